Context: an optimization exercise on an open-source flow, tuned for small area. The choices shown serve that exercise and are no tape-out recipe. At most, simulation tests tie the RTL to the original design; equivalence was not proved. The runs stand in the order in which they began. Some may have run side by side, so a run need not build on the results above it, and the first need not be the original design. Some runs may be left out. An edit can pass the tests and still lose a function that they never use. Only the layout flow was run in runs 14 and 16 to 18; the RTL was not checked for function there.

`design/flow/config.mk`:
```
export PLATFORM = sky130hd
export DESIGN_NAME = tx_upconverter
export DESIGN_NICKNAME = tx_upconverter
export VERILOG_FILES = /design/flow/design.v
export SDC_FILE = /design/flow/constraint.sdc
export NUM_CORES = 4
export LEC_CHECK = 0
export CAP_MARGIN = 20
export CORE_MARGIN = 2
export CORE_UTILIZATION = 40
export SLEW_MARGIN = 20
```
`design/flow/constraint.sdc`:
```
create_clock -name core_clock -period 6.0 [get_ports {clk}]
set_input_delay 1.2000 -clock core_clock [delete_from_list [all_inputs] [get_ports {clk}]]
set_output_delay 1.2000 -clock core_clock [all_outputs]
set_load 0.01 [all_outputs]
```
`design/flow/design.v`:
```
module CicInterpM5(
    input clock,
    input rst,                   
    output reg req,              
    input signed [IBITS-1:0] x_real,     
    input signed [IBITS-1:0] x_imag,
    output signed [OBITS-1:0] y_real,    
    output signed [OBITS-1:0] y_imag
    );
    parameter RRRR = 320;        
    parameter IBITS = 20;        
    parameter OBITS = 16;        
    parameter GBITS = 34;        
    localparam CBITS = IBITS + GBITS;    
    reg [8:0] counter;       
    reg signed [CBITS-1:0] x0, x1, x2, x3, x4, x5, dx0, dx1, dx2, dx3, dx4;      
    reg signed [CBITS-1:0] y1, y2, y3, y4, y5;   
    reg signed [CBITS-1:0] q0, q1, q2, q3, q4, q5, dq0, dq1, dq2, dq3, dq4;      
    reg signed [CBITS-1:0] s1, s2, s3, s4, s5;   
    wire signed [CBITS-1:0] sxtxr, sxtxi;
    assign sxtxr = {{(CBITS - IBITS){x_real[IBITS-1]}}, x_real};     
    assign sxtxi = {{(CBITS - IBITS){x_imag[IBITS-1]}}, x_imag};
    assign y_real = y5[CBITS-1 -:OBITS] + y5[(CBITS-1)-OBITS];       
    assign y_imag = s5[CBITS-1 -:OBITS] + s5[(CBITS-1)-OBITS];
    always @(posedge clock)
    begin
        if (rst)
        begin
            counter <= 0;
            req <= 0;
            x0 <= 0;
            x1 <= 0;
            x2 <= 0;
            x3 <= 0;
            x4 <= 0;
            x5 <= 0;
            q0 <= 0;
            q1 <= 0;
            q2 <= 0;
            q3 <= 0;
            q4 <= 0;
            q5 <= 0;
            y1 <= 0;
            y2 <= 0;
            y3 <= 0;
            y4 <= 0;
            y5 <= 0;
            s1 <= 0;
            s2 <= 0;
            s3 <= 0;
            s4 <= 0;
            s5 <= 0;
            dx0 <= 0;
            dx1 <= 0;
            dx2 <= 0;
            dx3 <= 0;
            dx4 <= 0;
            dq0 <= 0;
            dq1 <= 0;
            dq2 <= 0;
            dq3 <= 0;
            dq4 <= 0;
        end
        else
        begin
            if (counter == RRRR - 1)
            begin    
                counter <= 1'd0;
                x0 <= sxtxr;
                q0 <= sxtxi;
                req <= 1'd1;
                x1 <= x0 - dx0;
                x2 <= x1 - dx1;         
                x3 <= x2 - dx2;             
                x4 <= x3 - dx3;             
                x5 <= x4 - dx4;         
                dx0 <= x0;
                dx1 <= x1;
                dx2 <= x2;
                dx3 <= x3;
                dx4 <= x4;
                q1 <= q0 - dq0;
                q2 <= q1 - dq1;
                q3 <= q2 - dq2;
                q4 <= q3 - dq3;
                q5 <= q4 - dq4;
                dq0 <= q0;
                dq1 <= q1;
                dq2 <= q2;
                dq3 <= q3;
                dq4 <= q4;
            end
            else
            begin
                counter <= counter + 1'd1;
                x5 <= 0;     
                q5 <= 0;
                req <= 1'd0;
            end
            y1 <= y1 + x5;
            y2 <= y2 + y1;
            y3 <= y3 + y2;
            y4 <= y4 + y3;
            y5 <= y5 + y4;
            s1 <= s1 + q5;
            s2 <= s2 + s1;
            s3 <= s3 + s2;
            s4 <= s4 + s3;
            s5 <= s5 + s4;
        end
    end
endmodule
module cpl_cordic(
  input clock,
  input signed [WF-1:0] frequency,
  input signed [IN_WIDTH-1:0] in_data_I,
  input signed [IN_WIDTH-1:0] in_data_Q,
  output signed [WO-1:0] out_data_I,
  output signed [WO-1:0] out_data_Q
  );
parameter IN_WIDTH   = 16;  
parameter EXTRA_BITS = 5;   
parameter OUT_WIDTH = WR;   
localparam WR =  IN_WIDTH + EXTRA_BITS + 2;  
localparam WZ =  IN_WIDTH + EXTRA_BITS - 1;  
localparam STG = IN_WIDTH + EXTRA_BITS - 2;  
localparam WO = OUT_WIDTH;
localparam WF = 32;  
localparam WP = 32;  
localparam WT = 32;
wire signed [WT-1:0] atan_table [1:WT-1];
assign atan_table[01] = 32'b00100101110010000000101000111011;  
assign atan_table[02] = 32'b00010011111101100111000010110111;  
assign atan_table[03] = 32'b00001010001000100010001110101000;  
assign atan_table[04] = 32'b00000101000101100001101010000110;  
assign atan_table[05] = 32'b00000010100010111010111111000011;  
assign atan_table[06] = 32'b00000001010001011110110000111101;  
assign atan_table[07] = 32'b00000000101000101111100010101010;  
assign atan_table[08] = 32'b00000000010100010111110010100111;  
assign atan_table[09] = 32'b00000000001010001011111001011101;  
assign atan_table[10] = 32'b00000000000101000101111100110000;  
assign atan_table[11] = 32'b00000000000010100010111110011000;  
assign atan_table[12] = 32'b00000000000001010001011111001100;  
assign atan_table[13] = 32'b00000000000000101000101111100110;  
assign atan_table[14] = 32'b00000000000000010100010111110011;  
assign atan_table[15] = 32'b00000000000000001010001011111010;  
assign atan_table[16] = 32'b00000000000000000101000101111101;  
assign atan_table[17] = 32'b00000000000000000010100010111110;  
assign atan_table[18] = 32'b00000000000000000001010001011111;  
assign atan_table[19] = 32'b00000000000000000000101000110000;  
assign atan_table[20] = 32'b00000000000000000000010100011000;  
assign atan_table[21] = 32'b00000000000000000000001010001100;  
assign atan_table[22] = 32'b00000000000000000000000101000110;  
assign atan_table[23] = 32'b00000000000000000000000010100011;  
assign atan_table[24] = 32'b00000000000000000000000001010001;  
assign atan_table[25] = 32'b00000000000000000000000000101001;  
assign atan_table[26] = 32'b00000000000000000000000000010100;  
assign atan_table[27] = 32'b00000000000000000000000000001010;  
assign atan_table[28] = 32'b00000000000000000000000000000101;  
assign atan_table[29] = 32'b00000000000000000000000000000011;  
assign atan_table[30] = 32'b00000000000000000000000000000001;  
assign atan_table[31] = 32'b00000000000000000000000000000001;  
reg [WP-1:0] phase;
wire [1:0] quadrant = phase[WP-1:WP-2];
reg signed [WR-1:0] X [0:STG-1];
reg signed [WR-1:0] Y [0:STG-1];
reg signed [WZ-1:0] Z [0:STG-1];
wire signed [WR-1:0] in_data_I_ext = {{2{in_data_I[IN_WIDTH-1]}}, in_data_I, {EXTRA_BITS{1'b0}}};
wire signed [WR-1:0] in_data_Q_ext = {{2{in_data_Q[IN_WIDTH-1]}}, in_data_Q, {EXTRA_BITS{1'b0}}};
always @(posedge clock)
  begin
  case (quadrant)
    0: begin X[0] <=  in_data_I_ext - in_data_Q_ext;   Y[0] <=  in_data_I_ext + in_data_Q_ext; end
    1: begin X[0] <= -in_data_I_ext - in_data_Q_ext;   Y[0] <=  in_data_I_ext - in_data_Q_ext; end
    2: begin X[0] <= -in_data_I_ext + in_data_Q_ext;   Y[0] <= -in_data_I_ext - in_data_Q_ext; end
    3: begin X[0] <=  in_data_I_ext + in_data_Q_ext;   Y[0] <= -in_data_I_ext + in_data_Q_ext; end
  endcase
  Z[0] <= {~phase[WP-3], ~phase[WP-3], phase[WP-4:WP-WZ-1]};
  if (frequency == 1'b0)
    phase <= 1'b0;
  else
    phase <= phase + frequency;
  end
genvar n;
generate
  for (n=0; n<=(STG-2); n=n+1)
    begin : stages
    wire signed [WR-1:0] X_shr = {{(n+1){X[n][WR-1]}}, X[n][WR-1:n+1]};
    wire signed [WR-1:0] Y_shr = {{(n+1){Y[n][WR-1]}}, Y[n][WR-1:n+1]};
    wire [WZ-2-n:0] atan = atan_table[n+1][WT-2-n:WT-WZ] + atan_table[n+1][WT-WZ-1];
    wire Z_sign = Z[n][WZ-1-n];
    always @(posedge clock)
      begin
      X[n+1] <= Z_sign ? X[n] + Y_shr + Y[n][n] : X[n] - Y_shr - Y[n][n];
      Y[n+1] <= Z_sign ? Y[n] - X_shr - X[n][n] : Y[n] + X_shr + X[n][n];
      if (n < STG-2)
        begin : angles
        Z[n+1][WZ-2-n:0] <= Z_sign ? Z[n][WZ-2-n:0] + atan : Z[n][WZ-2-n:0] - atan;
        end
      end
    end
endgenerate
generate
  if (OUT_WIDTH == WR)
    begin
    assign out_data_I = X[STG-1];
    assign out_data_Q = Y[STG-1];
    end
  else
    begin
    reg signed [WO-1:0] rounded_I;
    reg signed [WO-1:0] rounded_Q;
    always @(posedge clock)
      begin
      rounded_I <= X[STG-1][WR-1 : WR-WO] + X[STG-1][WR-1-WO];
      rounded_Q <= Y[STG-1][WR-1 : WR-WO] + Y[STG-1][WR-1-WO];
      end
    assign out_data_I = rounded_I;
    assign out_data_Q = rounded_Q;
    end
endgenerate
endmodule
module tx_upconverter(
  input clk,
  input rst,
  input [31:0] frequency,
  input signed [19:0] x_real,
  input signed [19:0] x_imag,
  output req,
  output signed [15:0] out_I,
  output signed [15:0] out_Q
  );
  localparam GBITS = 31;
  localparam RRRR = 200;
  wire signed [15:0] y2_r, y2_i;
  CicInterpM5 #(.RRRR(RRRR), .IBITS(20), .OBITS(16), .GBITS(GBITS)) in2 (
    .clock(clk),
    .rst(rst),
    .req(req),
    .x_real(x_real),
    .x_imag(x_imag),
    .y_real(y2_r),
    .y_imag(y2_i)
    );
  cpl_cordic #(.OUT_WIDTH(16)) cordic_inst (
    .clock(clk),
    .frequency(frequency),
    .in_data_I(y2_i),
    .in_data_Q(y2_r),
    .out_data_I(out_I),
    .out_data_Q(out_Q)
    );
endmodule
```
`design/flow/run.sh`:
```
#!/bin/bash
# synth_recipe.tcl (not shown) runs the flow's synth.tcl, then flattens the netlist and writes it again
# the make line also repeats each setting of config.mk as NAME=value (left out here)
make -C /OpenROAD-flow-scripts/flow DESIGN_CONFIG=/design/flow/config.mk WORK_HOME=/design/flow/orfs CLKGATE_MAP_FILE= SYNTH_SCRIPT=/design/flow/synth_recipe.tcl finish
```
==> results of run 1 <==
## metrics by stage
stage	hold WS, ns	util [%]	setup WS (ns)	cell area (um2)
floorplan	0.310	-	1.74	209000
global placement	0.316	41.8	0.921	217000
detailed placement	0.312	41.8	0.999	217000
CTS	0.325	43.9	0.993	228000
global route	0.332	43.9	0.458	228000
finish	0.325	43.9	0.929	228000
## cells in the mapped netlist, drive strengths merged (49+ instances only)
cell,count,area share [%]
a22o,75,0.31
a221oi,54,0.23
and4,53,0.22
ha,3364,20
mux2i,101,0.48
o21a,242,0.87
and3,173,0.52
and2,94,0.28
a21o,993,3.6
nor4,79,0.24
a311oi,49,0.21
o31ai,186,0.67
or3,234,0.70
a21boi,129,0.46
nor2b,301,0.90
nand2b,345,1.0
inv,3258,5.9
a41oi,55,0.23
fa,161,1.5
nor3,460,1.1
a2111oi,55,0.25
a211oi,190,0.68
nand3,396,0.95
o211ai,131,0.47
a31oi,234,0.70
o21bai,342,1.2
xor2,726,3.0
nand2,1931,3.5
nor2,2058,3.7
xnor2,1514,6.3
dfxtp,2503,24
buf,54,0.099
o22ai,73,0.22
a21oi,2147,5.1
o41ai,68,0.32
a211o,74,0.31
o21ai,2016,4.8
clkbuf,521,0.94
nand4,185,0.55
or2,82,0.25
## area by class of cell
cell class | instances | area [um2] | share of cell area [%]
diodes | 4 | 10.0 | 0.00438
clock buffers | 407 | 8720 | 3.82
clock inverters | 157 | 2200 | 0.962
inverters | 3265 | 12300 | 5.37
multi-input cells | 20000 | 145000 | 63.3
flip-flops and latches | 2503 | 50100 | 22.0
well taps | 6942 | 8690 | 3.80
repair buffers | 190 | 1820 | 0.798
## worst max-delay path, cell delays in order, from the launching register on
cell and delay (ns):
dfxtp_1 0.33, ha_1 0.27, ha_1 0.36, inv_1 0.17, ha_1 0.22, o21ai_0 0.14, nor3_1 0.71, nand3_1 0.18
xor2_1 0.21, ha_1 0.43, nor3_1 0.30, a31oi_1 0.16, a21oi_1 0.29, a221o_1 0.25, nand2_1 0.11, or3_1 0.32
a31oi_1 0.14, a211oi_1 0.07, a211o_1 0.30
## cells by family (layout without fill, tap and decap cells)
kind of cell / count (synthesis) / in the layout / share of synthesized area [%]
mux: 162 / 162 / 0.931
other cells: 0 / 4 / 0
simple gates: 6544 / 6544 / 14.5
compound gates: 7552 / 7552 / 22.6
buf+inv: 3840 / 4019 / 6.90
flops: 2503 / 2503 / 24.0
xor+xnor: 2240 / 2240 / 9.39
fa+ha+maj: 3525 / 3525 / 21.7
## metal layers
| layer | global-route usage, % | vias to the layer above | wire length, um |
|---|---|---|---|
| met4 | 4.48 | 0 | 12800 |
| li1 | - | 91100 | - |
| met5 | 0 | - | 0 |
| met1 | 25.9 | 80600 | 254000 |
| met3 | 1.80 | 636 | 17400 |
| met2 | 32.2 | 2461 | 238000 |
## worst min-delay path by stage
stage                    startpoint  cells past startpoint              endpoint
4_1_cts         cordic_inst.Z[7][2]                      0   cordic_inst.Z[8][2]
3_3_place_gp   cordic_inst.Z[13][1]                      0  cordic_inst.Z[14][1]
5_1_grt         cordic_inst.Z[7][2]                      0   cordic_inst.Z[8][2]
6_report        cordic_inst.Z[7][2]                      0   cordic_inst.Z[8][2]
3_5_place_dp    cordic_inst.Z[7][2]                      0   cordic_inst.Z[8][2]
2_1_floorplan   cordic_inst.Z[9][0]                      0  cordic_inst.Z[10][0]
==> results.cfg, run 1 <==
[outcome]
status = no timing/DRC/antenna violations

[sta]
drv_slew = 0
hold_viol = 0
finalCriticalPeriod_ns = 5.07
slew_headroom_pct = 27.3
fin_crit_sh_pct = 84.5
setup_viol = 0
finClkSkew_ns = 0.110
worst_pin_slew_ns = 1.09
tns_ns = 0
rsz0062_at_grt = no
max_freq_mhz = 197

[worst_setup_path]
crit_type = flip-flop to flip-flop
crit_fanout = 8
r2r-start = in2.s5[34]
r2r_end = cordic_inst.X[0][21]
cp-end-kind = flip-flop
r2r_setup_slack_ns = 0.93
startpoint = in2.s5[34]
endpoint = cordic_inst.X[0][21]
crit_required_ns = 6.79
arrival_ns = 5.87
rr_worst_depth = 18
start_kind = flip-flop

[layout]
syn_to_final_growth_pct = 9.25
layout_common_cells = 3364 x ha_1, 3254 x inv_1, 2484 x dfxtp_1, 2147 x a21oi_1, 2056 x nor2_1
largestRegisters = cordic_inst.X x419, cordic_inst.Y x418, cordic_inst.Z x204
largest_reg_flops = 419
drive_gt1_share_pct = 3.23
top_register = cordic_inst.X
final_common_cell = ha_1
fill_cells = 52300
finalNetCount = 29900
fin_cells = 33500

[drt]
finalWirelength_um = 523000
via_per_inst = 5.22
drt-pass1-iter-count = 6
dr.first_iter.drc_count = 9826
drtAntennaViolNets = 0
drc = 0
vias = 175000
wire_per_inst_um = 15.6

[die]
design.die.area_um2 = 528000
coreArea_um2 = 521000
fp-row-count = 265
dieWidth_um = 727
start_util_pct = 40.2
die_h_um = 727
pin_count = 107

[grt]
grt_usage_pct = 19.0
antenna_found_initial = 4
grt_max_degree = 213
first_global_vias = 165000
grt_overflow_total = 0
grt_pass1_wl_um = 851000

[place]
place_congestion = 0.892
io_buffers = 106
place_inst = 32900
post-dp-hpwl_um = 414000

[cts]
cts_setup_buffers = 0
worstSkewPairLatency_ns = 0.99
cts.sinks = 2503
cts.path.max_buffers = 4
h-tree-depth = 5
holdBufCountCts = 0
cts_tree = yes
cts_resized = 0
clock-root-buffer = clkbuf_16
cts-buffers-inserted = 313
path_clk_slew_ns = 0.06

[logic_synthesis]
syn-num-nets = 30000
synth_ff_type = dfxtp_1
synth-seq-cells = 2503
synthCells = 26400
ys_seq_area_share_pct = 24.0
ys_types = 95
yosysWarnings = 5
synth_area_per_cell_um2 = 7.93
ys_async_sr_fraction_pct = 0
synth_area_um2 = 209000
synth_edf_count = 0

[min_path]
hold_class = flip-flop to flip-flop

[job]
drv_cap = 0
Power of run 1 is not shown: the default activity estimate is doubtful for this run.
==> run 2: changes to the inputs <==
==> design/flow/design.v (replaced) <==
module CicInterpM5(
    input clock,
    input rst,                   
    output reg req,              
    input signed [19:0] x_real,  
    input signed [19:0] x_imag,
    output reg signed [16:0] p_out,    
    output reg signed [16:0] m_out     
    );
    reg [7:0] counter;
    reg [3:0] ev;            
    always @(posedge clock)
    begin
        if (rst)
        begin
            counter <= 0;
            req <= 0;
            ev <= 0;
        end
        else
        begin
            if (counter == 8'd199)
            begin
                counter <= 0;
                req <= 1'b1;
                if (ev != 4'd9) ev <= ev + 1'd1;
            end
            else
            begin
                counter <= counter + 1'd1;
                req <= 1'b0;
            end
        end
    end
    wire wr_new  = (counter >= 8'd171) && (counter <= 8'd190);    
    wire ser_b0  = (counter == 8'd171);                           
    wire ser_b1  = (counter == 8'd172);
    wire ser_b19 = (counter == 8'd190);                           
    wire ser_ext = (counter >= 8'd191) && (counter <= 8'd194);    
    wire [4:0] bidx = counter[4:0] - 5'd11;                       
    wire [3:0] ld;
    assign ld[0] = (counter == 8'd195);
    assign ld[1] = (counter == 8'd196);
    assign ld[2] = (counter == 8'd197);
    assign ld[3] = (counter == 8'd198);
    wire [4:0] mv = {ev >= 4'd9, ev >= 4'd8, ev >= 4'd7, ev >= 4'd6, ev >= 4'd5};
    wire [15:0] yr, yi;        
    cic_chan ch_r (.clk(clock), .rst(rst), .x(x_real), .wr_new(wr_new), .bidx(bidx),
                   .ser_b0(ser_b0), .ser_b1(ser_b1), .ser_b19(ser_b19), .ser_ext(ser_ext),
                   .ld(ld), .mv(mv), .y(yr));
    cic_chan ch_i (.clk(clock), .rst(rst), .x(x_imag), .wr_new(wr_new), .bidx(bidx),
                   .ser_b0(ser_b0), .ser_b1(ser_b1), .ser_b19(ser_b19), .ser_ext(ser_ext),
                   .ld(ld), .mv(mv), .y(yi));
    wire [16:0] yi17 = {yi[15], yi};
    wire [16:0] yr17 = {yr[15], yr};
    wire [16:0] psum, msum;
    cadd #(.W(17), .B0(8), .B(9)) padd (.a(yi17), .b(yr17), .ci(1'b0), .s(psum));
    cadd #(.W(17), .B0(8), .B(9)) madd (.a(yi17), .b(~yr17), .ci(1'b1), .s(msum));
    always @(posedge clock)
    begin
        p_out <= psum;
        m_out <= msum;
    end
endmodule
module cic_chan(
    input clk,
    input rst,
    input [19:0] x,
    input wr_new,
    input [4:0] bidx,
    input ser_b0, ser_b1, ser_b19, ser_ext,
    input [3:0] ld,
    input [4:0] mv,
    output [15:0] y
    );
    reg [179:0] sr;
    wire lin = wr_new ? x[bidx] : sr[179];
    always @(posedge clk) sr <= {sr[178:0], lin};
    wire [4:0] tap = {sr[179], sr[159], sr[139], sr[119], sr[99]} & mv;
    reg [4:0] sgn;
    always @(posedge clk) if (ser_b19) sgn <= tap;
    wire [4:0] op = ser_ext ? sgn : tap;
    wire a0 = op[0], a1 = op[1], a2 = op[2], a3 = op[3], a4 = op[4];
    reg cp, cu, cv, cw, cr, a2d, ud1, ud2;
    wire cp_i = ser_b0 ? 1'b1 : cp;
    wire cu_i = ser_b0 ? 1'b1 : cu;
    wire cv_i = ser_b0 ? 1'b0 : cv;
    wire cw_i = ser_b0 ? 1'b0 : cw;
    wire cr_i = ser_b0 ? 1'b0 : cr;
    wire p = a2 ^ ~a1 ^ cp_i;
    wire u = p ^ ~a3 ^ cu_i;
    wire v = a0 ^ a4 ^ cv_i;
    wire a2s = ser_b0 ? 1'b0 : a2d;
    wire w = v ^ a2s ^ cw_i;
    wire u4 = (ser_b0 | ser_b1) ? 1'b0 : ud2;
    wire r = w ^ u4 ^ cr_i;
    always @(posedge clk)
    begin
        cp <= (a2 & ~a1) | (cp_i & (a2 ^ ~a1));
        cu <= (p & ~a3) | (cu_i & (p ^ ~a3));
        cv <= (a0 & a4) | (cv_i & (a0 ^ a4));
        cw <= (v & a2s) | (cw_i & (v ^ a2s));
        cr <= (w & u4) | (cr_i & (w ^ u4));
        a2d <= a2;
        ud1 <= u;
        ud2 <= ud1;
    end
    reg [23:0] d;
    always @(posedge clk) d <= {d[22:0], r};
    reg [9:0] y1s0;
    reg [9:0] y1s1;
    reg [3:0] y1s2;
    reg y1g3;    
    always @(posedge clk)
    begin
        if (rst)
        begin
            y1s0 <= 0;
            y1s1 <= 0;
            y1s2 <= 0;
            y1g3 <= 0;
        end
        else
        begin
            if (ld[0]) y1s0 <= {d[14], d[15], d[16], d[17], d[18], d[19], d[20], d[21], d[22], d[23]};
            if (ld[1]) y1s1 <= {d[5], d[6], d[7], d[8], d[9], d[10], d[11], d[12], d[13], d[14]};
            if (ld[2]) y1s2 <= {d[2], d[3], d[4], d[5]};
            if (ld[3]) y1g3 <= d[3];
        end
    end
    reg [9:0] y2s0;
    wire [9:0] n2s0;
    wire o2s0;
    reg [9:0] y2s1;
    wire [9:0] n2s1;
    wire o2s1;
    reg c2s1;
    reg [9:0] y2s2;
    wire [9:0] n2s2;
    wire o2s2;
    reg c2s2;
    reg [0:0] y2s3;
    wire [0:0] n2s3;
    wire o2s3;
    reg c2s3;
    reg [9:0] y3s0;
    wire [9:0] n3s0;
    wire o3s0;
    reg [9:0] y3s1;
    wire [9:0] n3s1;
    wire o3s1;
    reg c3s1;
    reg [9:0] y3s2;
    wire [9:0] n3s2;
    wire o3s2;
    reg c3s2;
    reg [6:0] y3s3;
    wire [6:0] n3s3;
    wire o3s3;
    reg c3s3;
    reg y3sd1;
    reg [9:0] y4s0;
    wire [9:0] n4s0;
    wire o4s0;
    reg [9:0] y4s1;
    wire [9:0] n4s1;
    wire o4s1;
    reg c4s1;
    reg [9:0] y4s2;
    wire [9:0] n4s2;
    wire o4s2;
    reg c4s2;
    reg [9:0] y4s3;
    wire [9:0] n4s3;
    wire o4s3;
    reg c4s3;
    reg [3:0] y4s4;
    wire [3:0] n4s4;
    wire o4s4;
    reg c4s4;
    reg [9:0] y5s0;
    wire [9:0] n5s0;
    wire o5s0;
    reg [9:0] y5s1;
    wire [9:0] n5s1;
    wire o5s1;
    reg c5s1;
    reg [9:0] y5s2;
    wire [9:0] n5s2;
    wire o5s2;
    reg c5s2;
    reg [9:0] y5s3;
    wire [9:0] n5s3;
    wire o5s3;
    reg c5s3;
    reg [10:0] y5s4;
    wire [10:0] n5s4;
    wire o5s4;
    reg c5s4;
    radd #(10) a2s0 (.a(y2s0), .b({y1s0[9], y1s0[8], y1s0[7], y1s0[6], y1s0[5], y1s0[4], y1s0[3], y1s0[2], y1s0[1], y1s0[0]}), .ci(1'b0), .s(n2s0), .co(o2s0));
    radd #(10) a2s1 (.a(y2s1), .b({y1s1[9], y1s1[8], y1s1[7], y1s1[6], y1s1[5], y1s1[4], y1s1[3], y1s1[2], y1s1[1], y1s1[0]}), .ci(c2s1), .s(n2s1), .co(o2s1));
    radd #(10) a2s2 (.a(y2s2), .b({y1s2[3], y1s2[3], y1s2[3], y1s2[3], y1s2[3], y1s2[3], y1s2[3], y1s2[2], y1s2[1], y1s2[0]}), .ci(c2s2), .s(n2s2), .co(o2s2));
    radd #(1) a2s3 (.a(y2s3), .b({y1g3}), .ci(c2s3), .s(n2s3), .co(o2s3));
    radd #(10) a3s0 (.a(y3s0), .b({y2s0[9], y2s0[8], y2s0[7], y2s0[6], y2s0[5], y2s0[4], y2s0[3], y2s0[2], y2s0[1], y2s0[0]}), .ci(1'b0), .s(n3s0), .co(o3s0));
    radd #(10) a3s1 (.a(y3s1), .b({y2s1[9], y2s1[8], y2s1[7], y2s1[6], y2s1[5], y2s1[4], y2s1[3], y2s1[2], y2s1[1], y2s1[0]}), .ci(c3s1), .s(n3s1), .co(o3s1));
    radd #(10) a3s2 (.a(y3s2), .b({y2s2[9], y2s2[8], y2s2[7], y2s2[6], y2s2[5], y2s2[4], y2s2[3], y2s2[2], y2s2[1], y2s2[0]}), .ci(c3s2), .s(n3s2), .co(o3s2));
    radd #(7) a3s3 (.a(y3s3), .b({y2s3[0], y2s3[0], y2s3[0], y2s3[0], y2s3[0], y2s3[0], y2s3[0]}), .ci(c3s3), .s(n3s3), .co(o3s3));
    radd #(10) a4s0 (.a(y4s0), .b({y3s0[9], y3s0[8], y3s0[7], y3s0[6], y3s0[5], y3s0[4], y3s0[3], y3s0[2], y3s0[1], y3s0[0]}), .ci(1'b0), .s(n4s0), .co(o4s0));
    radd #(10) a4s1 (.a(y4s1), .b({y3s1[9], y3s1[8], y3s1[7], y3s1[6], y3s1[5], y3s1[4], y3s1[3], y3s1[2], y3s1[1], y3s1[0]}), .ci(c4s1), .s(n4s1), .co(o4s1));
    radd #(10) a4s2 (.a(y4s2), .b({y3s2[9], y3s2[8], y3s2[7], y3s2[6], y3s2[5], y3s2[4], y3s2[3], y3s2[2], y3s2[1], y3s2[0]}), .ci(c4s2), .s(n4s2), .co(o4s2));
    radd #(10) a4s3 (.a(y4s3), .b({y3s3[6], y3s3[6], y3s3[6], y3s3[6], y3s3[5], y3s3[4], y3s3[3], y3s3[2], y3s3[1], y3s3[0]}), .ci(c4s3), .s(n4s3), .co(o4s3));
    radd #(4) a4s4 (.a(y4s4), .b({y3sd1, y3sd1, y3sd1, y3sd1}), .ci(c4s4), .s(n4s4), .co(o4s4));
    radd #(10) a5s0 (.a(y5s0), .b({y4s0[9], y4s0[8], y4s0[7], y4s0[6], y4s0[5], y4s0[4], y4s0[3], y4s0[2], y4s0[1], y4s0[0]}), .ci(1'b0), .s(n5s0), .co(o5s0));
    radd #(10) a5s1 (.a(y5s1), .b({y4s1[9], y4s1[8], y4s1[7], y4s1[6], y4s1[5], y4s1[4], y4s1[3], y4s1[2], y4s1[1], y4s1[0]}), .ci(c5s1), .s(n5s1), .co(o5s1));
    radd #(10) a5s2 (.a(y5s2), .b({y4s2[9], y4s2[8], y4s2[7], y4s2[6], y4s2[5], y4s2[4], y4s2[3], y4s2[2], y4s2[1], y4s2[0]}), .ci(c5s2), .s(n5s2), .co(o5s2));
    radd #(10) a5s3 (.a(y5s3), .b({y4s3[9], y4s3[8], y4s3[7], y4s3[6], y4s3[5], y4s3[4], y4s3[3], y4s3[2], y4s3[1], y4s3[0]}), .ci(c5s3), .s(n5s3), .co(o5s3));
    radd #(11) a5s4 (.a(y5s4), .b({y4s4[3], y4s4[3], y4s4[3], y4s4[3], y4s4[3], y4s4[3], y4s4[3], y4s4[3], y4s4[2], y4s4[1], y4s4[0]}), .ci(c5s4), .s(n5s4), .co(o5s4));
    always @(posedge clk)
    begin
        if (rst)
        begin
            y2s0 <= 10'd0;
            c2s1 <= 0;
            y2s1 <= 10'd0;
            c2s2 <= 0;
            y2s2 <= 10'd0;
            c2s3 <= 0;
            y2s3 <= 1'd0;
            y3s0 <= 10'd0;
            c3s1 <= 0;
            y3s1 <= 10'd0;
            c3s2 <= 0;
            y3s2 <= 10'd0;
            c3s3 <= 0;
            y3s3 <= 7'd0;
            y3sd1 <= 0;
            y4s0 <= 10'd0;
            c4s1 <= 0;
            y4s1 <= 10'd0;
            c4s2 <= 0;
            y4s2 <= 10'd0;
            c4s3 <= 0;
            y4s3 <= 10'd0;
            c4s4 <= 0;
            y4s4 <= 4'd0;
            y5s0 <= 10'd0;
            c5s1 <= 0;
            y5s1 <= 10'd0;
            c5s2 <= 0;
            y5s2 <= 10'd0;
            c5s3 <= 0;
            y5s3 <= 10'd16;
            c5s4 <= 0;
            y5s4 <= 11'd0;
        end
        else
        begin
            y2s0 <= n2s0;
            c2s1 <= o2s0;
            y2s1 <= n2s1;
            c2s2 <= o2s1;
            y2s2 <= n2s2;
            c2s3 <= o2s2;
            y2s3 <= n2s3;
            y3s0 <= n3s0;
            c3s1 <= o3s0;
            y3s1 <= n3s1;
            c3s2 <= o3s1;
            y3s2 <= n3s2;
            c3s3 <= o3s2;
            y3s3 <= n3s3;
            y3sd1 <= y3s3[6];
            y4s0 <= n4s0;
            c4s1 <= o4s0;
            y4s1 <= n4s1;
            c4s2 <= o4s1;
            y4s2 <= n4s2;
            c4s3 <= o4s2;
            y4s3 <= n4s3;
            c4s4 <= o4s3;
            y4s4 <= n4s4;
            y5s0 <= n5s0;
            c5s1 <= o5s0;
            y5s1 <= n5s1;
            c5s2 <= o5s1;
            y5s2 <= n5s2;
            c5s3 <= o5s2;
            y5s3 <= n5s3;
            c5s4 <= o5s3;
            y5s4 <= n5s4;
        end
    end
    reg ob39d1;
    reg ob38d1;
    reg ob37d1;
    reg ob36d1;
    reg ob35d1;
    always @(posedge clk)
    begin
        ob39d1 <= y5s3[9];
        ob38d1 <= y5s3[8];
        ob37d1 <= y5s3[7];
        ob36d1 <= y5s3[6];
        ob35d1 <= y5s3[5];
    end
    assign y = {y5s4[10], y5s4[9], y5s4[8], y5s4[7], y5s4[6], y5s4[5], y5s4[4], y5s4[3], y5s4[2], y5s4[1], y5s4[0], ob39d1, ob38d1, ob37d1, ob36d1, ob35d1};
endmodule
module cpl_cordic(
  input clock,
  input [31:0] frequency,
  input signed [16:0] in_p,
  input signed [16:0] in_m,
  output reg signed [15:0] out_data_I,
  output reg signed [15:0] out_data_Q
  );
localparam WR = 23;    
localparam WZ = 20;    
localparam STG = 19;   
localparam WT = 32;
wire [WT-1:0] atan_table [1:WT-1];
assign atan_table[01] = 32'b00100101110010000000101000111011;  
assign atan_table[02] = 32'b00010011111101100111000010110111;  
assign atan_table[03] = 32'b00001010001000100010001110101000;  
assign atan_table[04] = 32'b00000101000101100001101010000110;  
assign atan_table[05] = 32'b00000010100010111010111111000011;  
assign atan_table[06] = 32'b00000001010001011110110000111101;  
assign atan_table[07] = 32'b00000000101000101111100010101010;  
assign atan_table[08] = 32'b00000000010100010111110010100111;  
assign atan_table[09] = 32'b00000000001010001011111001011101;  
assign atan_table[10] = 32'b00000000000101000101111100110000;  
assign atan_table[11] = 32'b00000000000010100010111110011000;  
assign atan_table[12] = 32'b00000000000001010001011111001100;  
assign atan_table[13] = 32'b00000000000000101000101111100110;  
assign atan_table[14] = 32'b00000000000000010100010111110011;  
assign atan_table[15] = 32'b00000000000000001010001011111010;  
assign atan_table[16] = 32'b00000000000000000101000101111101;  
assign atan_table[17] = 32'b00000000000000000010100010111110;  
assign atan_table[18] = 32'b00000000000000000001010001011111;  
assign atan_table[19] = 32'b00000000000000000000101000110000;  
assign atan_table[20] = 32'b00000000000000000000010100011000;  
assign atan_table[21] = 32'b00000000000000000000001010001100;  
assign atan_table[22] = 32'b00000000000000000000000101000110;  
assign atan_table[23] = 32'b00000000000000000000000010100011;  
assign atan_table[24] = 32'b00000000000000000000000001010001;  
assign atan_table[25] = 32'b00000000000000000000000000101001;  
assign atan_table[26] = 32'b00000000000000000000000000010100;  
assign atan_table[27] = 32'b00000000000000000000000000001010;  
assign atan_table[28] = 32'b00000000000000000000000000000101;  
assign atan_table[29] = 32'b00000000000000000000000000000011;  
assign atan_table[30] = 32'b00000000000000000000000000000001;  
assign atan_table[31] = 32'b00000000000000000000000000000001;  
reg [31:0] phase;
wire [31:0] phase_sum;
cadd #(.W(32), .B0(7), .B(7)) nco_add (.a(phase), .b(frequency), .ci(1'b0), .s(phase_sum));
always @(posedge clock)
  if (frequency == 32'd0)
    phase <= 32'd0;      
  else
    phase <= phase_sum;
wire [1:0] quadrant = phase[31:30];
wire [17:0] p18 = {in_p[16], in_p};
wire [17:0] m18 = {in_m[16], in_m};
wire [17:0] xv = quadrant[0] ? p18 : m18;
wire [17:0] yv = quadrant[0] ? m18 : p18;
wire xneg = quadrant[1] ^ quadrant[0];
wire yneg = quadrant[1];
wire [17:0] xlow, ylow;      
assign xlow[0] = 1'b0;
assign ylow[0] = 1'b0;
genvar j;
generate
  for (j = 1; j < 18; j = j + 1) begin : neg
    assign xlow[j] = xlow[j-1] | xv[j-1];
    assign ylow[j] = ylow[j-1] | yv[j-1];
  end
endgenerate
reg [WR-1:0] X [0:STG-1];
reg [WR-1:0] Y [0:STG-1];
reg [WZ-1:0] Z [0:STG-1];
always @(posedge clock)
  begin
  X[0] <= {xv ^ ({18{xneg}} & xlow), 5'b0};
  Y[0] <= {yv ^ ({18{yneg}} & ylow), 5'b0};
  Z[0] <= {~phase[29], ~phase[29], phase[28:11]};
  end
genvar n;
generate
  for (n = 0; n <= STG-2; n = n + 1)
    begin : stages
    wire [WR-1:0] X_shr = {{(n+1){X[n][WR-1]}}, X[n][WR-1:n+1]};
    wire [WR-1:0] Y_shr = {{(n+1){Y[n][WR-1]}}, Y[n][WR-1:n+1]};
    wire [WZ-2-n:0] atan = atan_table[n+1][WT-2-n:WT-WZ] + atan_table[n+1][WT-WZ-1];
    wire zs = Z[n][WZ-1-n];
    wire [WR-1:0] xn, yn;
    cadd #(.W(WR), .B0(8), .B(8)) ax (.a(X[n]), .b(Y_shr ^ {WR{~zs}}), .ci(Y[n][n] ^ ~zs), .s(xn));
    cadd #(.W(WR), .B0(8), .B(8)) ay (.a(Y[n]), .b(X_shr ^ {WR{zs}}),  .ci(X[n][n] ^ zs),  .s(yn));
    always @(posedge clock)
      begin
      X[n+1] <= xn;
      Y[n+1] <= yn;
      end
    if (n < STG-2)
      begin : angles
      wire [WZ-2-n:0] zn;
      cadd #(.W(WZ-1-n), .B0(8), .B(8)) az (.a(Z[n][WZ-2-n:0]), .b(atan ^ {(WZ-1-n){~zs}}), .ci(~zs), .s(zn));
      always @(posedge clock)
        Z[n+1][WZ-2-n:0] <= zn;
      end
    end
endgenerate
wire [15:0] xr, yr;
cinc #(16) ix (.a(X[STG-1][WR-1 : WR-16]), .ci(X[STG-1][WR-1-16]), .s(xr));
cinc #(16) iy (.a(Y[STG-1][WR-1 : WR-16]), .ci(Y[STG-1][WR-1-16]), .s(yr));
always @(posedge clock)
  begin
  out_data_I <= xr;
  out_data_Q <= yr;
  end
endmodule
module tx_upconverter(
  input clk,
  input rst,
  input [31:0] frequency,
  input signed [19:0] x_real,
  input signed [19:0] x_imag,
  output req,
  output signed [15:0] out_I,
  output signed [15:0] out_Q
  );
  wire signed [16:0] sum_p, sum_m;    
  CicInterpM5 in2 (
    .clock(clk),
    .rst(rst),
    .req(req),
    .x_real(x_real),
    .x_imag(x_imag),
    .p_out(sum_p),
    .m_out(sum_m)
    );
  cpl_cordic cordic_inst (
    .clock(clk),
    .frequency(frequency),
    .in_p(sum_p),
    .in_m(sum_m),
    .out_data_I(out_I),
    .out_data_Q(out_Q)
    );
endmodule
module cadd #(parameter W = 23, parameter B0 = 12, parameter B = 11) (
  input  [W-1:0] a,
  input  [W-1:0] b,
  input          ci,
  output [W-1:0] s
  );
  wire [W:0] c;       
  wire [W-1:0] s0;    
  wire [W-1:0] ones;  
  wire [W-1:0] bc;    
  assign c[0] = ci;
  genvar i;
  generate
    for (i = 0; i < W; i = i + 1) begin : g
      if (i < B0) begin : lo
        assign s0[i] = a[i] ^ b[i] ^ c[i];
        assign c[i+1] = (a[i] & b[i]) | (c[i] & (a[i] ^ b[i]));
        assign ones[i] = 1'b0;
        assign bc[i] = 1'b0;
        assign s[i] = s0[i];
      end else if (((i - B0) % B) == 0) begin : st
        assign s0[i] = a[i] ^ b[i];
        assign c[i+1] = a[i] & b[i];
        assign ones[i] = 1'b1;
        if (i == B0) begin : f
          assign bc[i] = c[i];
        end else begin : n
          assign bc[i] = c[i] | (bc[i-1] & ones[i-1] & s0[i-1]);
        end
        assign s[i] = s0[i] ^ bc[i];
      end else begin : md
        assign s0[i] = a[i] ^ b[i] ^ c[i];
        assign c[i+1] = (a[i] & b[i]) | (c[i] & (a[i] ^ b[i]));
        assign ones[i] = ones[i-1] & s0[i-1];
        assign bc[i] = bc[i-1];
        assign s[i] = s0[i] ^ (bc[i] & ones[i]);
      end
    end
  endgenerate
endmodule
module radd #(parameter W = 13) (
  input  [W-1:0] a,
  input  [W-1:0] b,
  input          ci,
  output [W-1:0] s,
  output         co
  );
  wire [W:0] c;
  assign c[0] = ci;
  genvar i;
  generate
    for (i = 0; i < W; i = i + 1) begin : g
      assign s[i] = a[i] ^ b[i] ^ c[i];
      assign c[i+1] = (a[i] & b[i]) | (c[i] & (a[i] ^ b[i]));
    end
  endgenerate
  assign co = c[W];
endmodule
module cinc #(parameter W = 16) (
  input  [W-1:0] a,
  input          ci,
  output [W-1:0] s
  );
  wire [W:0] c;
  assign c[0] = ci;
  genvar i;
  generate
    for (i = 0; i < W; i = i + 1) begin : g
      assign s[i] = a[i] ^ c[i];
      assign c[i+1] = a[i] & c[i];
    end
  endgenerate
endmodule
==> results.cfg, run 2 <==
[outcome]
status = no timing/DRC/antenna violations

[cts]
holdBufCountCts = 0
cts.path.max_buffers = 3
cts_tree = yes
path_clk_slew_ns = 0.06
cts-buffers-inserted = 199
worstSkewPairLatency_ns = 0.82
cts.sinks = 2001
h-tree-depth = 4
clock-root-buffer = clkbuf_16

[drt]
drc = 0
vias = 45400
finalWirelength_um = 137000
drt-pass1-iter-count = 5
wire_per_inst_um = 12.7
via_per_inst = 4.20
drtAntennaViolNets = 0
dr.first_iter.drc_count = 1384

[logic_synthesis]
synth_ff_type = dfxtp_1
synth.top_cells.by_count = 1991 x dfxtp_1, 1202 x fa_1, 1174 x inv_1, 660 x xnor2_1, 502 x xor2_1
yosys.area_share.simple_pct = 6.76
synth-xor-area-share_pct = 11.2
synthMostInstantiatedCell = dfxtp_1
muxShareOfSynthArea_pct = 0.771
synthCells = 7372
ys_async_sr_fraction_pct = 0
yosys.area.top_type_share_pct = 43.7
synth_top_family_by_area = adder cells
synthTopCellsByArea = dfxtp_1 44%, fa_1 26%, xnor2_1 6.3%, inv_1 4.8%, xor2_1 4.8%
yosysWarnings = 9
synth_compound_area_share_pct = 0.975
synth_area_um2 = 91100
synth_fa_ha_area_share_pct = 30.8
syn-num-nets = 8966
synth_edf_count = 10
ys_types = 66
synth_area_per_cell_um2 = 12.4
ys_seq_area_share_pct = 44.1
synth-seq-cells = 2001
yosysTopAreaCell = dfxtp_1

[die]
pin_count = 107
start_util_pct = 40.1
fp-row-count = 175
coreArea_um2 = 227000
die_h_um = 481
design.die.area_um2 = 232000
dieWidth_um = 481

[layout]
syn_to_final_growth_pct = 13.6
fill_cells = 20500
finalNetCount = 9234
multi_input_area_um2 = 46300
drive_gt1_share_pct = 7.74
top_register = cordic_inst.X
layout_common_cells = 1974 x dfxtp_1, 1183 x fa_1, 1173 x inv_1, 654 x xnor2_1, 494 x xor2_1
largestRegisters = cordic_inst.X x419, cordic_inst.Y x418, cordic_inst.Z x204
register_area_um2 = 40200
final_common_cell = dfxtp_1
largest_reg_flops = 419

[worst_setup_path]
slowest_delay_ns = 0.49
arrival_ns = 6.52
path_buf_inv = 3
crit_family = simple AND/OR/NAND/NOR gates
start_kind = input port
cp-end-kind = flip-flop
crit_required_ns = 6.73
crit_type = input port to flip-flop
crit_fanout = 3
slowest_stage = clkdlybuf4s50_1

[sta]
slew_headroom_pct = 41.7
max_freq_mhz = 173
setup_viol = 0
hold_ws_ns = 0.317
worst_pin_slew_ns = 0.874
drv_slew = 0
tns_ns = 0
hold_viol = 0
finClkSkew_ns = 0.0319
fin_crit_sh_pct = 96.6
finalCriticalPeriod_ns = 5.79

[grt]
antenna_found_initial = 1
grt_max_degree = 167
grt_usage_pct = 12.4
grt_pass1_wl_um = 240000
first_global_vias = 49800
grt_overflow_total = 0

[place]
post-dp-hpwl_um = 108000
io_buffers = 106
place_congestion = 0.813

[min_path]
hold_class = flip-flop to flip-flop

[job]
drv_cap = 0
==> run 2: cell types whose count changed in the layout (fill, tap and decap cells not counted), sizes merged, moves of 266 or more <==
| cell | change |
|---|---|
| nand3 | -266 |
| nand2 | -1716 |
| xnor2 | -854 |
| o21ai | -2002 |
| a21o | -988 |
| nor3 | -433 |
| fa | +1041 |
| ha | -3046 |
| dfxtp | -512 |
| inv | -2103 |
| nand2b | -332 |
| a21oi | -2075 |
| nor2 | -1810 |
| o21bai | -342 |
==> run 2: what timing repair did <==
action,in CTS,in global routing
buffers inserted,0,7
endpoints found under the setup margin,0,55
endpoints found under the hold margin,0,0
resized for setup,0,53
==> run 2: cell families after synthesis <==
group           after synthesis
xor+xnor                   1162
fa+ha+maj                  1520
mux                          56
buf+inv                    1322
simple gates               1172
flops                      2001
compound gates              139
==> run 2: metrics by stage <==
step | utilization, % | instances | instance area [um2] | setup slack (ns)
3_5_place_dp | 42.5 | 10400 | 96400 | -0.815
2_1_floorplan | - | 7372 | 91300 | 0.00114
4_1_cts | 45.5 | 10800 | 103000 | 0.0498
6_report | 45.6 | 10800 | 104000 | 0.205
3_3_place_gp | 42.5 | 10400 | 96400 | -0.797
5_1_grt | 45.6 | 10800 | 104000 | -0.00163
==> run 2: final timing paths <==
path	start	endpoint	slack, ns	cells past startpoint
max	frequency[0]	cordic_inst.phase[30]	0.21	26
min	in2.ch_i.sr[131]	in2.ch_i.sr[132]	0.32	0
max reg2reg	cordic_inst.Z[11][8]	cordic_inst.X[12][22]	0.29	20
min reg2reg	in2.ch_i.sr[131]	in2.ch_i.sr[132]	0.32	0
==> run 2: routing by layer <==
| metal | global-route usage [%] | wire length [um] |
|---|---|---|
| met1 | 15.7 | 60900 |
| met2 | 21.4 | 68200 |
| met3 | 2.14 | 3950 |
| met4 | 4.43 | 4380 |
| met5 | 0 | 0 |
==> run 2: area by class of cell <==
| class | instances | area share [%] |
|---|---|---|
| antenna | 3 | 0.00725 |
| sequential | 2001 | 38.8 |
| inverter | 1174 | 4.25 |
| clock buffer | 273 | 5.44 |
| tap | 3009 | 3.63 |
| clock inverter | 92 | 1.28 |
| multi-input combinational | 4049 | 44.7 |
| timing repair buffer | 215 | 1.86 |
Power of run 2 is not shown: default switching activity piles up to over one toggle a cycle in this logic, so the estimate is an artifact.
==> run 3: changes to the inputs <==
--- a/design/flow/config.mk
+++ b/design/flow/config.mk
@@ -9,3 +9,4 @@
 export CORE_MARGIN = 2
 export CORE_UTILIZATION = 40
+export CTS_BUF_LIST = sky130_fd_sc_hd__clkbuf_4
 export SLEW_MARGIN = 20
==> results.cfg, run 3 <==
[layout]
top_register = cordic_inst.X
final_util_pct = 45.3
syn_to_final_growth_pct = 12.9
layout_common_cells = 1975 x dfxtp_1, 1185 x fa_1, 1173 x inv_1, 746 x clkbuf_4, 654 x xnor2_1
largestRegisters = cordic_inst.X x419, cordic_inst.Y x418, cordic_inst.Z x204
finalNetCount = 9566
drive_gt1_share_pct = 12.8
final_common_cell = dfxtp_1
largest_reg_flops = 419

[logic_synthesis]
yosysTopAreaCell = dfxtp_1
synthCells = 7372
ys_seq_area_share_pct = 44.1
synth.top_cells.by_count = 1991 x dfxtp_1, 1202 x fa_1, 1174 x inv_1, 660 x xnor2_1, 502 x xor2_1
ys_types = 66
syn-num-nets = 8966
synth-seq-cells = 2001
synth_area_per_cell_um2 = 12.4
synth_ff_type = dfxtp_1
yosys.area.top_type_share_pct = 43.7
ys_async_sr_fraction_pct = 0
synth_area_um2 = 91100
yosysWarnings = 9
synth_edf_count = 10
synthTopCellsByArea = dfxtp_1 44%, fa_1 26%, xnor2_1 6.3%, inv_1 4.8%, xor2_1 4.8%
synthMostInstantiatedCell = dfxtp_1

[grt]
grt_max_degree = 167
grt_overflow_total = 0
grt_pass1_wl_um = 246000
grt_usage_pct = 12.7
antenna_found_initial = 3
first_global_vias = 52900

[worst_setup_path]
cp_common_cell = fa_1
path_buf_inv = 1
crit_required_ns = 7.17
crit_type = flip-flop to flip-flop
arrival_ns = 6.90
startpoint = cordic_inst.Z[11][8]
slowest_stage = fa_1
crit_fanout = 10
r2r-start = cordic_inst.Z[11][8]
crit_family = adder cells
path_cells = xor2_1, fa_1, fa_1, fa_1, fa_1, fa_1, fa_1, fa_1, inv_1, fa_2, and3_4, and3_1, nand3_1, nor2_1, ha_1, or2_2, and3b_1, and3_1, nand3_1, xnor2_1
slowest_delay_ns = 0.45
cp-end-kind = flip-flop
start_kind = flip-flop

[die]
coreArea_um2 = 227000
design.die.area_um2 = 232000
die_h_um = 481
start_util_pct = 40.1
fp-row-count = 175
dieWidth_um = 481
pin_count = 107

[drt]
drc = 0
dr.first_iter.drc_count = 1226
drtAntennaViolNets = 0
vias = 47400
via_per_inst = 4.19
finalWirelength_um = 141000
drt-pass1-iter-count = 5
wire_per_inst_um = 12.4

[place]
pre_cts_ws_ns = -0.815
post-dp-hpwl_um = 108000
place_congestion = 0.813
io_buffers = 106

[cts]
h-tree-depth = 6
path_clk_slew_ns = 0.06
cts-buffers-inserted = 536
worstSkewPairLatency_ns = 1.28
cts.path.max_buffers = 4
clock-root-buffer = clkbuf_4
cts_tree = yes
cts.sinks = 2001

[sta]
finClkSkew_ns = 0.0806
worst_pin_slew_ns = 0.867
drv_slew = 0
fin_crit_sh_pct = 95.4
max_freq_mhz = 175
setup_viol = 0
finalCriticalPeriod_ns = 5.73
fin_ws_ns = 0.274
hold_ws_ns = 0.298
hold_viol = 0
slew_headroom_pct = 42.2

[min_path]
min_from = in2.ch_r.sr[74]
hold_class = flip-flop to flip-flop

[job]
drv_cap = 0

[outcome]
status = no timing/DRC/antenna violations
## run 3: logic make-up after synthesis
kind of cell    after synthesis  share of synthesized area (%)
simple gates               1172                           6.76
compound gates              139                          0.975
fa+ha+maj                  1520                           30.8
buf+inv                    1322                           5.50
mux                          56                          0.771
xor+xnor                   1162                           11.2
flops                      2001                           44.1
## run 3: worst paths after layout
kind	slack, ns	cells after the start	to
hold reg to reg	0.30	0	in2.ch_r.sr[75]
setup reg to reg	0.27	20	cordic_inst.X[12][22]
hold / removal	0.30	0	in2.ch_r.sr[75]
setup / recovery	0.27	20	cordic_inst.X[12][22]
## run 3: layer usage
layer  up-vias  GRT usage [%]  routed length, um  share of wire (%)
met3       351           2.93               5070                3.6
met5         -              0                 11             0.0078
met2       653           21.4              69800                 50
met1     22900           15.4              60700                 43
met4         2           6.26               5150                3.7
li1      23600              -                  -                  -
## run 3: area by class of cell
| class | count | area, um2 |
|---|---|---|
| clock buffer | 746 | 5600 |
| sequential | 2001 | 40200 |
| timing repair buffer | 210 | 1890 |
| tap | 3009 | 3760 |
| fill | 20900 | 124000 |
| antenna | 12 | 30.0 |
| inverter | 1174 | 4410 |
| multi-input combinational | 4049 | 46300 |
| clock inverter | 119 | 741 |
## run 3: timing repair
item	in CTS	in global routing
endpoints found under the hold margin	0	0
gates resized for setup	0	47
buffers inserted	0	2
hold buffers	0	0
endpoints found under the setup margin	0	55
## run 3: stage by stage
stage	area, um2	cells	setup TNS, ns
after floorplan	91300	7372	0
after global placement	96400	10400	-3.73
after detailed placement	96400	10400	-4.17
after CTS	103000	11300	0
after global routing	103000	11300	-0.0191
final	103000	11300	0
## run 3: worst reg2reg max path, cell delays in order, from the launching register on
cell and delay [ns]:
dfxtp_4 0.41, xor2_1 0.20, fa_1 0.45, fa_1 0.43, fa_1 0.43, fa_1 0.43
fa_1 0.44, fa_1 0.43, fa_1 0.41, inv_1 0.10, fa_2 0.26, and3_4 0.21
and3_1 0.21, nand3_1 0.13, nor2_1 0.13, ha_1 0.16, or2_2 0.11, and3b_1 0.22
and3_1 0.24, nand3_1 0.11, xnor2_1 0.13
Power of run 3 is left out for the same reason.
==> run 4: changes to the inputs <==
--- a/design/flow/config.mk
+++ b/design/flow/config.mk
@@ -8,5 +8,6 @@
 export CAP_MARGIN = 20
 export CORE_MARGIN = 2
-export CORE_UTILIZATION = 40
-export CTS_BUF_LIST = sky130_fd_sc_hd__clkbuf_4
+export CORE_UTILIZATION = 55
+export CTS_BUF_LIST = sky130_fd_sc_hd__clkbuf_4 sky130_fd_sc_hd__clkbuf_8
+export CTS_CLUSTER_SIZE = 20
 export SLEW_MARGIN = 20
==> results.cfg, run 4 <==
[outcome]
status = no timing/DRC/antenna violations

[cts]
path_clk_slew_ns = 0.06
cts.sinks = 2001
holdBufCountCts = 0
cts-buffers-inserted = 344
worstSkewPairLatency_ns = 1.03
h-tree-depth = 5
cts_tree = yes
cts.path.max_buffers = 4
clock-root-buffer = clkbuf_8

[logic_synthesis]
synth_ff_type = dfxtp_1
ys_types = 66
synthMostInstantiatedCell = dfxtp_1
ys_async_sr_fraction_pct = 0
yosysTopAreaCell = dfxtp_1
synth-seq-cells = 2001
ys_seq_area_share_pct = 44.1
synthCells = 7372
yosys.area.top_type_share_pct = 43.7
synth_area_per_cell_um2 = 12.4
synth.top_cells.by_count = 1991 x dfxtp_1, 1202 x fa_1, 1174 x inv_1, 660 x xnor2_1, 502 x xor2_1
syn-num-nets = 8966
yosysWarnings = 9
synth_area_um2 = 91100
synth_edf_count = 10
synthTopCellsByArea = dfxtp_1 44%, fa_1 26%, xnor2_1 6.3%, inv_1 4.8%, xor2_1 4.8%

[job]
drv_cap = 0

[worst_setup_path]
arrival_ns = 6.65
crit_required_ns = 6.92
crit_type = flip-flop to flip-flop
cp_common_cell = fa_1
crit_fanout = 9
cp-end-kind = flip-flop
start_kind = flip-flop
rr_worst_depth = 20
crit_family = adder cells
path_depth = 20
path_buf_inv = 1
slowest_delay_ns = 0.46
path_cells = xor2_1, fa_1, fa_1, fa_1, fa_1, fa_1, fa_1, fa_1, inv_1, fa_2, and3_4, and3_4, nand3_1, nor2_1, ha_1, or2_2, and3b_1, and3_2, nand3_1, xnor2_1
slowest_stage = fa_1

[sta]
finalCriticalPeriod_ns = 5.73
hold_viol = 0
setup_viol = 0
max_freq_mhz = 174
worst_pin_slew_ns = 0.930
fin_crit_sh_pct = 95.6
fin_ws_ns = 0.267
drv_slew = 0
slew_headroom_pct = 37.8
finClkSkew_ns = 0.0784

[min_path]
hold_depth = 0
hold_class = flip-flop to flip-flop

[place]
place_congestion = 0.828
pre_cts_ws_ns = -0.678
io_buffers = 106
post-dp-hpwl_um = 108000

[drt]
vias = 46000
finalWirelength_um = 141000
drt-pass1-iter-count = 4
via_per_inst = 4.51
drtAntennaViolNets = 0
dr.first_iter.drc_count = 1473
wire_per_inst_um = 13.8
drc = 0

[layout]
multi_input_area_um2 = 46300
syn_to_final_growth_pct = 12.8
largest_reg_flops = 419
final_common_cell = dfxtp_1
layout_common_cells = 1974 x dfxtp_1, 1188 x fa_1, 1173 x inv_1, 654 x xnor2_1, 494 x xor2_1
top_register = cordic_inst.X
fill_cells = 13300
register_area_um2 = 40200
drive_gt1_share_pct = 10.7
largestRegisters = cordic_inst.X x419, cordic_inst.Y x418, cordic_inst.Z x204
finalNetCount = 9369

[grt]
grt_overflow_total = 0
grt_usage_pct = 17.7
antenna_found_initial = 1
grt_max_degree = 119
grt_pass1_wl_um = 245000
first_global_vias = 50800

[die]
fp-row-count = 149
pin_count = 107
design.die.area_um2 = 169000
dieWidth_um = 411
coreArea_um2 = 165000
start_util_pct = 55.3
die_h_um = 411
-- run 4: metrics by stage --
step	hold slack [ns]	setup TNS, ns	cells	instance area [um2]	util [%]
6_report	0.282	0	10200	103000	62.4
4_1_cts	0.281	0	10200	103000	62.3
3_3_place_gp	0.310	-3.13	9618	95300	57.9
2_1_floorplan	0.310	0	7372	91300	-
3_5_place_dp	0.312	-3.28	9618	95300	57.9
5_1_grt	0.271	-0.00429	10200	103000	62.4
-- run 4: worst reg2reg max path: cells and delay by family (launching register included) --
kind                     cells  cell delay [ns]
adder cells (fa/ha/maj)      9             3.48
AND/OR/NAND/NOR              8             1.33
flip-flops                   1             0.41
XOR/XNOR                     2             0.36
buffers and inverters        1             0.10
-- run 4: kinds of logic after synthesis --
| logic type | Yosys count | synth area share [%] |
|---|---|---|
| mux | 56 | 0.771 |
| flops | 2001 | 44.1 |
| simple gates | 1172 | 6.76 |
| compound gates | 139 | 0.975 |
| fa+ha+maj | 1520 | 30.8 |
| xor+xnor | 1162 | 11.2 |
| buf+inv | 1322 | 5.50 |
-- run 4: what timing repair did --
action,CTS,global route
gates resized for setup,0,45
buffers inserted,0,0
endpoints found under the setup margin,0,52
-- run 4: worst paths after layout --
path / from / end / slack (ns)
worst max-delay path: cordic_inst.Z[11][8] / cordic_inst.X[12][22] / 0.27
worst min-delay path: in2.ch_r.sr[29] / in2.ch_r.sr[30] / 0.28
worst max register to register: cordic_inst.Z[11][8] / cordic_inst.X[12][22] / 0.27
worst min register to register: in2.ch_r.sr[29] / in2.ch_r.sr[30] / 0.28
-- run 4: cell type report --
class,count,area share (%)
clock inverter,63,0.579
multi-input combinational,4049,45.0
clock buffer,526,6.53
tap,2189,2.66
antenna,2,0.00487
timing repair buffer,205,1.78
sequential,2001,39.1
inverter,1174,4.29
-- run 4: per-layer routing --
metal | global-route usage, % | up-vias | wire (um)
met1 | 23.0 | 22300 | 62900
met4 | 6.02 | 0 | 3660
met3 | 3.53 | 284 | 4820
met5 | 0 | - | 0
met2 | 29.6 | 488 | 69300
li1 | - | 23000 | -
Power of run 4 is left out for the same reason.
==> run 5: changes to the inputs <==
--- a/design/flow/design.v
+++ b/design/flow/design.v
@@ -33,15 +33,15 @@
         end
     end
-    wire wr_new  = (counter >= 8'd171) && (counter <= 8'd190);    
-    wire ser_b0  = (counter == 8'd171);                           
-    wire ser_b1  = (counter == 8'd172);
-    wire ser_b19 = (counter == 8'd190);                           
-    wire ser_ext = (counter >= 8'd191) && (counter <= 8'd194);    
-    wire [4:0] bidx = counter[4:0] - 5'd11;                       
+    wire wr_new  = (counter >= 8'd172) && (counter <= 8'd191);    
+    wire ser_b0  = (counter == 8'd172);                           
+    wire ser_b1  = (counter == 8'd173);
+    wire ser_b19 = (counter == 8'd191);                           
+    wire ser_ext = (counter >= 8'd192) && (counter <= 8'd195);    
+    wire [4:0] bidx = counter[4:0] - 5'd12;                       
     wire [3:0] ld;
-    assign ld[0] = (counter == 8'd195);
-    assign ld[1] = (counter == 8'd196);
-    assign ld[2] = (counter == 8'd197);
-    assign ld[3] = (counter == 8'd198);
+    assign ld[0] = (counter == 8'd196);
+    assign ld[1] = (counter == 8'd197);
+    assign ld[2] = (counter == 8'd198);
+    assign ld[3] = (counter == 8'd199);
     wire [4:0] mv = {ev >= 4'd9, ev >= 4'd8, ev >= 4'd7, ev >= 4'd6, ev >= 4'd5};
     wire [15:0] yr, yi;        
@@ -358,5 +358,8 @@
   else
     phase <= phase_sum;
-wire [1:0] quadrant = phase[31:30];
+reg [20:0] pd;
+always @(posedge clock)
+  pd <= phase[31:11];
+wire [1:0] quadrant = pd[20:19];
 wire [17:0] p18 = {in_p[16], in_p};
 wire [17:0] m18 = {in_m[16], in_m};
@@ -382,9 +385,9 @@
   X[0] <= {xv ^ ({18{xneg}} & xlow), 5'b0};
   Y[0] <= {yv ^ ({18{yneg}} & ylow), 5'b0};
-  Z[0] <= {~phase[29], ~phase[29], phase[28:11]};
+  Z[0] <= {~pd[18], ~pd[18], pd[17:0]};
   end
 genvar n;
 generate
-  for (n = 0; n <= STG-2; n = n + 1)
+  for (n = 0; n <= STG-3; n = n + 1)
     begin : stages
     wire [WR-1:0] X_shr = {{(n+1){X[n][WR-1]}}, X[n][WR-1:n+1]};
@@ -392,7 +395,13 @@
     wire [WZ-2-n:0] atan = atan_table[n+1][WT-2-n:WT-WZ] + atan_table[n+1][WT-WZ-1];
     wire zs = Z[n][WZ-1-n];
+    localparam LZ = (n == 0) ? 4 : (n == 1) ? 2 : 0;
     wire [WR-1:0] xn, yn;
-    cadd #(.W(WR), .B0(8), .B(8)) ax (.a(X[n]), .b(Y_shr ^ {WR{~zs}}), .ci(Y[n][n] ^ ~zs), .s(xn));
-    cadd #(.W(WR), .B0(8), .B(8)) ay (.a(Y[n]), .b(X_shr ^ {WR{zs}}),  .ci(X[n][n] ^ zs),  .s(yn));
+    cadd #(.W(WR-LZ), .B0(7), .B(8)) ax (.a(X[n][WR-1:LZ]), .b(Y_shr[WR-1:LZ] ^ {(WR-LZ){~zs}}), .ci(Y[n][n] ^ ~zs), .s(xn[WR-1:LZ]));
+    cadd #(.W(WR-LZ), .B0(7), .B(8)) ay (.a(Y[n][WR-1:LZ]), .b(X_shr[WR-1:LZ] ^ {(WR-LZ){zs}}),  .ci(X[n][n] ^ zs),  .s(yn[WR-1:LZ]));
+    if (LZ > 0)
+      begin : lz
+      assign xn[LZ-1:0] = {LZ{1'b0}};
+      assign yn[LZ-1:0] = {LZ{1'b0}};
+      end
     always @(posedge clock)
       begin
@@ -403,5 +412,5 @@
       begin : angles
       wire [WZ-2-n:0] zn;
-      cadd #(.W(WZ-1-n), .B0(8), .B(8)) az (.a(Z[n][WZ-2-n:0]), .b(atan ^ {(WZ-1-n){~zs}}), .ci(~zs), .s(zn));
+      cadd #(.W(WZ-1-n), .B0(7), .B(8)) az (.a(Z[n][WZ-2-n:0]), .b(atan ^ {(WZ-1-n){~zs}}), .ci(~zs), .s(zn));
       always @(posedge clock)
         Z[n+1][WZ-2-n:0] <= zn;
@@ -409,7 +418,16 @@
     end
 endgenerate
+wire zs17 = Z[STG-2][WZ-1-(STG-2)];
+wire [4:0] ux = Y[STG-2][WR-1:WR-5] ^ {5{~zs17}};
+wire sux = Y[STG-2][WR-1] ^ ~zs17;
+wire [4:0] uy = X[STG-2][WR-1:WR-5] ^ {5{zs17}};
+wire suy = X[STG-2][WR-1] ^ zs17;
+wire [6:0] lox, loy;
+wire cox, coy;
+radd #(7) lx (.a(X[STG-2][6:0]), .b({~sux, sux, ux}), .ci(Y[STG-2][STG-2] ^ ~zs17), .s(lox), .co(cox));
+radd #(7) ly (.a(Y[STG-2][6:0]), .b({~suy, suy, uy}), .ci(X[STG-2][STG-2] ^ zs17),  .s(loy), .co(coy));
 wire [15:0] xr, yr;
-cinc #(16) ix (.a(X[STG-1][WR-1 : WR-16]), .ci(X[STG-1][WR-1-16]), .s(xr));
-cinc #(16) iy (.a(Y[STG-1][WR-1 : WR-16]), .ci(Y[STG-1][WR-1-16]), .s(yr));
+cinc #(16) ix (.a(X[STG-2][WR-1:7]), .ci(cox), .s(xr));
+cinc #(16) iy (.a(Y[STG-2][WR-1:7]), .ci(coy), .s(yr));
 always @(posedge clock)
   begin
@@ -510,11 +528,11 @@
   output [W-1:0] s
   );
-  wire [W:0] c;
-  assign c[0] = ci;
+  wire [W:0] p;
+  assign p[0] = 1'b1;
   genvar i;
   generate
     for (i = 0; i < W; i = i + 1) begin : g
-      assign s[i] = a[i] ^ c[i];
-      assign c[i+1] = a[i] & c[i];
+      assign s[i] = a[i] ^ (ci & p[i]);
+      assign p[i+1] = p[i] & a[i];
     end
   endgenerate
--- a/design/flow/config.mk
+++ b/design/flow/config.mk
@@ -8,6 +8,4 @@
 export CAP_MARGIN = 20
 export CORE_MARGIN = 2
-export CORE_UTILIZATION = 55
-export CTS_BUF_LIST = sky130_fd_sc_hd__clkbuf_4 sky130_fd_sc_hd__clkbuf_8
-export CTS_CLUSTER_SIZE = 20
+export CORE_UTILIZATION = 40
 export SLEW_MARGIN = 20
==> results.cfg, run 5 <==
[outcome]
status = no timing/DRC/antenna violations

[cts]
path_clk_slew_ns = 0.06
cts_tree = yes
cts-buffers-inserted = 201
worstSkewPairLatency_ns = 0.84
cts.sinks = 1988
h-tree-depth = 4
clock-root-buffer = clkbuf_16
cts.path.max_buffers = 3

[grt]
grt_overflow_total = 0
first_global_vias = 50000
grt_max_degree = 147
grt_pass1_wl_um = 238000
grt_usage_pct = 12.4
antenna_found_initial = 1

[drt]
dr_wl_met3_um = 3990
drc = 0
dr.first_iter.drc_count = 1465
drt-pass1-iter-count = 4
met2_length_um = 68000
highest_layer = met4
drtAntennaViolNets = 0
vias = 45200
wl_met1_um = 59900
via_per_inst = 4.21
finalWirelength_um = 135000
wire_per_inst_um = 12.6

[sta]
slew_headroom_pct = 28.5
fin_crit_sh_pct = 96.6
setup_viol = 0
finClkSkew_ns = 0.0655
drv_slew = 0
finalCriticalPeriod_ns = 5.80
worst_pin_slew_ns = 1.07
rsz0062_at_grt = no
max_freq_mhz = 173
hold_viol = 0

[worst_setup_path]
crit_required_ns = 6.71
cp-end-kind = flip-flop
crit_fanout = 2
r2r_end = cordic_inst.X[15][22]
arrival_ns = 6.51
rr_worst_depth = 20
slowest_delay_ns = 0.43
crit_family = adder cells
path_buf_inv = 3
r2r-start = cordic_inst.Z[14][5]
cp_common_cell = fa_2
crit_type = input port to flip-flop
start_kind = input port
slowest_stage = clkdlybuf4s50_1
r2r_setup_slack_ns = 0.37
path_depth = 28

[logic_synthesis]
yosys.area_share.simple_pct = 7.18
synth_compound_area_share_pct = 1.08
synthCells = 7343
synth_area_um2 = 90200
synth_top_family_by_area = adder cells
muxShareOfSynthArea_pct = 0.659
ys_seq_area_share_pct = 44.3
ys_types = 62
synth-seq-cells = 1988
synth_area_per_cell_um2 = 12.3
synth_ff_type = dfxtp_1
synth-xor-area-share_pct = 11.6
synth.top_cells.by_count = 1978 x dfxtp_1, 1172 x fa_1, 1093 x inv_1, 648 x xnor2_1, 542 x xor2_1
yosys.area.top_type_share_pct = 43.9
synth_edf_count = 10
synth_fa_ha_area_share_pct = 30.1
synthTopCellsByArea = dfxtp_1 44%, fa_1 26%, xnor2_1 6.3%, xor2_1 5.3%, inv_1 4.6%
ys_async_sr_fraction_pct = 0
syn-num-nets = 8880
yosysWarnings = 9
synthMostInstantiatedCell = dfxtp_1
yosysTopAreaCell = dfxtp_1

[die]
design.die.area_um2 = 229000
pin_count = 107
coreArea_um2 = 224000
fp-row-count = 174
die_h_um = 479
start_util_pct = 40.2
dieWidth_um = 479

[job]
drv_cap = 0

[layout]
fin_cells = 10700
syn_to_final_growth_pct = 13.6
finalNetCount = 9128
final_common_cell = dfxtp_1
drive_gt1_share_pct = 6.94
top_register = cordic_inst.Y
largestRegisters = cordic_inst.Y x402, cordic_inst.X x401, cordic_inst.Z x204
largest_reg_flops = 402
layout_common_cells = 1964 x dfxtp_1, 1161 x fa_1, 1092 x inv_1, 641 x xnor2_1, 536 x xor2_1

[place]
place_inst = 10400
post-dp-hpwl_um = 106000
io_buffers = 106
place_congestion = 0.783

[min_path]
hold_depth = 0
hold_class = flip-flop to flip-flop
min_from = in2.ch_i.sr[102]
min_to = in2.ch_i.sr[103]
## run 5: stage by stage
step / util, % / TNS [ns] / hold slack (ns) / worst slack [ns] / area (um2)
after global routing: 45.6 / 0 / 0.319 / 0.00488 / 102000
after floorplan: - / -0.0233 / 0.310 / -0.0223 / 90300
after detailed placement: 42.5 / -4.27 / 0.312 / -0.824 / 95300
final: 45.6 / 0 / 0.320 / 0.203 / 102000
after global placement: 42.5 / -5.04 / 0.310 / -0.917 / 95300
after CTS: 45.6 / 0 / 0.321 / 0.0878 / 102000
## run 5: metal layers
layer | up-vias | track usage (%)
li1 | 22600 | -
met1 | 22000 | 15.5
met4 | 0 | 3.74
met5 | - | 0
met3 | 237 | 2.29
met2 | 385 | 21.8
## run 5: worst max path at each step
stage | start | endpoint | slack [ns]
6_report | frequency[0] | cordic_inst.phase[28] | 0.20
5_1_grt | cordic_inst.Z[16][3] | cordic_inst.X[17][22] | 0.005
4_1_cts | frequency[0] | cordic_inst.phase[29] | 0.09
3_5_place_dp | frequency[0] | cordic_inst.phase[29] | -0.82
3_3_place_gp | frequency[7] | cordic_inst.phase[31] | -0.92
2_1_floorplan | frequency[0] | cordic_inst.phase[28] | -0.02
## run 5: timing repair
action                                  in CTS  in global routing
hold buffers                                 0                  0
buffers inserted                             0                  2
endpoints found under the setup margin       0                  9
gates resized for setup                      0                  7
hold endpoints to repair                     0                  0
## run 5: logic make-up (layout without fill, tap and decap cells)
family	after synthesis	after routing
AND/OR/NAND/NOR	1254	1254
multiplexers	43	43
AO/OA/AOI/OAI	163	163
other	0	1
flip-flops	1988	1988
buffers and inverters	1240	1650
adder cells (fa/ha/maj)	1465	1465
XOR/XNOR	1190	1190
## run 5: layout make-up
cell class	count	area, um2
antenna	1	2.50
clock buffer	280	5780
clock inverter	85	1250
fill	20300	122000
inverter	1093	4100
multi-input combinational	4115	45800
sequential	1988	39900
tap	2992	3740
timing repair buffer	192	1800
Power of run 5 is left out for the same reason.
==> run 6: changes to the inputs <==
--- a/design/flow/config.mk
+++ b/design/flow/config.mk
@@ -9,3 +9,5 @@
 export CORE_MARGIN = 2
 export CORE_UTILIZATION = 40
+export CTS_CLUSTER_DIAMETER = 80
+export CTS_CLUSTER_SIZE = 25
 export SLEW_MARGIN = 20
==> results.cfg, run 6 <==
[place]
place_congestion = 0.783
place_inst = 10400
io_buffers = 106
pre_cts_ws_ns = -0.824
post-dp-hpwl_um = 106000

[cts]
path_clk_slew_ns = 0.09
cts.path.max_buffers = 3
h-tree-depth = 3
clock-root-buffer = clkbuf_16
worstSkewPairLatency_ns = 0.76
cts.sinks = 1988
cts_tree = yes
cts-buffers-inserted = 107

[drt]
vias = 44400
dr.first_iter.drc_count = 1448
wire_per_inst_um = 12.5
drt-pass1-iter-count = 5
drtAntennaViolNets = 0
finalWirelength_um = 132000
via_per_inst = 4.21
drc = 0

[layout]
largest_reg_flops = 402
fin_cells = 10600
syn_to_final_growth_pct = 9.61
finalNetCount = 9034
final_common_cell = dfxtp_1
largestRegisters = cordic_inst.Y x402, cordic_inst.X x401, cordic_inst.Z x204
top_register = cordic_inst.Y
final_util_pct = 44.0
layout_common_cells = 1964 x dfxtp_1, 1161 x fa_1, 1092 x inv_1, 641 x xnor2_1, 536 x xor2_1
drive_gt1_share_pct = 4.91

[logic_synthesis]
yosysWarnings = 9
synth_area_um2 = 90200
yosys.area.top_type_share_pct = 43.9
synth.top_cells.by_count = 1978 x dfxtp_1, 1172 x fa_1, 1093 x inv_1, 648 x xnor2_1, 542 x xor2_1
synth-seq-cells = 1988
synth_ff_type = dfxtp_1
ys_seq_area_share_pct = 44.3
synthCells = 7343
synthTopCellsByArea = dfxtp_1 44%, fa_1 26%, xnor2_1 6.3%, xor2_1 5.3%, inv_1 4.6%
ys_types = 62
synth_area_per_cell_um2 = 12.3
ys_async_sr_fraction_pct = 0
synth_edf_count = 10
yosysTopAreaCell = dfxtp_1
syn-num-nets = 8880
synthMostInstantiatedCell = dfxtp_1

[worst_setup_path]
cp-end-kind = flip-flop
startpoint = frequency[0]
crit_required_ns = 6.66
r2r-start = cordic_inst.Z[14][5]
endpoint = cordic_inst.phase[28]
crit_fanout = 2
rr_worst_depth = 20
r2r_setup_slack_ns = 0.36
arrival_ns = 6.44
start_kind = input port
r2r_end = cordic_inst.X[15][22]
crit_type = input port to flip-flop

[sta]
worst_pin_slew_ns = 1.07
setup_viol = 0
max_freq_mhz = 173
hold_viol = 0
slew_headroom_pct = 28.4
fin_ws_ns = 0.217
fin_crit_sh_pct = 96.4
finClkSkew_ns = 0.0557
finalCriticalPeriod_ns = 5.78
rsz0062_at_grt = yes
hold_ws_ns = 0.320
drv_slew = 0

[die]
dieWidth_um = 479
pin_count = 107
fp-row-count = 174
coreArea_um2 = 224000
design.die.area_um2 = 229000
start_util_pct = 40.2
die_h_um = 479

[min_path]
hold_class = flip-flop to flip-flop

[grt]
grt_overflow_total = 0
grt_max_degree = 147
grt_pass1_wl_um = 233000
antenna_found_initial = 1
first_global_vias = 48700
grt_usage_pct = 12.1

[job]
drv_cap = 0

[outcome]
status = no timing/DRC/antenna violations
-- run 6: cell count changes in the layout (fill, tap and decap cells not counted), sizes merged --
cell      delta
clkinv      -26
clkbuf     -166
inv         +20
bufinv      -16
clkinvlp     -7
-- run 6: area by class of cell --
type                       count  area (um2)
antenna                        1        2.50
clock buffer                 114        2710
clock inverter                56         744
fill                       20600      126000
inverter                    1093        4100
multi-input combinational   4115       45800
sequential                  1988       39900
tap                         2992        3740
timing repair buffer         192        1800
-- run 6: metal layers --
| metal | vias to the layer above | part of all wire, % | track usage (%) |
|---|---|---|---|
| met3 | 173 | 2.2 | 1.72 |
| li1 | 22300 | - | - |
| met5 | - | 0 | 0 |
| met2 | 294 | 51 | 21.5 |
| met1 | 21700 | 45 | 15.4 |
| met4 | 0 | 2.4 | 3.07 |
-- run 6: kinds of logic after synthesis --
| kind of cell | count (synthesis) | share of synthesized area (%) |
|---|---|---|
| buf+inv | 1240 | 5.19 |
| mux | 43 | 0.659 |
| xor+xnor | 1190 | 11.6 |
| flops | 1988 | 44.3 |
| compound gates | 163 | 1.08 |
| fa+ha+maj | 1465 | 30.1 |
| simple gates | 1254 | 7.18 |
-- run 6: metrics by stage --
step                      area (um2)  setup TNS (ns)
final                          98800               0
after global routing           98800         -0.0215
after CTS                      98800               0
after detailed placement       95300           -4.27
after global placement         95300           -5.04
after floorplan                90300         -0.0233
-- run 6: worst min path at each step --
| stage | start | end | cells after the start |
|---|---|---|---|
| floorplan | cordic_inst.pd[0] | cordic_inst.Z[0][0] | 0 |
| global placement | in2.ch_r.sr[168] | in2.ch_r.sr[169] | 0 |
| detailed placement | in2.ch_i.sr[140] | in2.ch_i.sr[141] | 0 |
| CTS | in2.ch_r.sr[35] | in2.ch_r.sr[36] | 0 |
| global route | in2.ch_r.sr[35] | in2.ch_r.sr[36] | 0 |
| finish | in2.ch_r.sr[35] | in2.ch_r.sr[36] | 0 |
-- run 6: timing repair --
| action | CTS | global route |
|---|---|---|
| buffers inserted | 0 | 2 |
| resized for setup | 0 | 7 |
| setup endpoints to repair | 0 | 11 |
| hold buffers | 0 | 0 |
-- run 6: worst max-delay path: stages --
cell	delay, ns
clkdlybuf4s50_1	0.43
ha_2	0.20
fa_2	0.39
fa_2	0.36
fa_2	0.39
fa_2	0.35
fa_2	0.35
inv_2	0.06
fa_2	0.19
nor2_1	0.05
nand2_1	0.09
or2_4	0.14
nor4_4	0.04
ha_2	0.16
nand2b_4	0.13
and3b_1	0.17
nand2b_1	0.12
nor4_2	0.05
ha_1	0.17
nand2b_4	0.13
and3b_1	0.18
nand2b_1	0.11
nor4_2	0.06
ha_1	0.18
or2_4	0.25
buf_4	0.14
ha_4	0.22
nor2b_1	0.12
Power of run 6 is left out for the same reason.
==> run 7: changes to the inputs <==
--- a/design/flow/config.mk
+++ b/design/flow/config.mk
@@ -9,5 +9,5 @@
 export CORE_MARGIN = 2
 export CORE_UTILIZATION = 40
-export CTS_CLUSTER_DIAMETER = 80
-export CTS_CLUSTER_SIZE = 25
+export CTS_CLUSTER_DIAMETER = 100
+export CTS_CLUSTER_SIZE = 30
 export SLEW_MARGIN = 20
==> results.cfg, run 7 <==
[outcome]
status = no timing/DRC/antenna violations

[cts]
worstSkewPairLatency_ns = 0.74
cts.sinks = 1988
cts_tree = yes
cts.path.max_buffers = 3
path_clk_slew_ns = 0.11
cts-buffers-inserted = 79
holdBufCountCts = 0
h-tree-depth = 3
clock-root-buffer = clkbuf_16

[worst_setup_path]
slowest_stage = clkdlybuf4s50_1
start_kind = input port
slowest_delay_ns = 0.43
crit_fanout = 2
r2r_end = cordic_inst.X[15][22]
path_buf_inv = 3
cp_common_cell = fa_2
cp-end-kind = flip-flop
rr_worst_depth = 20
crit_type = input port to flip-flop
r2r-start = cordic_inst.Z[14][5]
r2r_setup_slack_ns = 0.38
crit_family = adder cells
arrival_ns = 6.44
crit_required_ns = 6.64

[layout]
largest_reg_flops = 402
final_common_cell = dfxtp_1
fill_cells = 20700
syn_to_final_growth_pct = 8.34
register_area_um2 = 39900
multi_input_area_um2 = 45800
drive_gt1_share_pct = 4.09
largestRegisters = cordic_inst.Y x402, cordic_inst.X x401, cordic_inst.Z x204
layout_common_cells = 1964 x dfxtp_1, 1161 x fa_1, 1092 x inv_1, 641 x xnor2_1, 536 x xor2_1
top_register = cordic_inst.Y
finalNetCount = 9006

[logic_synthesis]
synth.top_cells.by_count = 1978 x dfxtp_1, 1172 x fa_1, 1093 x inv_1, 648 x xnor2_1, 542 x xor2_1
syn-num-nets = 8880
yosysWarnings = 9
synth_compound_area_share_pct = 1.08
synth_top_family_by_area = adder cells
ys_async_sr_fraction_pct = 0
muxShareOfSynthArea_pct = 0.659
synth-xor-area-share_pct = 11.6
synthTopCellsByArea = dfxtp_1 44%, fa_1 26%, xnor2_1 6.3%, xor2_1 5.3%, inv_1 4.6%
synthMostInstantiatedCell = dfxtp_1
yosys.area_share.simple_pct = 7.18
synth-seq-cells = 1988
ys_types = 62
synth_ff_type = dfxtp_1
synth_area_um2 = 90200
yosys.area.top_type_share_pct = 43.9
yosysTopAreaCell = dfxtp_1
synth_fa_ha_area_share_pct = 30.1
synth_edf_count = 10
synthCells = 7343
ys_seq_area_share_pct = 44.3
synth_area_per_cell_um2 = 12.3

[drt]
via_per_inst = 4.21
wire_per_inst_um = 12.5
drt-pass1-iter-count = 5
drc = 0
drtAntennaViolNets = 0
dr.first_iter.drc_count = 1485
finalWirelength_um = 131000
vias = 44200

[die]
die_h_um = 479
design.die.area_um2 = 229000
start_util_pct = 40.2
fp-row-count = 174
pin_count = 107
coreArea_um2 = 224000
dieWidth_um = 479

[grt]
grt_pass1_wl_um = 232000
grt_usage_pct = 12.0
grt_overflow_total = 0
antenna_found_initial = 1
grt_max_degree = 147
first_global_vias = 48400

[min_path]
min_to = in2.ch_r.sr[138]
hold_class = flip-flop to flip-flop
hold_depth = 0
min_from = in2.ch_r.sr[137]

[sta]
worst_pin_slew_ns = 1.06
hold_viol = 0
drv_slew = 0
hold_ws_ns = 0.325
fin_crit_sh_pct = 96.7
max_freq_mhz = 172
finClkSkew_ns = 0.0629
rsz0062_at_grt = yes
finalCriticalPeriod_ns = 5.80
setup_viol = 0
slew_headroom_pct = 29.3

[job]
drv_cap = 0

[place]
place_congestion = 0.783
post-dp-hpwl_um = 106000
io_buffers = 106
==> run 7: cell counts after synthesis <==
No cell type changed its count.
==> run 7: logic make-up (layout without fill, tap and decap cells) <==
group | count (synthesis) | in the layout
muxes | 43 | 43
and+or+nand+nor | 1254 | 1254
xor gates and xnor gates | 1190 | 1190
buffers and inverters | 1240 | 1385
other | 0 | 1
adders and majority gates | 1465 | 1465
DFF | 1988 | 1988
AOI/OAI and AO/OA | 163 | 163
==> run 7: per-stage QoR <==
step                      setup TNS, ns  instance area [um2]  std cells  worst slack (ns)  util, %
after floorplan                 -0.0233                90300       7343           -0.0223        -
after global placement            -5.04                95300      10400            -0.917     42.5
after detailed placement          -4.27                95300      10400            -0.824     42.5
after CTS                             0                97600      10500           0.00832     43.5
after global routing            -0.0438                97700      10500           -0.0438     43.5
final                                 0                97700      10500             0.200     43.5
==> run 7: layout make-up <==
class | instances | share of cell area [%]
Multi-Input combinational cell | 4115 | 46.9
Sequential cell | 1988 | 40.9
Inverter | 1093 | 4.20
Tap cell | 2992 | 3.83
Clock buffer | 82 | 2.06
Timing Repair Buffer | 192 | 1.84
Clock inverter | 18 | 0.307
Antenna cell | 1 | 0.00256
==> run 7: metal layers <==
layer  wire (um)  up-vias  track usage, %
li1            -    22200               -
met4        3100        0            2.99
met1       58900    21600            15.3
met5           0        -               0
met2       66900      243            21.4
met3        2520      148            1.49
==> run 7: timing repair <==
action	in CTS	in global routing
setup buffers	0	2
resized for setup	0	8
endpoints found under the hold margin	0	0
setup endpoints to repair	0	13
==> run 7: worst max path at each step <==
stage,from,endpoint,slack [ns],depth (start not counted)
2_1_floorplan,frequency[0],cordic_inst.phase[28],-0.02,26
3_3_place_gp,frequency[7],cordic_inst.phase[31],-0.92,26
3_5_place_dp,frequency[0],cordic_inst.phase[29],-0.82,29
4_1_cts,frequency[0],cordic_inst.phase[29],0.008,29
5_1_grt,frequency[7],cordic_inst.phase[31],-0.04,26
6_report,frequency[0],cordic_inst.phase[28],0.20,28
Power of run 7 is left out for the same reason.
==> run 8: changes to the inputs <==
--- a/design/flow/config.mk
+++ b/design/flow/config.mk
@@ -9,5 +9,5 @@
 export CORE_MARGIN = 2
 export CORE_UTILIZATION = 40
-export CTS_CLUSTER_DIAMETER = 100
-export CTS_CLUSTER_SIZE = 30
+export CTS_CLUSTER_DIAMETER = 90
+export CTS_CLUSTER_SIZE = 28
 export SLEW_MARGIN = 20
==> results.cfg, run 8 <==
[die]
design.die.area_um2 = 229000
start_util_pct = 40.2
coreArea_um2 = 224000
fp-row-count = 174
dieWidth_um = 479
die_h_um = 479
pin_count = 107

[worst_setup_path]
crit_type = input port to flip-flop
crit_required_ns = 6.66
path_buf_inv = 3
crit_fanout = 2
arrival_ns = 6.44
slowest_stage = clkdlybuf4s50_1
start_kind = input port
crit_family = adder cells
cp-end-kind = flip-flop
cp_common_cell = fa_2
slowest_delay_ns = 0.43

[logic_synthesis]
synth_area_um2 = 90200
yosysWarnings = 9
syn-num-nets = 8880
ys_seq_area_share_pct = 44.3
ys_async_sr_fraction_pct = 0
synth-seq-cells = 1988
ys_types = 62
synthMostInstantiatedCell = dfxtp_1
synthCells = 7343
synth_ff_type = dfxtp_1
synth_edf_count = 10
synthTopCellsByArea = dfxtp_1 44%, fa_1 26%, xnor2_1 6.3%, xor2_1 5.3%, inv_1 4.6%
yosys.area.top_type_share_pct = 43.9
yosysTopAreaCell = dfxtp_1
synth_area_per_cell_um2 = 12.3
synth.top_cells.by_count = 1978 x dfxtp_1, 1172 x fa_1, 1093 x inv_1, 648 x xnor2_1, 542 x xor2_1

[min_path]
hold_class = flip-flop to flip-flop

[layout]
drive_gt1_share_pct = 4.66
fill_cells = 20600
largestRegisters = cordic_inst.Y x402, cordic_inst.X x401, cordic_inst.Z x204
syn_to_final_growth_pct = 9.07
top_register = cordic_inst.Y
finalNetCount = 9020
largest_reg_flops = 402
layout_common_cells = 1964 x dfxtp_1, 1161 x fa_1, 1092 x inv_1, 641 x xnor2_1, 536 x xor2_1
final_common_cell = dfxtp_1
design_area_um2 = 98300

[drt]
drc = 0
drt-pass1-iter-count = 5
finalWirelength_um = 132000
via_per_inst = 4.21
drtAntennaViolNets = 0
dr.first_iter.drc_count = 1474
vias = 44300
wire_per_inst_um = 12.6

[sta]
finClkSkew_ns = 0.0283
rsz0062_at_grt = yes
drv_slew = 0
max_freq_mhz = 173
fin_crit_sh_pct = 96.4
setup_viol = 0
slew_headroom_pct = 29.0
hold_viol = 0
worst_pin_slew_ns = 1.06
finalCriticalPeriod_ns = 5.78

[grt]
grt_usage_pct = 12.1
grt_max_degree = 147
first_global_vias = 48600
grt_overflow_total = 0
grt_pass1_wl_um = 233000
antenna_found_initial = 1

[cts]
cts.sinks = 1988
worstSkewPairLatency_ns = 0.76
path_clk_slew_ns = 0.10
cts_tree = yes
clock-root-buffer = clkbuf_16
h-tree-depth = 3
cts-buffers-inserted = 93
cts.path.max_buffers = 3

[place]
place_congestion = 0.783
place_area_um2 = 95300
io_buffers = 106
post-dp-hpwl_um = 106000

[outcome]
status = no timing/DRC/antenna violations

[job]
drv_cap = 0
[run 8: cell counts after synthesis]
Identical to the previous run, type by type.
[run 8: final cells by class]
class,instances,area (um2),area share (%)
diodes,1,2.50,0.00254
multi-input cells,4115,45800,46.6
flip-flops and latches,1988,39900,40.6
clock buffers,98,2380,2.42
clock inverters,46,589,0.599
well taps,2992,3740,3.81
repair buffers,192,1800,1.83
inverters,1093,4100,4.17
[run 8: path summary, 6_finish.rpt]
path	slack, ns	end	start	cells after the start
min	0.32	in2.ch_r.sr[166]	in2.ch_r.sr[165]	0
min reg2reg	0.32	in2.ch_r.sr[166]	in2.ch_r.sr[165]	0
max reg2reg	0.34	cordic_inst.X[15][22]	cordic_inst.Z[14][5]	20
max	0.22	cordic_inst.phase[28]	frequency[0]	28
[run 8: what timing repair did]
action,4_1_cts,5_1_grt
hold buffers,0,0
buffers inserted,0,2
resized for setup,0,9
setup endpoints to repair,0,15
[run 8: cell families after synthesis]
group / after synthesis / share of synthesized area [%]
mux: 43 / 0.659
fa+ha+maj: 1465 / 30.1
simple gates: 1254 / 7.18
xor+xnor: 1190 / 11.6
compound gates: 163 / 1.08
flops: 1988 / 44.3
buf+inv: 1240 / 5.19
[run 8: metal layers]
metal | up-vias | share of wire (%) | GRT usage (%)
met3 | 170 | 2.2 | 1.72
met1 | 21700 | 45 | 15.4
met5 | - | 0 | 0
met2 | 258 | 50 | 21.4
li1 | 22200 | - | -
met4 | 0 | 2.4 | 3.16
[run 8: metrics by stage]
stage | utilization (%) | instances | setup TNS [ns] | hold slack [ns] | worst slack, ns
floorplan | - | 7343 | -0.0233 | 0.310 | -0.0223
global placement | 42.5 | 10400 | -5.04 | 0.310 | -0.917
detailed placement | 42.5 | 10400 | -4.27 | 0.312 | -0.824
CTS | 43.8 | 10500 | 0 | 0.327 | 0.0326
global route | 43.8 | 10500 | -0.0250 | 0.334 | -0.0250
finish | 43.8 | 10500 | 0 | 0.324 | 0.218
Power of run 8 is left out for the same reason.
==> run 9: changes to the inputs <==
--- a/design/flow/config.mk
+++ b/design/flow/config.mk
@@ -8,6 +8,6 @@
 export CAP_MARGIN = 20
 export CORE_MARGIN = 2
-export CORE_UTILIZATION = 40
-export CTS_CLUSTER_DIAMETER = 90
-export CTS_CLUSTER_SIZE = 28
+export CORE_UTILIZATION = 60
+export CTS_CLUSTER_DIAMETER = 100
+export CTS_CLUSTER_SIZE = 30
 export SLEW_MARGIN = 20
==> results.cfg, run 9 <==
[outcome]
status = no timing/DRC/antenna violations

[drt]
finalWirelength_um = 132000
wire_per_inst_um = 13.9
vias = 44300
drtAntennaViolNets = 0
dr.first_iter.drc_count = 1278
drc = 0
via_per_inst = 4.66
drt-pass1-iter-count = 5

[grt]
first_global_vias = 47700
grt_pass1_wl_um = 231000
antenna_found_initial = 1
grt_usage_pct = 18.4
grt_overflow_total = 0
grt_max_degree = 157

[cts]
path_clk_slew_ns = 0.11
cts.path.max_buffers = 3
h-tree-depth = 3
clock-root-buffer = clkbuf_16
holdBufCountCts = 0
worstSkewPairLatency_ns = 0.73
cts-buffers-inserted = 77
cts.sinks = 1988
cts_tree = yes

[sta]
finalCriticalPeriod_ns = 5.78
slew_headroom_pct = 32.7
fin_ws_ns = 0.223
hold_ws_ns = 0.323
finClkSkew_ns = 0.0407
rsz0062_at_grt = no
max_freq_mhz = 173
setup_viol = 0
fin_crit_sh_pct = 96.3
worst_pin_slew_ns = 1.01
hold_viol = 0
drv_slew = 0

[logic_synthesis]
syn-num-nets = 8880
synthMostInstantiatedCell = dfxtp_1
ys_seq_area_share_pct = 44.3
yosysWarnings = 9
synthCells = 7343
ys_async_sr_fraction_pct = 0
synthTopCellsByArea = dfxtp_1 44%, fa_1 26%, xnor2_1 6.3%, xor2_1 5.3%, inv_1 4.6%
synth_area_um2 = 90200
yosysTopAreaCell = dfxtp_1
synth-seq-cells = 1988
ys_types = 62
synth_ff_type = dfxtp_1
synth_edf_count = 10
synth.top_cells.by_count = 1978 x dfxtp_1, 1172 x fa_1, 1093 x inv_1, 648 x xnor2_1, 542 x xor2_1
synth_area_per_cell_um2 = 12.3
yosys.area.top_type_share_pct = 43.9

[min_path]
hold_depth = 0
min_to = in2.ch_i.sr[3]
min_from = in2.ch_i.sr[2]
hold_class = flip-flop to flip-flop

[die]
pin_count = 107
fp-row-count = 142
coreArea_um2 = 150000
dieWidth_um = 392
start_util_pct = 60.3
die_h_um = 392
design.die.area_um2 = 153000

[worst_setup_path]
rr_worst_depth = 20
r2r-start = cordic_inst.Z[8][11]
crit_required_ns = 6.63
crit_type = input port to flip-flop
r2r_setup_slack_ns = 0.38
cp-end-kind = flip-flop
arrival_ns = 6.40
crit_fanout = 5
r2r_end = cordic_inst.X[9][22]
start_kind = input port

[layout]
layout_common_cells = 1963 x dfxtp_1, 1161 x fa_1, 1092 x inv_1, 642 x xnor2_1, 535 x xor2_1
final_common_cell = dfxtp_1
top_register = cordic_inst.Y
drive_gt1_share_pct = 4.15
fill_cells = 11900
finalNetCount = 9013
diodes = 0
largest_reg_flops = 402
largestRegisters = cordic_inst.Y x402, cordic_inst.X x401, cordic_inst.Z x204
syn_to_final_growth_pct = 6.92

[place]
post-dp-hpwl_um = 106000
place_congestion = 0.825
pre_cts_ws_ns = -0.729
io_buffers = 106

[job]
drv_cap = 0
==> run 9: cell count changes in the layout (fill, tap and decap cells not counted), moves of 5 or more <==
cell	delta
buf_4	+13
inv_12	-7
clkinv_2	-6
inv_8	-7
clkbuf_16	-16
inv_6	-8
clkinv_8	-5
==> run 9: area by class of cell <==
| type | instances | area (um2) | share of cell area, % |
|---|---|---|---|
| tap | 2016 | 2520 | 2.62 |
| clock buffer | 85 | 1990 | 2.06 |
| inverter | 1093 | 4100 | 4.26 |
| timing repair buffer | 201 | 1820 | 1.88 |
| sequential | 1988 | 39900 | 41.4 |
| multi-input combinational | 4115 | 45800 | 47.5 |
| clock inverter | 12 | 239 | 0.248 |
==> run 9: worst max-delay path by stage <==
stage | startpoint | to
after floorplan | frequency[0] | cordic_inst.phase[28]
after global placement | frequency[7] | cordic_inst.phase[30]
after detailed placement | frequency[7] | cordic_inst.phase[30]
after CTS | frequency[7] | cordic_inst.phase[30]
after global routing | frequency[7] | cordic_inst.phase[31]
final | frequency[0] | cordic_inst.phase[28]
==> run 9: worst max-delay path: stages <==
cell	delay [ns]
clkdlybuf4s50_1	0.43
ha_2	0.21
fa_2	0.40
fa_2	0.40
fa_2	0.35
fa_2	0.35
fa_2	0.39
inv_2	0.06
fa_2	0.19
nor2_1	0.04
nand2_1	0.07
or2_4	0.14
nor4_2	0.05
ha_2	0.16
nand2b_4	0.13
and3b_1	0.17
nand2b_1	0.11
nor4_2	0.05
ha_2	0.16
nand2b_4	0.13
and3b_1	0.17
nand2b_1	0.11
nor4_2	0.05
ha_2	0.16
or2_4	0.25
buf_4	0.14
ha_4	0.22
nor2b_1	0.12
==> run 9: kinds of logic (layout without fill, tap and decap cells) <==
family | count (synthesis) | in the layout | share of synthesized area [%]
xor+xnor | 1190 | 1190 | 11.6
buf+inv | 1240 | 1391 | 5.19
fa+ha+maj | 1465 | 1465 | 30.1
mux | 43 | 43 | 0.659
flops | 1988 | 1988 | 44.3
compound gates | 163 | 163 | 1.08
simple gates | 1254 | 1254 | 7.18
==> run 9: timing repair <==
item | CTS | global route
gates resized for setup | 0 | 11
setup buffers | 0 | 2
setup endpoints to repair | 0 | 19
==> run 9: stage by stage <==
step | cell area (um2) | instances | util [%] | setup TNS [ns]
4_1_cts | 96300 | 9508 | 64.4 | 0
3_5_place_dp | 94100 | 9411 | 62.9 | -3.88
3_3_place_gp | 94100 | 9411 | 62.9 | -3.77
5_1_grt | 96400 | 9510 | 64.4 | 0
2_1_floorplan | 90300 | 7343 | - | -0.0233
6_report | 96400 | 9510 | 64.4 | 0
==> run 9: per-layer routing <==
metal,GRT usage [%],up-vias,part of all wire [%]
met1,25.0,21800,46
met5,0,-,0
met2,31.5,220,50
met4,4.39,0,2.4
met3,2.29,158,2.1
li1,-,22200,-
Power of run 9 is left out for the same reason.
==> run 10: changes to the inputs <==
--- a/design/flow/config.mk
+++ b/design/flow/config.mk
@@ -6,8 +6,8 @@
 export NUM_CORES = 4
 export LEC_CHECK = 0
-export CAP_MARGIN = 20
+export CAP_MARGIN = 5
 export CORE_MARGIN = 2
 export CORE_UTILIZATION = 60
 export CTS_CLUSTER_DIAMETER = 100
 export CTS_CLUSTER_SIZE = 30
-export SLEW_MARGIN = 20
+export SLEW_MARGIN = 5
==> results.cfg, run 10 <==
[outcome]
status = no timing/DRC/antenna violations

[grt]
grt_usage_pct = 18.4
grt_overflow_total = 0
first_global_vias = 47700
grt_max_degree = 157
grt_pass1_wl_um = 231000
antenna_found_initial = 1

[place]
place_inst = 9411
io_buffers = 106
post-dp-hpwl_um = 106000
place_congestion = 0.825

[layout]
diodes = 0
layout_common_cells = 1963 x dfxtp_1, 1161 x fa_1, 1092 x inv_1, 642 x xnor2_1, 535 x xor2_1
drive_gt1_share_pct = 4.10
final_common_cell = dfxtp_1
largest_reg_flops = 402
top_register = cordic_inst.Y
syn_to_final_growth_pct = 6.89
largestRegisters = cordic_inst.Y x402, cordic_inst.X x401, cordic_inst.Z x204
finalNetCount = 9012
fin_cells = 9509

[drt]
via_per_inst = 4.64
dr.first_iter.drc_count = 1387
wire_per_inst_um = 13.9
finalWirelength_um = 132000
drtAntennaViolNets = 0
vias = 44200
drc = 0
drt-pass1-iter-count = 5

[cts]
worstSkewPairLatency_ns = 0.74
h-tree-depth = 3
cts.sinks = 1988
cts.path.max_buffers = 3
cts-buffers-inserted = 77
clock-root-buffer = clkbuf_16
holdBufCountCts = 0
cts_tree = yes
path_clk_slew_ns = 0.11

[die]
die_h_um = 392
pin_count = 107
dieWidth_um = 392
design.die.area_um2 = 153000
coreArea_um2 = 150000
start_util_pct = 60.3
fp-row-count = 142

[worst_setup_path]
crit_fanout = 5
r2r-start = cordic_inst.Z[13][6]
cp_common_cell = fa_2
slowest_stage = clkdlybuf4s50_1
slowest_delay_ns = 0.43
cp-end-kind = flip-flop
r2r_setup_slack_ns = 0.37
arrival_ns = 6.45
r2r_end = cordic_inst.X[14][22]
start_kind = input port
crit_family = adder cells
crit_required_ns = 6.64
path_buf_inv = 3
rr_worst_depth = 16
crit_type = input port to flip-flop

[logic_synthesis]
ys_async_sr_fraction_pct = 0
synthTopCellsByArea = dfxtp_1 44%, fa_1 26%, xnor2_1 6.3%, xor2_1 5.3%, inv_1 4.6%
synth-seq-cells = 1988
syn-num-nets = 8880
synth_ff_type = dfxtp_1
yosysTopAreaCell = dfxtp_1
ys_types = 62
synth_edf_count = 10
synth_area_um2 = 90200
synth.top_cells.by_count = 1978 x dfxtp_1, 1172 x fa_1, 1093 x inv_1, 648 x xnor2_1, 542 x xor2_1
yosys.area.top_type_share_pct = 43.9
synth_area_per_cell_um2 = 12.3
ys_seq_area_share_pct = 44.3
synthMostInstantiatedCell = dfxtp_1
synthCells = 7343
yosysWarnings = 9

[min_path]
min_from = in2.ch_r.sr[146]
min_to = in2.ch_r.sr[147]
hold_depth = 0
hold_class = flip-flop to flip-flop

[job]
drv_cap = 0

[sta]
fin_crit_sh_pct = 96.9
finalCriticalPeriod_ns = 5.81
hold_ws_ns = 0.318
setup_viol = 0
finClkSkew_ns = 0.0382
drv_slew = 0
worst_pin_slew_ns = 1.02
max_freq_mhz = 172
tns_ns = 0
hold_viol = 0
slew_headroom_pct = 32.2
[run 10: area by class of cell]
class | count | area (um2)
fillers | 11900 | 53200
multi-input cells | 4115 | 45800
clock buffers | 84 | 1950
clock inverters | 13 | 268
inverters | 1093 | 4100
well taps | 2016 | 2520
repair buffers | 200 | 1810
flip-flops and latches | 1988 | 39900
[run 10: per-layer routing]
layer  vias up  global-route usage, %  routed length (um)
met5         -                      0                   0
met3       143                   2.09                2440
li1      22200                      -                   -
met1     21700                   25.1               60800
met4         0                   4.24                3060
met2       214                   31.6               65900
[run 10: worst max-delay path by stage]
stage                         start                    end  slack (ns)  depth (start not counted)
2_1_floorplan          frequency[0]  cordic_inst.phase[28]       -0.02                         26
6_report               frequency[0]  cordic_inst.phase[28]        0.19                         28
4_1_cts        cordic_inst.Z[12][7]  cordic_inst.X[13][22]        0.12                         20
3_5_place_dp           frequency[7]  cordic_inst.phase[30]       -0.70                         26
3_3_place_gp           frequency[7]  cordic_inst.phase[30]       -0.75                         26
5_1_grt                frequency[7]  cordic_inst.phase[30]      -0.004                         26
[run 10: per-stage QoR]
stage | setup slack [ns] | utilization (%) | instance area, um2
4_1_cts | 0.123 | 64.4 | 96300
5_1_grt | -0.00447 | 64.4 | 96400
3_5_place_dp | -0.699 | 62.9 | 94100
6_report | 0.185 | 64.4 | 96400
3_3_place_gp | -0.748 | 62.9 | 94100
2_1_floorplan | -0.0223 | - | 90300
[run 10: worst register-to-register path, delay by kind of cell (launching register included)]
kind                     cells  cell delay [ns]
adder cells (fa/ha/maj)      8             3.34
flip-flops                   1             0.65
buffers and inverters        2             0.38
XOR/XNOR                     2             0.31
AND/OR/NAND/NOR              4             0.87
[run 10: cell families after synthesis]
group | after synthesis | synth area share (%)
flip-flops | 1988 | 44.3
adder cells (fa/ha/maj) | 1465 | 30.1
AND/OR/NAND/NOR | 1254 | 7.18
buffers and inverters | 1240 | 5.19
XOR/XNOR | 1190 | 11.6
AO/OA/AOI/OAI | 163 | 1.08
multiplexers | 43 | 0.659
[run 10: timing repair]
item                       CTS  global route
resized for setup            0            10
setup endpoints to repair    0            20
setup buffers                0             1
Power of run 10 is left out for the same reason.
==> run 11: changes to the inputs <==
--- a/design/flow/config.mk
+++ b/design/flow/config.mk
@@ -6,8 +6,8 @@
 export NUM_CORES = 4
 export LEC_CHECK = 0
-export CAP_MARGIN = 5
+export CAP_MARGIN = 20
 export CORE_MARGIN = 2
-export CORE_UTILIZATION = 60
+export CORE_UTILIZATION = 70
 export CTS_CLUSTER_DIAMETER = 100
 export CTS_CLUSTER_SIZE = 30
-export SLEW_MARGIN = 5
+export SLEW_MARGIN = 20
==> results.cfg, run 11 <==
[die]
dieWidth_um = 363
coreArea_um2 = 128000
start_util_pct = 70.6
design.die.area_um2 = 132000
pin_count = 107
die_h_um = 363
fp-row-count = 131

[place]
place_congestion = 0.886
post-dp-hpwl_um = 107000
place_area_um2 = 93600
io_buffers = 106

[logic_synthesis]
synth-seq-cells = 1988
synthMostInstantiatedCell = dfxtp_1
synth.top_cells.by_count = 1978 x dfxtp_1, 1172 x fa_1, 1093 x inv_1, 648 x xnor2_1, 542 x xor2_1
synth_edf_count = 10
synth_area_per_cell_um2 = 12.3
synthTopCellsByArea = dfxtp_1 44%, fa_1 26%, xnor2_1 6.3%, xor2_1 5.3%, inv_1 4.6%
ys_types = 62
yosysWarnings = 9
yosys.area.top_type_share_pct = 43.9
synth_area_um2 = 90200
synthCells = 7343
ys_seq_area_share_pct = 44.3
synth_ff_type = dfxtp_1
ys_async_sr_fraction_pct = 0
yosysTopAreaCell = dfxtp_1
syn-num-nets = 8880

[sta]
worst_pin_slew_ns = 1.06
fin_crit_sh_pct = 97.2
setup_viol = 0
slew_headroom_pct = 29.3
max_freq_mhz = 171
hold_viol = 0
finalCriticalPeriod_ns = 5.83
drv_slew = 0
finClkSkew_ns = 0.0286

[grt]
grt_usage_pct = 21.4
first_global_vias = 48300
grt_max_degree = 134
grt_pass1_wl_um = 230000
grt_overflow_total = 0
antenna_found_initial = 1

[outcome]
status = no timing/DRC/antenna violations

[cts]
h-tree-depth = 3
holdBufCountCts = 0
cts.path.max_buffers = 3
cts.sinks = 1988
path_clk_slew_ns = 0.11
cts-buffers-inserted = 76
cts_tree = yes
clock-root-buffer = clkbuf_16
worstSkewPairLatency_ns = 0.72

[worst_setup_path]
crit_type = input port to flip-flop
crit_fanout = 4
start_kind = input port
slowest_delay_ns = 0.43
slowest_stage = clkdlybuf4s50_1
cp_common_cell = fa_2
crit_required_ns = 6.60
crit_family = adder cells
path_buf_inv = 3
cp-end-kind = flip-flop
arrival_ns = 6.44

[drt]
vias = 44600
finalWirelength_um = 133000
dr.first_iter.drc_count = 1811
drtAntennaViolNets = 0
via_per_inst = 4.87
wire_per_inst_um = 14.6
drt-pass1-iter-count = 5
drc = 0

[layout]
register_area_um2 = 39900
final_common_cell = dfxtp_1
syn_to_final_growth_pct = 6.28
largestRegisters = cordic_inst.Y x402, cordic_inst.X x401, cordic_inst.Z x204
layout_common_cells = 1960 x dfxtp_1, 1161 x fa_1, 1092 x inv_1, 642 x xnor2_1, 536 x xor2_1
fill_cells = 8568
multi_input_area_um2 = 45800
design_area_um2 = 95800
drive_gt1_share_pct = 4.10
largest_reg_flops = 402
finalNetCount = 9011
diodes = 0
top_register = cordic_inst.Y

[min_path]
hold_class = flip-flop to flip-flop

[job]
drv_cap = 0
[run 11: logic make-up (layout without fill, tap and decap cells)]
| kind of cell | count (synthesis) | in the layout | share of synthesized area, % |
|---|---|---|---|
| AND/OR/NAND/NOR | 1254 | 1254 | 7.18 |
| buffers and inverters | 1240 | 1386 | 5.19 |
| adder cells (fa/ha/maj) | 1465 | 1465 | 30.1 |
| XOR/XNOR | 1190 | 1190 | 11.6 |
| AO/OA/AOI/OAI | 163 | 163 | 1.08 |
| multiplexers | 43 | 43 | 0.659 |
| flip-flops | 1988 | 1988 | 44.3 |
[run 11: metrics by stage]
step	TNS (ns)	setup slack, ns	cells	hold slack (ns)	util (%)
global route	-0.0143	-0.00959	9151	0.331	75.0
floorplan	-0.0233	-0.0223	7343	0.310	-
CTS	0	0.0209	9150	0.329	75.0
detailed placement	-3.76	-0.788	9057	0.312	73.3
global placement	-3.66	-0.757	9057	0.310	73.3
finish	0	0.165	9151	0.330	75.0
[run 11: layout make-up]
type                    instances  share of cell area (%)
clock buffers                  83                    2.03
clock inverters                10                   0.198
inverters                    1093                    4.28
multi-input cells            4115                    47.8
flip-flops and latches       1988                    41.7
well taps                    1662                    2.17
repair buffers                200                    1.86
[run 11: worst register-to-register path, stage by stage (launching register included)]
cell	delay, ns
dfxtp_2	0.65
xor2_1	0.17
fa_1	0.46
fa_1	0.43
fa_1	0.44
fa_1	0.43
fa_1	0.45
fa_1	0.42
inv_1	0.09
fa_1	0.22
and3_1	0.21
and3_1	0.22
nand3_1	0.14
nor2_1	0.12
ha_1	0.15
or2_2	0.12
and3b_1	0.23
nand3_1	0.14
nor2_1	0.21
nand3_1	0.12
xnor2_1	0.14
[run 11: path summary, 6_finish.rpt]
kind / end / slack, ns / cells past startpoint / startpoint
max: cordic_inst.phase[28] / 0.17 / 28 / frequency[0]
min: in2.ch_r.sr[69] / 0.33 / 0 / in2.ch_r.sr[68]
max reg2reg: cordic_inst.X[7][22] / 0.35 / 20 / cordic_inst.Z[6][13]
min reg2reg: in2.ch_r.sr[69] / 0.33 / 0 / in2.ch_r.sr[68]
[run 11: metal layers]
metal | global-route usage (%) | part of all wire [%] | vias up
li1 | - | - | 22200
met5 | 0 | 0 | -
met4 | 5.35 | 2.4 | 0
met2 | 38.0 | 51 | 282
met1 | 28.2 | 44 | 22000
met3 | 2.38 | 2.0 | 169
[run 11: repair_timing]
item,4_1_cts,5_1_grt
endpoints found under the setup margin,0,30
resized for setup,0,13
buffers inserted,0,1
Power of run 11 is left out for the same reason.
==> run 12: changes to the inputs <==
--- a/design/flow/design.v
+++ b/design/flow/design.v
@@ -397,6 +397,9 @@
     localparam LZ = (n == 0) ? 4 : (n == 1) ? 2 : 0;
     wire [WR-1:0] xn, yn;
-    cadd #(.W(WR-LZ), .B0(7), .B(8)) ax (.a(X[n][WR-1:LZ]), .b(Y_shr[WR-1:LZ] ^ {(WR-LZ){~zs}}), .ci(Y[n][n] ^ ~zs), .s(xn[WR-1:LZ]));
-    cadd #(.W(WR-LZ), .B0(7), .B(8)) ay (.a(Y[n][WR-1:LZ]), .b(X_shr[WR-1:LZ] ^ {(WR-LZ){zs}}),  .ci(X[n][n] ^ zs),  .s(yn[WR-1:LZ]));
+    wire [WR-1:LZ] xnc, ync;
+    cadd #(.W(WR-LZ), .B0(7), .B(8)) ax (.a(~X[n][WR-1:LZ]), .b(Y_shr[WR-1:LZ] ^ {(WR-LZ){zs}}), .ci(Y[n][n] ^ zs), .s(xnc));
+    cadd #(.W(WR-LZ), .B0(7), .B(8)) ay (.a(~Y[n][WR-1:LZ]), .b(X_shr[WR-1:LZ] ^ {(WR-LZ){~zs}}),  .ci(X[n][n] ^ ~zs),  .s(ync));
+    assign xn[WR-1:LZ] = ~xnc;
+    assign yn[WR-1:LZ] = ~ync;
     if (LZ > 0)
       begin : lz
--- a/design/flow/config.mk
+++ b/design/flow/config.mk
@@ -8,5 +8,5 @@
 export CAP_MARGIN = 20
 export CORE_MARGIN = 2
-export CORE_UTILIZATION = 70
+export CORE_UTILIZATION = 60
 export CTS_CLUSTER_DIAMETER = 100
 export CTS_CLUSTER_SIZE = 30
==> results.cfg, run 12 <==
[logic_synthesis]
synth_ff_type = dfxtp_1
ys_types = 67
synth_area_um2 = 89400
synthCells = 7151
synth.top_cells.by_count = 1978 x dfxtp_1, 1172 x fa_1, 917 x inv_1, 614 x xnor2_1, 507 x xor2_1
synth_edf_count = 10
synth-seq-cells = 1988
yosysWarnings = 9
synthTopCellsByArea = dfxtp_1 44%, fa_1 26%, xnor2_1 6.0%, xor2_1 5.0%, ha_1 4.1%
synth_area_per_cell_um2 = 12.5
ys_async_sr_fraction_pct = 0
syn-num-nets = 8687
yosys.area.top_type_share_pct = 44.3
ys_seq_area_share_pct = 44.6
yosysTopAreaCell = dfxtp_1
synthMostInstantiatedCell = dfxtp_1

[drt]
via_per_inst = 4.71
vias = 43800
finalWirelength_um = 133000
drtAntennaViolNets = 0
wire_per_inst_um = 14.3
drc = 0
dr.first_iter.drc_count = 1275
drt-pass1-iter-count = 7

[grt]
grt_usage_pct = 18.4
grt_overflow_total = 0
grt_pass1_wl_um = 230000
first_global_vias = 47600
antenna_found_initial = 1
grt_max_degree = 149

[place]
pre_cts_ws_ns = -0.794
post-dp-hpwl_um = 107000
io_buffers = 106
place_congestion = 0.872
place_area_um2 = 93600

[sta]
drv_slew = 0
max_freq_mhz = 174
setup_viol = 0
worst_pin_slew_ns = 0.969
finClkSkew_ns = 0.0419
fin_crit_sh_pct = 95.7
hold_viol = 0
fin_ws_ns = 0.261
finalCriticalPeriod_ns = 5.74
slew_headroom_pct = 35.4
tns_ns = 0

[layout]
design_area_um2 = 96300
final_common_cell = dfxtp_1
finalNetCount = 8885
fill_cells = 11500
diodes = 0
layout_common_cells = 1962 x dfxtp_1, 1143 x fa_1, 916 x inv_1, 613 x xnor2_1, 507 x xor2_1
largest_reg_flops = 402
syn_to_final_growth_pct = 7.74
top_register = cordic_inst.Y
largestRegisters = cordic_inst.Y x402, cordic_inst.X x401, cordic_inst.Z x204
drive_gt1_share_pct = 5.73

[worst_setup_path]
crit_fanout = 15
crit_required_ns = 6.63
path_cells = buf_12, xor2_1, fa_1, fa_1, fa_1, fa_1, fa_1, fa_1, fa_1, inv_1, nand2_1, nor3_2, nand2b_1, nor4_1, ha_1, nand2b_1, nand3b_1, or3_4, nor2_2, nand3b_1, xnor2_1
slowest_delay_ns = 0.46
slowest_stage = fa_1
crit_type = flip-flop to flip-flop
cp_common_cell = fa_1
cp-end-kind = flip-flop
arrival_ns = 6.37
start_kind = flip-flop

[die]
die_h_um = 390
fp-row-count = 141
coreArea_um2 = 148000
dieWidth_um = 390
design.die.area_um2 = 152000
pin_count = 107
start_util_pct = 60.4

[cts]
cts_tree = yes
h-tree-depth = 3
holdBufCountCts = 0
cts.path.max_buffers = 3
worstSkewPairLatency_ns = 0.73
cts-buffers-inserted = 76
path_clk_slew_ns = 0.11
clock-root-buffer = clkbuf_16
cts.sinks = 1988

[outcome]
status = no timing/DRC/antenna violations

[job]
drv_cap = 0

[min_path]
hold_class = flip-flop to flip-flop
## run 12: cell count changes in the layout (fill, tap and decap cells not counted), moves of 29 or more
| cell | before | now |
|---|---|---|
| xnor2_1 | 642 | 613 |
| o21ai_0 | 35 | 94 |
| or2_2 | 39 | 10 |
| nand3_1 | 119 | 41 |
| nand2_1 | 287 | 251 |
| xor2_1 | 536 | 507 |
| nand2b_1 | 18 | 111 |
| and3b_1 | 34 | 2 |
| nor3_1 | 30 | 69 |
| and3_1 | 77 | 11 |
| nand3b_1 | 5 | 61 |
| inv_1 | 1092 | 916 |
| buf_4 | 93 | 145 |
## run 12: layout make-up
cell class              count  area (um2)  area share [%]
clock buffers              83        1950            2.02
clock inverters            10         203           0.211
inverters                 917        3440            3.58
multi-input cells        4107       46000            47.8
flip-flops and latches   1988       39900            41.5
well taps                1930        2410            2.51
repair buffers            259        2310            2.40
## run 12: final timing paths
path / start / to / slack [ns] / cells past startpoint
worst max-delay path: cordic_inst.Z[15][4] / cordic_inst.Y[16][22] / 0.26 / 21
worst min-delay path: in2.ch_r.sr[44] / in2.ch_r.sr[45] / 0.33 / 0
worst max register to register: cordic_inst.Z[15][4] / cordic_inst.Y[16][22] / 0.26 / 21
worst min register to register: in2.ch_r.sr[44] / in2.ch_r.sr[45] / 0.33 / 0
## run 12: per-layer routing
metal	global-route usage (%)	up-vias	share of wire (%)
met5	0	-	0.0053
met1	24.5	21500	45
li1	-	21900	-
met3	2.06	135	2.2
met2	32.3	242	50
met4	4.51	2	2.0
## run 12: cell families after synthesis
group	after synthesis	share of synthesized area, %
adders and majority gates	1464	30.3
muxes	50	0.727
DFF	1988	44.6
buffers and inverters	1056	4.50
AOI/OAI and AO/OA	208	1.39
xor gates and xnor gates	1121	11.0
and+or+nand+nor	1264	7.41
## run 12: stage by stage
step                hold WS, ns  util [%]  std cells
floorplan                 0.310         -       7151
global placement          0.311      63.3       9198
detailed placement        0.312      63.3       9198
CTS                       0.322      64.8       9291
global route              0.325      65.1       9294
finish                    0.327      65.1       9294
## run 12: critical path: cells and delay by family, from the launching register on
kind	cells	cell delay, ns
adder cells (fa/ha/maj)	8	3.28
buffers and inverters	2	0.26
XOR/XNOR	2	0.31
flip-flops	1	0.34
AND/OR/NAND/NOR	9	1.45
## run 12: what timing repair did
action | CTS | global route
pin swaps | 0 | 25
buffers inserted | 0 | 3
resized for setup | 6 | 120
setup endpoints to repair | 7 | 86
Power of run 12 is left out for the same reason.
==> run 13: changes to the inputs <==
--- a/design/flow/design.v
+++ b/design/flow/design.v
@@ -33,15 +33,15 @@
         end
     end
-    wire wr_new  = (counter >= 8'd172) && (counter <= 8'd191);    
-    wire ser_b0  = (counter == 8'd172);                           
-    wire ser_b1  = (counter == 8'd173);
-    wire ser_b19 = (counter == 8'd191);                           
-    wire ser_ext = (counter >= 8'd192) && (counter <= 8'd195);    
-    wire [4:0] bidx = counter[4:0] - 5'd12;                       
+    wire wr_new  = (counter >= 8'd173) && (counter <= 8'd192);    
+    wire ser_b0  = (counter == 8'd173);                           
+    wire ser_b1  = (counter == 8'd174);
+    wire ser_b19 = (counter == 8'd192);                           
+    wire ser_ext = (counter >= 8'd193) && (counter <= 8'd196);    
+    wire [4:0] bidx = counter[4:0] - 5'd13;                       
     wire [3:0] ld;
-    assign ld[0] = (counter == 8'd196);
-    assign ld[1] = (counter == 8'd197);
-    assign ld[2] = (counter == 8'd198);
-    assign ld[3] = (counter == 8'd199);
+    assign ld[0] = (counter == 8'd197);
+    assign ld[1] = (counter == 8'd198);
+    assign ld[2] = (counter == 8'd199);
+    assign ld[3] = (counter == 8'd0) && (ev != 4'd0);
     wire [4:0] mv = {ev >= 4'd9, ev >= 4'd8, ev >= 4'd7, ev >= 4'd6, ev >= 4'd5};
     wire [15:0] yr, yi;        
@@ -311,6 +311,6 @@
   input signed [16:0] in_p,
   input signed [16:0] in_m,
-  output reg signed [15:0] out_data_I,
-  output reg signed [15:0] out_data_Q
+  output signed [15:0] out_data_I,
+  output signed [15:0] out_data_Q
   );
 localparam WR = 23;    
@@ -358,7 +358,10 @@
   else
     phase <= phase_sum;
-reg [20:0] pd;
+reg [20:0] pd0, pd;
 always @(posedge clock)
-  pd <= phase[31:11];
+  begin
+  pd0 <= phase[31:11];
+  pd <= pd0;
+  end
 wire [1:0] quadrant = pd[20:19];
 wire [17:0] p18 = {in_p[16], in_p};
@@ -433,9 +436,6 @@
 cinc #(16) ix (.a(X[STG-2][WR-1:7]), .ci(cox), .s(xr));
 cinc #(16) iy (.a(Y[STG-2][WR-1:7]), .ci(coy), .s(yr));
-always @(posedge clock)
-  begin
-  out_data_I <= xr;
-  out_data_Q <= yr;
-  end
+assign out_data_I = xr;
+assign out_data_Q = yr;
 endmodule
 module tx_upconverter(
==> results.cfg, run 13 <==
[logic_synthesis]
synth_ff_type = dfxtp_1
yosysTopAreaCell = dfxtp_1
yosysWarnings = 9
synthCells = 7084
synthMostInstantiatedCell = dfxtp_1
synth_edf_count = 10
synthTopCellsByArea = dfxtp_1 44%, fa_1 26%, xnor2_1 6.1%, xor2_1 5.0%, ha_1 4.0%
ys_async_sr_fraction_pct = 0
ys_seq_area_share_pct = 44.5
synth-seq-cells = 1977
syn-num-nets = 8616
ys_types = 67
yosys.area.top_type_share_pct = 44.2
synth.top_cells.by_count = 1967 x dfxtp_1, 1172 x fa_1, 910 x inv_1, 616 x xnor2_1, 512 x xor2_1
synth_area_per_cell_um2 = 12.6
synth_area_um2 = 89200

[grt]
first_global_vias = 46800
grt_overflow_total = 0
grt_usage_pct = 18.2
antenna_found_initial = 1
grt_max_degree = 152
grt_pass1_wl_um = 227000

[sta]
fin_crit_sh_pct = 96.5
finalCriticalPeriod_ns = 5.79
hold_viol = 0
slew_headroom_pct = 30.8
worst_pin_slew_ns = 1.04
finClkSkew_ns = 0.0258
drv_slew = 0
setup_viol = 0
max_freq_mhz = 173

[die]
start_util_pct = 60.4
coreArea_um2 = 148000
dieWidth_um = 389
design.die.area_um2 = 152000
die_h_um = 389
pin_count = 107
fp-row-count = 141

[cts]
worstSkewPairLatency_ns = 0.72
cts.sinks = 1977
cts-buffers-inserted = 76
path_clk_slew_ns = 0.11
clock-root-buffer = clkbuf_16
h-tree-depth = 3
cts.path.max_buffers = 3
cts_tree = yes
holdBufCountCts = 0

[place]
place_congestion = 0.847
post-dp-hpwl_um = 105000
io_buffers = 106
place_inst = 9126
place_area_um2 = 93300

[drt]
drt-pass1-iter-count = 5
drc = 0
finalWirelength_um = 131000
via_per_inst = 4.69
drtAntennaViolNets = 0
dr.first_iter.drc_count = 1296
vias = 43300
wire_per_inst_um = 14.2

[job]
drv_cap = 0

[layout]
fill_cells = 11500
final_common_cell = dfxtp_1
syn_to_final_growth_pct = 7.85
largest_reg_flops = 402
design_area_um2 = 96200
finalNetCount = 8814
largestRegisters = cordic_inst.X x402, cordic_inst.Y x401, cordic_inst.Z x204
fin_cells = 9230
diodes = 0
drive_gt1_share_pct = 5.84
top_register = cordic_inst.X
layout_common_cells = 1952 x dfxtp_1, 1145 x fa_1, 908 x inv_1, 615 x xnor2_1, 512 x xor2_1

[worst_setup_path]
crit_required_ns = 6.60
arrival_ns = 6.39
start_kind = input port
cp-end-kind = flip-flop
crit_type = input port to flip-flop
crit_fanout = 2

[outcome]
status = no timing/DRC/antenna violations

[min_path]
hold_class = flip-flop to flip-flop
[run 13: what timing repair did]
action	CTS	global route
endpoints found under the setup margin	13	88
gates resized for setup	10	121
buffers inserted	0	7
endpoints found under the hold margin	0	0
gates cloned	0	1
pin swaps	0	19
[run 13: through the flow]
step / setup WS (ns) / TNS [ns] / utilization (%) / hold slack [ns]
after global routing: -0.0311 / -0.0668 / 65.1 / 0.331
after CTS: 0.00337 / 0 / 64.7 / 0.317
after floorplan: 0.00504 / 0 / - / 0.310
after global placement: -0.730 / -3.90 / 63.2 / 0.311
after detailed placement: -0.729 / -4.18 / 63.2 / 0.312
final: 0.212 / 0 / 65.1 / 0.321
[run 13: worst paths after layout]
path,end,slack (ns),cells after the start,start
worst max-delay path,cordic_inst.phase[29],0.21,25,frequency[8]
worst min-delay path,in2.ch_i.sr[172],0.32,0,in2.ch_i.sr[171]
worst max register to register,cordic_inst.Y[12][22],0.26,19,cordic_inst.Z[11][8]
worst min register to register,in2.ch_i.sr[172],0.32,0,in2.ch_i.sr[171]
[run 13: cells by family after synthesis]
group / Yosys count / share of synthesized area, %
xor+xnor: 1129 / 11.1
flops: 1977 / 44.5
mux: 104 / 1.35
compound gates: 150 / 1.02
buf+inv: 1050 / 4.47
fa+ha+maj: 1458 / 30.3
simple gates: 1216 / 7.24
[run 13: worst max-delay path: stages]
cell and delay (ns):
clkdlybuf4s50_1 0.48, inv_1 0.07, fa_2 0.38, fa_2 0.36, fa_2 0.41, fa_2 0.36, fa_2 0.35, fa_1 0.51
inv_1 0.05, ha_2 0.17, nand2b_4 0.14, and3b_1 0.18, nand2b_1 0.13, nor4_2 0.05, ha_2 0.18, nand2b_4 0.13
and3b_1 0.17, nand2b_1 0.10, nor4_2 0.05, ha_2 0.17, or2_4 0.22, buf_4 0.13, ha_1 0.18, xnor2_1 0.17
nor2_1 0.05
[run 13: final cells by class]
| cell class | instances | area (um2) | area share [%] |
|---|---|---|---|
| multi-input combinational | 4057 | 46100 | 47.9 |
| timing repair buffer | 260 | 2330 | 2.43 |
| sequential | 1977 | 39700 | 41.3 |
| clock buffer | 83 | 1950 | 2.03 |
| clock inverter | 13 | 221 | 0.230 |
| tap | 1930 | 2410 | 2.51 |
| inverter | 910 | 3420 | 3.55 |
[run 13: per-layer routing]
metal	GRT usage, %	part of all wire (%)
met5	0	0
met4	4.14	1.8
met3	1.96	2.0
met2	31.6	50
met1	24.8	46
Power of run 13 is left out for the same reason.
==> run 14: changes to the inputs <==
--- a/design/flow/design.v
+++ b/design/flow/design.v
@@ -384,4 +384,5 @@
 reg [WR-1:0] Y [0:STG-1];
 reg [WZ-1:0] Z [0:STG-1];
+reg [STG-2:0] ZN;    
 always @(posedge clock)
   begin
@@ -389,6 +390,7 @@
   Y[0] <= {yv ^ ({18{yneg}} & ylow), 5'b0};
   Z[0] <= {~pd[18], ~pd[18], pd[17:0]};
+  ZN[0] <= pd[18];
   end
-genvar n;
+genvar n, k;
 generate
   for (n = 0; n <= STG-3; n = n + 1)
@@ -398,9 +400,10 @@
     wire [WZ-2-n:0] atan = atan_table[n+1][WT-2-n:WT-WZ] + atan_table[n+1][WT-WZ-1];
     wire zs = Z[n][WZ-1-n];
+    wire zsn = ZN[n];
     localparam LZ = (n == 0) ? 4 : (n == 1) ? 2 : 0;
     wire [WR-1:0] xn, yn;
     wire [WR-1:LZ] xnc, ync;
     cadd #(.W(WR-LZ), .B0(7), .B(8)) ax (.a(~X[n][WR-1:LZ]), .b(Y_shr[WR-1:LZ] ^ {(WR-LZ){zs}}), .ci(Y[n][n] ^ zs), .s(xnc));
-    cadd #(.W(WR-LZ), .B0(7), .B(8)) ay (.a(~Y[n][WR-1:LZ]), .b(X_shr[WR-1:LZ] ^ {(WR-LZ){~zs}}),  .ci(X[n][n] ^ ~zs),  .s(ync));
+    cadd #(.W(WR-LZ), .B0(7), .B(8)) ay (.a(~Y[n][WR-1:LZ]), .b(X_shr[WR-1:LZ] ^ {(WR-LZ){zsn}}),  .ci(X[n][n] ^ zsn),  .s(ync));
     assign xn[WR-1:LZ] = ~xnc;
     assign yn[WR-1:LZ] = ~ync;
@@ -418,18 +421,27 @@
       begin : angles
       wire [WZ-2-n:0] zn;
-      cadd #(.W(WZ-1-n), .B0(7), .B(8)) az (.a(Z[n][WZ-2-n:0]), .b(atan ^ {(WZ-1-n){~zs}}), .ci(~zs), .s(zn));
+      wire [WZ-2-n:0] asel;    
+      for (k = 0; k <= WZ-2-n; k = k + 1)
+        begin : ab
+        assign asel[k] = atan[k] ? zs : zsn;
+        end
+      cadd #(.W(WZ-1-n), .B0(7), .B(8)) az (.a(Z[n][WZ-2-n:0]), .b(asel), .ci(zsn), .s(zn));
       always @(posedge clock)
+        begin
         Z[n+1][WZ-2-n:0] <= zn;
+        ZN[n+1] <= ~zn[WZ-2-n];
+        end
       end
     end
 endgenerate
 wire zs17 = Z[STG-2][WZ-1-(STG-2)];
-wire [4:0] ux = Y[STG-2][WR-1:WR-5] ^ {5{~zs17}};
-wire sux = Y[STG-2][WR-1] ^ ~zs17;
+wire zsn17 = ZN[STG-2];
+wire [4:0] ux = Y[STG-2][WR-1:WR-5] ^ {5{zsn17}};
+wire sux = Y[STG-2][WR-1] ^ zsn17;
 wire [4:0] uy = X[STG-2][WR-1:WR-5] ^ {5{zs17}};
 wire suy = X[STG-2][WR-1] ^ zs17;
 wire [6:0] lox, loy;
 wire cox, coy;
-radd #(7) lx (.a(X[STG-2][6:0]), .b({~sux, sux, ux}), .ci(Y[STG-2][STG-2] ^ ~zs17), .s(lox), .co(cox));
+radd #(7) lx (.a(X[STG-2][6:0]), .b({~sux, sux, ux}), .ci(Y[STG-2][STG-2] ^ zsn17), .s(lox), .co(cox));
 radd #(7) ly (.a(Y[STG-2][6:0]), .b({~suy, suy, uy}), .ci(X[STG-2][STG-2] ^ zs17),  .s(loy), .co(coy));
 wire [15:0] xr, yr;
==> results.cfg, run 14 <==
[drt]
drtAntennaViolNets = 0
finalWirelength_um = 136000
vias = 43700
dr.first_iter.drc_count = 1215
via_per_inst = 4.73
wire_per_inst_um = 14.7
drc = 0
drt-pass1-iter-count = 5

[cts]
h-tree-depth = 3
cts.sinks = 1997
cts-buffers-inserted = 77
path_clk_slew_ns = 0.10
cts.path.max_buffers = 3
worstSkewPairLatency_ns = 0.73
cts_tree = yes
holdBufCountCts = 0
clock-root-buffer = clkbuf_16

[logic_synthesis]
synthMostInstantiatedCell = dfxtp_1
synth_area_um2 = 89700
synth_area_per_cell_um2 = 12.6
synthTopCellsByArea = dfxtp_1 44%, fa_1 26%, xnor2_1 7.9%, ha_1 3.9%, inv_1 3.5%
yosys.area.top_type_share_pct = 44.3
synth_ff_type = dfxtp_1
yosysTopAreaCell = dfxtp_1
ys_async_sr_fraction_pct = 0
synthCells = 7103
syn-num-nets = 8636
ys_seq_area_share_pct = 44.7
synth_edf_count = 10
synth.top_cells.by_count = 1987 x dfxtp_1, 1180 x fa_1, 841 x inv_1, 805 x xnor2_1, 332 x xor2_1
synth-seq-cells = 1997
ys_types = 67
yosysWarnings = 9

[grt]
grt_pass1_wl_um = 234000
grt_usage_pct = 18.8
grt_overflow_total = 0
antenna_found_initial = 0
first_global_vias = 47700
grt_max_degree = 140

[worst_setup_path]
crit_required_ns = 6.60
arrival_ns = 6.42
crit_fanout = 2
start_kind = input port
cp-end-kind = flip-flop
crit_type = input port to flip-flop

[place]
post-dp-hpwl_um = 110000
place_congestion = 0.856
place_area_um2 = 93800
io_buffers = 106

[layout]
multi_input_area_um2 = 46500
syn_to_final_growth_pct = 7.60
largest_reg_flops = 403
design_area_um2 = 96600
largestRegisters = cordic_inst.X x403, cordic_inst.Y x402, cordic_inst.Z x204
drive_gt1_share_pct = 6.15
register_area_um2 = 40100
layout_common_cells = 1959 x dfxtp_1, 1158 x fa_1, 840 x inv_1, 799 x xnor2_1, 331 x xor2_1
top_register = cordic_inst.X
fill_cells = 11600
final_common_cell = dfxtp_1
finalNetCount = 8813

[sta]
setup_viol = 0
worst_pin_slew_ns = 1.09
hold_ws_ns = 0.322
hold_viol = 0
slew_headroom_pct = 27.2
finClkSkew_ns = 0.0355
drv_slew = 0
fin_crit_sh_pct = 96.9
finalCriticalPeriod_ns = 5.82
max_freq_mhz = 172

[min_path]
hold_class = flip-flop to flip-flop

[die]
dieWidth_um = 391
die_h_um = 391
start_util_pct = 60.5
pin_count = 107
design.die.area_um2 = 153000
coreArea_um2 = 148000
fp-row-count = 141

[job]
drv_cap = 0

[outcome]
status = no timing/DRC/antenna violations
## run 14: path summary, 6_finish.rpt
kind	start	end	slack (ns)	cells after the start
max	frequency[8]	cordic_inst.phase[28]	0.18	24
min reg2reg	in2.ch_i.sr[144]	in2.ch_i.sr[145]	0.32	0
min	in2.ch_i.sr[144]	in2.ch_i.sr[145]	0.32	0
max reg2reg	cordic_inst.X[10][10]	cordic_inst.Y[11][22]	0.24	19
## run 14: per-layer routing
metal | global-route usage, % | vias to the layer above | routed length (um)
li1 | - | 21900 | -
met5 | 0 | - | 0
met2 | 32.6 | 241 | 67600
met1 | 25.5 | 21500 | 62200
met4 | 4.41 | 0 | 3270
met3 | 2.16 | 163 | 2520
## run 14: cells by family (layout without fill, tap and decap cells)
logic type	count (synthesis)	in the layout	synth area share, %
adders and majority gates	1459	1459	30.2
xor gates and xnor gates	1137	1137	11.1
AOI/OAI and AO/OA	197	197	1.37
muxes	63	63	0.862
and+or+nand+nor	1259	1259	7.57
other	0	1	0
DFF	1997	1997	44.7
buffers and inverters	991	1190	4.22
## run 14: critical path: stages
cell,delay [ns]
clkdlybuf4s50_1,0.49
inv_1,0.07
fa_2,0.40
fa_2,0.38
fa_2,0.41
fa_2,0.37
fa_2,0.35
fa_1,0.52
inv_1,0.05
ha_2,0.17
nand2b_4,0.13
and3b_1,0.17
nand2b_1,0.11
nor4_2,0.05
ha_2,0.18
nand2b_4,0.13
and3b_1,0.17
nand2b_1,0.11
nor4_2,0.05
ha_2,0.17
or2_4,0.22
buf_4,0.13
ha_1,0.25
nor2b_1,0.13
## run 14: repair_timing
action,CTS,global route
setup endpoints to repair,5,87
buffers inserted,0,4
pin swaps,0,14
resized for setup,4,126
## run 14: cell type report
cell class / count / share of cell area [%]
Multi-Input combinational cell: 4115 / 48.1
Clock inverter: 14 / 0.299
Sequential cell: 1997 / 41.6
Timing Repair Buffer: 248 / 2.23
Clock buffer: 87 / 2.03
Inverter: 841 / 3.27
Antenna cell: 1 / 0.00259
Tap cell: 1930 / 2.50
## run 14: through the flow
stage | setup slack [ns] | utilization, % | TNS [ns] | std cells
2_1_floorplan | 0.00378 | - | 0 | 7103
3_3_place_gp | -0.767 | 63.3 | -3.96 | 9127
3_5_place_dp | -0.786 | 63.3 | -4.57 | 9127
4_1_cts | 0.0138 | 64.8 | 0 | 9228
5_1_grt | -0.0464 | 65.2 | -0.0833 | 9232
6_report | 0.184 | 65.2 | 0 | 9233
Power of run 14 is left out for the same reason.
==> run 15: changes to the inputs <==
--- a/design/flow/design.v
+++ b/design/flow/design.v
@@ -5,6 +5,6 @@
     input signed [19:0] x_real,  
     input signed [19:0] x_imag,
-    output reg signed [16:0] p_out,    
-    output reg signed [16:0] m_out     
+    output signed [15:0] y_real,   
+    output signed [15:0] y_imag
     );
     reg [7:0] counter;
@@ -33,15 +33,15 @@
         end
     end
-    wire wr_new  = (counter >= 8'd173) && (counter <= 8'd192);    
-    wire ser_b0  = (counter == 8'd173);                           
-    wire ser_b1  = (counter == 8'd174);
-    wire ser_b19 = (counter == 8'd192);                           
-    wire ser_ext = (counter >= 8'd193) && (counter <= 8'd196);    
-    wire [4:0] bidx = counter[4:0] - 5'd13;                       
+    wire wr_new  = (counter >= 8'd174) && (counter <= 8'd193);    
+    wire ser_b0  = (counter == 8'd174);                           
+    wire ser_b1  = (counter == 8'd175);
+    wire ser_b19 = (counter == 8'd193);                           
+    wire ser_ext = (counter >= 8'd194) && (counter <= 8'd197);    
+    wire [4:0] bidx = counter[4:0] - 5'd14;                       
     wire [3:0] ld;
-    assign ld[0] = (counter == 8'd197);
-    assign ld[1] = (counter == 8'd198);
-    assign ld[2] = (counter == 8'd199);
-    assign ld[3] = (counter == 8'd0) && (ev != 4'd0);
+    assign ld[0] = (counter == 8'd198);
+    assign ld[1] = (counter == 8'd199);
+    assign ld[2] = (counter == 8'd0) && (ev != 4'd0);
+    assign ld[3] = (counter == 8'd1) && (ev != 4'd0);
     wire [4:0] mv = {ev >= 4'd9, ev >= 4'd8, ev >= 4'd7, ev >= 4'd6, ev >= 4'd5};
     wire [15:0] yr, yi;        
@@ -52,14 +52,6 @@
                    .ser_b0(ser_b0), .ser_b1(ser_b1), .ser_b19(ser_b19), .ser_ext(ser_ext),
                    .ld(ld), .mv(mv), .y(yi));
-    wire [16:0] yi17 = {yi[15], yi};
-    wire [16:0] yr17 = {yr[15], yr};
-    wire [16:0] psum, msum;
-    cadd #(.W(17), .B0(8), .B(9)) padd (.a(yi17), .b(yr17), .ci(1'b0), .s(psum));
-    cadd #(.W(17), .B0(8), .B(9)) madd (.a(yi17), .b(~yr17), .ci(1'b1), .s(msum));
-    always @(posedge clock)
-    begin
-        p_out <= psum;
-        m_out <= msum;
-    end
+    assign y_real = yr;
+    assign y_imag = yi;
 endmodule
 module cic_chan(
@@ -309,6 +301,6 @@
   input clock,
   input [31:0] frequency,
-  input signed [16:0] in_p,
-  input signed [16:0] in_m,
+  input signed [15:0] in_data_I,
+  input signed [15:0] in_data_Q,
   output signed [15:0] out_data_I,
   output signed [15:0] out_data_Q
@@ -365,4 +357,9 @@
   end
 wire [1:0] quadrant = pd[20:19];
+wire [16:0] i17 = {in_data_I[15], in_data_I};
+wire [16:0] q17 = {in_data_Q[15], in_data_Q};
+wire [16:0] in_p, in_m;
+cadd #(.W(17), .B0(6), .B(6)) padd (.a(i17), .b(q17), .ci(1'b0), .s(in_p));
+cadd #(.W(17), .B0(6), .B(6)) madd (.a(i17), .b(~q17), .ci(1'b1), .s(in_m));
 wire [17:0] p18 = {in_p[16], in_p};
 wire [17:0] m18 = {in_m[16], in_m};
@@ -371,18 +368,23 @@
 wire xneg = quadrant[1] ^ quadrant[0];
 wire yneg = quadrant[1];
-wire [17:0] xlow, ylow;      
-assign xlow[0] = 1'b0;
-assign ylow[0] = 1'b0;
-genvar j;
-generate
-  for (j = 1; j < 18; j = j + 1) begin : neg
-    assign xlow[j] = xlow[j-1] | xv[j-1];
-    assign ylow[j] = ylow[j-1] | yv[j-1];
+wire [17:0] xlow, ylow;
+assign xlow = {pfx_or18(xv[16:0]), 1'b0};
+assign ylow = {pfx_or18(yv[16:0]), 1'b0};
+function [16:0] pfx_or18;    
+  input [16:0] v;
+  integer lv, b;
+  reg [16:0] t;
+  begin
+    t = v;
+    for (lv = 1; lv < 17; lv = lv * 2)
+      for (b = 16; b >= 0; b = b - 1)
+        if ((b / lv) % 2 == 1)
+          t[b] = t[b] | t[(b / lv) * lv - 1];
+    pfx_or18 = t;
   end
-endgenerate
+endfunction
 reg [WR-1:0] X [0:STG-1];
 reg [WR-1:0] Y [0:STG-1];
 reg [WZ-1:0] Z [0:STG-1];
-reg [STG-2:0] ZN;    
 always @(posedge clock)
   begin
@@ -390,7 +392,6 @@
   Y[0] <= {yv ^ ({18{yneg}} & ylow), 5'b0};
   Z[0] <= {~pd[18], ~pd[18], pd[17:0]};
-  ZN[0] <= pd[18];
   end
-genvar n, k;
+genvar n;
 generate
   for (n = 0; n <= STG-3; n = n + 1)
@@ -400,10 +401,9 @@
     wire [WZ-2-n:0] atan = atan_table[n+1][WT-2-n:WT-WZ] + atan_table[n+1][WT-WZ-1];
     wire zs = Z[n][WZ-1-n];
-    wire zsn = ZN[n];
     localparam LZ = (n == 0) ? 4 : (n == 1) ? 2 : 0;
     wire [WR-1:0] xn, yn;
     wire [WR-1:LZ] xnc, ync;
     cadd #(.W(WR-LZ), .B0(7), .B(8)) ax (.a(~X[n][WR-1:LZ]), .b(Y_shr[WR-1:LZ] ^ {(WR-LZ){zs}}), .ci(Y[n][n] ^ zs), .s(xnc));
-    cadd #(.W(WR-LZ), .B0(7), .B(8)) ay (.a(~Y[n][WR-1:LZ]), .b(X_shr[WR-1:LZ] ^ {(WR-LZ){zsn}}),  .ci(X[n][n] ^ zsn),  .s(ync));
+    cadd #(.W(WR-LZ), .B0(7), .B(8)) ay (.a(~Y[n][WR-1:LZ]), .b(X_shr[WR-1:LZ] ^ {(WR-LZ){~zs}}),  .ci(X[n][n] ^ ~zs),  .s(ync));
     assign xn[WR-1:LZ] = ~xnc;
     assign yn[WR-1:LZ] = ~ync;
@@ -421,27 +421,18 @@
       begin : angles
       wire [WZ-2-n:0] zn;
-      wire [WZ-2-n:0] asel;    
-      for (k = 0; k <= WZ-2-n; k = k + 1)
-        begin : ab
-        assign asel[k] = atan[k] ? zs : zsn;
-        end
-      cadd #(.W(WZ-1-n), .B0(7), .B(8)) az (.a(Z[n][WZ-2-n:0]), .b(asel), .ci(zsn), .s(zn));
+      cadd #(.W(WZ-1-n), .B0(7), .B(8)) az (.a(Z[n][WZ-2-n:0]), .b(atan ^ {(WZ-1-n){~zs}}), .ci(~zs), .s(zn));
       always @(posedge clock)
-        begin
         Z[n+1][WZ-2-n:0] <= zn;
-        ZN[n+1] <= ~zn[WZ-2-n];
-        end
       end
     end
 endgenerate
 wire zs17 = Z[STG-2][WZ-1-(STG-2)];
-wire zsn17 = ZN[STG-2];
-wire [4:0] ux = Y[STG-2][WR-1:WR-5] ^ {5{zsn17}};
-wire sux = Y[STG-2][WR-1] ^ zsn17;
+wire [4:0] ux = Y[STG-2][WR-1:WR-5] ^ {5{~zs17}};
+wire sux = Y[STG-2][WR-1] ^ ~zs17;
 wire [4:0] uy = X[STG-2][WR-1:WR-5] ^ {5{zs17}};
 wire suy = X[STG-2][WR-1] ^ zs17;
 wire [6:0] lox, loy;
 wire cox, coy;
-radd #(7) lx (.a(X[STG-2][6:0]), .b({~sux, sux, ux}), .ci(Y[STG-2][STG-2] ^ zsn17), .s(lox), .co(cox));
+radd #(7) lx (.a(X[STG-2][6:0]), .b({~sux, sux, ux}), .ci(Y[STG-2][STG-2] ^ ~zs17), .s(lox), .co(cox));
 radd #(7) ly (.a(Y[STG-2][6:0]), .b({~suy, suy, uy}), .ci(X[STG-2][STG-2] ^ zs17),  .s(loy), .co(coy));
 wire [15:0] xr, yr;
@@ -461,5 +452,5 @@
   output signed [15:0] out_Q
   );
-  wire signed [16:0] sum_p, sum_m;    
+  wire signed [15:0] y2_r, y2_i;
   CicInterpM5 in2 (
     .clock(clk),
@@ -468,12 +459,12 @@
     .x_real(x_real),
     .x_imag(x_imag),
-    .p_out(sum_p),
-    .m_out(sum_m)
+    .y_real(y2_r),
+    .y_imag(y2_i)
     );
   cpl_cordic cordic_inst (
     .clock(clk),
     .frequency(frequency),
-    .in_p(sum_p),
-    .in_m(sum_m),
+    .in_data_I(y2_i),
+    .in_data_Q(y2_r),
     .out_data_I(out_I),
     .out_data_Q(out_Q)
==> results.cfg, run 15 <==
[place]
post-dp-hpwl_um = 106000
io_buffers = 106
place_congestion = 0.876

[drt]
vias = 43400
wire_per_inst_um = 14.3
via_per_inst = 4.68
drc = 0
drt-pass1-iter-count = 5
finalWirelength_um = 132000
drtAntennaViolNets = 0
dr.first_iter.drc_count = 1395

[cts]
cts_tree = yes
clock-root-buffer = clkbuf_16
cts.path.max_buffers = 3
h-tree-depth = 3
cts.sinks = 1946
cts-buffers-inserted = 76
worstSkewPairLatency_ns = 0.73
path_clk_slew_ns = 0.10

[logic_synthesis]
yosysWarnings = 9
synthTopCellsByArea = dfxtp_1 44%, fa_1 26%, xnor2_1 6.2%, xor2_1 5.0%, ha_1 4.1%
synth.top_cells.by_count = 1936 x dfxtp_1, 1168 x fa_1, 916 x inv_1, 623 x xnor2_1, 500 x xor2_1
synth_area_per_cell_um2 = 12.4
synth_ff_type = dfxtp_1
synth-seq-cells = 1946
yosysTopAreaCell = dfxtp_1
yosys.area.top_type_share_pct = 43.8
ys_seq_area_share_pct = 44.2
syn-num-nets = 8655
ys_types = 67
synthMostInstantiatedCell = dfxtp_1
synth_area_um2 = 88400
synthCells = 7120
ys_async_sr_fraction_pct = 0
synth_edf_count = 10

[layout]
register_area_um2 = 39100
multi_input_area_um2 = 46100
fill_cells = 11400
drive_gt1_share_pct = 6.63
final_common_cell = dfxtp_1
syn_to_final_growth_pct = 8.16
largestRegisters = cordic_inst.Y x403, cordic_inst.X x402, cordic_inst.Z x204
layout_common_cells = 1918 x dfxtp_1, 1130 x fa_1, 910 x inv_1, 622 x xnor2_1, 499 x xor2_1
finalNetCount = 8857
top_register = cordic_inst.Y
largest_reg_flops = 403
diodes = 0

[sta]
finalCriticalPeriod_ns = 5.91
tns_ns = 0
setup_viol = 0
finClkSkew_ns = 0.0423
drv_slew = 0
fin_crit_sh_pct = 98.5
worst_pin_slew_ns = 1.06
max_freq_mhz = 169
slew_headroom_pct = 29.3
rsz0062_at_grt = yes
hold_viol = 0

[min_path]
min_from = in2.ch_r.sr[79]
min_to = in2.ch_r.sr[80]
hold_depth = 0
hold_class = flip-flop to flip-flop

[worst_setup_path]
crit_required_ns = 6.61
arrival_ns = 6.52
rr_worst_depth = 27
start_kind = input port
r2r_end = cordic_inst.phase[31]
r2r_setup_slack_ns = 0.23
slowest_delay_ns = 0.55
crit_type = input port to flip-flop
cp_common_cell = fa_2
slowest_stage = or4_4
r2r-start = cordic_inst.phase[7]
crit_fanout = 4
cp-end-kind = flip-flop

[grt]
grt_usage_pct = 18.4
antenna_found_initial = 1
first_global_vias = 46900
grt_pass1_wl_um = 228000
grt_max_degree = 164
grt_overflow_total = 0

[die]
coreArea_um2 = 146000
design.die.area_um2 = 150000
pin_count = 107
dieWidth_um = 388
fp-row-count = 140
die_h_um = 388
start_util_pct = 60.6

[job]
drv_cap = 0

[outcome]
status = no timing/DRC/antenna violations
-- run 15: cell types whose count changed after synthesis, moves of 26 or more --
cell,previous run,this run
xnor2_1,805,623
xor2_1,332,500
inv_1,841,916
nor2_1,233,287
dfxtp_1,1987,1936
nand2_1,199,243
nand3b_1,68,34
clkbuf_1,86,113
nand3_1,62,36
-- run 15: worst max-delay path, delay by kind of cell --
| kind | cells | cell delay (ns) |
|---|---|---|
| and+or+nand+nor | 16 | 3.13 |
| adders and majority gates | 10 | 1.93 |
| buffers and inverters | 2 | 0.13 |
| xor gates and xnor gates | 1 | 0.12 |
-- run 15: worst max-delay path by stage --
stage / startpoint / end / cells past startpoint
finish: frequency[0] / cordic_inst.phase[31] / 29
global route: frequency[0] / cordic_inst.phase[31] / 29
CTS: frequency[7] / cordic_inst.phase[30] / 28
detailed placement: frequency[7] / cordic_inst.phase[30] / 28
global placement: frequency[7] / cordic_inst.phase[30] / 28
floorplan: frequency[7] / cordic_inst.phase[31] / 27
-- run 15: area by class of cell --
class,instances,share of cell area [%]
well taps,1917,2.51
clock inverters,16,0.307
multi-input cells,4109,48.2
repair buffers,272,2.49
flip-flops and latches,1946,40.9
clock buffers,83,2.03
inverters,917,3.60
-- run 15: layer usage --
metal,global-route usage [%],up-vias,routed length (um)
li1,-,21800,-
met1,25.1,21200,60600
met2,31.7,230,65900
met3,2.06,149,2380
met4,4.57,0,3340
met5,0,-,0
-- run 15: logic make-up after synthesis --
logic type,share of synthesized area [%]
compound gates,1.41
fa+ha+maj,30.6
simple gates,7.41
mux,0.735
flops,44.2
buf+inv,4.55
xor+xnor,11.1
-- run 15: per-stage QoR --
step                      util [%]  instance area, um2  hold WS (ns)  worst slack [ns]  std cells
final                         65.5               95600         0.314            0.0894       9260
after global placement        63.5               92700         0.311             -1.07       9147
after floorplan                  -               88700         0.310            -0.284       7120
after CTS                     65.1               95000         0.322           0.00756       9249
after detailed placement      63.5               92700         0.312             -1.11       9147
after global routing          65.5               95600         0.320            -0.111       9260
-- run 15: timing repair --
item                                    CTS  global route
endpoints found under the hold margin     0             0
hold buffers                              0             0
setup buffers                             3            11
pin swaps                                11            37
endpoints found under the setup margin   17            78
gates resized for setup                  15           155
Power of run 15 is left out for the same reason.
==> run 16: changes to the inputs <==
--- a/design/flow/design.v
+++ b/design/flow/design.v
@@ -404,6 +404,6 @@
     wire [WR-1:0] xn, yn;
     wire [WR-1:LZ] xnc, ync;
-    cadd #(.W(WR-LZ), .B0(7), .B(8)) ax (.a(~X[n][WR-1:LZ]), .b(Y_shr[WR-1:LZ] ^ {(WR-LZ){zs}}), .ci(Y[n][n] ^ zs), .s(xnc));
-    cadd #(.W(WR-LZ), .B0(7), .B(8)) ay (.a(~Y[n][WR-1:LZ]), .b(X_shr[WR-1:LZ] ^ {(WR-LZ){~zs}}),  .ci(X[n][n] ^ ~zs),  .s(ync));
+    cadd #(.W(WR-LZ), .B0(9), .B(7)) ax (.a(~X[n][WR-1:LZ]), .b(Y_shr[WR-1:LZ] ^ {(WR-LZ){zs}}), .ci(Y[n][n] ^ zs), .s(xnc));
+    cadd #(.W(WR-LZ), .B0(9), .B(7)) ay (.a(~Y[n][WR-1:LZ]), .b(X_shr[WR-1:LZ] ^ {(WR-LZ){~zs}}),  .ci(X[n][n] ^ ~zs),  .s(ync));
     assign xn[WR-1:LZ] = ~xnc;
     assign yn[WR-1:LZ] = ~ync;
==> results.cfg, run 16 <==
[logic_synthesis]
syn-num-nets = 8430
ys_types = 67
synth_area_um2 = 87300
synth-seq-cells = 1946
ys_async_sr_fraction_pct = 0
synth.top_cells.by_count = 1936 x dfxtp_1, 1168 x fa_1, 848 x inv_1, 589 x xnor2_1, 465 x xor2_1
synth_area_per_cell_um2 = 12.7
synthTopCellsByArea = dfxtp_1 44%, fa_1 27%, xnor2_1 5.9%, xor2_1 4.7%, ha_1 4.2%
synth_ff_type = dfxtp_1
yosysTopAreaCell = dfxtp_1
synthCells = 6895
synth_edf_count = 10
ys_seq_area_share_pct = 44.7
yosysWarnings = 9
yosys.area.top_type_share_pct = 44.4
synthMostInstantiatedCell = dfxtp_1

[cts]
path_clk_slew_ns = 0.11
cts-buffers-inserted = 76
cts.path.max_buffers = 3
worstSkewPairLatency_ns = 0.72
holdBufCountCts = 0
cts_tree = yes
cts.sinks = 1946
clock-root-buffer = clkbuf_16
h-tree-depth = 3

[drt]
drc = 0
dr.first_iter.drc_count = 1435
vias = 42800
wire_per_inst_um = 14.5
drtAntennaViolNets = 0
via_per_inst = 4.71
drt-pass1-iter-count = 5
finalWirelength_um = 132000

[sta]
worst_pin_slew_ns = 1.02
max_freq_mhz = 169
hold_viol = 0
rsz0062_at_grt = yes
setup_viol = 0
fin_crit_sh_pct = 98.6
fin_ws_ns = 0.0839
tns_ns = 0
hold_ws_ns = 0.306
finalCriticalPeriod_ns = 5.92
slew_headroom_pct = 31.6
finClkSkew_ns = 0.0445
drv_slew = 0

[outcome]
status = no timing/DRC/antenna violations

[place]
place_inst = 8934
place_congestion = 0.878
io_buffers = 106
post-dp-hpwl_um = 105000
pre_cts_ws_ns = -1.13

[min_path]
hold_class = flip-flop to flip-flop
hold_depth = 0
min_to = in2.ch_i.sr[66]
min_from = in2.ch_i.sr[65]

[layout]
drive_gt1_share_pct = 11.3
fill_cells = 11000
top_register = cordic_inst.Y
diodes = 0
largest_reg_flops = 403
finalNetCount = 8696
register_area_um2 = 39100
fin_cells = 9094
syn_to_final_growth_pct = 9.82
largestRegisters = cordic_inst.Y x403, cordic_inst.X x402, cordic_inst.Z x204
multi_input_area_um2 = 46100
layout_common_cells = 1918 x dfxtp_1, 911 x fa_1, 837 x inv_1, 586 x xnor2_1, 465 x xor2_1
final_common_cell = dfxtp_1

[die]
dieWidth_um = 386
design.die.area_um2 = 149000
start_util_pct = 60.6
coreArea_um2 = 144000
die_h_um = 386
pin_count = 107
fp-row-count = 139

[grt]
first_global_vias = 46600
grt_use_met3_pct = 2.17
antenna_found_initial = 1
grt_max_degree = 173
grt_pass1_wl_um = 227000
grt_overflow_total = 0
gr-usage-met2_pct = 32.5
use_met1_pct = 25.3
grt_usage_pct = 18.7
busiest_layer = met2

[worst_setup_path]
cp-end-kind = flip-flop
arrival_ns = 6.51
r2r_setup_slack_ns = 0.20
start_kind = input port
rr_worst_depth = 20
r2r_end = cordic_inst.Y[7][22]
crit_required_ns = 6.60
crit_fanout = 2
r2r-start = cordic_inst.Z[6][13]
crit_type = input port to flip-flop

[job]
drv_cap = 0
[run 16: cell families (layout without fill, tap and decap cells)]
| logic type | count (synthesis) | after routing | synth area share [%] |
|---|---|---|---|
| XOR/XNOR | 1055 | 1055 | 10.6 |
| AO/OA/AOI/OAI | 220 | 220 | 1.47 |
| buffers and inverters | 990 | 1286 | 4.26 |
| multiplexers | 53 | 53 | 0.797 |
| flip-flops | 1946 | 1946 | 44.7 |
| AND/OR/NAND/NOR | 1170 | 1170 | 7.18 |
| adder cells (fa/ha/maj) | 1461 | 1461 | 31.0 |
[run 16: layout make-up]
class                   instances  area share (%)
inverters                     849            3.33
multi-input cells            3959            48.1
well taps                    1903            2.48
repair buffers                329            2.93
clock inverters                16           0.297
flip-flops and latches       1946            40.8
clock buffers                  92            2.06
[run 16: layer usage]
metal	vias up	wire length (um)
met5	-	0
met4	0	2720
met3	130	2640
met2	224	66500
met1	21200	59900
li1	21300	-
[run 16: worst max path at each step]
| stage | slack [ns] | startpoint | cells after the start | end |
|---|---|---|---|---|
| floorplan | -0.27 | frequency[7] | 27 | cordic_inst.phase[31] |
| global placement | -1.04 | frequency[0] | 31 | cordic_inst.phase[31] |
| detailed placement | -1.13 | frequency[0] | 31 | cordic_inst.phase[31] |
| CTS | -0.01 | frequency[8] | 27 | cordic_inst.phase[31] |
| global route | -0.05 | frequency[7] | 28 | cordic_inst.phase[31] |
| finish | 0.08 | frequency[7] | 28 | cordic_inst.phase[31] |
[run 16: repair_timing]
item	CTS	global route
buffers inserted	9	43
gates resized for setup	34	181
setup endpoints to repair	45	118
pin swaps	30	179
[run 16: metrics by stage]
step	utilization, %	cell area (um2)
after global placement	64.3	92500
after floorplan	-	88700
after detailed placement	64.3	92500
final	66.6	95900
after global routing	66.6	95900
after CTS	65.9	95000
[run 16: worst max-delay path, stage by stage]
cell,delay (ns)
buf_8,0.08
ha_4,0.11
inv_2,0.03
fa_2,0.33
fa_2,0.35
fa_2,0.35
fa_2,0.36
fa_2,0.39
fa_1,0.48
inv_2,0.07
ha_2,0.15
nand2b_4,0.11
and3b_1,0.17
nand2b_1,0.09
or3_4,0.39
nor2_4,0.12
ha_2,0.17
nand2b_4,0.11
and3b_1,0.18
nand2b_1,0.09
or3_4,0.40
nor2_4,0.14
ha_4,0.13
or2_4,0.12
nand3_4,0.07
nor2_4,0.13
xnor2_1,0.12
nor2_1,0.05
Power of run 16 is left out for the same reason.
==> run 17: changes to the inputs <==
--- a/design/flow/design.v
+++ b/design/flow/design.v
@@ -404,6 +404,6 @@
     wire [WR-1:0] xn, yn;
     wire [WR-1:LZ] xnc, ync;
-    cadd #(.W(WR-LZ), .B0(9), .B(7)) ax (.a(~X[n][WR-1:LZ]), .b(Y_shr[WR-1:LZ] ^ {(WR-LZ){zs}}), .ci(Y[n][n] ^ zs), .s(xnc));
-    cadd #(.W(WR-LZ), .B0(9), .B(7)) ay (.a(~Y[n][WR-1:LZ]), .b(X_shr[WR-1:LZ] ^ {(WR-LZ){~zs}}),  .ci(X[n][n] ^ ~zs),  .s(ync));
+    cadd #(.W(WR-LZ), .B0(8), .B(7)) ax (.a(~X[n][WR-1:LZ]), .b(Y_shr[WR-1:LZ] ^ {(WR-LZ){zs}}), .ci(Y[n][n] ^ zs), .s(xnc));
+    cadd #(.W(WR-LZ), .B0(8), .B(7)) ay (.a(~Y[n][WR-1:LZ]), .b(X_shr[WR-1:LZ] ^ {(WR-LZ){~zs}}),  .ci(X[n][n] ^ ~zs),  .s(ync));
     assign xn[WR-1:LZ] = ~xnc;
     assign yn[WR-1:LZ] = ~ync;
==> results.cfg, run 17 <==
[cts]
clock-root-buffer = clkbuf_16
cts-buffers-inserted = 76
cts_tree = yes
h-tree-depth = 3
holdBufCountCts = 0
path_clk_slew_ns = 0.11
cts.path.max_buffers = 3
worstSkewPairLatency_ns = 0.75
cts.sinks = 1946

[place]
place_area_um2 = 93200
place_congestion = 0.829
post-dp-hpwl_um = 105000
io_buffers = 106

[die]
coreArea_um2 = 146000
pin_count = 107
fp-row-count = 140
start_util_pct = 60.5
dieWidth_um = 387
design.die.area_um2 = 150000
die_h_um = 387

[logic_synthesis]
synth_ff_type = dfxtp_1
synth-seq-cells = 1946
synthCells = 7024
synth.top_cells.by_count = 1936 x dfxtp_1, 1168 x fa_1, 906 x inv_1, 540 x xnor2_1, 465 x xor2_1
yosysWarnings = 9
synth_area_per_cell_um2 = 12.5
ys_types = 71
yosys.area.top_type_share_pct = 44.0
synth_area_um2 = 88100
syn-num-nets = 8589
yosysTopAreaCell = dfxtp_1
ys_async_sr_fraction_pct = 0
synthTopCellsByArea = dfxtp_1 44%, fa_1 27%, xnor2_1 5.4%, xor2_1 4.6%, ha_1 4.6%
synthMostInstantiatedCell = dfxtp_1
synth_edf_count = 10
ys_seq_area_share_pct = 44.3

[layout]
register_area_um2 = 39100
layout_common_cells = 1919 x dfxtp_1, 941 x fa_1, 898 x inv_1, 537 x xnor2_1, 464 x xor2_1
design_area_um2 = 96700
syn_to_final_growth_pct = 9.73
top_register = cordic_inst.Y
drive_gt1_share_pct = 10.8
fill_cells = 11200
largest_reg_flops = 403
finalNetCount = 8842
diodes = 0
multi_input_area_um2 = 46800
final_common_cell = dfxtp_1
largestRegisters = cordic_inst.Y x403, cordic_inst.X x402, cordic_inst.Z x204

[drt]
drc = 0
finalWirelength_um = 133000
drt-pass1-iter-count = 5
dr.first_iter.drc_count = 1343
vias = 43300
wire_per_inst_um = 14.4
drtAntennaViolNets = 0
via_per_inst = 4.69

[worst_setup_path]
start_kind = input port
slowest_stage = fa_1
crit_fanout = 3
arrival_ns = 6.54
crit_required_ns = 6.63
cp-end-kind = flip-flop
crit_type = input port to flip-flop
crit_family = adder cells
cp_common_cell = fa_2
path_buf_inv = 3
slowest_delay_ns = 0.46

[grt]
grt_max_degree = 153
grt_usage_pct = 18.5
first_global_vias = 46600
grt_overflow_total = 0
grt_pass1_wl_um = 229000
antenna_found_initial = 3

[sta]
drv_slew = 0
setup_viol = 0
rsz0062_at_grt = yes
max_freq_mhz = 169
hold_viol = 0
slew_headroom_pct = 37.0
worst_pin_slew_ns = 0.943
fin_crit_sh_pct = 98.5
finClkSkew_ns = 0.0396
finalCriticalPeriod_ns = 5.91

[job]
drv_cap = 0

[min_path]
hold_class = flip-flop to flip-flop

[outcome]
status = no timing/DRC/antenna violations
## run 17: cell types whose count changed after synthesis, moves of 5 or more
cell | before | now
nand2b_1 | 155 | 172
buf_1 | 33 | 26
clkbuf_1 | 103 | 110
a21oi_1 | 64 | 59
nor2_1 | 185 | 154
and2_1 | 18 | 51
or2_2 | 8 | 41
ha_1 | 293 | 323
nor2b_1 | 349 | 365
nand2_1 | 211 | 234
inv_1 | 848 | 906
xnor2_1 | 589 | 540
## run 17: cells by family after synthesis
group	Yosys count	synth area share, %
mux	51	0.770
compound gates	214	1.44
buf+inv	1050	4.49
simple gates	1267	7.85
flops	1946	44.3
xor+xnor	1005	9.99
fa+ha+maj	1491	31.1
## run 17: area by class of cell
class,count,share of cell area [%]
repair buffers,319,2.82
well taps,1917,2.48
multi-input cells,4028,48.4
inverters,906,3.52
clock buffers,90,2.07
clock inverters,12,0.294
flip-flops and latches,1946,40.5
## run 17: per-stage QoR
stage          util [%]  setup TNS, ns  cells  setup WS, ns  hold slack (ns)
2_1_floorplan         -          -1.17   7024        -0.302            0.310
3_3_place_gp       64.0          -6.41   9078         -1.08            0.311
3_5_place_dp       64.0          -7.90   9078         -1.12            0.312
4_1_cts            65.7              0   9186      0.000234            0.309
5_1_grt            66.3         -0.341   9218       -0.0652            0.309
6_report           66.3              0   9218        0.0911            0.311
## run 17: routing by layer
| metal | global-route usage (%) | wire length (um) | vias up |
|---|---|---|---|
| li1 | - | - | 21600 |
| met1 | 25.6 | 61000 | 21300 |
| met2 | 31.7 | 66400 | 226 |
| met3 | 2.14 | 2560 | 145 |
| met4 | 4.01 | 2780 | 0 |
| met5 | 0 | 0 | - |
## run 17: final timing paths
path	from	end	slack [ns]	cells after the start
min	in2.ch_i.sr[111]	in2.ch_i.sr[112]	0.31	0
min reg2reg	in2.ch_i.sr[111]	in2.ch_i.sr[112]	0.31	0
max	frequency[7]	cordic_inst.phase[28]	0.09	26
max reg2reg	cordic_inst.Z[9][10]	cordic_inst.Y[10][22]	0.22	24
## run 17: timing repair
item | 4_1_cts | 5_1_grt
pin swaps | 18 | 123
setup endpoints to repair | 26 | 81
buffers inserted | 6 | 32
cloned | 0 | 0
hold endpoints to repair | 0 | 0
gates resized for setup | 47 | 178
Power of run 17 is left out for the same reason.
==> run 18: changes to the inputs <==
--- a/design/flow/design.v
+++ b/design/flow/design.v
@@ -404,6 +404,6 @@
     wire [WR-1:0] xn, yn;
     wire [WR-1:LZ] xnc, ync;
-    cadd #(.W(WR-LZ), .B0(8), .B(7)) ax (.a(~X[n][WR-1:LZ]), .b(Y_shr[WR-1:LZ] ^ {(WR-LZ){zs}}), .ci(Y[n][n] ^ zs), .s(xnc));
-    cadd #(.W(WR-LZ), .B0(8), .B(7)) ay (.a(~Y[n][WR-1:LZ]), .b(X_shr[WR-1:LZ] ^ {(WR-LZ){~zs}}),  .ci(X[n][n] ^ ~zs),  .s(ync));
+    cadd #(.W(WR-LZ), .B0(6), .B(8)) ax (.a(~X[n][WR-1:LZ]), .b(Y_shr[WR-1:LZ] ^ {(WR-LZ){zs}}), .ci(Y[n][n] ^ zs), .s(xnc));
+    cadd #(.W(WR-LZ), .B0(6), .B(8)) ay (.a(~Y[n][WR-1:LZ]), .b(X_shr[WR-1:LZ] ^ {(WR-LZ){~zs}}),  .ci(X[n][n] ^ ~zs),  .s(ync));
     assign xn[WR-1:LZ] = ~xnc;
     assign yn[WR-1:LZ] = ~ync;
==> results.cfg, run 18 <==
[drt]
vias = 44000
drt-pass1-iter-count = 5
finalWirelength_um = 133000
drtAntennaViolNets = 0
drc = 0
wire_per_inst_um = 14.2
via_per_inst = 4.71
dr.first_iter.drc_count = 1461

[place]
post-dp-hpwl_um = 106000
io_buffers = 106
place_congestion = 0.865

[logic_synthesis]
yosys.area.top_type_share_pct = 43.5
synthMostInstantiatedCell = dfxtp_1
synth_area_um2 = 89100
yosysTopAreaCell = dfxtp_1
ys_async_sr_fraction_pct = 0
synthTopCellsByArea = dfxtp_1 44%, fa_1 26%, xnor2_1 5.6%, xor2_1 5.0%, ha_1 4.5%
synth_edf_count = 10
synth_ff_type = dfxtp_1
synth.top_cells.by_count = 1936 x dfxtp_1, 1168 x fa_1, 977 x inv_1, 571 x xnor2_1, 508 x xor2_1
synthCells = 7213
synth-seq-cells = 1946
ys_seq_area_share_pct = 43.8
ys_types = 71
syn-num-nets = 8778
synth_area_per_cell_um2 = 12.3
yosysWarnings = 9

[worst_setup_path]
crit_fanout = 4
cp_common_cell = fa_2
crit_type = input port to flip-flop
crit_required_ns = 6.60
start_kind = input port
arrival_ns = 6.49
cp-end-kind = flip-flop
r2r_setup_slack_ns = 0.24
slowest_stage = fa_1
slowest_delay_ns = 0.45

[job]
drv_cap = 0

[die]
die_h_um = 389
pin_count = 107
fp-row-count = 141
dieWidth_um = 389
design.die.area_um2 = 152000
start_util_pct = 60.4
coreArea_um2 = 147000

[cts]
cts.path.max_buffers = 3
h-tree-depth = 3
path_clk_slew_ns = 0.10
cts.sinks = 1946
cts-buffers-inserted = 76
holdBufCountCts = 0
cts_tree = yes
worstSkewPairLatency_ns = 0.74
clock-root-buffer = clkbuf_16

[sta]
fin_crit_sh_pct = 98.3
rsz0062_at_grt = yes
slew_headroom_pct = 31.5
finalCriticalPeriod_ns = 5.90
worst_pin_slew_ns = 1.02
setup_viol = 0
tns_ns = 0
hold_viol = 0
max_freq_mhz = 170
finClkSkew_ns = 0.0261
drv_slew = 0

[min_path]
hold_class = flip-flop to flip-flop

[grt]
antenna_found_initial = 0
first_global_vias = 47200
grt_usage_pct = 18.3
grt_overflow_total = 0
grt_max_degree = 155
grt_pass1_wl_um = 229000

[layout]
finalNetCount = 8970
syn_to_final_growth_pct = 8.09
layout_common_cells = 1923 x dfxtp_1, 1152 x fa_1, 971 x inv_1, 570 x xnor2_1, 506 x xor2_1
largest_reg_flops = 403
top_register = cordic_inst.Y
diodes = 0
final_common_cell = dfxtp_1
drive_gt1_share_pct = 5.64
fill_cells = 11500
largestRegisters = cordic_inst.Y x403, cordic_inst.X x402, cordic_inst.Z x204

[outcome]
status = no timing/DRC/antenna violations
[run 18: changes by cell type in the layout (fill, tap and decap cells not counted), moves of 22 or more]
cell     change
fa_1       +211
fa_2       -211
nor2_1      +94
inv_1       +73
buf_4       -72
nor2b_1     -59
nor3_1      +44
xor2_1      +42
nand2_1     -34
xnor2_1     +33
or3_1       +26
nor3_4      -25
nor4_1      +22
[run 18: layout make-up]
cell class              instances  area [um2]  area share (%)
inverters                     978        3680            3.82
clock inverters                15         319           0.331
clock buffers                  84        1970            2.05
multi-input cells            4145       46400            48.2
repair buffers                258        2360            2.45
flip-flops and latches       1946       39100            40.6
well taps                    1930        2410            2.51
[run 18: critical path: cells and delay by family]
kind | cells | cell delay, ns
adders and majority gates | 11 | 3.00
buffers and inverters | 4 | 0.27
and+or+nand+nor | 12 | 2.03
[run 18: layer usage]
| layer | vias to the layer above | share of wire, % | GRT usage, % | routed length [um] |
|---|---|---|---|---|
| met5 | - | 0 | 0 | 0 |
| met4 | 0 | 2.5 | 4.45 | 3260 |
| met1 | 21500 | 46 | 25.2 | 61200 |
| met3 | 162 | 1.9 | 1.98 | 2470 |
| met2 | 257 | 50 | 31.4 | 65900 |
| li1 | 22100 | - | - | - |
[run 18: through the flow]
step / setup WS (ns) / cell area [um2] / cells / util, % / hold slack [ns]
5_1_grt: -0.0626 / 96300 / 9356 / 65.3 / 0.334
6_report: 0.103 / 96300 / 9356 / 65.3 / 0.327
3_3_place_gp: -1.16 / 93200 / 9225 / 63.2 / 0.309
2_1_floorplan: -0.302 / 89300 / 7213 / - / 0.310
3_5_place_dp: -1.16 / 93200 / 9225 / 63.2 / 0.312
4_1_cts: 0.000954 / 95500 / 9327 / 64.8 / 0.324
[run 18: repair_timing]
action	CTS	global route
pin swaps	26	31
hold endpoints to repair	0	0
gates cloned	0	0
resized for setup	20	116
setup buffers	3	29
setup endpoints to repair	9	67
[run 18: kinds of logic (layout without fill, tap and decap cells)]
family	Yosys count	after routing	synth area share, %
fa+ha+maj	1491	1491	30.8
mux	50	50	0.716
simple gates	1288	1288	7.78
flops	1946	1946	43.8
buf+inv	1122	1335	4.76
compound gates	237	237	1.50
xor+xnor	1079	1079	10.6
[run 18: path summary, 6_finish.rpt]
path / to / cells after the start / start
setup / recovery: cordic_inst.phase[28] / 27 / frequency[7]
hold / removal: in2.ch_r.sr[52] / 0 / in2.ch_r.sr[51]
setup reg to reg: cordic_inst.phase[28] / 26 / cordic_inst.phase[7]
hold reg to reg: in2.ch_r.sr[52] / 0 / in2.ch_r.sr[51]
Power of run 18 is left out for the same reason.
==> run 19: changes to the inputs <==
--- a/design/flow/design.v
+++ b/design/flow/design.v
@@ -403,9 +403,6 @@
     localparam LZ = (n == 0) ? 4 : (n == 1) ? 2 : 0;
     wire [WR-1:0] xn, yn;
-    wire [WR-1:LZ] xnc, ync;
-    cadd #(.W(WR-LZ), .B0(6), .B(8)) ax (.a(~X[n][WR-1:LZ]), .b(Y_shr[WR-1:LZ] ^ {(WR-LZ){zs}}), .ci(Y[n][n] ^ zs), .s(xnc));
-    cadd #(.W(WR-LZ), .B0(6), .B(8)) ay (.a(~Y[n][WR-1:LZ]), .b(X_shr[WR-1:LZ] ^ {(WR-LZ){~zs}}),  .ci(X[n][n] ^ ~zs),  .s(ync));
-    assign xn[WR-1:LZ] = ~xnc;
-    assign yn[WR-1:LZ] = ~ync;
+    cadd #(.W(WR-LZ), .B0(7), .B(8)) ax (.a(X[n][WR-1:LZ]), .b(Y_shr[WR-1:LZ] ^ {(WR-LZ){~zs}}), .ci(Y[n][n] ^ ~zs), .s(xn[WR-1:LZ]));
+    cadd #(.W(WR-LZ), .B0(7), .B(8)) ay (.a(Y[n][WR-1:LZ]), .b(X_shr[WR-1:LZ] ^ {(WR-LZ){zs}}),  .ci(X[n][n] ^ zs),  .s(yn[WR-1:LZ]));
     if (LZ > 0)
       begin : lz
==> results.cfg, run 19 <==
[worst_setup_path]
start_kind = input port
arrival_ns = 6.37
cp-end-kind = flip-flop
crit_required_ns = 6.61
crit_fanout = 3
startpoint = frequency[7]
crit_type = input port to flip-flop
r2r-start = in2.ch_r.ob35d1

[die]
coreArea_um2 = 148000
dieWidth_um = 390
start_util_pct = 60.4
die_h_um = 390
design.die.area_um2 = 152000
pin_count = 107
fp-row-count = 141

[sta]
finalCriticalPeriod_ns = 5.76
hold_viol = 0
worst_pin_slew_ns = 1.03
slew_headroom_pct = 31.5
fin_ws_ns = 0.243
max_freq_mhz = 174
fin_crit_sh_pct = 96.0
setup_viol = 0
drv_slew = 0
finClkSkew_ns = 0.0418

[logic_synthesis]
yosysWarnings = 9
synth_area_um2 = 89300
synth.top_cells.by_count = 1936 x dfxtp_1, 1168 x fa_1, 1089 x inv_1, 673 x xnor2_1, 527 x xor2_1
synth-seq-cells = 1946
synth_ff_type = dfxtp_1
synthMostInstantiatedCell = dfxtp_1
synth_area_per_cell_um2 = 12.3
yosysTopAreaCell = dfxtp_1
synth_edf_count = 10
ys_types = 73
ys_seq_area_share_pct = 43.8
ys_async_sr_fraction_pct = 0
syn-num-nets = 8803
yosys.area.top_type_share_pct = 43.4
synthCells = 7267
synthTopCellsByArea = dfxtp_1 43%, fa_1 26%, xnor2_1 6.6%, xor2_1 5.2%, inv_1 4.6%

[place]
post-dp-hpwl_um = 105000
pre_cts_ws_ns = -1.11
place_congestion = 0.836
io_buffers = 106

[grt]
grt_max_degree = 146
grt_pass1_wl_um = 226000
first_global_vias = 46800
grt_overflow_total = 0
antenna_found_initial = 0
grt_usage_pct = 18.0

[job]
drv_cap = 0

[cts]
holdBufCountCts = 0
path_clk_slew_ns = 0.11
cts_tree = yes
cts.path.max_buffers = 3
cts-buffers-inserted = 77
cts.sinks = 1946
h-tree-depth = 3
clock-root-buffer = clkbuf_16
worstSkewPairLatency_ns = 0.72

[layout]
drive_gt1_share_pct = 4.24
largestRegisters = cordic_inst.Y x403, cordic_inst.X x402, cordic_inst.Z x204
largest_reg_flops = 403
diodes = 0
layout_common_cells = 1922 x dfxtp_1, 1157 x fa_1, 1088 x inv_1, 667 x xnor2_1, 520 x xor2_1
top_register = cordic_inst.Y
final_common_cell = dfxtp_1
final_util_pct = 64.6
finalNetCount = 8922
syn_to_final_growth_pct = 6.90

[outcome]
status = no timing/DRC/antenna violations

[drt]
wire_per_inst_um = 13.9
dr.first_iter.drc_count = 1342
drt-pass1-iter-count = 4
drc = 0
vias = 43600
drtAntennaViolNets = 0
finalWirelength_um = 130000
via_per_inst = 4.67

[min_path]
hold_class = flip-flop to flip-flop
min_from = in2.ch_r.sr[173]
run 19: routing by layer:
metal  track usage (%)  part of all wire (%)
met1              24.5                    46
met2              31.2                    50
met3              1.88                   1.9
met4              4.52                   2.1
met5                 0                     0
run 19: kinds of logic (layout without fill, tap and decap cells):
kind of cell | Yosys count | after routing | synth area share, %
compound gates | 149 | 149 | 1.03
xor+xnor | 1201 | 1201 | 11.8
fa+ha+maj | 1462 | 1462 | 30.3
buf+inv | 1235 | 1376 | 5.23
flops | 1946 | 1946 | 43.8
mux | 46 | 46 | 0.697
simple gates | 1228 | 1228 | 7.17
run 19: layout make-up:
class,instances,area [um2]
Clock buffer,83,1960
Fill cell,11600,52200
Timing Repair Buffer,185,1750
Inverter,1090,4110
Tap cell,1930,2410
Multi-Input combinational cell,4086,45800
Clock inverter,18,353
Sequential cell,1946,39100
run 19: worst paths after layout:
path | endpoint | slack [ns] | cells after the start
worst max-delay path | cordic_inst.phase[31] | 0.24 | 28
worst min-delay path | in2.ch_r.sr[174] | 0.33 | 0
worst max register to register | cordic_inst.Y[0][22] | 0.38 | 18
worst min register to register | in2.ch_r.sr[174] | 0.33 | 0
run 19: repair_timing:
action	in CTS	in global routing
endpoints found under the setup margin	4	17
pin swaps	11	2
gates resized for setup	6	15
setup buffers	1	2
run 19: critical path, stage by stage:
cell and delay [ns]:
clkbuf_2 0.11, ha_4 0.12, inv_2 0.03, fa_2 0.33, fa_2 0.36, fa_2 0.35
fa_2 0.35, fa_2 0.43, nor4_2 0.28, buf_4 0.15, ha_2 0.15, nand2b_4 0.11
and3b_1 0.17, nand2b_1 0.07, or3_4 0.35, nor2_4 0.12, ha_2 0.17, nand2b_4 0.12
and3b_1 0.17, nand2b_1 0.09, or3_4 0.36, nor2_4 0.14, ha_4 0.13, or2_4 0.11
nand3_2 0.09, nor2_4 0.13, xnor2_1 0.12, nor2_1 0.05
run 19: metrics by stage:
step                      cell area, um2  std cells  hold WS, ns  TNS (ns)
after floorplan                    89400       7267        0.310    -0.901
after detailed placement           93100       9234        0.312     -6.73
after CTS                          95400       9336        0.326         0
final                              95400       9338        0.325         0
after global routing               95400       9338        0.332  -0.00274
after global placement             93100       9234        0.310     -6.39
Power of run 19 is left out for the same reason.
==> run 20: changes to the inputs <==
--- a/design/flow/design.v
+++ b/design/flow/design.v
@@ -418,5 +418,5 @@
       begin : angles
       wire [WZ-2-n:0] zn;
-      cadd #(.W(WZ-1-n), .B0(7), .B(8)) az (.a(Z[n][WZ-2-n:0]), .b(atan ^ {(WZ-1-n){~zs}}), .ci(~zs), .s(zn));
+      cadd #(.W(WZ-1-n), .B0((WZ-1-n <= 15) ? 11 : 7), .B(8)) az (.a(Z[n][WZ-2-n:0]), .b(atan ^ {(WZ-1-n){~zs}}), .ci(~zs), .s(zn));
       always @(posedge clock)
         Z[n+1][WZ-2-n:0] <= zn;
==> results.cfg, run 20 <==
[outcome]
status = no timing/DRC/antenna violations

[layout]
final_common_cell = dfxtp_1
drive_gt1_share_pct = 4.38
finalNetCount = 8905
top_register = cordic_inst.Y
syn_to_final_growth_pct = 6.87
diodes = 0
largest_reg_flops = 403
largestRegisters = cordic_inst.Y x403, cordic_inst.X x402, cordic_inst.Z x204
layout_common_cells = 1920 x dfxtp_1, 1161 x fa_1, 1100 x inv_1, 660 x xnor2_1, 506 x xor2_1

[sta]
slew_headroom_pct = 29.0
drv_slew = 0
fin_ws_ns = 0.280
max_freq_mhz = 175
fin_crit_sh_pct = 95.3
setup_viol = 0
hold_viol = 0
rsz0062_at_grt = no
hold_ws_ns = 0.289
finClkSkew_ns = 0.0629
finalCriticalPeriod_ns = 5.72
worst_pin_slew_ns = 1.06

[logic_synthesis]
synth_fa_ha_area_share_pct = 30.4
synth.top_cells.by_count = 1936 x dfxtp_1, 1172 x fa_1, 1102 x inv_1, 665 x xnor2_1, 513 x xor2_1
yosys.area_share.simple_pct = 7.13
synthMostInstantiatedCell = dfxtp_1
synthCells = 7248
yosys.area.top_type_share_pct = 43.5
synth_ff_type = dfxtp_1
yosysWarnings = 9
ys_seq_area_share_pct = 43.8
yosysTopAreaCell = dfxtp_1
synthTopCellsByArea = dfxtp_1 44%, fa_1 26%, xnor2_1 6.5%, xor2_1 5.0%, inv_1 4.6%
syn-num-nets = 8780
synth_area_um2 = 89100
ys_types = 72
synth-xor-area-share_pct = 11.6
synth_top_family_by_area = adder cells
synth_compound_area_share_pct = 1.04
muxShareOfSynthArea_pct = 0.754
ys_async_sr_fraction_pct = 0
synth-seq-cells = 1946
synth_area_per_cell_um2 = 12.3
synth_edf_count = 10

[worst_setup_path]
arrival_ns = 6.33
start_kind = input port
crit_fanout = 2
r2r_setup_slack_ns = 0.34
crit_required_ns = 6.61
cp-end-kind = flip-flop
crit_type = input port to flip-flop
rr_worst_depth = 20

[die]
start_util_pct = 60.4
coreArea_um2 = 147000
pin_count = 107
fp-row-count = 141
design.die.area_um2 = 152000
die_h_um = 389
dieWidth_um = 389

[drt]
dr.first_iter.drc_count = 1280
vias = 43500
finalWirelength_um = 130000
via_per_inst = 4.67
drc = 0
wire_per_inst_um = 14.0
drtAntennaViolNets = 0
drt-pass1-iter-count = 5

[grt]
antenna_found_initial = 0
grt_usage_pct = 18.3
first_global_vias = 47300
grt_overflow_total = 0
grt_max_degree = 127
grt_pass1_wl_um = 228000

[cts]
cts_tree = yes
cts-buffers-inserted = 76
h-tree-depth = 3
clock-root-buffer = clkbuf_16
path_clk_slew_ns = 0.10
cts.path.max_buffers = 3
holdBufCountCts = 0
cts.sinks = 1946
worstSkewPairLatency_ns = 0.74

[job]
drv_cap = 0

[min_path]
hold_depth = 0
hold_class = flip-flop to flip-flop

[place]
io_buffers = 106
pre_cts_ws_ns = -0.771
place_congestion = 0.845
post-dp-hpwl_um = 105000
## run 20: cell count changes after synthesis, sizes merged, moves of 5 or more
cell / change
ha: -8
xnor2: -8
buf: -6
clkbuf: +7
nand2: -5
inv: +14
and2: -8
nor3: +7
xor2: -15
and3: +7
nor2: -8
mux2: +6
## run 20: final cells by class
class,instances,area [um2]
Fill cell,11700,52300
Multi-Input combinational cell,4052,45500
Sequential cell,1946,39100
Inverter,1104,4140
Tap cell,1930,2410
Clock buffer,82,1930
Timing Repair Buffer,193,1770
Clock inverter,17,320
## run 20: per-layer routing
metal	track usage, %	vias up	share of wire, %
met3	1.97	158	1.8
met1	24.9	21300	46
met4	4.68	0	2.6
li1	-	21900	-
met2	31.3	241	49
met5	0	-	0
## run 20: path summary, 6_finish.rpt
path | from | endpoint
setup / recovery | frequency[7] | cordic_inst.phase[31]
hold / removal | in2.ch_r.sr[59] | in2.ch_r.sr[60]
setup reg to reg | cordic_inst.Z[10][9] | cordic_inst.X[11][22]
hold reg to reg | in2.ch_r.sr[59] | in2.ch_r.sr[60]
## run 20: per-stage QoR
| stage | instances | TNS [ns] | cell area (um2) | util, % |
|---|---|---|---|---|
| after floorplan | 7248 | -0.0631 | 89200 | - |
| after global placement | 9223 | -3.83 | 92900 | 63.0 |
| after detailed placement | 9223 | -4.06 | 92900 | 63.0 |
| after CTS | 9322 | 0 | 95100 | 64.5 |
| after global routing | 9324 | 0 | 95200 | 64.5 |
| final | 9324 | 0 | 95200 | 64.5 |
## run 20: what timing repair did
item                       CTS  global route
resized for setup            0            20
hold endpoints to repair     0             0
setup endpoints to repair    0            17
buffers inserted             0             1
## run 20: critical path, stage by stage
cell            delay (ns)
dlymetal6s2s_1        0.12
ha_2                  0.17
inv_1                 0.05
fa_2                  0.36
fa_2                  0.35
fa_2                  0.36
fa_2                  0.36
fa_2                  0.34
fa_1                  0.43
inv_1                 0.07
ha_2                  0.16
nand2b_4              0.12
and3b_1               0.17
nand2b_1              0.09
nor4_2                0.27
ha_2                  0.20
nand2b_4              0.11
and3b_1               0.17
nand2b_1              0.10
nor4_2                0.32
buf_4                 0.16
ha_1                  0.14
or2_4                 0.13
nand3_2               0.09
nor2_4                0.13
xnor2_1               0.12
nor2_1                0.05
## run 20: cell families after synthesis
| group | Yosys count |
|---|---|
| flip-flops | 1946 |
| adder cells (fa/ha/maj) | 1458 |
| buffers and inverters | 1250 |
| AND/OR/NAND/NOR | 1219 |
| XOR/XNOR | 1178 |
| AO/OA/AOI/OAI | 148 |
| multiplexers | 49 |
Power of run 20 is left out for the same reason.
==> run 21: changes to the inputs <==
--- a/design/flow/config.mk
+++ b/design/flow/config.mk
@@ -9,4 +9,5 @@
 export CORE_MARGIN = 2
 export CORE_UTILIZATION = 60
+export CTS_BUF_LIST = sky130_fd_sc_hd__clkbuf_8 sky130_fd_sc_hd__clkbuf_16
 export CTS_CLUSTER_DIAMETER = 100
 export CTS_CLUSTER_SIZE = 30
==> results.cfg, run 21 <==
[place]
place_congestion = 0.845
post-dp-hpwl_um = 105000
place_inst = 9223
io_buffers = 106

[worst_setup_path]
r2r-start = cordic_inst.Z[10][9]
startpoint = frequency[7]
crit_required_ns = 6.61
start_kind = input port
arrival_ns = 6.33
crit_fanout = 2
r2r_end = cordic_inst.X[11][22]
r2r_setup_slack_ns = 0.34
crit_type = input port to flip-flop
rr_worst_depth = 20
cp-end-kind = flip-flop

[die]
pin_count = 107
coreArea_um2 = 147000
die_h_um = 389
design.die.area_um2 = 152000
fp-row-count = 141
start_util_pct = 60.4
dieWidth_um = 389

[sta]
fin_crit_sh_pct = 95.3
rsz0062_at_grt = no
hold_viol = 0
slew_headroom_pct = 29.0
drv_slew = 0
finClkSkew_ns = 0.0629
worst_pin_slew_ns = 1.06
max_freq_mhz = 175
finalCriticalPeriod_ns = 5.72
setup_viol = 0

[layout]
top_register = cordic_inst.Y
fin_cells = 9324
fill_cells = 11700
diodes = 0
drive_gt1_share_pct = 4.38
layout_common_cells = 1920 x dfxtp_1, 1161 x fa_1, 1105 x inv_1, 660 x xnor2_1, 506 x xor2_1
multi_input_area_um2 = 45500
final_common_cell = dfxtp_1
syn_to_final_growth_pct = 6.87
finalNetCount = 8905
largestRegisters = cordic_inst.Y x403, cordic_inst.X x402, cordic_inst.Z x204
largest_reg_flops = 403
final_util_pct = 64.5
register_area_um2 = 39100

[cts]
cts_tree = yes
cts.path.max_buffers = 3
clock-root-buffer = clkbuf_16
worstSkewPairLatency_ns = 0.74
path_clk_slew_ns = 0.10
holdBufCountCts = 0
h-tree-depth = 3
cts.sinks = 1946
cts-buffers-inserted = 76

[drt]
vias = 43500
dr.first_iter.drc_count = 1281
finalWirelength_um = 130000
wire_per_inst_um = 14.0
drt-pass1-iter-count = 7
via_per_inst = 4.67
drtAntennaViolNets = 0
drc = 0

[logic_synthesis]
synth_area_um2 = 89100
synth_area_per_cell_um2 = 12.3
yosysTopAreaCell = dfxtp_1
synthCells = 7248
syn-num-nets = 8780
synthMostInstantiatedCell = dfxtp_1
synth-seq-cells = 1946
yosys.area.top_type_share_pct = 43.5
synth.top_cells.by_count = 1936 x dfxtp_1, 1172 x fa_1, 1102 x inv_1, 665 x xnor2_1, 513 x xor2_1
synthTopCellsByArea = dfxtp_1 44%, fa_1 26%, xnor2_1 6.5%, xor2_1 5.0%, inv_1 4.6%
ys_seq_area_share_pct = 43.8
ys_types = 72
yosysWarnings = 9
synth_ff_type = dfxtp_1
ys_async_sr_fraction_pct = 0
synth_edf_count = 10

[grt]
grt_overflow_total = 0
grt_max_degree = 127
antenna_found_initial = 0
grt_pass1_wl_um = 228000
grt_usage_pct = 18.3
first_global_vias = 47300

[job]
drv_cap = 0

[min_path]
min_to = in2.ch_r.sr[60]
hold_depth = 0
hold_class = flip-flop to flip-flop
min_from = in2.ch_r.sr[59]

[outcome]
status = no timing/DRC/antenna violations
## run 21: cell counts after synthesis
No cell type changed its count.
## run 21: area by class of cell
cell class / instances / share of cell area [%]
Multi-Input combinational cell: 4052 / 47.8
Sequential cell: 1946 / 41.1
Inverter: 1104 / 4.35
Tap cell: 1930 / 2.54
Clock buffer: 77 / 2.01
Timing Repair Buffer: 193 / 1.86
Clock inverter: 22 / 0.356
## run 21: cells by family (layout without fill, tap and decap cells)
kind of cell             Yosys count  after routing  synth area share, %
flip-flops                      1946           1946                 43.8
AND/OR/NAND/NOR                 1219           1219                 7.13
AO/OA/AOI/OAI                    148            148                 1.04
buffers and inverters           1250           1396                 5.29
adder cells (fa/ha/maj)         1458           1458                 30.4
XOR/XNOR                        1178           1178                 11.6
multiplexers                      49             49                0.754
## run 21: how the worst max path moves through the flow
| stage | end | slack [ns] |
|---|---|---|
| 6_report | cordic_inst.phase[31] | 0.28 |
| 5_1_grt | cordic_inst.X[14][22] | 0.02 |
| 4_1_cts | cordic_inst.phase[30] | 0.04 |
| 3_5_place_dp | cordic_inst.phase[30] | -0.77 |
| 3_3_place_gp | cordic_inst.phase[31] | -0.75 |
| 2_1_floorplan | cordic_inst.phase[29] | -0.03 |
## run 21: metal layers
layer	GRT usage (%)	vias to the layer above	wire [um]
met2	31.3	255	64300
met5	0	-	0
li1	-	21900	-
met4	4.68	0	3410
met1	24.9	21300	60300
met3	1.97	160	2440
## run 21: critical path: stages
cell and delay (ns):
dlymetal6s2s_1 0.12, ha_2 0.17, inv_1 0.05, fa_2 0.36, fa_2 0.35, fa_2 0.36, fa_2 0.36, fa_2 0.34
fa_1 0.43, inv_1 0.07, ha_2 0.16, nand2b_4 0.12, and3b_1 0.17, nand2b_1 0.09, nor4_2 0.27, ha_2 0.20
nand2b_4 0.11, and3b_1 0.17, nand2b_1 0.10, nor4_2 0.32, buf_4 0.16, ha_1 0.14, or2_4 0.13, nand3_2 0.09
nor2_4 0.13, xnor2_1 0.12, nor2_1 0.05
## run 21: metrics by stage
stage	worst slack [ns]	setup TNS (ns)	area [um2]	hold slack, ns
after floorplan	-0.0317	-0.0631	89200	0.310
after global routing	0.0215	0	95200	0.293
final	0.280	0	95200	0.289
after detailed placement	-0.771	-4.06	92900	0.312
after global placement	-0.753	-3.83	92900	0.310
after CTS	0.0442	0	95100	0.278
## run 21: repair_timing
item                                    4_1_cts  5_1_grt
endpoints found under the setup margin        0       17
setup buffers                                 0        1
gates resized for setup                       0       20
Power of run 21 is left out for the same reason.
==> run 22: changes to the inputs <==
--- a/design/flow/design.v
+++ b/design/flow/design.v
@@ -213,35 +213,20 @@
         begin
             y2s0 <= 10'd0;
-            c2s1 <= 0;
             y2s1 <= 10'd0;
-            c2s2 <= 0;
             y2s2 <= 10'd0;
-            c2s3 <= 0;
             y2s3 <= 1'd0;
             y3s0 <= 10'd0;
-            c3s1 <= 0;
             y3s1 <= 10'd0;
-            c3s2 <= 0;
             y3s2 <= 10'd0;
-            c3s3 <= 0;
             y3s3 <= 7'd0;
-            y3sd1 <= 0;
             y4s0 <= 10'd0;
-            c4s1 <= 0;
             y4s1 <= 10'd0;
-            c4s2 <= 0;
             y4s2 <= 10'd0;
-            c4s3 <= 0;
             y4s3 <= 10'd0;
-            c4s4 <= 0;
             y4s4 <= 4'd0;
             y5s0 <= 10'd0;
-            c5s1 <= 0;
             y5s1 <= 10'd0;
-            c5s2 <= 0;
             y5s2 <= 10'd0;
-            c5s3 <= 0;
             y5s3 <= 10'd16;
-            c5s4 <= 0;
             y5s4 <= 11'd0;
         end
@@ -249,38 +234,41 @@
         begin
             y2s0 <= n2s0;
-            c2s1 <= o2s0;
             y2s1 <= n2s1;
-            c2s2 <= o2s1;
             y2s2 <= n2s2;
-            c2s3 <= o2s2;
             y2s3 <= n2s3;
             y3s0 <= n3s0;
-            c3s1 <= o3s0;
             y3s1 <= n3s1;
-            c3s2 <= o3s1;
             y3s2 <= n3s2;
-            c3s3 <= o3s2;
             y3s3 <= n3s3;
-            y3sd1 <= y3s3[6];
             y4s0 <= n4s0;
-            c4s1 <= o4s0;
             y4s1 <= n4s1;
-            c4s2 <= o4s1;
             y4s2 <= n4s2;
-            c4s3 <= o4s2;
             y4s3 <= n4s3;
-            c4s4 <= o4s3;
             y4s4 <= n4s4;
             y5s0 <= n5s0;
-            c5s1 <= o5s0;
             y5s1 <= n5s1;
-            c5s2 <= o5s1;
             y5s2 <= n5s2;
-            c5s3 <= o5s2;
             y5s3 <= n5s3;
-            c5s4 <= o5s3;
             y5s4 <= n5s4;
         end
     end
+    always @(posedge clk)
+    begin
+        c2s1 <= o2s0;
+        c2s2 <= o2s1;
+        c2s3 <= o2s2;
+        c3s1 <= o3s0;
+        c3s2 <= o3s1;
+        c3s3 <= o3s2;
+        y3sd1 <= y3s3[6];
+        c4s1 <= o4s0;
+        c4s2 <= o4s1;
+        c4s3 <= o4s2;
+        c4s4 <= o4s3;
+        c5s1 <= o5s0;
+        c5s2 <= o5s1;
+        c5s3 <= o5s2;
+        c5s4 <= o5s3;
+    end
     reg ob39d1;
     reg ob38d1;
--- a/design/flow/config.mk
+++ b/design/flow/config.mk
@@ -9,5 +9,4 @@
 export CORE_MARGIN = 2
 export CORE_UTILIZATION = 60
-export CTS_BUF_LIST = sky130_fd_sc_hd__clkbuf_8 sky130_fd_sc_hd__clkbuf_16
 export CTS_CLUSTER_DIAMETER = 100
 export CTS_CLUSTER_SIZE = 30
==> results.cfg, run 22 <==
[outcome]
status = no timing/DRC/antenna violations

[sta]
max_freq_mhz = 172
setup_viol = 0
finalCriticalPeriod_ns = 5.82
hold_viol = 0
slew_headroom_pct = 29.0
finClkSkew_ns = 0.0244
worst_pin_slew_ns = 1.06
hold_ws_ns = 0.323
drv_slew = 0
fin_crit_sh_pct = 96.9

[drt]
finalWirelength_um = 131000
drt-pass1-iter-count = 6
drc = 0
dr.first_iter.drc_count = 1344
wire_per_inst_um = 14.0
via_per_inst = 4.65
vias = 43400
drtAntennaViolNets = 0

[logic_synthesis]
yosysWarnings = 9
synth_edf_count = 10
synthCells = 7242
synth_area_per_cell_um2 = 12.3
ys_types = 66
ys_seq_area_share_pct = 43.9
synth_area_um2 = 89000
yosys.area.top_type_share_pct = 43.5
synth.top_cells.by_count = 1936 x dfxtp_1, 1172 x fa_1, 1134 x inv_1, 659 x xnor2_1, 522 x xor2_1
syn-num-nets = 8774
synth-seq-cells = 1946
yosysTopAreaCell = dfxtp_1
synthMostInstantiatedCell = dfxtp_1
synthTopCellsByArea = dfxtp_1 44%, fa_1 26%, xnor2_1 6.5%, xor2_1 5.1%, inv_1 4.8%
synth_ff_type = dfxtp_1
ys_async_sr_fraction_pct = 0

[grt]
antenna_found_initial = 1
grt_overflow_total = 0
grt_pass1_wl_um = 227000
first_global_vias = 46900
grt_max_degree = 169
grt_usage_pct = 18.3

[cts]
h-tree-depth = 3
worstSkewPairLatency_ns = 0.73
cts_tree = yes
clock-root-buffer = clkbuf_16
path_clk_slew_ns = 0.12
cts-buffers-inserted = 76
cts.sinks = 1946
cts.path.max_buffers = 3

[die]
pin_count = 107
fp-row-count = 141
start_util_pct = 60.4
design.die.area_um2 = 151000
die_h_um = 389
coreArea_um2 = 147000
dieWidth_um = 389

[layout]
syn_to_final_growth_pct = 6.85
layout_common_cells = 1920 x dfxtp_1, 1161 x fa_1, 1133 x inv_1, 653 x xnor2_1, 515 x xor2_1
final_common_cell = dfxtp_1
fill_cells = 11600
top_register = cordic_inst.Y
finalNetCount = 8911
largestRegisters = cordic_inst.Y x403, cordic_inst.X x402, cordic_inst.Z x204
diodes = 0
largest_reg_flops = 403
drive_gt1_share_pct = 4.35

[place]
place_congestion = 0.861
post-dp-hpwl_um = 105000
io_buffers = 106

[job]
drv_cap = 0

[worst_setup_path]
start_kind = input port
crit_required_ns = 6.59
crit_fanout = 2
cp-end-kind = flip-flop
r2r-start = cordic_inst.Z[8][11]
r2r_end = cordic_inst.X[9][22]
arrival_ns = 6.41
r2r_setup_slack_ns = 0.34
rr_worst_depth = 20
crit_type = input port to flip-flop

[min_path]
hold_depth = 0
hold_class = flip-flop to flip-flop
min_to = in2.ch_r.sr[178]
min_from = in2.ch_r.sr[177]
-- run 22: cell count changes after synthesis, moves of 6 or more --
cell and change:
buf_2 -6, clkbuf_1 -8, inv_1 +32, nand2_1 +11, nand3_1 -9, nor2_1 -42, xnor2_1 -6, xor2_1 +9
-- run 22: kinds of logic after synthesis --
family,after synthesis,share of synthesized area (%)
muxes,49,0.722
adders and majority gates,1458,30.4
AOI/OAI and AO/OA,146,1.01
and+or+nand+nor,1187,6.97
DFF,1946,43.9
buffers and inverters,1275,5.43
xor gates and xnor gates,1181,11.6
-- run 22: worst max path at each step --
stage | start | end | cells after the start
after floorplan | frequency[0] | cordic_inst.phase[29] | 27
after global placement | frequency[7] | cordic_inst.phase[31] | 25
after detailed placement | frequency[7] | cordic_inst.phase[31] | 25
after CTS | frequency[7] | cordic_inst.phase[31] | 26
after global routing | frequency[0] | cordic_inst.phase[29] | 29
final | frequency[0] | cordic_inst.phase[28] | 28
-- run 22: through the flow --
step	setup WS (ns)	area (um2)	setup TNS, ns	util [%]	cells
6_report	0.185	95100	0	64.5	9327
5_1_grt	-0.00490	95100	-0.00490	64.5	9327
4_1_cts	0.0511	95000	0	64.4	9326
3_5_place_dp	-0.858	92800	-4.90	63.0	9230
3_3_place_gp	-0.743	92800	-3.86	63.0	9230
2_1_floorplan	0.00481	89100	0	-	7242
-- run 22: worst max-delay path, stage by stage --
cell and delay [ns]:
clkdlybuf4s50_1 0.43, ha_2 0.20, fa_2 0.35, fa_2 0.40, fa_2 0.35, fa_2 0.36, fa_2 0.39, inv_2 0.06
fa_2 0.19, nor2_1 0.04, nand2_1 0.09, or2_4 0.13, nor4_2 0.04, ha_1 0.17, nand2b_4 0.13, and3b_1 0.17
nand2b_1 0.14, nor4_4 0.06, ha_2 0.18, nand2b_4 0.13, and3b_1 0.17, nand2b_1 0.11, nor4_2 0.05, ha_2 0.17
or2_4 0.23, buf_4 0.14, ha_4 0.20, nor2b_1 0.12
-- run 22: area by class of cell --
type	count	area, um2	area share [%]
inverters	1134	4260	4.47
clock inverters	15	249	0.262
multi-input cells	4021	45400	47.7
clock buffers	81	1930	2.03
well taps	1930	2410	2.54
repair buffers	200	1830	1.93
flip-flops and latches	1946	39100	41.1
-- run 22: per-layer routing --
metal  vias up  part of all wire (%)  global-route usage, %  wire (um)
li1      21800                     -                      -          -
met1     21200                    46                   24.7      60000
met2       251                    50                   31.7      65000
met3       159                   1.9                   2.04       2460
met4         0                   2.4                   4.40       3190
met5         -                     0                      0          0
-- run 22: timing repair --
item / in CTS / in global routing
gates resized for setup: 2 / 16
setup endpoints to repair: 3 / 36
cloned: 0 / 0
hold buffers: 0 / 0
pin swaps: 0 / 13
buffers inserted: 0 / 0
Power of run 22 is left out for the same reason.
==> run 23: changes to the inputs <==
--- a/design/flow/config.mk
+++ b/design/flow/config.mk
@@ -12,2 +12,3 @@
 export CTS_CLUSTER_SIZE = 30
 export SLEW_MARGIN = 20
+export TNS_END_PERCENT = 30
==> results.cfg, run 23 <==
[sta]
finClkSkew_ns = 0.0304
max_freq_mhz = 172
setup_viol = 0
worst_pin_slew_ns = 1.04
fin_crit_sh_pct = 96.9
drv_slew = 0
fin_ws_ns = 0.189
finalCriticalPeriod_ns = 5.81
slew_headroom_pct = 30.7
hold_viol = 0

[cts]
clock-root-buffer = clkbuf_16
cts.path.max_buffers = 3
cts.sinks = 1946
path_clk_slew_ns = 0.11
h-tree-depth = 3
cts_tree = yes
cts-buffers-inserted = 76
worstSkewPairLatency_ns = 0.75

[place]
place_congestion = 0.855
pre_cts_ws_ns = -0.783
io_buffers = 106
post-dp-hpwl_um = 105000

[min_path]
hold_class = flip-flop to flip-flop

[grt]
busiest_layer = met2
grt_max_degree = 148
grt_use_met3_pct = 2.14
grt_usage_pct = 18.2
grt_overflow_total = 0
grt_pass1_wl_um = 227000
use_met1_pct = 24.6
gr-usage-met2_pct = 31.4
antenna_found_initial = 1
first_global_vias = 46800

[outcome]
status = no timing/DRC/antenna violations

[layout]
largestRegisters = cordic_inst.Y x403, cordic_inst.X x402, cordic_inst.Z x204
diodes = 0
final_common_cell = dfxtp_1
top_register = cordic_inst.Y
layout_common_cells = 1922 x dfxtp_1, 1161 x fa_1, 1132 x inv_1, 654 x xnor2_1, 515 x xor2_1
syn_to_final_growth_pct = 6.85
largest_reg_flops = 403
drive_gt1_share_pct = 4.23
fill_cells = 11700
finalNetCount = 8905

[logic_synthesis]
synth-seq-cells = 1946
synth.top_cells.by_count = 1936 x dfxtp_1, 1172 x fa_1, 1134 x inv_1, 659 x xnor2_1, 522 x xor2_1
ys_async_sr_fraction_pct = 0
ys_seq_area_share_pct = 43.9
synthMostInstantiatedCell = dfxtp_1
syn-num-nets = 8774
ys_types = 66
synth_area_per_cell_um2 = 12.3
yosys.area.top_type_share_pct = 43.5
synth_ff_type = dfxtp_1
synth_edf_count = 10
yosysTopAreaCell = dfxtp_1
yosysWarnings = 9
synthTopCellsByArea = dfxtp_1 44%, fa_1 26%, xnor2_1 6.5%, xor2_1 5.1%, inv_1 4.8%
synth_area_um2 = 89000
synthCells = 7242

[die]
start_util_pct = 60.4
design.die.area_um2 = 151000
die_h_um = 389
fp-row-count = 141
dieWidth_um = 389
coreArea_um2 = 147000
pin_count = 107

[worst_setup_path]
crit_required_ns = 6.61
start_kind = input port
cp-end-kind = flip-flop
crit_type = input port to flip-flop
r2r_setup_slack_ns = 0.37
slowest_delay_ns = 0.43
cp_common_cell = fa_2
slowest_stage = clkdlybuf4s50_1
arrival_ns = 6.43
crit_fanout = 2

[drt]
via_per_inst = 4.65
drt-pass1-iter-count = 4
dr.first_iter.drc_count = 1442
finalWirelength_um = 130000
vias = 43300
drc = 0
drtAntennaViolNets = 0
wire_per_inst_um = 13.9

[job]
drv_cap = 0
[run 23: cell counts after synthesis]
No cell type changed its count.
[run 23: kinds of logic after synthesis]
| logic type | count (synthesis) | synth area share (%) |
|---|---|---|
| and+or+nand+nor | 1187 | 6.97 |
| DFF | 1946 | 43.9 |
| muxes | 49 | 0.722 |
| buffers and inverters | 1275 | 5.43 |
| xor gates and xnor gates | 1181 | 11.6 |
| AOI/OAI and AO/OA | 146 | 1.01 |
| adders and majority gates | 1458 | 30.4 |
[run 23: final cells by class]
cell class / instances / area (um2) / share of cell area (%)
clock buffers: 83 / 1940 / 2.04
well taps: 1930 / 2410 / 2.54
repair buffers: 194 / 1800 / 1.89
inverters: 1134 / 4260 / 4.47
multi-input cells: 4021 / 45300 / 47.7
clock inverters: 16 / 305 / 0.321
flip-flops and latches: 1946 / 39100 / 41.1
[run 23: layer usage]
metal,routed length (um),vias to the layer above
met5,0,-
met4,3130,0
met3,2620,151
met2,64400,252
met1,59600,21100
li1,-,21800
[run 23: timing repair]
item | 4_1_cts | 5_1_grt
buffers inserted | 0 | 1
hold buffers | 0 | 0
resized for setup | 0 | 15
endpoints found under the setup margin | 0 | 25
[run 23: critical path, delay by kind of cell]
| kind | cells | cell delay, ns |
|---|---|---|
| adder cells (fa/ha/maj) | 11 | 2.92 |
| buffers and inverters | 3 | 0.63 |
| AND/OR/NAND/NOR | 14 | 1.56 |
| XOR/XNOR | 1 | 0.12 |
[run 23: through the flow]
| stage | cell area, um2 | hold slack (ns) | utilization (%) | TNS (ns) | instances |
|---|---|---|---|---|---|
| floorplan | 89100 | 0.310 | - | -1.09 | 7242 |
| global placement | 92800 | 0.310 | 62.9 | -4.18 | 9223 |
| detailed placement | 92800 | 0.312 | 62.9 | -4.26 | 9223 |
| CTS | 95100 | 0.324 | 64.5 | 0 | 9322 |
| global route | 95100 | 0.330 | 64.5 | -0.0166 | 9324 |
| finish | 95100 | 0.322 | 64.5 | 0 | 9324 |
[run 23: worst paths after layout]
| path | start | endpoint | depth (start not counted) |
|---|---|---|---|
| max | frequency[0] | cordic_inst.phase[29] | 29 |
| min | in2.ch_i.sr[124] | in2.ch_i.sr[125] | 0 |
| max reg2reg | cordic_inst.Z[9][10] | cordic_inst.X[10][22] | 20 |
| min reg2reg | in2.ch_i.sr[124] | in2.ch_i.sr[125] | 0 |
Power of run 23 is left out for the same reason.
==> run 24: changes to the inputs <==
--- a/design/flow/config.mk
+++ b/design/flow/config.mk
@@ -11,4 +11,4 @@
 export CTS_CLUSTER_DIAMETER = 100
 export CTS_CLUSTER_SIZE = 30
+export GPL_TIMING_DRIVEN = 0
 export SLEW_MARGIN = 20
-export TNS_END_PERCENT = 30
==> results.cfg, run 24 <==
[logic_synthesis]
synth_area_um2 = 89000
ys_seq_area_share_pct = 43.9
yosysTopAreaCell = dfxtp_1
synthMostInstantiatedCell = dfxtp_1
synth_area_per_cell_um2 = 12.3
yosys.area.top_type_share_pct = 43.5
synth.top_cells.by_count = 1936 x dfxtp_1, 1172 x fa_1, 1134 x inv_1, 659 x xnor2_1, 522 x xor2_1
yosysWarnings = 9
ys_async_sr_fraction_pct = 0
ys_types = 66
synth-seq-cells = 1946
syn-num-nets = 8774
synth_ff_type = dfxtp_1
synthCells = 7242
synth_edf_count = 10
synthTopCellsByArea = dfxtp_1 44%, fa_1 26%, xnor2_1 6.5%, xor2_1 5.1%, inv_1 4.8%

[grt]
grt_max_degree = 32
antenna_found_initial = 2
grt_pass1_wl_um = 241000
gr-usage-met2_pct = 34.4
first_global_vias = 48000
grt_usage_pct = 19.8
grt_use_met3_pct = 2.11
grt_overflow_total = 0
busiest_layer = met2
use_met1_pct = 26.4

[drt]
drt-pass1-iter-count = 5
drc = 0
dr.first_iter.drc_count = 1232
vias = 44100
drtAntennaViolNets = 0
via_per_inst = 4.69
finalWirelength_um = 142000
wire_per_inst_um = 15.1

[die]
start_util_pct = 60.4
design.die.area_um2 = 151000
pin_count = 107
fp-row-count = 141
die_h_um = 389
dieWidth_um = 389
coreArea_um2 = 147000

[job]
drv_cap = 0

[sta]
hold_viol = 0
finClkSkew_ns = 0.0320
slew_headroom_pct = 26.8
drv_slew = 0
finalCriticalPeriod_ns = 5.88
setup_viol = 0
max_freq_mhz = 170
worst_pin_slew_ns = 1.10
rsz0062_at_grt = yes
fin_crit_sh_pct = 97.9

[worst_setup_path]
start_kind = input port
crit_required_ns = 6.58
crit_type = input port to flip-flop
arrival_ns = 6.46
cp-end-kind = flip-flop
crit_fanout = 4
rr_worst_depth = 17

[layout]
design_area_um2 = 95800
fin_cells = 9411
syn_to_final_growth_pct = 7.62
drive_gt1_share_pct = 4.93
top_register = cordic_inst.Y
finalNetCount = 8992
largest_reg_flops = 403
final_util_pct = 65.0
largestRegisters = cordic_inst.Y x403, cordic_inst.X x402, cordic_inst.Z x204
final_common_cell = dfxtp_1
layout_common_cells = 1921 x dfxtp_1, 1156 x fa_1, 1131 x inv_1, 653 x xnor2_1, 511 x xor2_1

[cts]
h-tree-depth = 3
cts.path.max_buffers = 3
worstSkewPairLatency_ns = 0.72
cts-buffers-inserted = 76
cts_tree = yes
cts.sinks = 1946
holdBufCountCts = 0
clock-root-buffer = clkbuf_16
path_clk_slew_ns = 0.11

[min_path]
hold_depth = 0
hold_class = flip-flop to flip-flop

[place]
post-dp-hpwl_um = 115000
io_buffers = 105
place_inst = 9285
place_area_um2 = 92800
place_congestion = 0.837

[outcome]
status = no timing/DRC/antenna violations
## run 24: cell counts after synthesis
No cell type changed its count.
## run 24: area by class of cell
cell class	instances	area (um2)
antenna	2	5.00
clock inverter	12	189
fill	11500	51700
sequential	1946	39100
buffer	134	860
multi-input combinational	4021	45600
clock buffer	85	1970
tap	1930	2410
inverter	1134	4260
timing repair buffer	147	1430
## run 24: cells by family after synthesis
| family | Yosys count | synth area share (%) |
|---|---|---|
| AOI/OAI and AO/OA | 146 | 1.01 |
| buffers and inverters | 1275 | 5.43 |
| adders and majority gates | 1458 | 30.4 |
| DFF | 1946 | 43.9 |
| and+or+nand+nor | 1187 | 6.97 |
| muxes | 49 | 0.722 |
| xor gates and xnor gates | 1181 | 11.6 |
## run 24: final timing paths
kind,from,to,slack [ns]
max,frequency[8],cordic_inst.phase[31],0.12
min,in2.ch_r.sr[169],in2.ch_r.sr[170],0.32
max reg2reg,cordic_inst.Z[2][17],cordic_inst.X[3][22],0.24
min reg2reg,in2.ch_r.sr[169],in2.ch_r.sr[170],0.32
## run 24: metrics by stage
step / worst slack, ns / hold slack, ns / TNS (ns)
floorplan: 0.00481 / 0.310 / 0
global placement: -1.13 / 0.310 / -109.62
global route: -0.0487 / 0.317 / -0.0807
finish: 0.123 / 0.322 / 0
detailed placement: -1.28 / 0.312 / -135.33
CTS: 0.000294 / 0.322 / 0
## run 24: routing by layer
metal  up-vias  wire length, um
li1      22000                -
met1     21700            63900
met2       290            71500
met3       148             3170
met4         0             3380
met5         -                0
## run 24: timing repair
action                     in CTS  in global routing
setup buffers                   7                 27
setup endpoints to repair     284                115
pin swaps                       1                 10
gates resized for setup       119                120
## run 24: critical path, cell delays in order
cell	delay, ns
clkdlybuf4s50_1	0.51
inv_1	0.08
fa_2	0.39
fa_2	0.36
fa_2	0.35
fa_2	0.35
fa_2	0.37
fa_1	0.45
inv_1	0.07
ha_1	0.15
nand2b_4	0.12
and3b_2	0.22
nand2b_4	0.08
nor4_4	0.27
ha_2	0.20
nand2b_4	0.11
and3b_2	0.22
nand2b_4	0.07
nor4_4	0.13
ha_2	0.19
or2_4	0.14
nand3_2	0.11
nor2_4	0.12
xnor2_1	0.12
nor2_1	0.05
Power of run 24 is left out for the same reason.
==> run 25: changes to the inputs <==
--- a/design/flow/config.mk
+++ b/design/flow/config.mk
@@ -11,4 +11,4 @@
 export CTS_CLUSTER_DIAMETER = 100
 export CTS_CLUSTER_SIZE = 30
-export GPL_TIMING_DRIVEN = 0
+export GPL_ROUTABILITY_DRIVEN = 0
 export SLEW_MARGIN = 20
==> results.cfg, run 25 <==
[layout]
diodes = 0
syn_to_final_growth_pct = 6.88
final_common_cell = dfxtp_1
largestRegisters = cordic_inst.Y x403, cordic_inst.X x402, cordic_inst.Z x204
finalNetCount = 8907
layout_common_cells = 1920 x dfxtp_1, 1161 x fa_1, 1133 x inv_1, 654 x xnor2_1, 515 x xor2_1
largest_reg_flops = 403
top_register = cordic_inst.Y
drive_gt1_share_pct = 4.31

[logic_synthesis]
synth-xor-area-share_pct = 11.6
muxShareOfSynthArea_pct = 0.722
ys_types = 66
synth_ff_type = dfxtp_1
synth_fa_ha_area_share_pct = 30.4
yosysWarnings = 9
synth_compound_area_share_pct = 1.01
synth_top_family_by_area = adder cells
yosys.area.top_type_share_pct = 43.5
synth.top_cells.by_count = 1936 x dfxtp_1, 1172 x fa_1, 1134 x inv_1, 659 x xnor2_1, 522 x xor2_1
synthTopCellsByArea = dfxtp_1 44%, fa_1 26%, xnor2_1 6.5%, xor2_1 5.1%, inv_1 4.8%
ys_seq_area_share_pct = 43.9
yosys.area_share.simple_pct = 6.97
yosysTopAreaCell = dfxtp_1
synth_area_um2 = 89000
synth-seq-cells = 1946
ys_async_sr_fraction_pct = 0
synth_edf_count = 10
synthCells = 7242
syn-num-nets = 8774
synth_area_per_cell_um2 = 12.3
synthMostInstantiatedCell = dfxtp_1

[sta]
slew_headroom_pct = 31.3
rsz0062_at_grt = no
max_freq_mhz = 171
hold_viol = 0
drv_slew = 0
finClkSkew_ns = 0.0364
setup_viol = 0
tns_ns = 0
finalCriticalPeriod_ns = 5.84
worst_pin_slew_ns = 1.03
fin_crit_sh_pct = 97.3

[cts]
cts.sinks = 1946
cts-buffers-inserted = 76
path_clk_slew_ns = 0.11
holdBufCountCts = 0
clock-root-buffer = clkbuf_16
worstSkewPairLatency_ns = 0.72
h-tree-depth = 3
cts.path.max_buffers = 3
cts_tree = yes

[grt]
antenna_found_initial = 1
grt_usage_pct = 18.2
grt_pass1_wl_um = 227000
grt_max_degree = 167
first_global_vias = 47000
grt_overflow_total = 0

[job]
drv_cap = 0

[die]
fp-row-count = 141
die_h_um = 389
dieWidth_um = 389
design.die.area_um2 = 151000
coreArea_um2 = 147000
pin_count = 107
start_util_pct = 60.4

[worst_setup_path]
crit_fanout = 2
r2r-start = cordic_inst.Z[12][7]
start_kind = input port
crit_type = input port to flip-flop
r2r_setup_slack_ns = 0.39
rr_worst_depth = 21
cp-end-kind = flip-flop
r2r_end = cordic_inst.X[13][22]
slowest_delay_ns = 0.43
cp_common_cell = fa_2
crit_required_ns = 6.63
slowest_stage = clkdlybuf4s50_1
arrival_ns = 6.47

[drt]
drtAntennaViolNets = 0
wire_per_inst_um = 14.0
drc = 0
via_per_inst = 4.66
finalWirelength_um = 131000
drt-pass1-iter-count = 5
vias = 43400
dr.first_iter.drc_count = 1316

[min_path]
min_to = in2.ch_r.sr[63]
hold_class = flip-flop to flip-flop
min_from = in2.ch_r.sr[62]
hold_depth = 0

[place]
post-dp-hpwl_um = 105000
io_buffers = 106

[outcome]
status = no timing/DRC/antenna violations
[run 25: cell counts after synthesis]
No cell type changed its count.
[run 25: cell families (layout without fill, tap and decap cells)]
kind of cell / after synthesis / after routing
flip-flops: 1946 / 1946
adder cells (fa/ha/maj): 1458 / 1458
buffers and inverters: 1275 / 1429
AND/OR/NAND/NOR: 1187 / 1187
XOR/XNOR: 1181 / 1181
AO/OA/AOI/OAI: 146 / 146
multiplexers: 49 / 49
[run 25: area by class of cell]
type / count / area, um2
repair buffers: 196 / 1800
well taps: 1930 / 2410
clock buffers: 83 / 1950
flip-flops and latches: 1946 / 39100
multi-input cells: 4021 / 45400
fillers: 11600 / 52300
inverters: 1134 / 4260
clock inverters: 16 / 282
[run 25: worst max-delay path by stage]
stage / from / to / slack, ns / depth (start not counted)
finish: frequency[0] / cordic_inst.phase[29] / 0.16 / 29
global route: frequency[0] / cordic_inst.phase[29] / 0.006 / 29
floorplan: frequency[0] / cordic_inst.phase[29] / 0.005 / 27
global placement: frequency[7] / cordic_inst.phase[30] / -0.75 / 26
CTS: frequency[7] / cordic_inst.phase[30] / 0.03 / 26
detailed placement: frequency[7] / cordic_inst.phase[30] / -0.82 / 26
[run 25: stage by stage]
step	setup WS (ns)	hold slack [ns]	instance area, um2	util [%]	std cells
global placement	-0.752	0.309	92800	62.9	9226
finish	0.160	0.316	95200	64.5	9326
floorplan	0.00481	0.310	89100	-	7242
global route	0.00595	0.316	95200	64.5	9326
CTS	0.0305	0.308	95100	64.5	9325
detailed placement	-0.818	0.312	92800	62.9	9226
[run 25: worst max-delay path: cells and delay by family]
kind	cells	cell delay, ns
AND/OR/NAND/NOR	14	1.51
adder cells (fa/ha/maj)	11	2.97
XOR/XNOR	1	0.14
buffers and inverters	3	0.63
[run 25: timing repair]
action,4_1_cts,5_1_grt
gates resized for setup,2,15
endpoints found under the setup margin,2,30
pin swaps,0,6
setup buffers,0,1
hold endpoints to repair,0,0
[run 25: routing by layer]
metal / global-route usage [%] / up-vias / wire length, um
met2: 31.5 / 274 / 64800
met4: 4.60 / 0 / 3350
met5: 0 / - / 0
met1: 24.7 / 21200 / 60000
met3: 2.08 / 168 / 2610
li1: - / 21800 / -
Power of run 25 is left out for the same reason.
==> run 26: changes to the inputs <==
--- a/design/flow/design.v
+++ b/design/flow/design.v
@@ -381,4 +381,32 @@
   Z[0] <= {~pd[18], ~pd[18], pd[17:0]};
   end
+localparam ZT = 13;
+wire [STG-2:ZT+1] zsig;    
+generate
+  genvar t;
+  for (t = ZT; t <= STG-3; t = t + 1)
+    begin : tailz
+    wire [WZ-1-t:0] zin;
+    if (t == ZT)
+      begin : first
+      assign zin = Z[ZT][WZ-1-ZT:0];
+      end
+    else
+      begin : next
+      assign zin = tailz[t-1].zout;
+      end
+    wire [WZ-2-t:0] at = atan_table[t+1][WT-2-t:WT-WZ] + atan_table[t+1][WT-WZ-1];
+    wire [WZ-2-t:0] zout = zin[WZ-1-t] ? zin[WZ-2-t:0] + at : zin[WZ-2-t:0] - at;
+    assign zsig[t+1] = zout[WZ-2-t];
+    end
+endgenerate
+reg [STG-2:ZT+1] zd [0:STG-2-ZT-1];
+integer dd;
+always @(posedge clock)
+  begin
+  zd[0] <= zsig;
+  for (dd = 1; dd <= STG-2-ZT-1; dd = dd + 1)
+    zd[dd] <= zd[dd-1];
+  end
 genvar n;
 generate
@@ -388,5 +416,5 @@
     wire [WR-1:0] Y_shr = {{(n+1){Y[n][WR-1]}}, Y[n][WR-1:n+1]};
     wire [WZ-2-n:0] atan = atan_table[n+1][WT-2-n:WT-WZ] + atan_table[n+1][WT-WZ-1];
-    wire zs = Z[n][WZ-1-n];
+    wire zs = (n <= ZT) ? Z[n][WZ-1-n] : zd[n-ZT-1][n];
     localparam LZ = (n == 0) ? 4 : (n == 1) ? 2 : 0;
     wire [WR-1:0] xn, yn;
@@ -403,5 +431,5 @@
       Y[n+1] <= yn;
       end
-    if (n < STG-2)
+    if (n < ZT)
       begin : angles
       wire [WZ-2-n:0] zn;
@@ -412,5 +440,5 @@
     end
 endgenerate
-wire zs17 = Z[STG-2][WZ-1-(STG-2)];
+wire zs17 = zd[STG-2-ZT-1][STG-2];
 wire [4:0] ux = Y[STG-2][WR-1:WR-5] ^ {5{~zs17}};
 wire sux = Y[STG-2][WR-1] ^ ~zs17;
--- a/design/flow/config.mk
+++ b/design/flow/config.mk
@@ -11,4 +11,3 @@
 export CTS_CLUSTER_DIAMETER = 100
 export CTS_CLUSTER_SIZE = 30
-export GPL_ROUTABILITY_DRIVEN = 0
 export SLEW_MARGIN = 20
==> results.cfg, run 26 <==
[layout]
layout_common_cells = 1914 x dfxtp_1, 1154 x fa_1, 1142 x inv_1, 648 x xnor2_1, 513 x xor2_1
top_register = cordic_inst.X
diodes = 0
final_util_pct = 64.9
largestRegisters = cordic_inst.X x403, cordic_inst.Y x402, cordic_inst.Z x188
finalNetCount = 8883
syn_to_final_growth_pct = 7.10
final_common_cell = dfxtp_1
drive_gt1_share_pct = 4.43
largest_reg_flops = 403

[grt]
antenna_found_initial = 0
grt_usage_pct = 18.2
first_global_vias = 46400
grt_overflow_total = 0
grt_pass1_wl_um = 227000
grt_max_degree = 181

[place]
post-dp-hpwl_um = 105000
io_buffers = 106
place_congestion = 0.837

[outcome]
status = complete, but fails checks
so.violations = negative setup slack

[logic_synthesis]
yosys.area.top_type_share_pct = 43.6
yosysTopAreaCell = dfxtp_1
synthTopCellsByArea = dfxtp_1 44%, fa_1 26%, xnor2_1 6.5%, xor2_1 5.1%, inv_1 4.8%
ys_types = 55
synth_area_um2 = 88600
ys_async_sr_fraction_pct = 0
ys_seq_area_share_pct = 44.0
synth.top_cells.by_count = 1930 x dfxtp_1, 1165 x fa_1, 1143 x inv_1, 656 x xnor2_1, 520 x xor2_1
yosysWarnings = 11
syn-num-nets = 8743
synthMostInstantiatedCell = dfxtp_1
synthCells = 7218
synth_ff_type = dfxtp_1
synth_edf_count = 10
synth-seq-cells = 1940
synth_area_per_cell_um2 = 12.3

[sta]
rsz0062_at_grt = yes
fin_crit_sh_pct = 100
max_freq_mhz = 166
finClkSkew_ns = 0.0410
hold_ws_ns = 0.308
drv_slew = 0
hold_viol = 0
slew_headroom_pct = 32.9
setup_viol = 2
worst_pin_slew_ns = 1.00
fin_ws_ns = -0.0292
finalCriticalPeriod_ns = 6.03

[die]
design.die.area_um2 = 151000
coreArea_um2 = 146000
pin_count = 107
fp-row-count = 140
start_util_pct = 60.6
dieWidth_um = 388
die_h_um = 388

[cts]
clock-root-buffer = clkbuf_16
worstSkewPairLatency_ns = 0.74
cts-buffers-inserted = 76
cts.sinks = 1940
h-tree-depth = 3
cts_tree = yes
cts.path.max_buffers = 3
path_clk_slew_ns = 0.11
holdBufCountCts = 0

[worst_setup_path]
endpoint = cordic_inst.phase[31]
rr_worst_depth = 27
crit_fanout = 2
crit_type = input port to flip-flop
arrival_ns = 6.64
cp-end-kind = flip-flop
r2r-start = cordic_inst.phase[7]
startpoint = frequency[7]
start_kind = input port
r2r_setup_slack_ns = 0.12
r2r_end = cordic_inst.phase[31]
crit_required_ns = 6.61

[drt]
wire_per_inst_um = 14.0
finalWirelength_um = 130000
drtAntennaViolNets = 0
via_per_inst = 4.64
dr.first_iter.drc_count = 1241
vias = 43100
drt-pass1-iter-count = 5
drc = 0

[min_path]
hold_class = flip-flop to flip-flop

[job]
drv_cap = 0
==> run 26: critical path, stage by stage <==
cell      delay (ns)
buf_8           0.07
ha_4            0.11
inv_2           0.04
fa_2            0.40
fa_2            0.38
fa_2            0.37
fa_2            0.37
fa_2            0.39
fa_1            0.43
inv_1           0.07
ha_2            0.16
nand2b_4        0.11
and3b_2         0.22
nand2b_4        0.06
or3_4           0.40
nor2_4          0.15
ha_4            0.14
nand2b_4        0.11
and3b_1         0.17
nand2b_1        0.10
or3_4           0.40
nor2_4          0.14
ha_4            0.13
or2_4           0.13
nand3_4         0.07
nor2_4          0.14
xnor2_2         0.11
nor2_1          0.05
==> run 26: through the flow <==
stage / area, um2 / worst slack [ns] / TNS [ns] / cells
floorplan: 88700 / -0.286 / -0.997 / 7218
global placement: 92400 / -1.08 / -6.28 / 9186
detailed placement: 92400 / -1.10 / -6.68 / 9186
CTS: 94700 / 0.0539 / 0 / 9293
global route: 94900 / -0.175 / -0.502 / 9298
finish: 94900 / -0.0292 / -0.0481 / 9298
==> run 26: logic make-up after synthesis <==
family	count (synthesis)	synth area share (%)
flip-flops	1940	44.0
adder cells (fa/ha/maj)	1451	30.4
buffers and inverters	1284	5.45
XOR/XNOR	1177	11.7
AND/OR/NAND/NOR	1162	6.78
AO/OA/AOI/OAI	151	0.992
multiplexers	53	0.787
==> run 26: metal layers <==
layer / up-vias / share of wire [%] / GRT usage, % / wire (um)
met5: - / 0 / 0 / 0
met4: 0 / 2.0 / 3.69 / 2550
met3: 131 / 1.9 / 2.16 / 2490
met2: 208 / 50 / 31.2 / 64700
met1: 21100 / 46 / 25.1 / 60500
li1: 21700 / - / - / -
==> run 26: worst min-delay path by stage <==
| stage | startpoint | slack, ns | cells after the start | to |
|---|---|---|---|---|
| 3_5_place_dp | in2.ch_i.sr[109] | 0.31 | 0 | in2.ch_i.sr[110] |
| 5_1_grt | in2.ch_r.sr[70] | 0.32 | 0 | in2.ch_r.sr[71] |
| 2_1_floorplan | cordic_inst.pd[0] | 0.31 | 0 | cordic_inst.Z[0][0] |
| 6_report | in2.ch_r.sr[76] | 0.31 | 0 | in2.ch_r.sr[77] |
| 3_3_place_gp | in2.ch_i.sr[157] | 0.31 | 0 | in2.ch_i.sr[158] |
| 4_1_cts | in2.ch_r.sr[76] | 0.31 | 0 | in2.ch_r.sr[77] |
==> run 26: layout make-up <==
type,count,area (um2)
clock buffers,84,1940
fillers,11600,51200
repair buffers,203,1830
clock inverters,17,339
well taps,1917,2400
flip-flops and latches,1940,39000
inverters,1143,4290
multi-input cells,3994,45100
==> run 26: repair_timing <==
| item | CTS | global route |
|---|---|---|
| setup endpoints to repair | 4 | 14 |
| pin swaps | 14 | 11 |
| gates resized for setup | 6 | 22 |
| setup buffers | 6 | 5 |
Power of run 26 is left out for the same reason.
==> run 27: changes to the inputs <==
--- a/design/flow/design.v
+++ b/design/flow/design.v
@@ -332,5 +332,5 @@
 reg [31:0] phase;
 wire [31:0] phase_sum;
-cadd #(.W(32), .B0(7), .B(7)) nco_add (.a(phase), .b(frequency), .ci(1'b0), .s(phase_sum));
+cadd #(.W(32), .B0(6), .B(6)) nco_add (.a(phase), .b(frequency), .ci(1'b0), .s(phase_sum));
 always @(posedge clock)
   if (frequency == 32'd0)
==> results.cfg, run 27 <==
[layout]
design_area_um2 = 94600
layout_common_cells = 1915 x dfxtp_1, 1155 x fa_1, 1034 x inv_1, 651 x xnor2_1, 508 x xor2_1
drive_gt1_share_pct = 4.45
fill_cells = 11400
top_register = cordic_inst.X
largest_reg_flops = 403
fin_cells = 9191
largestRegisters = cordic_inst.X x403, cordic_inst.Y x402, cordic_inst.Z x188
syn_to_final_growth_pct = 6.87
finalNetCount = 8781
final_common_cell = dfxtp_1
diodes = 0

[logic_synthesis]
synth_edf_count = 10
synth.top_cells.by_count = 1930 x dfxtp_1, 1164 x fa_1, 1037 x inv_1, 658 x xnor2_1, 515 x xor2_1
syn-num-nets = 8651
yosysWarnings = 11
yosysTopAreaCell = dfxtp_1
synth_ff_type = dfxtp_1
synth-seq-cells = 1940
ys_seq_area_share_pct = 44.0
synthCells = 7124
ys_types = 72
synth_area_per_cell_um2 = 12.4
synthMostInstantiatedCell = dfxtp_1
synth_area_um2 = 88600
ys_async_sr_fraction_pct = 0
synthTopCellsByArea = dfxtp_1 44%, fa_1 26%, xnor2_1 6.5%, xor2_1 5.1%, inv_1 4.4%
yosys.area.top_type_share_pct = 43.6

[cts]
path_clk_slew_ns = 0.11
cts.sinks = 1940
cts-buffers-inserted = 76
clock-root-buffer = clkbuf_16
h-tree-depth = 3
worstSkewPairLatency_ns = 0.72
cts_tree = yes
holdBufCountCts = 0
cts.path.max_buffers = 3

[drt]
drc = 0
drtAntennaViolNets = 0
finalWirelength_um = 130000
via_per_inst = 4.68
wire_per_inst_um = 14.1
drt-pass1-iter-count = 7
dr.first_iter.drc_count = 1455
vias = 43000

[worst_setup_path]
slowest_delay_ns = 0.39
start_kind = input port
crit_type = input port to flip-flop
cp-end-kind = flip-flop
crit_fanout = 4
r2r_end = cordic_inst.phase[31]
crit_required_ns = 6.62
arrival_ns = 6.50
cp_common_cell = fa_2
rr_worst_depth = 29
slowest_stage = fa_2
r2r_setup_slack_ns = 0.32
r2r-start = cordic_inst.phase[6]

[sta]
fin_ws_ns = 0.114
drv_slew = 0
setup_viol = 0
finClkSkew_ns = 0.0322
slew_headroom_pct = 32.7
finalCriticalPeriod_ns = 5.89
rsz0062_at_grt = yes
worst_pin_slew_ns = 1.01
tns_ns = 0
max_freq_mhz = 170
hold_viol = 0
fin_crit_sh_pct = 98.1

[place]
place_congestion = 0.841
place_inst = 9082
place_area_um2 = 92300
pre_cts_ws_ns = -1.02
post-dp-hpwl_um = 104000
io_buffers = 106

[die]
dieWidth_um = 388
die_h_um = 388
design.die.area_um2 = 151000
fp-row-count = 140
start_util_pct = 60.6
coreArea_um2 = 146000
pin_count = 107

[min_path]
hold_class = flip-flop to flip-flop
min_to = in2.ch_r.sr[74]
hold_depth = 0
min_from = in2.ch_r.sr[73]

[outcome]
status = no timing/DRC/antenna violations

[grt]
grt_overflow_total = 0
first_global_vias = 46600
grt_usage_pct = 18.2
antenna_found_initial = 0
grt_pass1_wl_um = 227000
grt_max_degree = 186

[job]
drv_cap = 0
-- run 27: worst max-delay path by stage --
stage	slack, ns	from	to
after global placement	-1.00	frequency[6]	cordic_inst.phase[31]
final	0.11	frequency[0]	cordic_inst.phase[31]
after CTS	0.008	frequency[6]	cordic_inst.phase[31]
after global routing	-0.10	frequency[6]	cordic_inst.phase[31]
after floorplan	-0.27	frequency[0]	cordic_inst.phase[31]
after detailed placement	-1.02	frequency[0]	cordic_inst.phase[31]
-- run 27: timing repair --
item,in CTS,in global routing
hold endpoints to repair,0,0
cloned,0,0
buffers inserted,7,2
gates resized for setup,1,18
pin swaps,5,19
endpoints found under the setup margin,2,16
-- run 27: cell families after synthesis --
| family | after synthesis | share of synthesized area [%] |
|---|---|---|
| adders and majority gates | 1453 | 30.4 |
| muxes | 52 | 0.766 |
| DFF | 1940 | 44.0 |
| buffers and inverters | 1179 | 5.08 |
| and+or+nand+nor | 1183 | 7.17 |
| AOI/OAI and AO/OA | 143 | 1.00 |
| xor gates and xnor gates | 1174 | 11.6 |
-- run 27: stage by stage --
step,hold WS (ns),util (%)
6_report,0.319,64.8
5_1_grt,0.323,64.8
4_1_cts,0.316,64.7
3_5_place_dp,0.312,63.2
3_3_place_gp,0.310,63.2
2_1_floorplan,0.310,-
-- run 27: final cells by class --
type | instances | area (um2) | share of cell area, %
clock buffers | 82 | 1940 | 2.05
clock inverters | 16 | 244 | 0.258
inverters | 1038 | 3900 | 4.12
multi-input cells | 4005 | 45400 | 48.0
flip-flops and latches | 1940 | 39000 | 41.2
well taps | 1917 | 2400 | 2.53
repair buffers | 193 | 1810 | 1.92
-- run 27: worst max-delay path, delay by kind of cell --
family / cells / cell delay (ns)
buf+inv: 2 / 0.33
xor+xnor: 2 / 0.31
simple gates: 18 / 2.01
fa+ha+maj: 11 / 2.64
-- run 27: routing by layer --
layer	global-route usage [%]	wire length [um]	vias up	part of all wire (%)
met2	31.3	64300	226	50
met3	2.02	2390	146	1.8
met5	0	0	-	0
met1	25.0	60300	21100	47
met4	4.03	2640	0	2.0
li1	-	-	21600	-
Power of run 27 is left out for the same reason.

[port drivers added, routing unchanged]
The results above use ideal ports. As a check the final layouts listed here were re-extracted and re-timed, cells and wires unchanged. Step 1 sets driving cells, clkbuf_16 on the clock port and buf_2 on the other inputs (assumed; they add their load-dependent delay and slew). Step 2 moves the port delays by t, midway between the first and last clock arrival at a register: inputs arrive t later, outputs are due t later. That takes back most of the time a late clock gives input paths. Slacks: ideal / step 1 / step 2; pairs: ideal / step 1.
| run | t, ns | setup slack, ns | worst data-port slew with drivers (ns) | cell pins on the clock port's net |
|---|---|---|---|---|
| run 1 | 1.075 | 0.929 / 0.929 / 0.929 | 0.11 | 1 |
| run 2 | 0.892 | 0.205 / 0.267 / -0.625 | 0.05 | 1 |
| run 3 | 1.339 | 0.274 / 0.274 / -0.819 | 0.05 | 1 |
| run 4 | 1.073 | 0.267 / 0.267 / -0.747 | 0.06 | 1 |
| run 5 | 0.894 | 0.203 / 0.267 / -0.627 | 0.05 | 1 |
| run 6 | 0.829 | 0.217 / 0.284 / -0.544 | 0.05 | 1 |
| run 7 | 0.798 | 0.200 / 0.264 / -0.534 | 0.05 | 1 |
| run 8 | 0.832 | 0.218 / 0.282 / -0.550 | 0.05 | 1 |
| run 9 | 0.788 | 0.223 / 0.270 / -0.518 | 0.06 | 1 |
| run 10 | 0.793 | 0.185 / 0.235 / -0.559 | 0.05 | 1 |
| run 11 | 0.778 | 0.165 / 0.211 / -0.568 | 0.05 | 1 |
| run 12 | 0.786 | 0.261 / 0.261 / -0.434 | 0.06 | 1 |
| run 13 | 0.792 | 0.212 / 0.262 / -0.518 | 0.06 | 1 |
| run 14 | 0.786 | 0.184 / 0.232 / -0.555 | 0.07 | 1 |
| run 15 | 0.790 | 0.089 / 0.115 / -0.676 | 0.06 | 1 |
| run 16 | 0.779 | 0.084 / 0.095 / -0.684 | 0.06 | 1 |
| run 17 | 0.801 | 0.091 / 0.136 / -0.666 | 0.06 | 1 |
| run 18 | 0.792 | 0.103 / 0.130 / -0.662 | 0.06 | 1 |
| run 19 | 0.784 | 0.243 / 0.294 / -0.490 | 0.07 | 1 |
| run 20 | 0.779 | 0.280 / 0.332 / -0.447 | 0.06 | 1 |
| run 21 | 0.779 | 0.280 / 0.332 / -0.447 | 0.06 | 1 |
| run 22 | 0.789 | 0.185 / 0.229 / -0.560 | 0.05 | 1 |
| run 23 | 0.795 | 0.189 / 0.229 / -0.566 | 0.05 | 1 |
| run 24 | 0.774 | 0.123 / 0.172 / -0.601 | 0.06 | 1 |
| run 25 | 0.778 | 0.160 / 0.208 / -0.570 | 0.05 | 1 |
| run 26 | 0.790 | -0.029 / -0.005 / -0.796 | 0.05 | 1 |
| run 27 | 0.787 | 0.114 / 0.178 / -0.609 | 0.06 | 1 |
With both steps, setup timing fails in 25 of these runs, where it was met with ideal ports. The setup slack of run 3, which loses most, moves by 0.000 ns with the drivers and by -1.093 ns with both steps.
